Context: an optimization exercise on an open-source flow, tuned for small area. The choices shown serve that exercise and are no tape-out recipe.
At most, simulation tests tie the RTL to the original design; equivalence was not proved.
The runs stand in the order in which they began. Some may have run side by side, so a run need not build on the results above it, and the first need not be the original design.
Some runs may be left out. An edit can pass the tests and still lose a function that they never use.
For runs 1, 12 and 13, only the layout was checked, not whether the RTL still works.
Power and IR drop assume default switching activity. The clock port is modelled as an ideal driver; clocking choices that lean on that would not hold on a real chip.

`design/flow/config.mk`:
```
export PLATFORM = sky130hd
export DESIGN_NAME = DLL_RD
export DESIGN_NICKNAME = DLL_RD
export VERILOG_FILES = /design/flow/design.v
export SDC_FILE = /design/flow/constraint.sdc
export NUM_CORES = 4
export LEC_CHECK = 0
export CAP_MARGIN = 20
export CORE_MARGIN = 2
export CORE_UTILIZATION = 40
export PLACE_DENSITY = 0.6
export SLEW_MARGIN = 20
```
`design/flow/constraint.sdc`:
```
create_clock -name core_clock -period 6.0 [get_ports {sclk}]
set_input_delay 1.2000 -clock core_clock [delete_from_list [all_inputs] [get_ports {sclk}]]
set_output_delay 1.2000 -clock core_clock [all_outputs]
set_load 0.01 [all_outputs]
```
`design/flow/design.v`:
```
package PCIE_PKG;
    typedef struct packed {                                 
        logic   [15:0]              zeros;
        logic   [15:0]              crc16;
        logic   [7:0]               acknak_seq_num_l;
        logic   [3:0]               reserved_l;
        logic   [3:0]               acknak_seq_num_h;
        logic   [7:0]               reserved_h;
        logic   [7:0]               dllp_type;
    } dllp_ACKNAK_packet_t;
    typedef struct packed {                                  
        logic   [15:0]              zeros;
        logic   [15:0]              crc16;
        logic   [23:0]              arbitrary_value;
        logic   [7:0]               dllp_type;
    } dllp_NOP_packet_t;
    typedef struct packed {                                  
        logic   [15:0]              zeros;
        logic   [15:0]              crc16;
        logic   [7:0]               dataFC_l;
        logic   [1:0]               hdrFC_l;
        logic   [1:0]               dataScale;
        logic   [3:0]               dataFC_h;
        logic   [1:0]               hdrScale;
        logic   [5:0]               hdrFC_h;
        logic   [7:0]               dllp_type;
    } dllp_FC_packet_t;
endpackage
module DLL_DLCMSM (
   input   wire    sclk,
   input   wire    srst_n,
   input   wire   init1_end_i,
   input   wire   init2_end_i,
   output  wire [1:0]    DLCM_state_o 
);
localparam              S_INACTIVE = 2'd0,
                        S_INIT1    = 2'd1,
                        S_INIT2    = 2'd2,
                        S_ACTIVE   = 2'd3;
reg    [1:0]         state, state_n;
always_ff @(posedge sclk) begin
    if (!srst_n) begin
        state               <= S_INACTIVE;
    end
    else begin
        state               <= state_n;
    end
end
always_comb begin
   state_n               = state;
   case (state)
      S_INACTIVE: begin
         if (srst_n) begin
            state_n = S_INIT1;
            end
         else begin
            state_n = S_INACTIVE;
         end
      end
      S_INIT1: begin
         if (init1_end_i) begin
            state_n = S_INIT2;
            end
         else begin
            state_n = S_INIT1;
         end
      end
      S_INIT2: begin
         if (init2_end_i) begin
            state_n = S_ACTIVE;
         end
         else begin
            state_n = S_INIT2;
         end
      end
      S_ACTIVE: begin
         state_n = S_ACTIVE;
      end
   endcase
end
assign DLCM_state_o = state;
endmodule
module DLL_DLLP_Generator
#(
    parameter   PIPE_DATA_WIDTH             = 256,
    parameter   SEQ_BITS                    = 12,
    parameter   CREDIT_LIMIT_P_HEADER       = 16,
    parameter   CREDIT_LIMIT_P_DATA         = 16,
    parameter   CREDIT_LIMIT_NP_HEADER      = 16,
    parameter   CREDIT_LIMIT_CPL_HEADER     = 16,
    parameter   CREDIT_LIMIT_CPL_DATA       = 16
)
(
    input   wire                                    sclk,
    input   wire                                    srst_n,
    input   wire     [1:0]                          DLCM_state_i,            
    output  wire                                    init1_send_o,            
    output  wire                                    init2_send_o,            
    input 	wire	[11:0]		                    cc_p_h_i,		         
    input 	wire	[11:0]		                    cc_p_d_i,		         
	input 	wire	[11:0]		                    cc_np_h_i,		         
	input 	wire	[11:0]		                    cc_cpl_h_i,	             
    input 	wire	[11:0]		                    cc_cpl_d_i,	             
    output  wire                                    updatefc_p_o,
    output  wire                                    updatefc_np_o,
    output  wire                                    updatefc_cpl_o,
    input   wire                                    NAK_scheduled_i,         
    input   wire    [SEQ_BITS-1:0]                  next_rcv_seq_i,          
    output  wire    [PIPE_DATA_WIDTH-1:0]           dllp_data_o,             
    output  wire                                    dllp_valid_o,             
    input   wire                                    arb_ready_i
);
reg [2:0]                   init1_state, init1_state_n;
reg [14:0]                  init1_cnt, init1_cnt_n;
reg                         init1_send, init1_send_n;
PCIE_PKG::dllp_FC_packet_t            init1_p_dllp;
PCIE_PKG::dllp_FC_packet_t            init1_np_dllp;
PCIE_PKG::dllp_FC_packet_t            init1_cpl_dllp;
PCIE_PKG::dllp_FC_packet_t            init1_p_dllp_n;
PCIE_PKG::dllp_FC_packet_t            init1_np_dllp_n;
PCIE_PKG::dllp_FC_packet_t            init1_cpl_dllp_n;
reg [47:0]                  init1_crc_input;
reg [15:0]                  init1_crc_temp;
reg [PIPE_DATA_WIDTH-1:0]   init1_dllp_data;
reg                         init1_dllp_valid;
localparam                  S_INIT1_IDLE     = 3'd0,
                            S_INIT1_CRC_P    = 3'd1,
                            S_INIT1_SEND_P   = 3'd2,
                            S_INIT1_CRC_NP   = 3'd3,
                            S_INIT1_SEND_NP  = 3'd4,
                            S_INIT1_CRC_CPL  = 3'd5,
                            S_INIT1_SEND_CPL = 3'd6,
                            S_INIT1_WAIT     = 3'd7;
always_ff @(posedge sclk) begin
    if (!srst_n || (DLCM_state_i != 2'd1)) begin
        init1_state     <= S_INIT1_IDLE;
        init1_cnt       <= 15'd0;
        init1_send      <= 1'b0;
    end
    else begin
        init1_state     <= init1_state_n;
        init1_cnt       <= init1_cnt_n;
        init1_send      <= init1_send_n;
    end
end
always_comb begin
    init1_state_n       = init1_state;
    init1_p_dllp_n = init1_p_dllp;
    init1_p_dllp_n.zeros = 16'd0;
    init1_np_dllp_n = init1_np_dllp;
    init1_np_dllp_n.zeros = 16'd0;
    init1_cpl_dllp_n = init1_cpl_dllp;
    init1_cpl_dllp_n.zeros = 16'd0;
    init1_cnt_n         = init1_cnt;
    init1_send_n        = init1_send;
    init1_crc_input     = 32'd0;
    init1_crc_temp      = 16'hFFFF;
    init1_dllp_data     = 'd0;
    init1_dllp_valid    = 1'b0;
    case (init1_state)
        S_INIT1_IDLE: begin
            if (DLCM_state_i == 2'd1) begin
                init1_p_dllp_n.crc16      = 16'd0;
                init1_p_dllp_n.dllp_type  = 8'b0100_0000;
                init1_p_dllp_n.hdrFC_h    = CREDIT_LIMIT_P_HEADER[7:2];
                init1_p_dllp_n.hdrFC_l    = CREDIT_LIMIT_P_HEADER[1:0];
                init1_p_dllp_n.dataFC_h   = CREDIT_LIMIT_P_DATA[11:8];
                init1_p_dllp_n.dataFC_l   = CREDIT_LIMIT_P_DATA[7:0];
                init1_p_dllp_n.hdrScale   = 2'b00;
                init1_p_dllp_n.dataScale  = 2'b00;
                init1_np_dllp_n.crc16      = 16'd0;
                init1_np_dllp_n.dllp_type  = 8'b0101_0000;
                init1_np_dllp_n.hdrFC_h    = CREDIT_LIMIT_NP_HEADER[7:2];
                init1_np_dllp_n.hdrFC_l    = CREDIT_LIMIT_NP_HEADER[1:0];
                init1_np_dllp_n.dataFC_h   = 4'd0;
                init1_np_dllp_n.dataFC_l   = 8'd0;
                init1_np_dllp_n.hdrScale   = 2'b00;
                init1_np_dllp_n.dataScale  = 2'b00;
                init1_cpl_dllp_n.crc16     = 16'd0;
                init1_cpl_dllp_n.dllp_type = 8'b0110_0000;
                init1_cpl_dllp_n.hdrFC_h   = CREDIT_LIMIT_CPL_HEADER[7:2];
                init1_cpl_dllp_n.hdrFC_l   = CREDIT_LIMIT_CPL_HEADER[1:0];
                init1_cpl_dllp_n.dataFC_h  = CREDIT_LIMIT_CPL_DATA[11:8];
                init1_cpl_dllp_n.dataFC_l  = CREDIT_LIMIT_CPL_DATA[7:0];
                init1_cpl_dllp_n.hdrScale  = 2'b00;
                init1_cpl_dllp_n.dataScale = 2'b00;
                init1_state_n            = S_INIT1_CRC_P;
            end
            else begin
                init1_state_n            = S_INIT1_IDLE;
            end
        end
        S_INIT1_CRC_P: begin
            init1_crc_input              = init1_p_dllp[31:0];
            for (int i = 0; i < 32; i++) begin
                if ((init1_crc_temp[15] ^ init1_crc_input[31 - i]) == 1'b1)
                    init1_crc_temp       = {init1_crc_temp[14:0], 1'b0} ^ 16'h100B;
                else
                    init1_crc_temp       = {init1_crc_temp[14:0], 1'b0};
            end
            init1_p_dllp_n.crc16           = ~init1_crc_temp;
            init1_state_n                = S_INIT1_SEND_P;
        end
        S_INIT1_SEND_P: begin
            init1_dllp_valid             = 1'b1;
            init1_dllp_data              = {192'd0, init1_p_dllp, 16'hACF0};
            if (arb_ready_i) begin
                init1_state_n                = S_INIT1_CRC_NP;
            end
        end
        S_INIT1_CRC_NP: begin
            if (!init1_send) begin
                init1_crc_input              = init1_np_dllp[31:0];
                for (int i = 0; i < 32; i++) begin
                    if ((init1_crc_temp[15] ^ init1_crc_input[31 - i]) == 1'b1)
                        init1_crc_temp       = {init1_crc_temp[14:0], 1'b0} ^ 16'h100B;
                    else
                        init1_crc_temp       = {init1_crc_temp[14:0], 1'b0};
                end
                init1_np_dllp_n.crc16          = ~init1_crc_temp;
            end
            init1_state_n                = S_INIT1_SEND_NP;
        end
        S_INIT1_SEND_NP: begin
            init1_dllp_valid             = 1'b1;
            init1_dllp_data              = {192'd0, init1_np_dllp, 16'hACF0};
            if (arb_ready_i) begin
                init1_state_n                = S_INIT1_CRC_CPL;
            end
        end
        S_INIT1_CRC_CPL: begin
            if (!init1_send) begin
                init1_crc_input              = init1_cpl_dllp[31:0];
                for (int i = 0; i < 32; i++) begin
                    if ((init1_crc_temp[15] ^ init1_crc_input[31 - i]) == 1'b1)
                        init1_crc_temp       = {init1_crc_temp[14:0], 1'b0} ^ 16'h100B;
                    else
                        init1_crc_temp       = {init1_crc_temp[14:0], 1'b0};
                end
                init1_cpl_dllp_n.crc16         = ~init1_crc_temp;
            end
            init1_state_n                = S_INIT1_SEND_CPL;
        end
        S_INIT1_SEND_CPL: begin
            init1_dllp_valid             = 1'b1;
            init1_dllp_data              = {128'd0, init1_cpl_dllp, 16'hACF0};
            if (arb_ready_i) begin
                init1_state_n                = S_INIT1_WAIT;
            end
        end
        S_INIT1_WAIT: begin
            init1_send_n                 = 1'b1;
            if (init1_cnt == 'd1023) begin
                init1_state_n            = S_INIT1_SEND_P;
                init1_cnt_n              = 15'd0;
            end
            else begin
                init1_state_n            = S_INIT1_WAIT;
                init1_cnt_n              = init1_cnt + 15'd1;
            end
        end
    endcase
end
reg [2:0]                   init2_state, init2_state_n;
reg [14:0]                  init2_cnt, init2_cnt_n;
reg                         init2_send, init2_send_n;
PCIE_PKG::dllp_FC_packet_t            init2_p_dllp;
PCIE_PKG::dllp_FC_packet_t            init2_np_dllp;
PCIE_PKG::dllp_FC_packet_t            init2_cpl_dllp;
PCIE_PKG::dllp_FC_packet_t            init2_p_dllp_n;
PCIE_PKG::dllp_FC_packet_t            init2_np_dllp_n;
PCIE_PKG::dllp_FC_packet_t            init2_cpl_dllp_n;
reg [47:0]                  init2_crc_input;
reg [15:0]                  init2_crc_temp;
reg [PIPE_DATA_WIDTH-1:0]   init2_dllp_data;
reg                         init2_dllp_valid;
localparam                  S_INIT2_IDLE     = 3'd0,
                            S_INIT2_CRC_P    = 3'd1,
                            S_INIT2_SEND_P   = 3'd2,
                            S_INIT2_CRC_NP   = 3'd3,
                            S_INIT2_SEND_NP  = 3'd4,
                            S_INIT2_CRC_CPL  = 3'd5,
                            S_INIT2_SEND_CPL = 3'd6,
                            S_INIT2_WAIT     = 3'd7;
always_ff @(posedge sclk) begin
    if (!srst_n || (DLCM_state_i != 2'd2)) begin
        init2_state     <= S_INIT2_IDLE;
        init2_cnt       <= 15'd0;
        init2_send      <= 1'b0;
    end
    else begin
        init2_state     <= init2_state_n;
        init2_cnt       <= init2_cnt_n;
        init2_send      <= init2_send_n;
    end
end
always_comb begin
    init2_state_n       = init2_state;
    init2_p_dllp_n = init2_p_dllp;
    init2_p_dllp_n.zeros = 16'd0;
    init2_np_dllp_n = init2_np_dllp;
    init2_np_dllp_n.zeros = 16'd0;
    init2_cpl_dllp_n = init2_cpl_dllp;
    init2_cpl_dllp_n.zeros = 16'd0;
    init2_cnt_n         = init2_cnt;
    init2_send_n        = init2_send;
    init2_crc_input     = 32'd0;
    init2_crc_temp      = 16'hFFFF;
    init2_dllp_data     = 'd0;
    init2_dllp_valid    = 1'b0;
    case (init2_state)
        S_INIT2_IDLE: begin
            if (DLCM_state_i == 2'd2) begin
                init2_p_dllp_n.crc16      = 16'd0;
                init2_p_dllp_n.dllp_type  = 8'b1100_0000;
                init2_p_dllp_n.hdrFC_h    = CREDIT_LIMIT_P_HEADER[7:2];
                init2_p_dllp_n.hdrFC_l    = CREDIT_LIMIT_P_HEADER[1:0];
                init2_p_dllp_n.dataFC_h   = CREDIT_LIMIT_P_DATA[11:8];
                init2_p_dllp_n.dataFC_l   = CREDIT_LIMIT_P_DATA[7:0];
                init2_p_dllp_n.hdrScale   = 2'b00;
                init2_p_dllp_n.dataScale  = 2'b00;
                init2_np_dllp_n.crc16      = 16'd0;
                init2_np_dllp_n.dllp_type  = 8'b1101_0000;
                init2_np_dllp_n.hdrFC_h    = CREDIT_LIMIT_NP_HEADER[7:2];
                init2_np_dllp_n.hdrFC_l    = CREDIT_LIMIT_NP_HEADER[1:0];
                init2_np_dllp_n.dataFC_h   = 4'd0;
                init2_np_dllp_n.dataFC_l   = 8'd0;
                init2_np_dllp_n.hdrScale   = 2'b00;
                init2_np_dllp_n.dataScale  = 2'b00;
                init2_cpl_dllp_n.crc16     = 16'd0;
                init2_cpl_dllp_n.dllp_type = 8'b1110_0000;
                init2_cpl_dllp_n.hdrFC_h   = CREDIT_LIMIT_CPL_HEADER[7:2];
                init2_cpl_dllp_n.hdrFC_l   = CREDIT_LIMIT_CPL_HEADER[1:0];
                init2_cpl_dllp_n.dataFC_h  = CREDIT_LIMIT_CPL_DATA[11:8];
                init2_cpl_dllp_n.dataFC_l  = CREDIT_LIMIT_CPL_DATA[7:0];
                init2_cpl_dllp_n.hdrScale  = 2'b00;
                init2_cpl_dllp_n.dataScale = 2'b00;
                init2_state_n            = S_INIT2_CRC_P;
            end
            else begin
                init2_state_n            = S_INIT2_IDLE;
            end
        end
        S_INIT2_CRC_P: begin
            init2_crc_input              = init2_p_dllp[31:0];
            for (int i = 0; i < 32; i++) begin
                if ((init2_crc_temp[15] ^ init2_crc_input[31 - i]) == 1'b1)
                    init2_crc_temp       = {init2_crc_temp[14:0], 1'b0} ^ 16'h100B;
                else
                    init2_crc_temp       = {init2_crc_temp[14:0], 1'b0};
            end
            init2_p_dllp_n.crc16           = ~init2_crc_temp;
            init2_state_n                = S_INIT2_SEND_P;
        end
        S_INIT2_SEND_P: begin
            init2_dllp_valid             = 1'b1;
            init2_dllp_data              = {192'd0, init2_p_dllp, 16'hACF0};
            if (arb_ready_i) begin
                init2_state_n                = S_INIT2_CRC_NP;
            end
        end
        S_INIT2_CRC_NP: begin
            if (!init2_send) begin
                init2_crc_input              = init2_np_dllp[31:0];
                for (int i = 0; i < 32; i++) begin
                    if ((init2_crc_temp[15] ^ init2_crc_input[31 - i]) == 1'b1)
                        init2_crc_temp       = {init2_crc_temp[14:0], 1'b0} ^ 16'h100B;
                    else
                        init2_crc_temp       = {init2_crc_temp[14:0], 1'b0};
                end
                init2_np_dllp_n.crc16          = ~init2_crc_temp;
            end
            init2_state_n                = S_INIT2_SEND_NP;
        end
        S_INIT2_SEND_NP: begin
            init2_dllp_valid             = 1'b1;
            init2_dllp_data              = {192'd0, init2_np_dllp, 16'hACF0};
            if (arb_ready_i) begin
                init2_state_n                = S_INIT2_CRC_CPL;
            end
        end
        S_INIT2_CRC_CPL: begin
            if (!init2_send) begin
                init2_crc_input              = init2_cpl_dllp[31:0];
                for (int i = 0; i < 32; i++) begin
                    if ((init2_crc_temp[15] ^ init2_crc_input[31 - i]) == 1'b1)
                        init2_crc_temp       = {init2_crc_temp[14:0], 1'b0} ^ 16'h100B;
                    else
                        init2_crc_temp       = {init2_crc_temp[14:0], 1'b0};
                end
                init2_cpl_dllp_n.crc16         = ~init2_crc_temp;
            end
            init2_state_n                = S_INIT2_SEND_CPL;
        end
        S_INIT2_SEND_CPL: begin
            init2_dllp_valid             = 1'b1;
            init2_dllp_data              = {128'd0, init2_cpl_dllp, 16'hACF0};
            if (arb_ready_i) begin
                init2_state_n                = S_INIT2_WAIT;
            end
        end
        S_INIT2_WAIT: begin
            init2_send_n                 = 1'b1;
            if (init2_cnt == 'd1023) begin
                init2_state_n            = S_INIT2_SEND_P;
                init2_cnt_n              = 15'd0;
            end
            else begin
                init2_state_n            = S_INIT2_WAIT;
                init2_cnt_n              = init2_cnt + 15'd1;
            end
        end
    endcase
end
reg [3:0]                   active_state, active_state_n;
reg [14:0]                  active_cnt, active_cnt_n;
PCIE_PKG::dllp_FC_packet_t            active_updatefc_p_dllp;
PCIE_PKG::dllp_FC_packet_t            active_updatefc_np_dllp;
PCIE_PKG::dllp_FC_packet_t            active_updatefc_cpl_dllp;
PCIE_PKG::dllp_ACKNAK_packet_t        active_acknak_dllp;
PCIE_PKG::dllp_FC_packet_t            active_updatefc_p_dllp_n;
PCIE_PKG::dllp_FC_packet_t            active_updatefc_np_dllp_n;
PCIE_PKG::dllp_FC_packet_t            active_updatefc_cpl_dllp_n;
PCIE_PKG::dllp_ACKNAK_packet_t        active_acknak_dllp_n;
reg [47:0]                  active_crc_input;
reg [15:0]                  active_crc_temp;
reg [PIPE_DATA_WIDTH-1:0]   active_dllp_data;
reg                         active_dllp_valid;
reg updatefc_p, updatefc_np, updatefc_cpl;
localparam                  S_ACTIVE_IDLE        = 4'd0,
                            S_ACTIVE_CRC_FC_P    = 4'd1,
                            S_ACTIVE_SEND_FC_P   = 4'd2,
                            S_ACTIVE_CRC_FC_NP   = 4'd3,
                            S_ACTIVE_SEND_FC_NP  = 4'd4,
                            S_ACTIVE_CRC_FC_CPL  = 4'd5,
                            S_ACTIVE_SEND_FC_CPL = 4'd6,
                            S_ACTIVE_CRC_AN      = 4'd7,
                            S_ACTIVE_SEND_AN     = 4'd8,
                            S_ACTIVE_WAIT        = 4'd9;
always_ff @(posedge sclk) begin
    if (!srst_n || (DLCM_state_i != 2'd3)) begin
        active_state    <= S_ACTIVE_IDLE;
        active_cnt      <= 15'd0;
    end
    else begin
        active_state    <= active_state_n;
        active_cnt      <= active_cnt_n;
    end
end
always_comb begin
    active_state_n      = active_state;
    active_updatefc_p_dllp_n = active_updatefc_p_dllp;
    active_updatefc_p_dllp_n.zeros = 16'd0;
    active_updatefc_np_dllp_n = active_updatefc_np_dllp;
    active_updatefc_np_dllp_n.zeros = 16'd0;
    active_updatefc_cpl_dllp_n = active_updatefc_cpl_dllp;
    active_updatefc_cpl_dllp_n.zeros = 16'd0;
    active_acknak_dllp_n = active_acknak_dllp;
    active_acknak_dllp_n.zeros = 16'd0;
    active_cnt_n        = active_cnt;
    active_crc_input    = 32'd0;
    active_crc_temp     = 16'hFFFF;
    active_dllp_data    = 'd0;
    active_dllp_valid   = 1'b0;
    updatefc_p   = 'd0;
    updatefc_np  = 'd0;
    updatefc_cpl = 'd0;
    case (active_state)
        S_ACTIVE_IDLE: begin
            if (DLCM_state_i == 2'd3) begin
                active_acknak_dllp_n.crc16            = 16'd0;
                active_acknak_dllp_n.dllp_type        = (NAK_scheduled_i)?'h00:'h10;
                active_acknak_dllp_n.acknak_seq_num_h = next_rcv_seq_i[11:8];
                active_acknak_dllp_n.acknak_seq_num_l = next_rcv_seq_i[7:0];
                active_acknak_dllp_n.reserved_h       = 'd0;
                active_acknak_dllp_n.reserved_l       = 'd0;
                active_updatefc_p_dllp_n.crc16      = 16'd0;
                active_updatefc_p_dllp_n.dllp_type  = 8'b1000_0000;
                active_updatefc_p_dllp_n.hdrFC_h    = cc_p_h_i[7:2];
                active_updatefc_p_dllp_n.hdrFC_l    = cc_p_h_i[1:0];
                active_updatefc_p_dllp_n.dataFC_h   = cc_p_d_i[11:8];
                active_updatefc_p_dllp_n.dataFC_l   = cc_p_d_i[7:0];
                active_updatefc_p_dllp_n.hdrScale   = 2'b00;
                active_updatefc_p_dllp_n.dataScale  = 2'b00;
                active_updatefc_np_dllp_n.crc16      = 16'd0;
                active_updatefc_np_dllp_n.dllp_type  = 8'b1001_0000;
                active_updatefc_np_dllp_n.hdrFC_h    = cc_np_h_i[7:2];
                active_updatefc_np_dllp_n.hdrFC_l    = cc_np_h_i[1:0];
                active_updatefc_np_dllp_n.dataFC_h   = 4'd0;
                active_updatefc_np_dllp_n.dataFC_l   = 8'd0;
                active_updatefc_np_dllp_n.hdrScale   = 2'b00;
                active_updatefc_np_dllp_n.dataScale  = 2'b00;
                active_updatefc_cpl_dllp_n.crc16      = 16'd0;
                active_updatefc_cpl_dllp_n.dllp_type  = 8'b1010_0000;
                active_updatefc_cpl_dllp_n.hdrFC_h    = cc_cpl_h_i[7:2];
                active_updatefc_cpl_dllp_n.hdrFC_l    = cc_cpl_h_i[1:0];
                active_updatefc_cpl_dllp_n.dataFC_h   = cc_cpl_d_i[11:8];
                active_updatefc_cpl_dllp_n.dataFC_l   = cc_cpl_d_i[7:0];
                active_updatefc_cpl_dllp_n.hdrScale   = 2'b00;
                active_updatefc_cpl_dllp_n.dataScale  = 2'b00;
                active_state_n            = S_ACTIVE_CRC_FC_P;
            end
            else begin
                active_state_n            = S_ACTIVE_IDLE;
            end
        end
        S_ACTIVE_CRC_FC_P: begin
            active_crc_input              = active_updatefc_p_dllp[31:0];
            for (int i = 0; i < 32; i++) begin
                if ((active_crc_temp[15] ^ active_crc_input[31 - i]) == 1'b1)
                    active_crc_temp       = {active_crc_temp[14:0], 1'b0} ^ 16'h100B;
                else
                    active_crc_temp       = {active_crc_temp[14:0], 1'b0};
            end
            active_updatefc_p_dllp_n.crc16  = ~active_crc_temp;
            active_state_n                = S_ACTIVE_SEND_FC_P;
        end
        S_ACTIVE_SEND_FC_P: begin
            active_dllp_valid             = 1'b1;
            active_dllp_data              = {192'd0, active_updatefc_p_dllp, 16'hACF0};
            if (arb_ready_i) begin
                updatefc_p                = 1'b1;
                active_state_n            = S_ACTIVE_CRC_FC_NP;
            end
        end
        S_ACTIVE_CRC_FC_NP: begin
            active_crc_input              = active_updatefc_np_dllp[31:0];
            for (int i = 0; i < 32; i++) begin
                if ((active_crc_temp[15] ^ active_crc_input[31 - i]) == 1'b1)
                    active_crc_temp       = {active_crc_temp[14:0], 1'b0} ^ 16'h100B;
                else
                    active_crc_temp       = {active_crc_temp[14:0], 1'b0};
            end
            active_updatefc_np_dllp_n.crc16  = ~active_crc_temp;
            active_state_n                 = S_ACTIVE_SEND_FC_NP;
        end
        S_ACTIVE_SEND_FC_NP: begin
            active_dllp_valid             = 1'b1;
            active_dllp_data              = {192'd0, active_updatefc_np_dllp, 16'hACF0};
            if (arb_ready_i) begin
                updatefc_np               = 1'b1;
                active_state_n                = S_ACTIVE_CRC_FC_CPL;
            end
        end
        S_ACTIVE_CRC_FC_CPL: begin
            active_crc_input              = active_updatefc_cpl_dllp[31:0];
            for (int i = 0; i < 32; i++) begin
                if ((active_crc_temp[15] ^ active_crc_input[31 - i]) == 1'b1)
                    active_crc_temp       = {active_crc_temp[14:0], 1'b0} ^ 16'h100B;
                else
                    active_crc_temp       = {active_crc_temp[14:0], 1'b0};
            end
            active_updatefc_cpl_dllp_n.crc16 = ~active_crc_temp;
            active_state_n                 = S_ACTIVE_SEND_FC_CPL;
        end
        S_ACTIVE_SEND_FC_CPL: begin
            active_dllp_valid             = 1'b1;
            active_dllp_data              = {192'd0, active_updatefc_cpl_dllp, 16'hACF0};
            if (arb_ready_i) begin
                updatefc_cpl               = 1'b1;
                active_state_n                = S_ACTIVE_CRC_AN;
            end
        end
        S_ACTIVE_CRC_AN: begin
            active_crc_input              = active_acknak_dllp[31:0];
            for (int i = 0; i < 32; i++) begin
                if ((active_crc_temp[15] ^ active_crc_input[31 - i]) == 1'b1)
                    active_crc_temp       = {active_crc_temp[14:0], 1'b0} ^ 16'h100B;
                else
                    active_crc_temp       = {active_crc_temp[14:0], 1'b0};
            end
            active_acknak_dllp_n.crc16      = ~active_crc_temp;
            active_state_n                = S_ACTIVE_SEND_AN;
        end
        S_ACTIVE_SEND_AN: begin
            active_dllp_valid             = 1'b1;
            active_dllp_data              = {192'd0, active_acknak_dllp, 16'hACF0};
            if (arb_ready_i) begin
                active_state_n                = S_ACTIVE_WAIT;
            end
        end
        S_ACTIVE_WAIT: begin
            if (active_cnt == 'd1023) begin
                active_state_n            = S_ACTIVE_IDLE;
                active_cnt_n              = 15'd0;
            end
            else begin
                active_state_n            = S_ACTIVE_WAIT;
                active_cnt_n              = active_cnt + 15'd1;
            end
        end
    endcase
end
always_ff @(posedge sclk) begin
    init1_p_dllp                <= init1_p_dllp_n;
    init1_np_dllp               <= init1_np_dllp_n;
    init1_cpl_dllp              <= init1_cpl_dllp_n;
    init2_p_dllp                <= init2_p_dllp_n;
    init2_np_dllp               <= init2_np_dllp_n;
    init2_cpl_dllp              <= init2_cpl_dllp_n;
    active_updatefc_p_dllp      <= active_updatefc_p_dllp_n;
    active_updatefc_np_dllp     <= active_updatefc_np_dllp_n;
    active_updatefc_cpl_dllp    <= active_updatefc_cpl_dllp_n;
    active_acknak_dllp          <= active_acknak_dllp_n;
end
assign dllp_data_o  =   (DLCM_state_i == 2'd1) ? init1_dllp_data : 
                        (DLCM_state_i == 2'd2) ? init2_dllp_data : 
                        (DLCM_state_i == 2'd3) ? active_dllp_data : 256'd0;
assign dllp_valid_o =   (DLCM_state_i == 2'd1) ? init1_dllp_valid : 
                        (DLCM_state_i == 2'd2) ? init2_dllp_valid : 
                        (DLCM_state_i == 2'd3) ? active_dllp_valid : 1'b0;
assign init1_send_o = init1_send;
assign init2_send_o = init2_send;
assign updatefc_p_o = updatefc_p;
assign updatefc_np_o = updatefc_np;
assign updatefc_cpl_o = updatefc_cpl;
endmodule
module DLL_Decoder
#( 
    parameter       PIPE_DATA_WIDTH     = 256,
    parameter       CREDIT_DEPTH        = 12
)
(   
    input   wire                                    sclk,
    input   wire                                    srst_n,
    output  wire                                    init1_received_o,
    output  wire                                    init2_received_o,
    input   wire                                    pipe2dll_valid_i,
    input   wire     [PIPE_DATA_WIDTH-1:0]          pipe2dll_data_i,
    output  wire                                    NAK_scheduled_o,  
    output  wire      [11:0]                        next_rcv_seq_o,   
    output  wire      [15:0]                        acknak_seq_num_o,  
    output  wire      [1:0]                         acknak_seq_en_o,   
    output   wire     [PIPE_DATA_WIDTH-1:0]          dll2tl_data_o,
    output   wire     [2:0]                          dll2tl_data_en_o,
    output   wire     [CREDIT_DEPTH-1:0]             ep_cc_p_h_o,
    output   wire     [CREDIT_DEPTH-1:0]             ep_cc_p_d_o,
    output   wire                                    ep_cc_p_en_o,
    output   wire     [CREDIT_DEPTH-1:0]             ep_cc_np_h_o,
    output   wire                                    ep_cc_np_en_o,
    output   wire     [CREDIT_DEPTH-1:0]             ep_cc_cpl_h_o,
    output   wire     [CREDIT_DEPTH-1:0]             ep_cc_cpl_d_o,
    output   wire                                    ep_cc_cpl_en_o,
    output   wire     [CREDIT_DEPTH-1:0]             ep_cl_p_h_o,
    output   wire     [CREDIT_DEPTH-1:0]             ep_cl_p_d_o,
    output   wire     [CREDIT_DEPTH-1:0]             ep_cl_np_h_o,
    output   wire     [CREDIT_DEPTH-1:0]             ep_cl_cpl_h_o,
    output   wire     [CREDIT_DEPTH-1:0]             ep_cl_cpl_d_o
);
reg [PIPE_DATA_WIDTH-1:0] dllp_32B, dllp_32B_n;
reg [CREDIT_DEPTH-1:0]  ep_cl_p_h, ep_cl_p_h_n,
                        ep_cl_p_d, ep_cl_p_d_n,
                        ep_cl_np_h, ep_cl_np_h_n,
                        ep_cl_cpl_h, ep_cl_cpl_h_n,
                        ep_cl_cpl_d, ep_cl_cpl_d_n;               
reg                     init2_p_received, init2_p_received_n,
                        init2_np_received, init2_np_received_n,
                        init2_cpl_received, init2_cpl_received_n;
reg [CREDIT_DEPTH-1:0]  ep_cc_p_h, ep_cc_p_h_n,
                        ep_cc_p_d, ep_cc_p_d_n,
                        ep_cc_np_h, ep_cc_np_h_n,
                        ep_cc_cpl_h, ep_cc_cpl_h_n,
                        ep_cc_cpl_d, ep_cc_cpl_d_n;
reg                     ep_cc_p_en, ep_cc_p_en_n,
                        ep_cc_np_en, ep_cc_np_en_n,
                        ep_cc_cpl_en, ep_cc_cpl_en_n;
reg [CREDIT_DEPTH-1:0]  acknak_seq_num, acknak_seq_num_n;
reg [1:0]               acknak_seq_en, acknak_seq_en_n;          
localparam          S_DLLP_IDLE         = 2'd0,
                    S_DLLP_CRC_CHECK    = 2'd1,
                    S_DLLP_GET_DATA     = 2'd2;
reg [1:0]  dllp_state, dllp_state_n;
reg [31:0] dllp_crc_input;
reg [15:0] dllp_crc_result;
always_ff @(posedge sclk) begin
    if (!srst_n) begin
        dllp_state          <= S_DLLP_IDLE;
        dllp_32B            <= 'd0;
        ep_cl_p_h           <= 'd0;
        ep_cl_p_d           <= 'd0;
        ep_cl_np_h          <= 'd0;
        ep_cl_cpl_h         <= 'd0;
        ep_cl_cpl_d         <= 'd0;
        init2_p_received    <= 'd0;
        init2_np_received   <= 'd0;
        init2_cpl_received  <= 'd0;
        ep_cc_p_h           <= 'd0;
        ep_cc_p_d           <= 'd0;
        ep_cc_np_h          <= 'd0;
        ep_cc_cpl_h         <= 'd0;
        ep_cc_cpl_d         <= 'd0;
        ep_cc_p_en          <= 'd0;
        ep_cc_np_en         <= 'd0;
        ep_cc_cpl_en        <= 'd0;
        acknak_seq_num      <= 'd0;
        acknak_seq_en       <= 'd0;
    end
    else begin
        dllp_state          <= dllp_state_n;
        dllp_32B            <= dllp_32B_n;
        ep_cl_p_h           <= ep_cl_p_h_n;
        ep_cl_p_d           <= ep_cl_p_d_n;
        ep_cl_np_h          <= ep_cl_np_h_n;
        ep_cl_cpl_h         <= ep_cl_cpl_h_n;
        ep_cl_cpl_d         <= ep_cl_cpl_d_n;
        init2_p_received    <= init2_p_received_n;
        init2_np_received   <= init2_np_received_n;
        init2_cpl_received  <= init2_cpl_received_n;
        ep_cc_p_h           <= ep_cc_p_h_n;
        ep_cc_p_d           <= ep_cc_p_d_n;
        ep_cc_np_h          <= ep_cc_np_h_n;
        ep_cc_cpl_h         <= ep_cc_cpl_h_n;
        ep_cc_cpl_d         <= ep_cc_cpl_d_n;
        ep_cc_p_en          <= ep_cc_p_en_n;
        ep_cc_np_en         <= ep_cc_np_en_n;
        ep_cc_cpl_en        <= ep_cc_cpl_en_n;
        acknak_seq_num      <= acknak_seq_num_n;
        acknak_seq_en       <= acknak_seq_en_n;
    end
end
always_comb begin
    dllp_crc_input              = 32'd0;
    dllp_crc_result             = 16'hFFFF;
    dllp_state_n          = dllp_state;
    dllp_32B_n            = dllp_32B;
    ep_cl_p_h_n           = ep_cl_p_h;
    ep_cl_p_d_n           = ep_cl_p_d;
    ep_cl_np_h_n          = ep_cl_np_h;
    ep_cl_cpl_h_n         = ep_cl_cpl_h;
    ep_cl_cpl_d_n         = ep_cl_cpl_d;
    init2_p_received_n    = init2_p_received;
    init2_np_received_n   = init2_np_received;
    init2_cpl_received_n  = init2_cpl_received;
    ep_cc_p_h_n           = ep_cc_p_h;
    ep_cc_p_d_n           = ep_cc_p_d;
    ep_cc_np_h_n          = ep_cc_np_h;
    ep_cc_cpl_h_n         = ep_cc_cpl_h;
    ep_cc_cpl_d_n         = ep_cc_cpl_d;
    ep_cc_p_en_n          = ep_cc_p_en;
    ep_cc_np_en_n         = ep_cc_np_en;
    ep_cc_cpl_en_n        = ep_cc_cpl_en;
    acknak_seq_num_n      = acknak_seq_num;
    acknak_seq_en_n       = acknak_seq_en;
    case(dllp_state)
        S_DLLP_IDLE: begin
            acknak_seq_en_n       = 'd0;
            ep_cc_p_en_n          = 'd0;
            ep_cc_np_en_n         = 'd0;
            ep_cc_cpl_en_n        = 'd0;
            if ((pipe2dll_valid_i == 1'b1) && (pipe2dll_data_i[15:0] == 16'hACF0)) begin
                dllp_32B_n      = pipe2dll_data_i;
                dllp_state_n    =   S_DLLP_CRC_CHECK;
            end
        end
        S_DLLP_CRC_CHECK: begin
            dllp_crc_input  = dllp_32B[47:16];
            for (int i = 0; i < 32; i++) begin
                if ((dllp_crc_result[15] ^ dllp_crc_input[31 - i]) == 1'b1)
                    dllp_crc_result       = {dllp_crc_result[14:0], 1'b0} ^ 16'h100B;
                else
                    dllp_crc_result       = {dllp_crc_result[14:0], 1'b0};
            end
            if (dllp_32B[63:48] == ~dllp_crc_result) begin   
                dllp_state_n              = S_DLLP_GET_DATA;
            end
            else begin                                       
                dllp_state_n              = S_DLLP_IDLE;
            end
        end
        S_DLLP_GET_DATA: begin
            case (dllp_32B[23:16])
                8'b0100_0000: begin  
                    ep_cl_p_h_n = {4'd0, dllp_32B[29:24], dllp_32B[39:38]};  
                    ep_cl_p_d_n = {dllp_32B[35:32], dllp_32B[47:40]};        
                end
                8'b0101_0000: begin  
                    ep_cl_np_h_n = {4'd0, dllp_32B[29:24], dllp_32B[39:38]};  
                end
                8'b0110_0000: begin  
                    ep_cl_cpl_h_n = {4'd0, dllp_32B[29:24], dllp_32B[39:38]};  
                    ep_cl_cpl_d_n = {dllp_32B[35:32], dllp_32B[47:40]};        
                end
                8'b1100_0000: begin  
                    init2_p_received_n = 1'b1;
                end
                8'b1101_0000: begin  
                    init2_np_received_n = 1'b1;
                end
                8'b1110_0000: begin  
                    init2_cpl_received_n = 1'b1;
                end
                8'b1000_0000: begin  
                    ep_cc_p_h_n = {4'd0, dllp_32B[29:24], dllp_32B[39:38]};  
                    ep_cc_p_d_n = {dllp_32B[35:32], dllp_32B[47:40]};        
                    ep_cc_p_en_n = 1'b1;
                end
                8'b1001_0000: begin  
                    ep_cc_np_h_n = {4'd0, dllp_32B[29:24], dllp_32B[39:38]};  
                    ep_cc_np_en_n = 1'b1;
                end
                8'b1010_0000: begin  
                    ep_cc_cpl_h_n = {4'd0, dllp_32B[29:24], dllp_32B[39:38]};  
                    ep_cc_cpl_d_n = {dllp_32B[35:32], dllp_32B[47:40]};        
                    ep_cc_cpl_en_n = 1'b1;
                end
                8'b0000_0000: begin  
                    acknak_seq_en_n    = 2'd1;
                    acknak_seq_num_n = {dllp_32B[35:32], dllp_32B[47:40]};  
                end
                8'b0001_0000: begin  
                    acknak_seq_en_n    = 2'd2;
                    acknak_seq_num_n = {dllp_32B[35:32], dllp_32B[47:40]};  
                end
                default: begin
                end
            endcase
            dllp_state_n          = S_DLLP_IDLE; 
        end
    endcase
end
localparam          S_TLP_IDLE              = 3'd0,
                    S_TLP_NP_SEQ_CHECK      = 3'd1,
                    S_TLP_NP_SEND_DATA      = 3'd2,
                    S_TLP_NP_DONE           = 3'd3,
                    S_TLP_P_CPL_GET_PAYLOAD = 3'd4,
                    S_TLP_P_CPL_SEQ_CHECK   = 3'd5,
                    S_TLP_P_CPL_SEND_DATA   = 3'd6,
                    S_TLP_P_CPL_DONE        = 3'd7;
reg [PIPE_DATA_WIDTH-1:0] tlp_first_32B, tlp_first_32B_n;
reg [PIPE_DATA_WIDTH-1:0] tlp_payload_32B[4], tlp_payload_32B_n[4];
reg [10:0] cnt, cnt_n;
reg [10:0] wcnt, wcnt_n;
reg [2:0]  tlp_state, tlp_state_n;
reg [11:0] next_rcv_seq, next_rcv_seq_n;
reg NAK_scheduled, NAK_scheduled_n;
reg     [PIPE_DATA_WIDTH-1:0]          dll2tl_data, dll2tl_data_n;
reg     [2:0]                          dll2tl_data_en, dll2tl_data_en_n;
always_ff @(posedge sclk) begin
    if (!srst_n) begin
        tlp_state          <= S_TLP_IDLE;
        tlp_first_32B      <= 'd0;
        cnt                <= 'd0;
        wcnt               <= 'd0;
        next_rcv_seq       <= 'd0;
        NAK_scheduled      <= 'd0;
        dll2tl_data        <= 'd0;
        dll2tl_data_en     <= 'd0;
        for (int i=0; i<4; i++) begin
            tlp_payload_32B[i] <= {PIPE_DATA_WIDTH{1'b0}};
        end
    end
    else begin
        tlp_state          <= tlp_state_n;
        tlp_first_32B      <= tlp_first_32B_n;
        cnt                <= cnt_n;
        wcnt               <= wcnt_n;
        next_rcv_seq       <= next_rcv_seq_n;
        NAK_scheduled      <= NAK_scheduled_n;
        dll2tl_data        <= dll2tl_data_n;
        dll2tl_data_en     <= dll2tl_data_en_n;
        for (int i=0; i<4; i++) begin
            tlp_payload_32B[i] <= tlp_payload_32B_n[i];
        end
    end
end
always_comb begin
    tlp_state_n          = tlp_state;
    tlp_first_32B_n      = tlp_first_32B;
    cnt_n                = cnt;
    wcnt_n               = wcnt;
    next_rcv_seq_n       = next_rcv_seq;
    NAK_scheduled_n      = NAK_scheduled;
    dll2tl_data_n        = dll2tl_data;
    dll2tl_data_en_n     = dll2tl_data_en;
    for (int i=0; i<4; i++) begin
        tlp_payload_32B_n[i] = tlp_payload_32B[i];
    end
    case (tlp_state)
        S_TLP_IDLE: begin
            dll2tl_data_en_n = 3'd0;
            if ((pipe2dll_valid_i == 1'b1) && (pipe2dll_data_i[15:0] != 16'hACF0)) begin
                tlp_first_32B_n = pipe2dll_data_i;
                if (pipe2dll_data_i[3:0] == 4'b1111) begin
                    tlp_state_n     =   S_TLP_NP_SEQ_CHECK;
                end
                else begin
                    wcnt_n          =   ((pipe2dll_data_i[14:4] - 'd6) / 8);
                    if (((pipe2dll_data_i[14:4] - 'd6) / 8) != 'd0) begin    
                        cnt_n           =   ((pipe2dll_data_i[14:4] - 'd6) / 8) - 1;
                        tlp_state_n     =   S_TLP_P_CPL_GET_PAYLOAD;
                    end
                    else begin
                        cnt_n           =   'd0;
                        tlp_state_n     =   S_TLP_P_CPL_SEQ_CHECK;
                    end
                end
            end
        end
        S_TLP_NP_SEQ_CHECK: begin
            if (next_rcv_seq == {tlp_first_32B[19:16], tlp_first_32B[31:24]}) begin  
                next_rcv_seq_n  = next_rcv_seq + 'd1;
                NAK_scheduled_n = 1'b0;
                tlp_state_n     = S_TLP_NP_SEND_DATA;
            end
            else begin  
                NAK_scheduled_n = 1'b1;
                tlp_state_n     = S_TLP_IDLE;
            end
        end
        S_TLP_NP_SEND_DATA: begin
            dll2tl_data_n    = {128'd0, tlp_first_32B[159:32]};
            dll2tl_data_en_n = 3'd3;  
            tlp_state_n      = S_TLP_NP_DONE;
        end
        S_TLP_NP_DONE: begin
            dll2tl_data_en_n = 3'd7;  
            tlp_state_n = S_TLP_IDLE;
        end
        S_TLP_P_CPL_GET_PAYLOAD: begin
            if (cnt == 'd0) begin
                tlp_payload_32B_n[cnt] = pipe2dll_data_i;
                cnt_n                  = (tlp_first_32B[14:4] - 'd6) / 8;
                tlp_state_n            = S_TLP_P_CPL_SEQ_CHECK;
            end
            else begin
                tlp_payload_32B_n[cnt] = pipe2dll_data_i;
                cnt_n                  = cnt - 'd1;
                tlp_state_n            = S_TLP_P_CPL_GET_PAYLOAD;
            end
        end
        S_TLP_P_CPL_SEQ_CHECK: begin
            if (next_rcv_seq == {tlp_first_32B[115:112], tlp_first_32B[127:120]}) begin  
                next_rcv_seq_n  = next_rcv_seq + 'd1;
                NAK_scheduled_n = 1'b0;
                tlp_state_n     = S_TLP_P_CPL_SEND_DATA;
            end
            else begin  
                NAK_scheduled_n = 1'b1;
                tlp_state_n     = S_TLP_IDLE;
            end
        end
        S_TLP_P_CPL_SEND_DATA: begin
            if (wcnt == cnt) begin
                dll2tl_data_n    = {128'd0, tlp_first_32B[255:128]};
                if (tlp_first_32B[135:128] == 8'b0110_0000) begin
                    dll2tl_data_en_n = 3'd1;  
                end
                else begin
                    dll2tl_data_en_n = 3'd5;  
                end
            end
            else begin
                dll2tl_data_n    = tlp_payload_32B[wcnt];
                if (tlp_first_32B[135:128] == 8'b0110_0000) begin
                    dll2tl_data_en_n = 3'd2;  
                end
                else begin
                    dll2tl_data_en_n = 3'd6;  
                end
            end
            tlp_state_n          = S_TLP_P_CPL_DONE;
        end
        S_TLP_P_CPL_DONE: begin
            if (wcnt != 'd0) begin
                wcnt_n           = wcnt - 'd1;
                dll2tl_data_en_n = 3'd7;  
                tlp_state_n      = S_TLP_P_CPL_SEND_DATA;
            end
            else begin
                dll2tl_data_en_n = 3'd7;  
                tlp_state_n      = S_TLP_IDLE;
            end
        end
    endcase
end
assign init1_received_o = ep_cl_p_h && ep_cl_p_d && ep_cl_np_h && ep_cl_cpl_h && ep_cl_cpl_d;
assign init2_received_o = init2_p_received && init2_np_received && init2_cpl_received;
assign ep_cl_p_h_o      = ep_cl_p_h;
assign ep_cl_p_d_o      = ep_cl_p_d;
assign ep_cl_np_h_o     = ep_cl_np_h;
assign ep_cl_cpl_h_o    = ep_cl_cpl_h;
assign ep_cl_cpl_d_o    = ep_cl_cpl_d;
assign ep_cc_p_h_o      = ep_cc_p_h;
assign ep_cc_p_d_o      = ep_cc_p_d;
assign ep_cc_np_h_o     = ep_cc_np_h;
assign ep_cc_cpl_h_o    = ep_cc_cpl_h;
assign ep_cc_cpl_d_o    = ep_cc_cpl_d;
assign ep_cc_p_en_o   = ep_cc_p_en;
assign ep_cc_np_en_o  = ep_cc_np_en;
assign ep_cc_cpl_en_o = ep_cc_cpl_en;
assign next_rcv_seq_o = next_rcv_seq;
assign NAK_scheduled_o = NAK_scheduled;
assign acknak_seq_en_o  = acknak_seq_en;
assign acknak_seq_num_o = acknak_seq_num;
assign dll2tl_data_o = dll2tl_data;
assign dll2tl_data_en_o = dll2tl_data_en;
endmodule
module DLL_RD(
	input wire sclk,
	input wire srst_n,
	input wire [11:0] cc_p_h_i,		         
    input wire [11:0] cc_p_d_i,		         
	input wire [11:0] cc_np_h_i,		     
	input wire [11:0] cc_cpl_h_i,	         
    input wire [11:0] cc_cpl_d_i,            
	output wire [255:0] dll2tl_data_o,
    output wire [2:0] dll2tl_data_en_o,
    output wire [11:0] ep_cc_p_h_o,
    output wire [11:0] ep_cc_p_d_o,
	output wire ep_cc_p_en_o,
    output wire [11:0] ep_cc_np_h_o,
    output wire ep_cc_np_en_o,
    output wire [11:0] ep_cc_cpl_h_o,
    output wire [11:0] ep_cc_cpl_d_o,
    output wire ep_cc_cpl_en_o,
    output wire [11:0] ep_cl_p_h_o,
    output wire [11:0] ep_cl_p_d_o,
    output wire [11:0] ep_cl_np_h_o,
    output wire [11:0] ep_cl_cpl_h_o,
    output wire [11:0] ep_cl_cpl_d_o,
	output wire ep_cl_en_o,
	output wire updatefc_p_o,
	output wire updatefc_np_o,
	output wire updatefc_cpl_o,
	input wire arb_ready_i,
	output wire dllp_valid_o,
	output wire [255:0] dllp_data_o,
	input pipe2dll_valid_i,
	input wire [255:0] pipe2dll_data_i,
	output wire [15:0] acknak_seq_num_o,
    output wire [1:0] acknak_seq_en_o,
	output wire [1:0] dlcm_state
);
assign ep_cl_en_o = (dlcm_state == 2'd3);
wire init1_send;
wire init2_send;
wire init1_received;
wire init2_received;
wire NAK_scheduled;
wire [11:0] next_rcv_seq;
DLL_DLCMSM dlcmsm 
(
	.sclk(sclk),
	.srst_n(srst_n),
	.init1_end_i(init1_send & init1_received),
	.init2_end_i(init2_send & init2_received),
	.DLCM_state_o(dlcm_state)
);
DLL_DLLP_Generator dllp_generator
(
	.sclk(sclk),
	.srst_n(srst_n),
	.DLCM_state_i(dlcm_state),
	.init1_send_o(init1_send),
	.init2_send_o(init2_send),
	.cc_p_h_i(cc_p_h_i),
	.cc_p_d_i(cc_p_d_i),
	.cc_np_h_i(cc_np_h_i),
	.cc_cpl_h_i(cc_cpl_h_i),
	.cc_cpl_d_i(cc_cpl_d_i),
	.updatefc_p_o(updatefc_p_o),
	.updatefc_np_o(updatefc_np_o),
	.updatefc_cpl_o(updatefc_cpl_o),
	.NAK_scheduled_i(NAK_scheduled),
	.next_rcv_seq_i(next_rcv_seq),
	.arb_ready_i(arb_ready_i),
	.dllp_data_o(dllp_data_o),
	.dllp_valid_o(dllp_valid_o)
);
DLL_Decoder decoder
(
	.sclk(sclk),
	.srst_n(srst_n),
	.init1_received_o(init1_received),
	.init2_received_o(init2_received),
	.pipe2dll_valid_i(pipe2dll_valid_i),
	.pipe2dll_data_i(pipe2dll_data_i),
	.NAK_scheduled_o(NAK_scheduled),
	.next_rcv_seq_o(next_rcv_seq),
	.acknak_seq_num_o(acknak_seq_num_o),
	.acknak_seq_en_o(acknak_seq_en_o),
	.dll2tl_data_o(dll2tl_data_o),
	.dll2tl_data_en_o(dll2tl_data_en_o),
	.ep_cc_p_h_o(ep_cc_p_h_o),
	.ep_cc_p_d_o(ep_cc_p_d_o),	
	.ep_cc_p_en_o(ep_cc_p_en_o),
	.ep_cc_np_h_o(ep_cc_np_h_o),
	.ep_cc_np_en_o(ep_cc_np_en_o),
	.ep_cc_cpl_h_o(ep_cc_cpl_h_o),
	.ep_cc_cpl_d_o(ep_cc_cpl_d_o),
	.ep_cc_cpl_en_o(ep_cc_cpl_en_o),
	.ep_cl_p_h_o(ep_cl_p_h_o),
	.ep_cl_p_d_o(ep_cl_p_d_o),
	.ep_cl_np_h_o(ep_cl_np_h_o),
	.ep_cl_cpl_h_o(ep_cl_cpl_h_o),
	.ep_cl_cpl_d_o(ep_cl_cpl_d_o)
);
endmodule
```
`design/flow/run.sh`:
```
#!/bin/bash
# synth_recipe.tcl (not shown) runs the flow's synth.tcl, then flattens the netlist and writes it again
# the make line also repeats each setting of config.mk as NAME=value (left out here)
make -C /OpenROAD-flow-scripts/flow DESIGN_CONFIG=/design/flow/config.mk WORK_HOME=/design/flow/orfs CLKGATE_MAP_FILE= SYNTH_SCRIPT=/design/flow/synth_recipe.tcl finish
```
==> run summary, run 1 <==
syn_area_per_cell=7.97 µm²; post-synth cell types=76; Power Density=about 320 mW/mm²; root buffer cell=clkbuf_16; Max Slew Vio Count=0; Ports=between 900 and 1k; asr flop ratio synth=0%; top post-synthesis cells by area=dfxtp_1 (43%), nand2_1 (14%), a21oi_1 (9.5%); Mapped Cells=10.4k; Sinks on Clock Net=1923; slowest stage delay, CP=610 ps; flop and latch count out of synthesis=1923; Core Util, Final=between 40% and 50%; Final nets=10.9k; routed vias=74.0k; PortBufs=734; initial drt markers=7889; post-synthesis sequential area ratio=48.2%; multi-input logic area=about 0.039 mm²; Reg power frac=~45%; drt drc=0; period utilization=81.9%; DR WL/cell=about 23 µm; cell taking the most area after synthesis=dfxtp_1; Die Y=459 µm; Min Clock Period, post-route=~4900 ps; number of flops mapped to enable cells by yosys=131; layout cells sized above 1=4.44%; post-route ant nets=0; Post-CTS Setup Inserts=0; Logic pwr share=13.8%; Switch Pwr=0.00903 W; YS warnings=5; Worst Skew=46.7 ps; worst reg2reg path depth=8; maxcap violations=0; Reg area=0.0398 mm²; Setup CP Type=reg -> out; relative slew slack=around a quarter; CTS tree=done; vias per cell=5.51; Buf/Inv on CP=3; final setup fails=0; slowest stage cell, crit path=nand2_1; worst path arrival time=between 3000 and 4000 ps; crit end category=output port; worst skew pair latency=880 ps; die area=0.210 mm²; Worst Path Max Fanout=22; Top delay family on crit path=buffers and inverters; Hold Path Class=reg -> reg; # resized after CTS=0; total negative slack=0 ps; CTS clk-pin slew, worst paths=60 ps; Num CTS Buffers=~200; total power=0.0312 W; Mapped Area=approximately 0.083 mm²; H-tree lvl count=4; crit path launch type=flop; worst slew pin tran=1150 ps; TritonRoute pass-1 iters=8; final wirelength=307000 µm; CORE AREA=0.205 mm²; Pint=0.0222 W; Hold Crit Depth=2; global-route wire length before repair=448000 µm; Initial Util=between 40% and 50%; remaining global-route overflow=0; Total GRT Usage=between 20 and 30%; clock share of power=41.5%; CTS Buffer Depth=3; antenna violations before repair=52; Top FF cell, synth=dfxtp_1; vias in the first global route=just under 70k; status=timing/DRC/antenna clean; dpl hpwl=201000 µm; number of core rows=166; unrepaired setup endpoints after global routing=false; cells along the critical path=nand2_1 -> inv_1 -> o31ai_2 -> buf_4 -> o21ai_0 -> clkdlybuf4s50_1; top cell type's share of synthesized area=43.4%; Lkg Pwr=33.7 nW; largest net degree at the start of global routing=between 150 and 200; Final Hold Viols=0; Worst VDD drop=0.315 mV; Critical Path RT=4800 ps; area grow syn2layout=17.9%; hold buffer count at CTS=0; FILL cells=between 15k and 20k; critical path depth=6; f_max=between 0.2 and 0.25 GHz; Die W=459 µm; Final Wtd Congestion=approximately 0.89; Net Sw Frac=28.9%
power groups by stage:
stage	combinational, W	sequential (W)	clock [W]
6_report	0.00432	0.0139	0.0130
5_1_grt	0.00469	0.0140	0.0137
4_1_cts	0.00429	0.0139	0.0131
3_5_place_dp	0.00427	0.0142	0
3_3_place_gp	0.00422	0.0142	0
2_1_floorplan	0.00267	0.0140	0
synth_stat cells (all sizes together), types with 131 or more instances:
| master | number |
|---|---|
| nand2 | 3177 |
| clkbuf | 789 |
| dfxtp | 1792 |
| xor2 | 132 |
| a21oi | 1562 |
| edfxtp | 131 |
| buf | 303 |
| xnor2 | 271 |
| a211oi | 131 |
| nor2 | 733 |
| a222oi | 256 |
| a22oi | 131 |
| o21ai | 440 |
per-stage QoR:
| step | area, µm² | cells | hold slack, ps | setup slack, ps |
|---|---|---|---|---|
| floorplan | 83600 | 10612 | 406 | 2470 |
| global placement | 90600 | 13040 | 438 | 1340 |
| detailed placement | 90600 | 13040 | 437 | 1310 |
| CTS | 97500 | 13413 | 451 | 985 |
| global route | 97500 | 13426 | 463 | 878 |
| finish | 97500 | 13435 | 450 | 1090 |
registers in the layout (all words and copies together), names as in the netlist, 15 cells and up:
| name | flops |
|---|---|
| dllp_generator.init2_cnt | 15 |
| dllp_generator.init1_cnt | 15 |
| dllp_generator.active_updatefc_cpl_dllp | 36 |
| dllp_generator.active_updatefc_p_dllp | 36 |
| decoder.dll2tl_data | 256 |
| decoder.tlp_payload_32B | 1024 |
| decoder.tlp_first_32B | 246 |
| decoder.dllp_32B | 48 |
| dllp_generator.active_acknak_dllp | 29 |
| dllp_generator.active_updatefc_np_dllp | 24 |
| dllp_generator.active_cnt | 15 |
final cells by class:
cell class,count,share of cell area [%]
antenna,22,0.0565
clock buffer,302,6.02
tap,2688,3.45
inverter,24,0.108
timing repair buffer,832,8.75
sequential,1923,40.8
clock inverter,71,1.02
multi-input combinational,7573,39.8
worst paths after layout:
path	startpoint	end	slack, ps
worst max-delay path	dlcmsm.state[0]	dllp_data_o[63]	1090
worst min-delay path	decoder.tlp_payload_32B[0][40]	decoder.tlp_payload_32B[0][40]	450
worst max register to register	decoder.wcnt[0]	decoder.dll2tl_data[13]	2090
worst min register to register	decoder.tlp_payload_32B[0][40]	decoder.tlp_payload_32B[0][40]	450
layer usage:
layer / GRT usage, % / wire length (µm) / vias to the layer above / part of all wire [%]
met5: 0 / 316 / - / 0.10
met4: 16.5 / 19800 / 50 / 6.4
met3: 4.93 / 23200 / 582 / 7.5
met2: 43.9 / 139000 / 2998 / 45
met1: 35.8 / 125000 / 35544 / 41
li1: - / - / 34867 / -
worst reg2reg max path, cell delays in order (launching register included):
cell,delay [ps]
dfxtp_1,560
xor2_1,140
nor4_1,620
nand3_4,550
buf_4,530
o21ai_0,880
a211oi_1,240
a21oi_1,170
nor2_1,50
placed cells by master, fill, tap and decap left out, types with 27 or more instances in the layout:
master           netlist  layout
a211oi_1             131     131
a21oi_1             1562    1562
a222oi_1             256     256
a22oi_1              131     131
buf_12                 0      36
buf_4                245      61
clkbuf_1             784      59
clkbuf_16              0     205
clkbuf_8               3      38
clkdlybuf4s50_1        0     734
clkinv_2               0      27
conb_1                 1     236
dfxtp_1             1792    1790
edfxtp_1             131     131
mux2i_1              120     120
nand2_1             3177    3172
nand3_1               42      40
nor2_1               733     733
nor3_1                31      30
o21ai_0              439     439
xnor2_1              254     254
xnor3_1               34      34
xor2_1               128     128
kinds of logic after synthesis:
logic type | count (synthesis) | share of synthesized area [%]
other | 1 | 0.00454
multiplexers | 121 | 1.47
buffers and inverters | 1116 | 6.24
adder cells (fa/ha/maj) | 18 | 0.272
XOR/XNOR | 455 | 6.00
AND/OR/NAND/NOR | 4140 | 19.4
flip-flops | 1923 | 48.2
AO/OA/AOI/OAI | 2603 | 18.4
==> run 2: changes to the inputs <==
==> design/flow/design.v (replaced) <==
package PCIE_PKG;
    typedef struct packed {                                 
        logic   [15:0]              zeros;
        logic   [15:0]              crc16;
        logic   [7:0]               acknak_seq_num_l;
        logic   [3:0]               reserved_l;
        logic   [3:0]               acknak_seq_num_h;
        logic   [7:0]               reserved_h;
        logic   [7:0]               dllp_type;
    } dllp_ACKNAK_packet_t;
    typedef struct packed {                                  
        logic   [15:0]              zeros;
        logic   [15:0]              crc16;
        logic   [23:0]              arbitrary_value;
        logic   [7:0]               dllp_type;
    } dllp_NOP_packet_t;
    typedef struct packed {                                  
        logic   [15:0]              zeros;
        logic   [15:0]              crc16;
        logic   [7:0]               dataFC_l;
        logic   [1:0]               hdrFC_l;
        logic   [1:0]               dataScale;
        logic   [3:0]               dataFC_h;
        logic   [1:0]               hdrScale;
        logic   [5:0]               hdrFC_h;
        logic   [7:0]               dllp_type;
    } dllp_FC_packet_t;
endpackage
module DLL_DLCMSM (
   input   wire    sclk,
   input   wire    srst_n,
   input   wire   init1_end_i,
   input   wire   init2_end_i,
   output  wire [1:0]    DLCM_state_o,
   output  wire          DLCM_change_o
);
localparam              S_INACTIVE = 2'd0,
                        S_INIT1    = 2'd1,
                        S_INIT2    = 2'd2,
                        S_ACTIVE   = 2'd3;
reg    [1:0]         state, state_n;
always_ff @(posedge sclk) begin
    if (!srst_n) state <= S_INACTIVE;
    else         state <= state_n;
end
always_comb begin
   state_n = state;
   case (state)
      S_INACTIVE: state_n = S_INIT1;
      S_INIT1:    if (init1_end_i) state_n = S_INIT2;
      S_INIT2:    if (init2_end_i) state_n = S_ACTIVE;
      default:    state_n = S_ACTIVE;
   endcase
end
assign DLCM_state_o  = state;
assign DLCM_change_o = !srst_n || (state_n != state);
endmodule
module DLL_DLLP_Generator
#(
    parameter   PIPE_DATA_WIDTH             = 256,
    parameter   SEQ_BITS                    = 12,
    parameter   CREDIT_LIMIT_P_HEADER       = 16,
    parameter   CREDIT_LIMIT_P_DATA         = 16,
    parameter   CREDIT_LIMIT_NP_HEADER      = 16,
    parameter   CREDIT_LIMIT_CPL_HEADER     = 16,
    parameter   CREDIT_LIMIT_CPL_DATA       = 16
)
(
    input   wire                                    sclk,
    input   wire                                    clear_i,                 
    input   wire     [1:0]                          DLCM_state_i,
    output  wire                                    init1_send_o,
    output  wire                                    init2_send_o,
    input 	wire	[11:0]		                    cc_p_h_i,
    input 	wire	[11:0]		                    cc_p_d_i,
	input 	wire	[11:0]		                    cc_np_h_i,
	input 	wire	[11:0]		                    cc_cpl_h_i,
    input 	wire	[11:0]		                    cc_cpl_d_i,
    output  wire                                    updatefc_p_o,
    output  wire                                    updatefc_np_o,
    output  wire                                    updatefc_cpl_o,
    input   wire                                    NAK_scheduled_i,
    input   wire    [SEQ_BITS-1:0]                  next_rcv_seq_i,
    output  wire    [PIPE_DATA_WIDTH-1:0]           dllp_data_o,
    output  wire                                    dllp_valid_o,
    input   wire                                    arb_ready_i
);
localparam  S_IDLE     = 4'd0,
            S_CRC_P    = 4'd1,
            S_SEND_P   = 4'd2,
            S_CRC_NP   = 4'd3,
            S_SEND_NP  = 4'd4,
            S_CRC_CPL  = 4'd5,
            S_SEND_CPL = 4'd6,
            S_CRC_AN   = 4'd7,
            S_SEND_AN  = 4'd8,
            S_WAIT     = 4'd9;
function automatic [15:0] dllp_crc(input [31:0] d);
    reg [15:0] c;
    begin
        c = 16'hFFFF;
        for (int i = 0; i < 32; i++) begin
            if (c[15] ^ d[31 - i]) c = {c[14:0], 1'b0} ^ 16'h100B;
            else                   c = {c[14:0], 1'b0};
        end
        dllp_crc = ~c;
    end
endfunction
wire active = (DLCM_state_i == 2'd3);
reg [3:0]   state, state_n;
reg [9:0]   cnt;
reg         sent;
always_comb begin
    state_n = state;
    case (state)
        S_IDLE:     state_n = S_CRC_P;
        S_CRC_P:    state_n = S_SEND_P;
        S_SEND_P:   if (arb_ready_i) state_n = S_CRC_NP;
        S_CRC_NP:   state_n = S_SEND_NP;
        S_SEND_NP:  if (arb_ready_i) state_n = S_CRC_CPL;
        S_CRC_CPL:  state_n = S_SEND_CPL;
        S_SEND_CPL: if (arb_ready_i) state_n = active ? S_CRC_AN : S_WAIT;
        S_CRC_AN:   state_n = S_SEND_AN;
        S_SEND_AN:  if (arb_ready_i) state_n = S_WAIT;
        S_WAIT:     if (&cnt) state_n = active ? S_IDLE : S_SEND_P;
        default:    state_n = S_IDLE;
    endcase
end
always_ff @(posedge sclk) begin
    if (clear_i) begin
        state   <= S_IDLE;
        cnt     <= 10'd0;
        sent    <= 1'b0;
    end
    else begin
        state   <= state_n;
        if (state == S_WAIT) begin
            cnt     <= cnt + 10'd1;
            sent    <= 1'b1;
        end
    end
end
reg [7:0]   p_h, np_h, cpl_h;
reg [11:0]  p_d, cpl_d, seq;
reg         nak;
always_ff @(posedge sclk) begin
    if (state == S_IDLE) begin
        p_h     <= cc_p_h_i[7:0];
        p_d     <= cc_p_d_i;
        np_h    <= cc_np_h_i[7:0];
        cpl_h   <= cc_cpl_h_i[7:0];
        cpl_d   <= cc_cpl_d_i;
        seq     <= next_rcv_seq_i;
        nak     <= NAK_scheduled_i;
    end
end
wire snd_p   = (state == S_SEND_P);
wire snd_np  = (state == S_SEND_NP);
wire snd_cpl = (state == S_SEND_CPL);
wire snd_an  = (state == S_SEND_AN);
reg [7:0]   typ;
reg [7:0]   hdr;
reg [11:0]  dat;
always_comb begin
    typ = 8'd0;
    hdr = 8'd0;
    dat = 12'd0;
    if (!active) begin
        typ[7] = DLCM_state_i[1];
        typ[6] = 1'b1;
        typ[5] = snd_cpl;
        typ[4] = snd_np;
        hdr    = snd_p  ? CREDIT_LIMIT_P_HEADER[7:0] :
                 snd_np ? CREDIT_LIMIT_NP_HEADER[7:0] : CREDIT_LIMIT_CPL_HEADER[7:0];
        dat    = snd_p  ? CREDIT_LIMIT_P_DATA[11:0] :
                 snd_np ? 12'd0 : CREDIT_LIMIT_CPL_DATA[11:0];
    end
    else begin
        typ[7] = !snd_an;
        typ[5] = snd_cpl;
        typ[4] = snd_np | (snd_an & !nak);
        hdr    = snd_p  ? p_h  :
                 snd_np ? np_h :
                 snd_cpl ? cpl_h : 8'd0;
        dat    = snd_p  ? p_d :
                 snd_np ? 12'd0 :
                 snd_cpl ? cpl_d : seq;
    end
end
wire [31:0] body = {dat[7:0], hdr[1:0], 2'b00, dat[11:8], 2'b00, hdr[7:2], typ};
assign dllp_data_o  = {176'd0, 16'd0, dllp_crc(body), body, 16'hACF0};
assign dllp_valid_o = snd_p | snd_np | snd_cpl | snd_an;
assign updatefc_p_o   = active & snd_p   & arb_ready_i;
assign updatefc_np_o  = active & snd_np  & arb_ready_i;
assign updatefc_cpl_o = active & snd_cpl & arb_ready_i;
assign init1_send_o = sent;
assign init2_send_o = sent;
endmodule
module DLL_Decoder
#( 
    parameter       PIPE_DATA_WIDTH     = 256,
    parameter       CREDIT_DEPTH        = 12
)
(   
    input   wire                                    sclk,
    input   wire                                    srst_n,
    output  wire                                    init1_received_o,
    output  wire                                    init2_received_o,
    input   wire                                    pipe2dll_valid_i,
    input   wire     [PIPE_DATA_WIDTH-1:0]          pipe2dll_data_i,
    output  wire                                    NAK_scheduled_o,
    output  wire      [11:0]                        next_rcv_seq_o,
    output  wire      [15:0]                        acknak_seq_num_o,
    output  wire      [1:0]                         acknak_seq_en_o,
    output   wire     [PIPE_DATA_WIDTH-1:0]          dll2tl_data_o,
    output   wire     [2:0]                          dll2tl_data_en_o,
    output   wire     [CREDIT_DEPTH-1:0]             ep_cc_p_h_o,
    output   wire     [CREDIT_DEPTH-1:0]             ep_cc_p_d_o,
    output   wire                                    ep_cc_p_en_o,
    output   wire     [CREDIT_DEPTH-1:0]             ep_cc_np_h_o,
    output   wire                                    ep_cc_np_en_o,
    output   wire     [CREDIT_DEPTH-1:0]             ep_cc_cpl_h_o,
    output   wire     [CREDIT_DEPTH-1:0]             ep_cc_cpl_d_o,
    output   wire                                    ep_cc_cpl_en_o,
    output   wire     [CREDIT_DEPTH-1:0]             ep_cl_p_h_o,
    output   wire     [CREDIT_DEPTH-1:0]             ep_cl_p_d_o,
    output   wire     [CREDIT_DEPTH-1:0]             ep_cl_np_h_o,
    output   wire     [CREDIT_DEPTH-1:0]             ep_cl_cpl_h_o,
    output   wire     [CREDIT_DEPTH-1:0]             ep_cl_cpl_d_o
);
function automatic [15:0] dllp_crc(input [31:0] d);
    reg [15:0] c;
    begin
        c = 16'hFFFF;
        for (int i = 0; i < 32; i++) begin
            if (c[15] ^ d[31 - i]) c = {c[14:0], 1'b0} ^ 16'h100B;
            else                   c = {c[14:0], 1'b0};
        end
        dllp_crc = ~c;
    end
endfunction
wire dllp_tok = (pipe2dll_data_i[15:0] == 16'hACF0);
localparam  D_IDLE  = 2'd0,
            D_OK    = 2'd1,      
            D_BAD   = 2'd2,      
            D_GET   = 2'd3;
reg [1:0]   dstate;
reg [7:0]   f_hdr;
reg [11:0]  f_dat;
reg [3:0]   f_act;               
wire crc_ok = (pipe2dll_data_i[63:48] == dllp_crc(pipe2dll_data_i[47:16]));
always_ff @(posedge sclk) begin
    if (!srst_n)
        dstate <= D_IDLE;
    else case (dstate)
        D_IDLE:  if (pipe2dll_valid_i && dllp_tok) dstate <= crc_ok ? D_OK : D_BAD;
        D_OK:    dstate <= D_GET;
        default: dstate <= D_IDLE;
    endcase
end
always_ff @(posedge sclk) begin
    if (dstate == D_IDLE) begin
        f_hdr <= {pipe2dll_data_i[29:24], pipe2dll_data_i[39:38]};
        f_dat <= {pipe2dll_data_i[35:32], pipe2dll_data_i[47:40]};
        f_act <= (pipe2dll_data_i[19:16] == 4'd0) ? pipe2dll_data_i[23:20] : 4'hF;
    end
end
wire get = (dstate == D_GET);
reg [7:0]   cl_p_h, cl_np_h, cl_cpl_h, cc_p_h, cc_np_h, cc_cpl_h;
reg [11:0]  cl_p_d, cl_cpl_d, cc_p_d, cc_cpl_d, an_num;
reg         i2_p, i2_np, i2_cpl;
reg         cc_p_en, cc_np_en, cc_cpl_en;
reg [1:0]   an_en;
always_ff @(posedge sclk) begin
    if (!srst_n) begin
        cl_p_h  <= 8'd0;  cl_p_d  <= 12'd0;
        cl_np_h <= 8'd0;
        cl_cpl_h <= 8'd0; cl_cpl_d <= 12'd0;
        cc_p_h  <= 8'd0;  cc_p_d  <= 12'd0;
        cc_np_h <= 8'd0;
        cc_cpl_h <= 8'd0; cc_cpl_d <= 12'd0;
        i2_p <= 1'b0; i2_np <= 1'b0; i2_cpl <= 1'b0;
        an_num  <= 12'd0;
    end
    else if (get) begin
        case (f_act)
            4'h4: begin cl_p_h   <= f_hdr; cl_p_d   <= f_dat; end
            4'h5: begin cl_np_h  <= f_hdr; end
            4'h6: begin cl_cpl_h <= f_hdr; cl_cpl_d <= f_dat; end
            4'hC: i2_p   <= 1'b1;
            4'hD: i2_np  <= 1'b1;
            4'hE: i2_cpl <= 1'b1;
            4'h8: begin cc_p_h   <= f_hdr; cc_p_d   <= f_dat; end
            4'h9: begin cc_np_h  <= f_hdr; end
            4'hA: begin cc_cpl_h <= f_hdr; cc_cpl_d <= f_dat; end
            4'h0, 4'h1: an_num <= f_dat;
            default: ;
        endcase
    end
end
always_ff @(posedge sclk) begin
    cc_p_en   <= srst_n & get & (f_act == 4'h8);
    cc_np_en  <= srst_n & get & (f_act == 4'h9);
    cc_cpl_en <= srst_n & get & (f_act == 4'hA);
    an_en     <= {srst_n & get & (f_act == 4'h1), srst_n & get & (f_act == 4'h0)};
end
assign init1_received_o = (|cl_p_h) && (|cl_p_d) && (|cl_np_h) && (|cl_cpl_h) && (|cl_cpl_d);
assign init2_received_o = i2_p && i2_np && i2_cpl;
assign ep_cl_p_h_o   = {4'd0, cl_p_h};
assign ep_cl_p_d_o   = cl_p_d;
assign ep_cl_np_h_o  = {4'd0, cl_np_h};
assign ep_cl_cpl_h_o = {4'd0, cl_cpl_h};
assign ep_cl_cpl_d_o = cl_cpl_d;
assign ep_cc_p_h_o   = {4'd0, cc_p_h};
assign ep_cc_p_d_o   = cc_p_d;
assign ep_cc_np_h_o  = {4'd0, cc_np_h};
assign ep_cc_cpl_h_o = {4'd0, cc_cpl_h};
assign ep_cc_cpl_d_o = cc_cpl_d;
assign ep_cc_p_en_o   = cc_p_en;
assign ep_cc_np_en_o  = cc_np_en;
assign ep_cc_cpl_en_o = cc_cpl_en;
assign acknak_seq_en_o  = an_en;
assign acknak_seq_num_o = {4'd0, an_num};
localparam  T_IDLE  = 3'd0,
            T_GETP  = 3'd1,
            T_SEQ   = 3'd2,
            T_SENDH = 3'd3,
            T_DONEH = 3'd4,
            T_SENDD = 3'd5,
            T_DONED = 3'd6;
reg [2:0]   tstate, tstate_n;
reg [127:0] hdr;
reg [255:0] pipe_q [4];
reg         np, match, last0;
reg [1:0]   m;                   
reg [2:0]   c;                   
reg [11:0]  next_rcv_seq;
reg         nak;
reg [2:0]   en;
wire        in_np  = (pipe2dll_data_i[3:0] == 4'hF);
wire [5:0]  len_m6 = pipe2dll_data_i[9:4] - 6'd6;       
wire [2:0]  in_n   = len_m6[5:3];
wire [11:0] in_seq = in_np ? {pipe2dll_data_i[19:16],  pipe2dll_data_i[31:24]}
                           : {pipe2dll_data_i[115:112], pipe2dll_data_i[127:120]};
wire posted = (hdr[7:0] == 8'h60);
reg shift;
always_comb begin
    shift    = 1'b0;
    tstate_n = tstate;
    case (tstate)
        T_IDLE:  if (pipe2dll_valid_i && !dllp_tok)
                     tstate_n = (in_np || in_n == 3'd0) ? T_SEQ : T_GETP;
        T_GETP:  begin
                     shift = 1'b1;
                     if (c[1:0] == m) tstate_n = T_SEQ;
                 end
        T_SEQ:   begin
                     shift    = !c[2];
                     tstate_n = match ? T_SENDH : T_IDLE;
                 end
        T_SENDH: begin
                     shift    = !c[2];
                     tstate_n = T_DONEH;
                 end
        T_DONEH: begin
                     shift    = !c[2];
                     tstate_n = last0 ? T_IDLE : T_SENDD;
                 end
        T_SENDD: tstate_n = T_DONED;
        T_DONED: begin
                     if (c[1:0] == m) tstate_n = T_IDLE;
                     else begin
                         shift    = 1'b1;
                         tstate_n = T_SENDD;
                     end
                 end
        default: tstate_n = T_IDLE;
    endcase
end
always_ff @(posedge sclk) begin
    if (!srst_n) tstate <= T_IDLE;
    else         tstate <= tstate_n;
end
always_ff @(posedge sclk) begin
    if (tstate == T_IDLE) begin
        hdr   <= in_np ? pipe2dll_data_i[159:32] : pipe2dll_data_i[255:128];
        np    <= in_np;
        last0 <= in_np || in_n == 3'd0;
        m     <= in_n[1:0] - 2'd1;
        match <= (in_seq == next_rcv_seq);
        c     <= 3'd0;
    end
    else if (shift)
        c     <= c + 3'd1;
end
always_ff @(posedge sclk) begin
    if (shift) begin
        pipe_q[0] <= pipe_q[1];
        pipe_q[1] <= pipe_q[2];
        pipe_q[2] <= pipe_q[3];
        pipe_q[3] <= pipe2dll_data_i;
    end
end
always_ff @(posedge sclk) begin
    if (!srst_n) begin
        next_rcv_seq <= 12'd0;
        nak          <= 1'b0;
    end
    else if (tstate == T_SEQ) begin
        if (match) next_rcv_seq <= next_rcv_seq + 12'd1;
        nak <= !match;
    end
end
always_ff @(posedge sclk) begin
    if (!srst_n) en <= 3'd0;
    else case (tstate)
        T_SENDH: en <= np ? 3'd3 : posted ? 3'd1 : 3'd5;
        T_SENDD: en <= posted ? 3'd2 : 3'd6;
        T_DONEH, T_DONED: en <= 3'd7;
        default: en <= 3'd0;
    endcase
end
assign dll2tl_data_o    = {pipe_q[0][255:128] & {128{tstate[1]}},
                           tstate[1] ? pipe_q[0][127:0] : hdr};
assign dll2tl_data_en_o = en;
assign next_rcv_seq_o  = next_rcv_seq;
assign NAK_scheduled_o = nak;
endmodule
module DLL_RD(
	input wire sclk,
	input wire srst_n,
	input wire [11:0] cc_p_h_i,		         
    input wire [11:0] cc_p_d_i,		         
	input wire [11:0] cc_np_h_i,		     
	input wire [11:0] cc_cpl_h_i,	         
    input wire [11:0] cc_cpl_d_i,            
	output wire [255:0] dll2tl_data_o,
    output wire [2:0] dll2tl_data_en_o,
    output wire [11:0] ep_cc_p_h_o,
    output wire [11:0] ep_cc_p_d_o,
	output wire ep_cc_p_en_o,
    output wire [11:0] ep_cc_np_h_o,
    output wire ep_cc_np_en_o,
    output wire [11:0] ep_cc_cpl_h_o,
    output wire [11:0] ep_cc_cpl_d_o,
    output wire ep_cc_cpl_en_o,
    output wire [11:0] ep_cl_p_h_o,
    output wire [11:0] ep_cl_p_d_o,
    output wire [11:0] ep_cl_np_h_o,
    output wire [11:0] ep_cl_cpl_h_o,
    output wire [11:0] ep_cl_cpl_d_o,
	output wire ep_cl_en_o,
	output wire updatefc_p_o,
	output wire updatefc_np_o,
	output wire updatefc_cpl_o,
	input wire arb_ready_i,
	output wire dllp_valid_o,
	output wire [255:0] dllp_data_o,
	input pipe2dll_valid_i,
	input wire [255:0] pipe2dll_data_i,
	output wire [15:0] acknak_seq_num_o,
    output wire [1:0] acknak_seq_en_o,
	output wire [1:0] dlcm_state
);
assign ep_cl_en_o = (dlcm_state == 2'd3);
wire init1_send;
wire init2_send;
wire init1_received;
wire init2_received;
wire dlcm_change;
wire NAK_scheduled;
wire [11:0] next_rcv_seq;
DLL_DLCMSM dlcmsm 
(
	.sclk(sclk),
	.srst_n(srst_n),
	.init1_end_i(init1_send & init1_received),
	.init2_end_i(init2_send & init2_received),
	.DLCM_state_o(dlcm_state),
	.DLCM_change_o(dlcm_change)
);
DLL_DLLP_Generator dllp_generator
(
	.sclk(sclk),
	.clear_i(dlcm_change),
	.DLCM_state_i(dlcm_state),
	.init1_send_o(init1_send),
	.init2_send_o(init2_send),
	.cc_p_h_i(cc_p_h_i),
	.cc_p_d_i(cc_p_d_i),
	.cc_np_h_i(cc_np_h_i),
	.cc_cpl_h_i(cc_cpl_h_i),
	.cc_cpl_d_i(cc_cpl_d_i),
	.updatefc_p_o(updatefc_p_o),
	.updatefc_np_o(updatefc_np_o),
	.updatefc_cpl_o(updatefc_cpl_o),
	.NAK_scheduled_i(NAK_scheduled),
	.next_rcv_seq_i(next_rcv_seq),
	.arb_ready_i(arb_ready_i),
	.dllp_data_o(dllp_data_o),
	.dllp_valid_o(dllp_valid_o)
);
DLL_Decoder decoder
(
	.sclk(sclk),
	.srst_n(srst_n),
	.init1_received_o(init1_received),
	.init2_received_o(init2_received),
	.pipe2dll_valid_i(pipe2dll_valid_i),
	.pipe2dll_data_i(pipe2dll_data_i),
	.NAK_scheduled_o(NAK_scheduled),
	.next_rcv_seq_o(next_rcv_seq),
	.acknak_seq_num_o(acknak_seq_num_o),
	.acknak_seq_en_o(acknak_seq_en_o),
	.dll2tl_data_o(dll2tl_data_o),
	.dll2tl_data_en_o(dll2tl_data_en_o),
	.ep_cc_p_h_o(ep_cc_p_h_o),
	.ep_cc_p_d_o(ep_cc_p_d_o),	
	.ep_cc_p_en_o(ep_cc_p_en_o),
	.ep_cc_np_h_o(ep_cc_np_h_o),
	.ep_cc_np_en_o(ep_cc_np_en_o),
	.ep_cc_cpl_h_o(ep_cc_cpl_h_o),
	.ep_cc_cpl_d_o(ep_cc_cpl_d_o),
	.ep_cc_cpl_en_o(ep_cc_cpl_en_o),
	.ep_cl_p_h_o(ep_cl_p_h_o),
	.ep_cl_p_d_o(ep_cl_p_d_o),
	.ep_cl_np_h_o(ep_cl_np_h_o),
	.ep_cl_cpl_h_o(ep_cl_cpl_h_o),
	.ep_cl_cpl_d_o(ep_cl_cpl_d_o)
);
endmodule
==> run 2 against run 1 <==
First-iteration DRC count is 73% lower; critical endpoint is now dllp_data_o[50]; maximum frequency is 16% lower; flip-flop and latch count is 524 lower; count of clock-buffer cells in the layout is 113 lower; final cell count is 55% lower; still clean on timing, DRC and antenna; clock power is about 30% lower; design area is 31% lower; setup slack worse by 930 ps; die area is 35% lower; largest power group unchanged; routed wire length is 56% lower.
==> run summary, run 2 <==
status=timing/DRC/antenna clean; die area=approximately 0.14 mm²; CTS tree=done; Initial Util=40.1%; total negative slack=0 ps; f_max=0.171 GHz; Hold Crit Endpoint=decoder.pipe_q[0][30]; highest-count cells in the layout ignoring fill and taps=edfxtp_1 (1242), clkdlybuf4s50_1 (721), nand2_1 (611); YS warnings=4; unrepaired setup endpoints after global routing=false; R2R Setup Slk=2990 ps; routed vias=~29k; CTS Buffer Depth=3; worst skew pair latency=770 ps; area grow syn2layout=26.3%; worst path arrival time=4640 ps; TritonRoute pass-1 iters=5; Die Y=369 µm; syn_area_per_cell=15.9 µm²; Mapped Cells=3361; crit path launch type=flop; Hold Startpoint=decoder.pipe_q[1][30]; top post-synthesis cells by area=edfxtp_1 (70%), dfxtp_1 (5.9%), nand2_1 (4.3%); number of flops mapped to enable cells by yosys=1242; Critical Path RT=4800 ps; flop and latch count out of synthesis=between 1k and 1.5k; Ports=~980; Mapped Area=0.0534 mm²; period utilization=97.4%; Lkg Pwr=between 20 and 25 nW; post-synthesis sequential area ratio=75.8%; layout cells sized above 1=11.4%; Final nets=4522; initial drt markers=~2.1k; hold buffer count at CTS=0; root buffer cell=clkbuf_16; Final Wtd Congestion=around 0.85; Largest regs=decoder.pipe_q (1024), decoder.hdr (128); final wirelength=136000 µm; Max Slew Vio Count=0; global-route wire length before repair=192000 µm; vias in the first global route=27.8k; relative slew slack=31.2%; R2R Path End=decoder.pipe_q[2][233]; post-synth cell types=80; PortBufs=~730; CTS clk-pin slew, worst paths=roughly 60 ps; antenna violations before repair=26; dpl cells=5793; drt drc=0; Hold Crit Depth=0; Die W=around 370 µm; Power Density=453 mW/mm²; worst slew pin tran=1020 ps; Hold Path Class=reg -> reg; Min Clock Period, post-route=between 5000 and 6000 ps; Top FF cell, synth=edfxtp_1; maxcap violations=0; dpl hpwl=94100 µm; number of core rows=134; post-route ant nets=0; H-tree lvl count=4; asr flop ratio synth=0%; most flop-heavy register=decoder.pipe_q; Worst Path Max Fanout=12; top cell type's share of synthesized area=between 60% and 70%; Worst VDD drop=0.366 mV; CORE AREA=around 0.13 mm²; max reg flops=1024; final setup fails=0; commonest non-fill, non-tap cell in the layout=edfxtp_1; DR WL/cell=22.3 µm; Num CTS Buffers=149; Worst Skew=between 30 and 40 ps; Finished Layout Cells=6104; Total GRT Usage=19.5%; reg2reg start=decoder.tstate[2]; Post-synth top cells=edfxtp_1 (1242), nand2_1 (613), buf_4 (245); largest net degree at the start of global routing=between 150 and 200; crit end category=output port; Setup CP Type=reg -> out; Sinks on Clock Net=1399; cell taking the most area after synthesis=edfxtp_1; leading cell type by number of instances after synthesis=edfxtp_1; vias per cell=around 4.7; worst reg2reg path depth=5; remaining global-route overflow=0; Final Hold Viols=0
## run 2: worst max-delay path by stage
stage	cells after the start	slack (ps)	to	start
floorplan	7	-12040	decoder.c[2]	decoder.tstate[1]
finish	14	160	dllp_data_o[50]	dllp_generator.state[2]
global route	14	1	dllp_data_o[50]	dllp_generator.state[2]
global placement	12	260	dllp_data_o[52]	dllp_generator.state[2]
detailed placement	12	160	dllp_data_o[52]	dllp_generator.state[2]
CTS	12	10	dllp_data_o[51]	dllp_generator.state[2]
## run 2: area by class of cell
type                       count  area [µm²]
clock inverter                88         832
inverter                      10        42.5
multi-input combinational   1829       11700
clock buffer                 189        4040
timing repair buffer         809        8120
tap                         1768        2210
fill                       11189       65500
antenna                       12        30.0
sequential                  1399       40400
## run 2: cells by family (layout without fill, tap and decap cells)
family	after synthesis	count (layout)	synth area share, %
and+or+nand+nor	978	978	8.26
DFF	1399	1399	75.8
buffers and inverters	375	1096	4.41
other	2	256	0.0141
AOI/OAI and AO/OA	203	203	2.74
muxes	183	183	3.75
adders and majority gates	4	4	0.0938
xor gates and xnor gates	217	217	4.98
## run 2: where the power goes
part / leakage, nW / internal, W / total (W) / switching (W)
sequential: 13.1 / 0.0150 / 0.0158 / 0.000764
combinational: 8.38 / 0.00219 / 0.00572 / 0.00352
clock: 2.35 / 0.00523 / 0.00904 / 0.00381
total: 23.9 / 0.0225 / 0.0306 / 0.00810
## run 2: per-layer routing
metal / global-route usage (%) / vias to the layer above / part of all wire [%]
met2: 31.6 / 1001 / 48
met3: 5.88 / 191 / 7.9
met5: 0 / - / 0.082
met1: 25.6 / 14315 / 42
li1: - / 13265 / -
met4: 5.06 / 18 / 2.1
## run 2: worst max-delay path: stages (launching register included)
cell and delay, ps:
dfxtp_4 420, buf_8 170, mux2_2 390, o21a_1 220
o21ai_2 180, nor2_4 80, buf_4 160, xor2_1 170
xnor3_2 480, xnor3_2 440, xor2_2 170, xnor2_2 200
buf_4 160, xnor2_1 110, clkdlybuf4s50_1 550
## run 2: repair_timing
action / CTS / global route
buffers inserted: 12 / 10
hold endpoints to repair: 0 / 0
endpoints found under the setup margin: 16 / 14
pin swaps: 15 / 10
gates resized for setup: 17 / 27
## run 2: through the flow
step           power, W  util, %  hold slack (ps)  setup WS [ps]  cell area [µm²]
2_1_floorplan    0.0186        -              400         -12040            54300
4_1_cts          0.0310     50.5              406           9.89            67200
3_3_place_gp     0.0217     46.8              400            257            62200
6_report         0.0306     50.7              405            159            67400
5_1_grt          0.0319     50.7              402           1.42            67400
3_5_place_dp     0.0218     46.8              405            160            62200
==> run 3: changes to the inputs <==
--- a/design/flow/config.mk
+++ b/design/flow/config.mk
@@ -8,5 +8,6 @@
 export CAP_MARGIN = 20
 export CORE_MARGIN = 2
 export CORE_UTILIZATION = 40
+export CTS_BUF_LIST = sky130_fd_sc_hd__clkbuf_4 sky130_fd_sc_hd__clkbuf_8
 export PLACE_DENSITY = 0.6
 export SLEW_MARGIN = 20
==> run 3 against run 2 <==
Still clean on timing, DRC and antenna; register-to-register slack gained 50 ps; power down 2.5%; global-route usage is 0.16 points higher; largest power group unchanged; final cell count increased by 2.2%.
==> run summary, run 3 <==
routed vias=29.1k; number of flops mapped to enable cells by yosys=about 1.2k; final wirelength=137000 µm; post-synth cell types=80; worst slew pin tran=approximately 1000 ps; post-synthesis sequential area ratio=75.8%; largest family of logic cells by synthesized area=simple AND/OR/NAND/NOR gates; highest-count cells in the layout ignoring fill and taps=edfxtp_1 (1242), clkdlybuf4s50_1 (711), nand2_1 (611); die area=~0.14 mm²; dpl hpwl=94100 µm; simple-gate share of the synthesized area=8.26%; Lkg Pwr=24.0 nW; most flop-heavy register=decoder.pipe_q; antenna violations before repair=28; max reg flops=1024; relative slew slack=30.8%; Core Util, Final=50.6%; worst path arrival time=4600 ps; number of core rows=134; Sinks on Clock Net=1399; Crit. Startpoint=dllp_generator.state[2]; Synth Area in Compound Gates=2.74%; YS warnings=4; period utilization=a little over nine tenths; initial drt markers=~2.2k; Top delay family on crit path=XOR/XNOR gates; most used cell, CP=xor3_1; global-route wire length before repair=194000 µm; post-route cell area=between 0.06 and 0.07 mm²; root buffer cell=clkbuf_8; maxcap violations=0; asr flop ratio synth=0%; Final Wtd Congestion=0.849; crit end category=output port; f_max=~0.17 GHz; Post-DP Area=roughly 0.062 mm²; remaining global-route overflow=0; Final nets=~4.6k; slowest stage delay, CP=420 ps; Worst Setup EP=dllp_data_o[51]; Mapped Cells=about 3.4k; cells along the critical path=buf_12 -> mux2_2 -> and3_1 -> a221oi_4 -> xnor3_1 -> xor3_1 -> xor2_1 -> o21ai_2 -> buf_4 -> xnor2_4 -> xnor3_2 -> xor3_1 -> dlygate4sd2_1; H-tree lvl count=4; largest net degree at the start of global routing=166; Power Density=about 440 mW/mm²; PortBufs=726; Min Clock Period, post-route=around 5800 ps; Post-synth top cells=edfxtp_1 (1242), nand2_1 (613), buf_4 (245); vias in the first global route=between 20k and 30k; Post-Synth Adder-Cell Area=less than 1%; CORE AREA=around 0.13 mm²; unrepaired setup endpoints after global routing=false; R2R Path End=decoder.pipe_q[2][101]; commonest non-fill, non-tap cell in the layout=edfxtp_1; Initial Util=40.1%; CTS Buffer Depth=3; slowest stage cell, crit path=dfxtp_4; reg2reg start=decoder.tstate[2]; Max Slew Vio Count=0; cell taking the most area after synthesis=edfxtp_1; Setup CP Type=reg -> out; vias per cell=4.66; Buf/Inv on CP=3; leading cell type by number of instances after synthesis=edfxtp_1; TritonRoute pass-1 iters=5; final setup fails=0; Worst Skew=61.3 ps; CTS clk-pin slew, worst paths=approximately 60 ps; worst skew pair latency=960 ps; Finished Layout Cells=~6.2k; post-route ant nets=0; Largest regs=decoder.pipe_q (1024), decoder.hdr (128); hold buffer count at CTS=0; Mapped Area=0.0534 mm²; Ports=983; Die W=approximately 370 µm; Worst Path Max Fanout=10; Top FF cell, synth=edfxtp_1; worst reg2reg path depth=5; Num CTS Buffers=224; top post-synthesis cells by area=edfxtp_1 (70%), dfxtp_1 (5.9%), nand2_1 (4.3%); dpl cells=slightly below 6k; Die Y=369 µm; Hold Path Class=reg -> reg; R2R Setup Slk=3040 ps; flop and latch count out of synthesis=1399; XOR/XNOR share of the synthesized area=4.98%; DR WL/cell=22.0 µm; Critical Path RT=4800 ps; area grow syn2layout=25.9%; status=timing/DRC/antenna clean; Final Hold Viols=0; drt drc=0; syn_area_per_cell=15.9 µm²; top cell type's share of synthesized area=69.9%; Total GRT Usage=19.7%; mux share of post-synthesis cell area=3.75%; CTS tree=done; crit path launch type=flop; Worst VDD drop=a little under 0.4 mV; critical path depth=13; layout cells sized above 1=roughly 15%
[run 3: changes by cell type in the layout (fill, tap and decap cells not counted), sizes merged]
cell,change
clkbuf,+133
clkdlybuf4s50,-10
buf,+7
dlymetal6s2s,+7
clkinvlp,-6
inv,+4
bufinv,-3
dlygate4sd2,+3
diode,+2
clkinv,-1
or3b,+1
[run 3: layer usage]
metal | track usage [%] | vias up | part of all wire (%)
met5 | 0 | - | 0.088
met4 | 6.15 | 20 | 2.2
met3 | 6.15 | 218 | 7.8
met2 | 31.6 | 1029 | 48
met1 | 25.4 | 14378 | 42
li1 | - | 13469 | -
[run 3: repair_timing]
item | CTS | global route
gates resized for setup | 35 | 30
setup buffers | 20 | 8
endpoints found under the setup margin | 16 | 15
pin swaps | 20 | 8
cloned | 0 | 1
[run 3: worst min-delay path by stage]
stage	start	to	slack, ps	cells past startpoint
finish	decoder.pipe_q[2][5]	decoder.pipe_q[1][5]	380	0
global route	decoder.pipe_q[1][6]	decoder.pipe_q[0][6]	390	0
CTS	decoder.pipe_q[1][6]	decoder.pipe_q[0][6]	380	0
detailed placement	decoder.pipe_q[1][0]	decoder.pipe_q[0][0]	400	0
global placement	decoder.pipe_q[3][97]	decoder.pipe_q[2][97]	400	0
floorplan	decoder.pipe_q[1][0]	decoder.pipe_q[0][0]	400	0
[run 3: cell type report]
cell class | instances | area, µm²
multi-input cells | 1830 | 11700
well taps | 1768 | 2210
inverters | 10 | 42.5
diodes | 14 | 35.0
repair buffers | 815 | 8150
clock inverters | 82 | 713
fillers | 11332 | 65700
clock buffers | 323 | 3860
flip-flops and latches | 1399 | 40500
[run 3: logic make-up after synthesis]
family          Yosys count
buf+inv                 375
xor+xnor                217
other cells               2
compound gates          203
simple gates            978
flops                  1399
mux                     183
fa+ha+maj                 4
[run 3: report_power, final]
| group | total (W) | internal, W | switching [W] |
|---|---|---|---|
| registers | 0.0158 | 0.0150 | 0.000771 |
| logic | 0.00573 | 0.00220 | 0.00353 |
| clock network | 0.00827 | 0.00448 | 0.00379 |
[run 3: metrics by stage]
step                TNS [ps]  hold slack [ps]  total power (W)  setup WS, ps
finish                     0              385           0.0298           196
detailed placement         0              405           0.0218           160
global route               0              387           0.0312        0.0555
floorplan                  -              400           0.0186        -12040
global placement           0              400           0.0217           257
CTS                    -17.3              382           0.0302         -17.3
==> run 4: changes to the inputs <==
==> design/flow/config.mk (replaced) <==
export PLATFORM = sky130hd
export DESIGN_NAME = DLL_RD
export DESIGN_NICKNAME = DLL_RD
export VERILOG_FILES = /design/flow/design.v
export SDC_FILE = /design/flow/constraint.sdc
export NUM_CORES = 4
export LEC_CHECK = 0
export ABC_AREA = 1
export CAP_MARGIN = 20
export CORE_MARGIN = 2
export CORE_UTILIZATION = 40
export PLACE_DENSITY = 0.6
export SLEW_MARGIN = 20
==> run 4 against run 3 <==
Critical path depth is 9 higher; design area is 1.5% higher; hold slack better by 15 ps; combinational power is about 20% higher; clock power is 12% higher; highest routed layer unchanged; utilization is 0.19 points lower; first-iteration DRC count is 27% higher; sequential power is about 10% higher.
==> run summary, run 4 <==
top post-synthesis cells by area=edfxtp_1 (68%), nand2_1 (9.4%), dfxtp_1 (5.8%); post-route ant nets=0; Max Slew Vio Count=0; Ports=983; syn_area_per_cell=12.2 µm²; Min Clock Period, post-route=roughly 5600 ps; drt drc=0; WHS=399 ps; H-tree lvl count=4; CTS tree=done; Finished Layout Cells=7192; highest-count cells in the layout ignoring fill and taps=nand2_1 (1368), edfxtp_1 (1242), clkdlybuf4s50_1 (725); number of core rows=135; final setup fails=0; post-synth cell types=55; Power Density=492 mW/mm²; Sinks on Clock Net=1399; Top delay family on crit path=simple AND/OR/NAND/NOR gates; most used cell, CP=nand2_1; maxcap violations=0; cells along the critical path=inv_2 -> nand2_1 -> nor2_4 -> nor2_4 -> nand3_1 -> o21ai_2 -> nand2_2 -> nand2_2 -> nand2_4 -> nand2_1 -> nand2_1 -> nand2_1 -> nand2_1 -> nand2_1 -> nand4_2 -> nand2_4 -> nand2_2 -> nand2_4 -> nand2_2 -> nand2_2 -> xor2_1 -> clkdlybuf4s50_1; die area=between 0.1 and 0.15 mm²; Reg power frac=51.8%; worst path arrival time=4430 ps; Top FF cell, synth=edfxtp_1; Largest regs=decoder.pipe_q (1024), decoder.hdr (128); final wirelength=150000 µm; worst skew pair latency=about 800 ps; period utilization=93.9%; Buf/Inv on CP=2; routed vias=33.7k; antenna violations before repair=33; largest net degree at the start of global routing=roughly 180; Pint=0.0238 W; Initial Util=about 40%; Total GRT Usage=a little over a fifth; Post-synth top cells=nand2_1 (1369), edfxtp_1 (1242), inv_1 (400); Final nets=5594; global-route wire length before repair=214000 µm; PortBufs=726; flop and latch count out of synthesis=1399; most flop-heavy register=decoder.pipe_q; TritonRoute pass-1 iters=8; Worst Path Max Fanout=8; clock share of power=between 20% and 30%; initial drt markers=between 2k and 3k; Setup CP Type=reg -> out; slowest stage cell, crit path=clkdlybuf4s50_1; leading cell type by number of instances after synthesis=nand2_1; Logic pwr share=20.6%; Hold Path Class=reg -> reg; max reg flops=around 1.0k; Net Sw Frac=29.2%; worst slew pin tran=1060 ps; f_max=roughly 0.18 GHz; Num CTS Buffers=150; area grow syn2layout=24.9%; Post-DP Area=0.0631 mm²; Die W=roughly 370 µm; Switch Pwr=just under 0.01 W; unrepaired setup endpoints after global routing=false; CORE AREA=about 0.14 mm²; Mapped Cells=4471; crit end category=output port; Final Wtd Congestion=between 0.8 and 0.9; Lkg Pwr=27.1 nW; top cell type's share of synthesized area=68.3%; commonest non-fill, non-tap cell in the layout=nand2_1; dpl cells=about 6.9k; number of flops mapped to enable cells by yosys=1242; layout cells sized above 1=7.76%; Mapped Area=0.0546 mm²; crit path launch type=flop; dpl hpwl=106000 µm; Final Hold Viols=0; root buffer cell=clkbuf_16; cell taking the most area after synthesis=edfxtp_1; YS warnings=4; Worst Skew=between 20 and 25 ps; FILL cells=11.9k; relative slew slack=29.3%; vias per cell=4.68; total negative slack=0 ps; Worst VDD drop=~0.39 mV; slowest stage delay, CP=roughly 560 ps; asr flop ratio synth=0%; Critical Path RT=4800 ps; CTS Buffer Depth=3; Core Util, Final=50.4%; post-synthesis sequential area ratio=74.0%; remaining global-route overflow=0; Die Y=374 µm; vias in the first global route=32.0k; status=timing/DRC/antenna clean; CTS clk-pin slew, worst paths=60 ps; DR WL/cell=~21 µm; post-route cell area=between 0.06 and 0.07 mm²
-- run 4: cell types whose count changed after synthesis, moves of 105 or more --
cell     change
mux2_2     -136
inv_1      +391
and2_1     -145
o21ai_0    +178
nand3_1    +157
nor2_1     +105
nand2_1    +756
-- run 4: path summary, 6_finish.rpt --
path / from / end / slack, ps / cells past startpoint
hold reg to reg: decoder.pipe_q[3][111] / decoder.pipe_q[2][111] / 400 / 0
setup reg to reg: decoder.tstate[1] / decoder.pipe_q[1][160] / 2690 / 6
hold / removal: decoder.pipe_q[3][111] / decoder.pipe_q[2][111] / 400 / 0
setup / recovery: dllp_generator.state[0] / dllp_data_o[61] / 370 / 22
-- run 4: kinds of logic (layout without fill, tap and decap cells) --
family	Yosys count	count (layout)	share of synthesized area (%)
buf+inv	791	1476	7.22
mux	1	1	0.0183
fa+ha+maj	4	4	0.0916
xor+xnor	59	59	0.973
simple gates	1880	1880	14.4
other cells	2	257	0.0137
compound gates	335	335	3.27
flops	1399	1399	74.0
-- run 4: timing repair --
action / in CTS / in global routing
setup buffers: 0 / 8
hold endpoints to repair: 0 / 0
setup endpoints to repair: 0 / 16
resized for setup: 0 / 7
hold buffers: 0 / 0
-- run 4: power by group through the flow --
stage	Sequential (W)	Clock [W]	Combinational, W
after global routing	0.0178	0.00991	0.00753
final	0.0174	0.00928	0.00690
after global placement	0.0175	0	0.00701
after floorplan	0.0149	0	0.00274
after detailed placement	0.0176	0	0.00705
after CTS	0.0174	0.00952	0.00706
-- run 4: metrics by stage --
step	power (W)	worst slack, ps
after detailed placement	0.0247	899
after CTS	0.0340	63.6
final	0.0336	367
after floorplan	0.0177	-5200
after global placement	0.0245	922
after global routing	0.0352	16.8
-- run 4: area by class of cell --
class / instances / area [µm²] / share of cell area [%]
Clock inverter: 94 / 1070 / 1.57
Sequential cell: 1399 / 40400 / 59.3
Antenna cell: 13 / 32.5 / 0.0477
Tap cell: 1781 / 2230 / 3.27
Multi-Input combinational cell: 2523 / 11200 / 16.4
Inverter: 425 / 1620 / 2.37
Clock buffer: 186 / 3930 / 5.76
Timing Repair Buffer: 771 / 7680 / 11.3
-- run 4: per-layer routing --
metal / track usage (%) / wire length (µm)
met3: 6.15 / 11000
met1: 28.0 / 65100
met4: 6.03 / 3340
met5: 0 / 207
met2: 33.4 / 70000
==> run 5: changes to the inputs <==
==> design/flow/flow/run.sh (new file) <==
#!/bin/bash
# The standard layout (standard.sh: ORFS synthesis, floorplan, place, CTS, route,
# finish), with the port buffers that global placement inserts made from
# sky130_fd_sc_hd__buf_1 instead of the cell buffer_ports picks by default.
set -euo pipefail
cd "$(dirname "$0")/.."
bash standard.sh "BUFFER_PORTS_ARGS=-buffer_cell sky130_fd_sc_hd__buf_1" finish > make_finish.log 2>&1
==> design/flow/standard.sh (new file) <==
#!/bin/bash
# synth_recipe.tcl (not shown) runs the flow's synth.tcl, then flattens the netlist and writes it again
# the make line also repeats each setting of config.mk as NAME=value (left out here)
make -C /OpenROAD-flow-scripts/flow DESIGN_CONFIG=/design/flow/config.mk WORK_HOME=/design/flow/orfs CLKGATE_MAP_FILE= SYNTH_SCRIPT=/design/flow/synth_recipe.tcl "${@:-finish}"
--- a/design/flow/config.mk
+++ b/design/flow/config.mk
@@ -5,9 +5,9 @@
 export SDC_FILE = /design/flow/constraint.sdc
 export NUM_CORES = 4
 export LEC_CHECK = 0
-export ABC_AREA = 1
 export CAP_MARGIN = 20
 export CORE_MARGIN = 2
 export CORE_UTILIZATION = 40
+export CTS_BUF_LIST = sky130_fd_sc_hd__clkbuf_4 sky130_fd_sc_hd__clkbuf_8
 export PLACE_DENSITY = 0.6
 export SLEW_MARGIN = 20
removed: design/flow/run.sh
==> run 5 against run 4 <==
Die area down 2.3%; design area down 8.4%; hold slack worse by 13 ps; final cell count down 13%; largest power group unchanged; still clean on timing, DRC and antenna; first-iteration DRC count down 22%; critical path type unchanged; flip-flop and latch count unchanged; sequential share of layout area up 5.4 points; combinational power down 29%.
==> run summary, run 5 <==
Setup CP Type=reg -> out; simple-gate share of the synthesized area=8.26%; crit end category=output port; CTS clk-pin slew, worst paths=60 ps; asr flop ratio synth=0%; multi-input logic area=0.0117 mm²; Hold Crit Depth=0; largest net degree at the start of global routing=200; Num CTS Buffers=about 220; Final Wtd Congestion=0.859; CORE AREA=about 0.13 mm²; PortBufs=726; mux share of post-synthesis cell area=between 3 and 4%; Final nets=4585; H-tree lvl count=4; YS warnings=4; area grow syn2layout=17.1%; total negative slack=0 ps; Worst VDD drop=0.377 mV; dpl hpwl=92300 µm; slowest stage cell, crit path=xnor3_2; drt drc=0; flop and latch count out of synthesis=1399; cells along the critical path=or2_1 -> nor2_2 -> o221ai_1 -> nand3_1 -> mux2_2 -> a21oi_4 -> xnor2_4 -> xnor3_2 -> xnor2_4 -> xor3_1 -> buf_1; number of core rows=134; post-synthesis sequential area ratio=75.8%; vias per cell=4.63; post-place setup slack=approximately 450 ps; Reg area=a little over 0.04 mm²; Min Clock Period, post-route=about 5700 ps; Worst Path Max Fanout=11; Mapped Area=0.0534 mm²; slowest stage delay, CP=approximately 450 ps; top post-synthesis cells by area=edfxtp_1 (70%), dfxtp_1 (5.9%), nand2_1 (4.3%); min setup slack post-route=roughly 260 ps; highest-count cells in the layout ignoring fill and taps=edfxtp_1 (1242), buf_1 (725), nand2_1 (610); TritonRoute pass-1 iters=5; Finished Layout Cells=6225; final wirelength=between 100000 and 150000 µm; post-route ant nets=0; Total GRT Usage=a little under a fifth; vias in the first global route=27.8k; largest family of logic cells by synthesized area=simple AND/OR/NAND/NOR gates; Core Util, Final=47.0%; Hold Path Class=reg -> reg; total power=0.0292 W; XOR/XNOR share of the synthesized area=4.98%; FILL cells=11.7k; Largest regs=decoder.pipe_q (1024), decoder.hdr (128); number of flops mapped to enable cells by yosys=1242; crit path launch type=flop; status=timing/DRC/antenna clean; Post-synth top cells=edfxtp_1 (1242), nand2_1 (613), buf_4 (245); Synth Area in Compound Gates=2.74%; relative slew slack=around 25%; cell taking the most area after synthesis=edfxtp_1; Sinks on Clock Net=1399; CTS tree=done; die area=0.136 mm²; Post-Synth Adder-Cell Area=0.0938%; global-route wire length before repair=188000 µm; f_max=0.174 GHz; worst path arrival time=4540 ps; antenna violations before repair=31; commonest non-fill, non-tap cell in the layout=edfxtp_1; Ports=983; CTS Buffer Depth=3; Power Density=~470 mW/mm²; Mapped Cells=3361; most used cell, CP=xnor2_4; worst skew pair latency=930 ps; Die Y=369 µm; post-synth cell types=80; maxcap violations=0; leading cell type by number of instances after synthesis=edfxtp_1; Critical Path RT=4800 ps; remaining global-route overflow=0; Worst Skew=39.0 ps; top cell type's share of synthesized area=69.9%; initial drt markers=2156; layout cells sized above 1=14.2%; max reg flops=1024; Die W=369 µm; routed vias=a little under 30k; Max Slew Vio Count=0; DR WL/cell=approximately 22 µm; final setup fails=0; most flop-heavy register=decoder.pipe_q; syn_area_per_cell=between 15 and 20 µm²; root buffer cell=clkbuf_8; Final Hold Viols=0; Top FF cell, synth=edfxtp_1; Initial Util=40.1%; worst slew pin tran=about 1100 ps; Lkg Pwr=22.0 nW; worst reg2reg path depth=7; period utilization=between 90 and 100%; dpl cells=between 5k and 6k
[run 5: routing by layer]
| metal | routed length, µm | share of wire [%] | up-vias | global-route usage [%] |
|---|---|---|---|---|
| li1 | - | - | 13412 | - |
| met1 | 56800 | 42 | 14134 | 25.3 |
| met5 | 91 | 0.068 | - | 0 |
| met3 | 10300 | 7.7 | 208 | 5.59 |
| met2 | 63200 | 47 | 1078 | 29.9 |
| met4 | 3480 | 2.6 | 14 | 6.81 |
[run 5: cell families after synthesis]
logic type | count (synthesis)
DFF | 1399
adders and majority gates | 4
AOI/OAI and AO/OA | 203
other | 2
buffers and inverters | 375
xor gates and xnor gates | 217
muxes | 183
and+or+nand+nor | 978
[run 5: cell type report]
type	instances	area share [%]
Antenna cell	9	0.0360
Clock buffer	306	6.11
Clock inverter	107	1.39
Inverter	10	0.0741
Multi-Input combinational cell	1829	18.7
Sequential cell	1399	64.7
Tap cell	1768	3.54
Timing Repair Buffer	797	5.46
[run 5: path summary, 6_finish.rpt]
check | slack (ps) | end | start
worst max register to register | 2790 | decoder.pipe_q[3][232] | decoder.tstate[1]
worst min-delay path | 390 | decoder.pipe_q[1][227] | decoder.pipe_q[2][227]
worst min register to register | 390 | decoder.pipe_q[1][227] | decoder.pipe_q[2][227]
worst max-delay path | 260 | dllp_data_o[51] | dllp_generator.state[3]
[run 5: per-stage QoR]
| stage | hold WS [ps] | area [µm²] |
|---|---|---|
| after floorplan | 400 | 54300 |
| after global placement | 400 | 57500 |
| after detailed placement | 405 | 57600 |
| after CTS | 289 | 62400 |
| after global routing | 339 | 62500 |
| final | 386 | 62500 |
[run 5: where the power goes]
group | switching (W) | total (W) | internal (W)
clock network | 0.00381 | 0.00843 | 0.00463
registers | 0.000777 | 0.0158 | 0.0151
logic | 0.00348 | 0.00491 | 0.00143
total | 0.00806 | 0.0292 | 0.0211
[run 5: critical path, delay by kind of cell, from the launching register on]
kind,cells,cell delay [ps]
simple gates,3,910
buf+inv,1,140
compound gates,2,480
xor+xnor,4,1300
flops,1,410
mux,1,380
[run 5: what timing repair did]
item                       CTS  global route
pin swaps                    9             7
hold buffers                 0             0
buffers inserted             6            10
hold endpoints to repair     0             0
gates resized for setup     15            14
setup endpoints to repair   16             9
==> run 6: changes to the inputs <==
--- a/design/flow/config.mk
+++ b/design/flow/config.mk
@@ -8,6 +8,8 @@
 export CAP_MARGIN = 20
 export CORE_MARGIN = 2
 export CORE_UTILIZATION = 40
-export CTS_BUF_LIST = sky130_fd_sc_hd__clkbuf_4 sky130_fd_sc_hd__clkbuf_8
+export CTS_BUF_LIST = sky130_fd_sc_hd__clkbuf_8
+export CTS_CLUSTER_DIAMETER = 60
+export CTS_CLUSTER_SIZE = 20
 export PLACE_DENSITY = 0.6
 export SLEW_MARGIN = 20
==> run 6 against run 5 <==
Combinational power hardly changed; clock power is 32% lower; clock skew is 2.7 ps higher; utilization is 1.7 points lower; non-clock buffer count is 4 lower; count of clock-buffer cells in the layout is 192 lower; synthesized cell count stayed put; die area stayed put; power is 9.5% lower; maximum frequency is 0.11% lower.
==> run summary, run 6 <==
Top FF cell, synth=edfxtp_1; total negative slack=0 ps; Pint=0.0186 W; area grow syn2layout=12.9%; Worst VDD drop=0.377 mV; Mapped Area=0.0534 mm²; Num CTS Buffers=111; Ports=983; syn_area_per_cell=15.9 µm²; max reg flops=1024; relative slew slack=19.5%; slowest stage cell, crit path=xor3_1; CTS Buffer Depth=3; Die W=about 370 µm; PortBufs=726; DR WL/cell=22.0 µm; initial drt markers=2270; commonest non-fill, non-tap cell in the layout=edfxtp_1; highest-count cells in the layout ignoring fill and taps=edfxtp_1 (1242), buf_1 (725), nand2_1 (612); number of core rows=134; Finished Layout Cells=6007; hold buffer count at CTS=0; crit path launch type=flop; post-synth cell types=80; routed vias=28.1k; Final nets=~4.5k; most used cell, CP=xor3_1; vias per cell=around 4.7; f_max=0.174 GHz; leading cell type by number of instances after synthesis=edfxtp_1; Reg power frac=about three fifths; Post-synth top cells=edfxtp_1 (1242), nand2_1 (613), buf_4 (245); Initial Util=between 40 and 50%; unrepaired setup endpoints after global routing=false; Mapped Cells=about 3.4k; slowest stage delay, CP=570 ps; Max Slew Vio Count=0; post-route ant nets=0; Final Hold Viols=0; reg2reg start=decoder.tstate[1]; cells along the critical path=or3b_4 -> buf_4 -> o21ai_0 -> xor3_1 -> xor2_1 -> o21ai_2 -> xnor2_2 -> xnor3_2 -> xor3_1 -> buf_1; final wirelength=roughly 130000 µm; Logic pwr share=a little under a fifth; worst path arrival time=4550 ps; Hold Startpoint=decoder.pipe_q[1][85]; Critical Path RT=4800 ps; final setup fails=0; remaining global-route overflow=0; top cell type's share of synthesized area=a little over two thirds; root buffer cell=clkbuf_8; dpl cells=5787; Power Density=438 mW/mm²; Hold Path Class=reg -> reg; dpl hpwl=92300 µm; YS warnings=4; number of flops mapped to enable cells by yosys=1242; Total GRT Usage=18.7%; flop and latch count out of synthesis=1399; TritonRoute pass-1 iters=5; largest net degree at the start of global routing=200; Min Clock Period, post-route=~5800 ps; Worst Skew=between 40 and 50 ps; top post-synthesis cells by area=edfxtp_1 (70%), dfxtp_1 (5.9%), nand2_1 (4.3%); maxcap violations=0; CORE AREA=0.133 mm²; drt drc=0; die area=0.136 mm²; Die Y=369 µm; period utilization=a little over nine tenths; crit end category=output port; most flop-heavy register=decoder.pipe_q; antenna violations before repair=29; worst skew pair latency=840 ps; Largest regs=decoder.pipe_q (1024), decoder.hdr (128); Setup CP Type=reg -> out; cell taking the most area after synthesis=edfxtp_1; Worst Path Max Fanout=11; asr flop ratio synth=0%; Final Wtd Congestion=0.859; worst slew pin tran=1210 ps; Net Sw Frac=~30%; Switch Pwr=0.00778 W; CTS tree=done; global-route wire length before repair=184000 µm; post-synthesis sequential area ratio=75.8%; status=timing/DRC/antenna clean; vias in the first global route=26.5k; H-tree lvl count=3; layout cells sized above 1=10.6%; Crit. Startpoint=dllp_generator.state[3]; clock share of power=21.6%; Lkg Pwr=20.7 nW; Sinks on Clock Net=about 1.4k; CTS clk-pin slew, worst paths=110 ps
-- run 6: area by class of cell --
type | count | area, µm²
Fill cell | 11868 | 72700
Antenna cell | 10 | 25.0
Multi-Input combinational cell | 1829 | 11700
Inverter | 10 | 42.5
Sequential cell | 1399 | 40400
Tap cell | 1768 | 2210
Timing Repair Buffer | 793 | 3370
Clock inverter | 84 | 912
Clock buffer | 114 | 1570
-- run 6: metal layers --
layer / GRT usage [%] / wire (µm) / vias to the layer above
met5: 0 / 78 / -
met4: 5.39 / 3000 / 12
met2: 29.9 / 62800 / 969
met3: 4.48 / 9480 / 170
li1: - / - / 13076
met1: 25.4 / 56600 / 13911
-- run 6: critical path: cells and delay by family, from the launching register on --
| family | cells | cell delay [ps] |
|---|---|---|
| compound gates | 2 | 770 |
| flops | 1 | 430 |
| buf+inv | 2 | 310 |
| simple gates | 1 | 510 |
| xor+xnor | 5 | 1710 |
-- run 6: stage by stage --
| step | utilization, % | power (W) | hold WS (ps) | setup slack [ps] | cell area, µm² |
|---|---|---|---|---|---|
| 2_1_floorplan | - | 0.0186 | 400 | -12040 | 54300 |
| 3_3_place_gp | 43.3 | 0.0209 | 400 | 456 | 57500 |
| 5_1_grt | 45.3 | 0.0277 | 393 | 13.9 | 60200 |
| 3_5_place_dp | 43.3 | 0.0211 | 405 | 453 | 57600 |
| 6_report | 45.3 | 0.0264 | 391 | 249 | 60200 |
| 4_1_cts | 45.2 | 0.0268 | 381 | 3.37 | 60100 |
-- run 6: worst paths after layout --
path / slack, ps / to / cells after the start
worst max-delay path: 250 / dllp_data_o[51] / 10
worst min-delay path: 390 / decoder.pipe_q[0][85] / 0
worst max register to register: 2800 / decoder.pipe_q[0][116] / 7
worst min register to register: 390 / decoder.pipe_q[0][85] / 0
-- run 6: cell families (layout without fill, tap and decap cells) --
group,Yosys count,after routing,share of synthesized area [%]
compound gates,203,203,2.74
xor+xnor,217,217,4.98
fa+ha+maj,4,4,0.0938
buf+inv,375,1001,4.41
flops,1399,1399,75.8
mux,183,183,3.75
other cells,2,254,0.0141
simple gates,978,978,8.26
-- run 6: power groups by stage --
stage	Combinational [W]	Sequential (W)	Clock [W]
floorplan	0.00305	0.0156	0
global placement	0.00498	0.0159	0
detailed placement	0.00502	0.0160	0
CTS	0.00504	0.0158	0.00593
global route	0.00537	0.0161	0.00626
finish	0.00491	0.0158	0.00570
-- run 6: timing repair --
item,in CTS,in global routing
setup buffers,5,7
cloned,0,0
resized for setup,9,16
pin swaps,7,8
endpoints found under the setup margin,16,7
==> run 7: changes to the inputs <==
--- a/design/flow/config.mk
+++ b/design/flow/config.mk
@@ -8,8 +8,9 @@
 export CAP_MARGIN = 20
 export CORE_MARGIN = 2
 export CORE_UTILIZATION = 40
-export CTS_BUF_LIST = sky130_fd_sc_hd__clkbuf_8
-export CTS_CLUSTER_DIAMETER = 60
-export CTS_CLUSTER_SIZE = 20
+export CTS_BUF_LIST = sky130_fd_sc_hd__clkbuf_16
+export CTS_CLUSTER_DIAMETER = 80
+export CTS_CLUSTER_SIZE = 30
+export GPL_TIMING_DRIVEN = 0
 export PLACE_DENSITY = 0.6
 export SLEW_MARGIN = 20
==> run 7 against run 6 <==
Still clean; die area unchanged; synthesized cell count stayed put; critical path depth is 4 higher; non-clock buffer count grew 376; first-iteration DRC count up 13%; maximum frequency decreased by 0.48%; global-route usage rose by 2.1 points; combinational power is 33% higher.
==> run summary, run 7 <==
initial drt markers=2574; post-synthesis sequential area ratio=between 70% and 80%; min setup slack post-route=222 ps; Setup CP Type=reg -> out; Die Y=between 300 and 400 µm; Largest regs=decoder.pipe_q (1024), decoder.hdr (128); Hold Crit Endpoint=decoder.pipe_q[1][151]; vias per cell=4.66; total power=0.0284 W; max reg flops=1024; highest-count cells in the layout ignoring fill and taps=edfxtp_1 (1242), buf_1 (729), nand2_1 (612); Worst VDD drop=0.306 mV; vias in the first global route=28.1k; met2 Usage GRT=34.4%; relative slew slack=25.7%; crit path launch type=flop; top post-synthesis cells by area=edfxtp_1 (70%), dfxtp_1 (5.9%), nand2_1 (4.3%); Ports=983; Final Hold Viols=0; f_max=0.173 GHz; total negative slack=0 ps; Critical Path RT=4800 ps; Hold Crit Depth=0; cell taking the most area after synthesis=edfxtp_1; worst reg2reg path depth=12; crit end category=output port; R2R Setup Slk=2750 ps; largest net degree at the start of global routing=33; Max Slew Vio Count=0; asr flop ratio synth=0%; Mapped Area=0.0534 mm²; Top FF cell, synth=edfxtp_1; area grow syn2layout=19.7%; CTS tree=done; antenna violations before repair=28; commonest non-fill, non-tap cell in the layout=edfxtp_1; worst slew pin tran=around 1100 ps; Core Util, Final=between 40 and 50%; Hold Startpoint=decoder.pipe_q[2][151]; CORE AREA=0.133 mm²; post-place setup slack=-5.71 ps; Most Used Layer, Global Route=met2; remaining global-route overflow=0; status=timing/DRC/antenna clean; PortBufs=726; GRT met3 Usage=4.62%; Total GRT Usage=20.8%; Mapped Cells=around 3.4k; Min Clock Period, post-route=5780 ps; die area=~0.14 mm²; layout cells sized above 1=14.4%; Worst Skew=30.1 ps; Worst Path Max Fanout=10; period utilization=between 90% and 100%; leading cell type by number of instances after synthesis=edfxtp_1; root buffer cell=clkbuf_16; global-route wire length before repair=roughly 200000 µm; maxcap violations=0; Final nets=4807; TritonRoute pass-1 iters=5; FILL cells=11.6k; Post-synth top cells=edfxtp_1 (1242), nand2_1 (613), buf_4 (245); Die W=~370 µm; R2R Path End=decoder.pipe_q[0][224]; final wirelength=about 150000 µm; YS warnings=4; DR WL/cell=about 23 µm; worst skew pair latency=approximately 710 ps; H-tree lvl count=3; Power Density=roughly 440 mW/mm²; Sinks on Clock Net=1399; number of flops mapped to enable cells by yosys=roughly 1.2k; drt drc=0; CTS clk-pin slew, worst paths=100 ps; Num CTS Buffers=74; dpl hpwl=111000 µm; post-route ant nets=0; final setup fails=0; Hold Path Class=reg -> reg; flop and latch count out of synthesis=1399; Lkg Pwr=22.7 nW; routed vias=approximately 30k; Final Wtd Congestion=slightly below 0.9; number of core rows=134; Initial Util=40.1%; worst path arrival time=approximately 4600 ps; top cell type's share of synthesized area=between 60% and 70%; syn_area_per_cell=15.9 µm²; reg2reg start=decoder.tstate[2]; CTS Buffer Depth=3; post-synth cell types=80; most flop-heavy register=decoder.pipe_q; met1 Track Usage GR=27.2%
run 7: layer usage:
layer,up-vias,share of wire (%)
met4,12,2.9
met5,-,0.047
li1,13753,-
met3,194,7.5
met1,14463,41
met2,1022,49
run 7: critical path, cell delays in order (launching register included):
cell and delay (ps):
dfxtp_1 310, buf_2 170, or2_0 210, clkbuf_2 180
nand2_1 160, buf_2 270, nand2_1 80, o21ai_1 290
xor3_1 550, xor2_1 180, o21ai_2 290, xnor2_4 200
xnor3_1 470, xor3_1 390, buf_1 140
run 7: through the flow:
stage               area (µm²)  hold WS, ps  instances
floorplan                54300          400       3603
global placement         59300          400       6097
global route             63900          397       6305
detailed placement       61000          405       6166
finish                   63900          398       6312
CTS                      63800          394       6294
run 7: final cells by class:
| type | instances | area [µm²] | area share (%) |
|---|---|---|---|
| buffer | 365 | 2350 | 3.68 |
| timing repair buffer | 804 | 4500 | 7.05 |
| sequential | 1399 | 40400 | 63.3 |
| tap | 1768 | 2210 | 3.46 |
| clock buffer | 76 | 1900 | 2.98 |
| inverter | 10 | 37.5 | 0.0587 |
| clock inverter | 51 | 798 | 1.25 |
| antenna | 10 | 25.0 | 0.0392 |
| multi-input combinational | 1829 | 11600 | 18.2 |
run 7: worst max path at each step:
stage | slack [ps] | depth (start not counted) | from | to
floorplan | -12040 | 7 | decoder.tstate[1] | decoder.c[2]
global placement | -18860 | 6 | decoder.tstate[0] | decoder.c[2]
detailed placement | -6 | 10 | pipe2dll_data_i[44] | decoder.dstate[1]
CTS | 9 | 13 | dllp_generator.state[2] | dllp_data_o[51]
global route | -7 | 15 | dllp_generator.state[2] | dllp_data_o[52]
finish | 220 | 14 | dllp_generator.state[2] | dllp_data_o[51]
run 7: cell families (layout without fill, tap and decap cells):
family / count (synthesis) / in the layout / share of synthesized area, %
compound gates: 203 / 203 / 2.74
buf+inv: 375 / 1306 / 4.41
flops: 1399 / 1399 / 75.8
xor+xnor: 217 / 217 / 4.98
mux: 183 / 183 / 3.75
other cells: 2 / 254 / 0.0141
simple gates: 978 / 978 / 8.26
fa+ha+maj: 4 / 4 / 0.0938
run 7: what timing repair did:
item                                    CTS  global route
endpoints found under the setup margin    7             4
gates resized for setup                  11            13
pin swaps                                 1             6
hold buffers                              0             0
buffers inserted                          1             8
run 7: power by group:
part	leakage, nW	total (W)	internal, W	switching, W
logic	8.29	0.00653	0.00263	0.00390
registers	13.1	0.0157	0.0149	0.000726
clock network	1.30	0.00621	0.00267	0.00354
total	22.7	0.0284	0.0202	0.00818
==> run 8: changes to the inputs <==
==> design/flow/config.mk (replaced) <==
export PLATFORM = sky130hd
export DESIGN_NAME = DLL_RD
export DESIGN_NICKNAME = DLL_RD
export VERILOG_FILES = /design/flow/design.v
export SDC_FILE = /design/flow/constraint.sdc
export NUM_CORES = 4
export LEC_CHECK = 0
export CAP_MARGIN = 5
export CORE_MARGIN = 2
export CORE_UTILIZATION = 40
export CTS_BUF_LIST = sky130_fd_sc_hd__clkbuf_16
export CTS_CLUSTER_DIAMETER = 80
export CTS_CLUSTER_SIZE = 30
export PLACE_DENSITY = 0.6
export SLEW_MARGIN = 5
==> run 8 against run 7 <==
Flip-flop and latch count stayed put; power is 6.3% lower; count of clock-buffer cells in the layout is 3 lower; still clean on timing, DRC and antenna; setup slack better by 20 ps; largest power group unchanged; routed wire length is 9.7% lower.
==> run summary, run 8 <==
Sinks on Clock Net=roughly 1.4k; Mapped Cells=between 3k and 4k; reg2reg start=decoder.tstate[1]; TritonRoute pass-1 iters=5; global-route wire length before repair=approximately 180000 µm; Num CTS Buffers=72; max reg flops=just over 1k; Setup CP Type=reg -> out; final setup fails=0; root buffer cell=clkbuf_16; f_max=0.174 GHz; dpl hpwl=92600 µm; CORE AREA=0.133 mm²; Post-DP Area=0.0575 mm²; maxcap violations=0; CTS tree=done; Reg area=between 0.04 and 0.05 mm²; multi-input logic area=0.0116 mm²; Worst VDD drop=0.380 mV; top cell type's share of synthesized area=69.9%; vias per cell=around 4.7; Total GRT Usage=18.6%; Power Density=442 mW/mm²; layout cells sized above 1=under 10%; most flop-heavy register=decoder.pipe_q; total power=roughly 0.027 W; Top FF cell, synth=edfxtp_1; Core Util, Final=roughly 45%; Final Wtd Congestion=0.859; Mapped Area=between 0.05 and 0.06 mm²; Worst Path Max Fanout=12; worst skew pair latency=700 ps; Hold Path Class=reg -> reg; post-route ant nets=0; status=timing/DRC/antenna clean; final wirelength=roughly 130000 µm; Max Slew Vio Count=0; highest-count cells in the layout ignoring fill and taps=edfxtp_1 (1242), buf_1 (725), nand2_1 (612); Largest regs=decoder.pipe_q (1024), decoder.hdr (128); remaining global-route overflow=0; Hold Crit Depth=0; area grow syn2layout=12.8%; die area=approximately 0.14 mm²; Finished Layout Cells=5928; number of flops mapped to enable cells by yosys=1242; cell taking the most area after synthesis=edfxtp_1; initial drt markers=between 2k and 2.5k; flop and latch count out of synthesis=approximately 1.4k; Final nets=~4.4k; period utilization=96.0%; drt drc=0; YS warnings=4; FILL cells=between 10k and 15k; crit path launch type=flop; PortBufs=726; commonest non-fill, non-tap cell in the layout=edfxtp_1; Crit. Startpoint=dllp_generator.state[3]; CTS clk-pin slew, worst paths=110 ps; worst slew pin tran=~1200 ps; Die Y=between 300 and 400 µm; top post-synthesis cells by area=edfxtp_1 (70%), dfxtp_1 (5.9%), nand2_1 (4.3%); Die W=around 370 µm; Hold Startpoint=decoder.pipe_q[2][114]; crit end category=output port; worst reg2reg path depth=7; asr flop ratio synth=0%; largest net degree at the start of global routing=200; post-synth cell types=80; Final Hold Viols=0; syn_area_per_cell=~16 µm²; vias in the first global route=26.4k; DR WL/cell=around 22 µm; Min Clock Period, post-route=5760 ps; Initial Util=between 40% and 50%; antenna violations before repair=27; R2R Path End=decoder.pipe_q[2][217]; unrepaired setup endpoints after global routing=false; post-route cell area=0.0602 mm²; Lkg Pwr=20.7 nW; Hold Crit Endpoint=decoder.pipe_q[1][114]; R2R Setup Slk=between 2000 and 3000 ps; leading cell type by number of instances after synthesis=edfxtp_1; relative slew slack=17.3%; dpl cells=5786; total negative slack=0 ps; CTS Buffer Depth=3; Ports=983; number of core rows=134; post-synthesis sequential area ratio=75.8%; Post-synth top cells=edfxtp_1 (1242), nand2_1 (613), buf_4 (245); Critical Path RT=around 4800 ps; worst path arrival time=4560 ps; Worst Skew=43.8 ps; H-tree lvl count=3; routed vias=28.0k
run 8: critical path, cell delays in order (launching register included):
cell,delay (ps)
dfxtp_1,420
or3b_4,530
nor2_2,260
a211oi_1,70
a211o_1,400
xor2_4,260
xnor3_2,480
xnor3_2,480
xor2_2,190
xnor2_2,210
xnor3_1,430
buf_1,140
run 8: power breakdown:
group	leakage [nW]	total, W	internal, W	switching [W]
registers	13.1	0.0158	0.0150	0.000771
clock network	1.23	0.00592	0.00246	0.00345
logic	6.28	0.00491	0.00143	0.00348
total	20.7	0.0266	0.0189	0.00770
run 8: per-stage QoR:
stage                     setup WS, ps  hold WS [ps]
after floorplan                 -12040           400
after global placement             456           400
after detailed placement           446           405
after CTS                         48.4           385
after global routing              13.6           386
final                              241           378
run 8: repair_timing:
| action | 4_1_cts | 5_1_grt |
|---|---|---|
| setup endpoints to repair | 10 | 5 |
| hold buffers | 0 | 0 |
| pin swaps | 2 | 5 |
| setup buffers | 0 | 9 |
| resized for setup | 8 | 3 |
run 8: cell families (layout without fill, tap and decap cells):
family,count (synthesis),count (layout),synth area share (%)
adder cells (fa/ha/maj),4,4,0.0938
other,2,254,0.0141
XOR/XNOR,217,217,4.98
flip-flops,1399,1399,75.8
buffers and inverters,375,922,4.41
multiplexers,183,183,3.75
AO/OA/AOI/OAI,203,203,2.74
AND/OR/NAND/NOR,978,978,8.26
run 8: worst max-delay path by stage:
stage	slack, ps	to	cells after the start
2_1_floorplan	-12040	decoder.c[2]	7
3_3_place_gp	460	dllp_data_o[52]	12
5_1_grt	10	dllp_data_o[54]	13
3_5_place_dp	450	dllp_data_o[52]	12
6_report	240	dllp_data_o[52]	11
4_1_cts	50	dllp_data_o[52]	12
run 8: cell type report:
class,count,area share (%)
well taps,1768,3.67
repair buffers,790,5.57
inverters,10,0.0707
clock inverters,49,1.16
clock buffers,73,3.03
flip-flops and latches,1399,67.2
multi-input cells,1829,19.3
diodes,10,0.0416
run 8: metal layers:
| metal | GRT usage [%] | wire (µm) | part of all wire [%] | vias to the layer above |
|---|---|---|---|---|
| li1 | - | - | - | 12966 |
| met1 | 25.2 | 56600 | 43 | 14008 |
| met2 | 30.1 | 63000 | 48 | 903 |
| met3 | 4.39 | 9050 | 6.9 | 154 |
| met4 | 4.97 | 2540 | 1.9 | 12 |
| met5 | 0 | 75 | 0.057 | - |
==> run 9: changes to the inputs <==
==> design/flow/config.mk (replaced) <==
export PLATFORM = sky130hd
export DESIGN_NAME = DLL_RD
export DESIGN_NICKNAME = DLL_RD
export VERILOG_FILES = /design/flow/design.v
export SDC_FILE = /design/flow/constraint.sdc
export NUM_CORES = 4
export LEC_CHECK = 0
export CAP_MARGIN = 20
export CORE_MARGIN = 2
export CORE_UTILIZATION = 40
export CTS_BUF_LIST = sky130_fd_sc_hd__clkbuf_16
export CTS_CLUSTER_DIAMETER = 80
export CTS_CLUSTER_SIZE = 30
export PLACE_DENSITY = 0.6
export SLEW_MARGIN = 20
==> run 9 against run 8 <==
Still clean; power is 0.67% lower; die area unchanged; non-clock buffer count unchanged; highest routed layer unchanged.
==> run summary, run 9 <==
asr flop ratio synth=0%; largest family of logic cells by synthesized area=simple AND/OR/NAND/NOR gates; hold buffer count at CTS=0; slowest stage delay, CP=490 ps; vias per cell=~4.7; Worst VDD drop=0.377 mV; DRT met1 WL=approximately 56000 µm; total negative slack=0 ps; global-route wire length before repair=183000 µm; Post-synth top cells=edfxtp_1 (1242), nand2_1 (613), buf_4 (245); Met2 Wirelength=between 60000 and 70000 µm; mux share of post-synthesis cell area=roughly 3.8%; CTS clk-pin slew, worst paths=roughly 100 ps; Mapped Area=0.0534 mm²; Critical Path RT=4800 ps; root buffer cell=clkbuf_16; routed vias=27.9k; slowest stage cell, crit path=xnor3_1; remaining global-route overflow=0; Worst Path Max Fanout=12; vias in the first global route=26.2k; number of core rows=134; Die Y=369 µm; top post-synthesis cells by area=edfxtp_1 (70%), dfxtp_1 (5.9%), nand2_1 (4.3%); post-route ant nets=0; Initial Util=between 40% and 50%; die area=0.136 mm²; min setup slack post-route=about 230 ps; final wirelength=131000 µm; drt drc=0; Die W=369 µm; XOR/XNOR share of the synthesized area=4.98%; Top FF cell, synth=edfxtp_1; worst skew pair latency=approximately 700 ps; CTS Buffer Depth=3; highest-count cells in the layout ignoring fill and taps=edfxtp_1 (1242), buf_1 (725), nand2_1 (612); Final Hold Viols=0; DR WL/cell=roughly 22 µm; Worst Skew=~37 ps; top cell type's share of synthesized area=69.9%; WL met3=9430 µm; total power=about 0.026 W; Synth Area in Compound Gates=under 10%; PortBufs=726; Max Slew Vio Count=0; initial drt markers=2295; commonest non-fill, non-tap cell in the layout=edfxtp_1; Power Density=440 mW/mm²; YS warnings=4; post-route cell area=around 0.06 mm²; dpl cells=5787; syn_area_per_cell=15.9 µm²; period utilization=96.1%; Post-Synth Adder-Cell Area=0.0938%; Highest Signal Layer=met5; post-synth cell types=80; dpl hpwl=92300 µm; max reg flops=1024; post-place setup slack=approximately 450 ps; Ports=slightly below 1k; area grow syn2layout=12.6%; Num CTS Buffers=70; Post-DP Area=0.0576 mm²; leading cell type by number of instances after synthesis=edfxtp_1; Min Clock Period, post-route=5770 ps; Final nets=4424; antenna violations before repair=30; worst slew pin tran=between 1000 and 1500 ps; Lkg Pwr=a little over 20 nW; Setup CP Type=reg -> out; TritonRoute pass-1 iters=5; flop and latch count out of synthesis=~1.4k; largest net degree at the start of global routing=200; final setup fails=0; crit path launch type=flop; relative slew slack=26.3%; crit end category=output port; worst path arrival time=4570 ps; most flop-heavy register=decoder.pipe_q; cell taking the most area after synthesis=edfxtp_1; Sinks on Clock Net=1399; simple-gate share of the synthesized area=8.26%; cells along the critical path=buf_4 -> nor3b_1 -> buf_4 -> o21ai_0 -> a221oi_4 -> xnor3_1 -> xor3_1 -> xor2_1 -> o21ai_2 -> xnor2_2 -> xnor3_1 -> xor3_1 -> buf_1; post-synthesis sequential area ratio=approximately three quarters; Finished Layout Cells=5921; f_max=0.173 GHz; number of flops mapped to enable cells by yosys=1242; Final Wtd Congestion=0.859; Largest regs=decoder.pipe_q (1024), decoder.hdr (128); maxcap violations=0; Hold Path Class=reg -> reg; CTS tree=done; Mapped Cells=3361; Total GRT Usage=18.5%; status=timing/DRC/antenna clean; CORE AREA=about 0.13 mm²; H-tree lvl count=3; layout cells sized above 1=8.61%
[run 9: cell counts after synthesis]
Identical to the previous run, type by type.
[run 9: cell type report]
class	instances	area [µm²]
timing repair buffer	790	3350
sequential	1399	40400
inverter	10	42.5
multi-input combinational	1829	11600
antenna	9	22.5
clock inverter	44	609
clock buffer	72	1800
tap	1768	2210
fill	11819	72900
[run 9: final timing paths]
check	start	end	slack [ps]	depth (start not counted)
setup / recovery	dllp_generator.state[1]	dllp_data_o[51]	230	13
hold / removal	decoder.pipe_q[2][114]	decoder.pipe_q[1][114]	390	0
setup reg to reg	decoder.tstate[1]	decoder.pipe_q[2][231]	2810	7
hold reg to reg	decoder.pipe_q[2][114]	decoder.pipe_q[1][114]	390	0
[run 9: kinds of logic (layout without fill, tap and decap cells)]
group                    after synthesis  after routing
other                                  2            253
multiplexers                         183            183
XOR/XNOR                             217            217
buffers and inverters                375            916
AO/OA/AOI/OAI                        203            203
AND/OR/NAND/NOR                      978            978
flip-flops                          1399           1399
adder cells (fa/ha/maj)                4              4
[run 9: timing repair]
action	CTS	global route
resized for setup	4	7
setup endpoints to repair	7	4
setup buffers	0	9
pin swaps	1	5
[run 9: layer usage]
| layer | up-vias | track usage [%] |
|---|---|---|
| li1 | 12948 | - |
| met1 | 13865 | 25.3 |
| met2 | 957 | 29.6 |
| met3 | 158 | 4.28 |
| met4 | 12 | 5.09 |
| met5 | - | 0 |
[run 9: critical path: cells and delay by family (launching register included)]
| family | cells | cell delay (ps) |
|---|---|---|
| AOI/OAI and AO/OA | 3 | 640 |
| buffers and inverters | 3 | 530 |
| and+or+nand+nor | 1 | 210 |
| DFF | 1 | 350 |
| xor gates and xnor gates | 6 | 2170 |
[run 9: stage by stage]
step	utilization (%)	hold slack, ps
after floorplan	-	400
after detailed placement	43.3	405
after global routing	45.2	394
after global placement	43.3	400
final	45.2	391
after CTS	45.1	398
[run 9: power breakdown]
| group | leakage, nW | total [W] | switching, W | internal, W |
|---|---|---|---|---|
| registers | 13.1 | 0.0158 | 0.000770 | 0.0150 |
| clock network | 1.18 | 0.00575 | 0.00332 | 0.00243 |
| logic | 6.30 | 0.00490 | 0.00347 | 0.00143 |
==> run 10: changes to the inputs <==
--- a/design/flow/config.mk
+++ b/design/flow/config.mk
@@ -7,9 +7,9 @@
 export LEC_CHECK = 0
 export CAP_MARGIN = 20
 export CORE_MARGIN = 2
-export CORE_UTILIZATION = 40
+export CORE_UTILIZATION = 60
 export CTS_BUF_LIST = sky130_fd_sc_hd__clkbuf_16
 export CTS_CLUSTER_DIAMETER = 80
 export CTS_CLUSTER_SIZE = 30
-export PLACE_DENSITY = 0.6
+export PLACE_DENSITY = 0.75
 export SLEW_MARGIN = 20
==> run 10 against run 9 <==
Die area decreased by 33%; synthesized cell count unchanged; routed wire length is 5.5% lower; flip-flop and latch count did not move; highest routed layer unchanged; critical path depth is 2 lower; non-clock buffer count fell by 14; first-iteration DRC count rose by 17%; hold slack better by 15 ps.
==> run summary, run 10 <==
status=timing/DRC/antenna clean; FILL cells=6111; dpl hpwl=88100 µm; Min Clock Period, post-route=5740 ps; Mapped Area=0.0534 mm²; max reg flops=1024; Setup CP Type=reg -> out; DR WL/cell=about 23 µm; Die W=302 µm; CTS Buffer Depth=3; cell taking the most area after synthesis=edfxtp_1; CTS clk-pin slew, worst paths=110 ps; Final nets=roughly 4.4k; flop and latch count out of synthesis=roughly 1.4k; unrepaired setup endpoints after global routing=false; CTS tree=done; worst path arrival time=4540 ps; most flop-heavy register=decoder.pipe_q; global-route wire length before repair=172000 µm; crit path launch type=flop; period utilization=95.6%; Lkg Pwr=a little over 20 nW; Total GRT Usage=26.0%; post-synthesis sequential area ratio=75.8%; Max Slew Vio Count=0; final setup fails=0; TritonRoute pass-1 iters=5; PortBufs=~730; post-synth cell types=80; Worst Skew=33.7 ps; area grow syn2layout=9.58%; syn_area_per_cell=15.9 µm²; multi-input logic area=0.0116 mm²; Die Y=302 µm; root buffer cell=clkbuf_16; f_max=0.174 GHz; final wirelength=approximately 120000 µm; Worst Path Max Fanout=13; crit end category=output port; top cell type's share of synthesized area=between 60% and 70%; relative slew slack=28.8%; Worst VDD drop=0.415 mV; Post-synth top cells=edfxtp_1 (1242), nand2_1 (613), buf_4 (245); post-route ant nets=0; Largest regs=decoder.pipe_q (1024), decoder.hdr (128); leading cell type by number of instances after synthesis=edfxtp_1; number of core rows=109; Num CTS Buffers=56; Reg area=0.0404 mm²; vias in the first global route=26.2k; die area=0.0914 mm²; Top FF cell, synth=edfxtp_1; routed vias=28.2k; drt drc=0; Ports=983; number of flops mapped to enable cells by yosys=around 1.2k; Critical Path RT=around 4800 ps; Mapped Cells=3361; total negative slack=0 ps; remaining global-route overflow=0; Final Hold Viols=0; CORE AREA=0.0882 mm²; hold buffer count at CTS=0; worst slew pin tran=around 1100 ps; Hold Path Class=reg -> reg; asr flop ratio synth=0%; vias per cell=5.34; highest-count cells in the layout ignoring fill and taps=edfxtp_1 (1242), buf_1 (725), nand2_1 (611); top post-synthesis cells by area=edfxtp_1 (70%), dfxtp_1 (5.9%), nand2_1 (4.3%); total power=between 0.02 and 0.03 W; Initial Util=60.5%; largest net degree at the start of global routing=about 170; H-tree lvl count=2; maxcap violations=0; Finished Layout Cells=between 5k and 6k; commonest non-fill, non-tap cell in the layout=edfxtp_1; worst skew pair latency=680 ps; antenna violations before repair=20; layout cells sized above 1=7.49%; Power Density=around 430 mW/mm²; dpl cells=approximately 5.2k; YS warnings=4; initial drt markers=around 2.7k; Final Wtd Congestion=between 0.8 and 0.9; Sinks on Clock Net=1399
-- run 10: cell counts after synthesis --
Identical to the previous run, type by type.
-- run 10: cells by family after synthesis --
group	Yosys count	synth area share, %
other cells	2	0.0141
flops	1399	75.8
mux	183	3.75
xor+xnor	217	4.98
compound gates	203	2.74
buf+inv	375	4.41
simple gates	978	8.26
fa+ha+maj	4	0.0938
-- run 10: cell type report --
cell class	count	share of cell area (%)
flip-flops and latches	1399	69.2
multi-input cells	1829	19.9
repair buffers	776	5.50
well taps	1165	2.49
clock buffers	58	2.48
clock inverters	28	0.389
inverters	10	0.0727
diodes	13	0.0556
-- run 10: worst paths after layout --
path              slack, ps                     from  cells after the start                      to
setup / recovery        260  dllp_generator.state[0]                     11         dllp_data_o[51]
hold / removal          410    decoder.pipe_q[1][20]                      0   decoder.pipe_q[0][20]
setup reg to reg       2500        decoder.tstate[1]                      7  decoder.pipe_q[0][189]
hold reg to reg         410    decoder.pipe_q[1][20]                      0   decoder.pipe_q[0][20]
-- run 10: layer usage --
| layer | vias to the layer above | track usage [%] | wire length [µm] |
|---|---|---|---|
| met5 | - | 0 | 127 |
| met4 | 18 | 7.26 | 3430 |
| met3 | 172 | 6.21 | 10900 |
| met2 | 1199 | 43.0 | 60600 |
| met1 | 13909 | 34.9 | 48200 |
| li1 | 12881 | - | - |
-- run 10: worst max-delay path, cell delays in order, from the launching register on --
cell and delay (ps):
dfxtp_1 630, or2_1 310, o22ai_1 170, a221oi_4 360
xnor3_1 470, xor3_1 250, xor2_1 180, o21ai_2 110
xnor2_2 340, xnor3_1 500, xor3_1 380, buf_1 140
-- run 10: through the flow --
stage          setup WS, ps  instance area [µm²]  util (%)  hold WS (ps)
2_1_floorplan        -12040                54300         -           400
3_3_place_gp            460                56700      64.2           400
3_5_place_dp            408                56700      64.2           405
4_1_cts                5.23                58400      66.2           410
5_1_grt                16.9                58500      66.3           417
6_report                264                58500      66.3           406
-- run 10: timing repair --
action / 4_1_cts / 5_1_grt
cloned: 0 / 0
endpoints found under the setup margin: 7 / 6
endpoints found under the hold margin: 0 / 0
setup buffers: 0 / 5
resized for setup: 4 / 9
pin swaps: 1 / 4
-- run 10: report_power, final --
part | internal [W] | switching (W) | total, W | leakage, nW
clock network | 0.00181 | 0.00286 | 0.00467 | 0.866
registers | 0.0150 | 0.000821 | 0.0158 | 13.1
logic | 0.00144 | 0.00342 | 0.00486 | 6.21
==> run 11: changes to the inputs <==
==> design/flow/config.mk (replaced) <==
export PLATFORM = sky130hd
export DESIGN_NAME = DLL_RD
export DESIGN_NICKNAME = DLL_RD
export VERILOG_FILES = /design/flow/design.v
export SDC_FILE = /design/flow/constraint.sdc
export NUM_CORES = 4
export LEC_CHECK = 0
export CAP_MARGIN = 20
export CORE_MARGIN = 2
export CORE_UTILIZATION = 40
export CTS_BUF_LIST = sky130_fd_sc_hd__clkbuf_16
export CTS_CLUSTER_DIAMETER = 60
export CTS_CLUSTER_SIZE = 36
export PLACE_DENSITY = 0.6
export SLEW_MARGIN = 20
==> run 11 against run 10 <==
Power up 13%; utilization down 20 points; global-route usage shrank 7.3 points; non-clock buffer count grew 16; synthesized area unchanged; flip-flop and latch count did not move; die area up 49%; routed wire length increased by 6.8%; largest cell class unchanged; largest power group unchanged.
==> run summary, run 11 <==
layout cells sized above 1=around a tenth; Switch Pwr=roughly 0.0082 W; H-tree lvl count=3; Mapped Area=0.0534 mm²; Buf/Inv on CP=1; largest net degree at the start of global routing=200; Hold Path Class=reg -> reg; Pint=between 0.02 and 0.025 W; slowest stage cell, crit path=or3b_4; YS warnings=4; flop and latch count out of synthesis=1399; TritonRoute pass-1 iters=8; post-synthesis sequential area ratio=75.8%; remaining global-route overflow=0; post-synth cell types=80; Logic pwr share=17.1%; Critical Path RT=4800 ps; Final Hold Viols=0; vias in the first global route=~27k; Die W=369 µm; post-route ant nets=0; worst skew pair latency=750 ps; relative slew slack=a little over a quarter; worst path arrival time=4570 ps; most flop-heavy register=decoder.pipe_q; Top FF cell, synth=edfxtp_1; post-place setup slack=453 ps; total negative slack=0 ps; Die Y=369 µm; Setup CP Type=reg -> out; DR WL/cell=approximately 22 µm; dpl hpwl=92300 µm; hold buffer count at CTS=0; PortBufs=between 700 and 800; initial drt markers=about 2.3k; Worst Skew=45.9 ps; Worst Path Max Fanout=12; Largest regs=decoder.pipe_q (1024), decoder.hdr (128); leading cell type by number of instances after synthesis=edfxtp_1; number of flops mapped to enable cells by yosys=1242; worst slew pin tran=1100 ps; number of core rows=134; Reg power frac=55.1%; Lkg Pwr=21.4 nW; Top delay family on crit path=XOR/XNOR gates; final wirelength=roughly 130000 µm; most used cell, CP=xnor3_2; root buffer cell=clkbuf_16; die area=0.136 mm²; Min Clock Period, post-route=5770 ps; top post-synthesis cells by area=edfxtp_1 (70%), dfxtp_1 (5.9%), nand2_1 (4.3%); routed vias=28.3k; crit path launch type=flop; commonest non-fill, non-tap cell in the layout=edfxtp_1; cells along the critical path=or3b_4 -> nor2_2 -> a211oi_1 -> a211o_1 -> xor2_4 -> xnor3_2 -> xnor3_2 -> xor2_2 -> xnor2_2 -> xnor3_1 -> buf_1; Initial Util=40.1%; asr flop ratio synth=0%; slowest stage delay, CP=530 ps; Ports=983; period utilization=96.2%; antenna violations before repair=27; Final nets=4465; Total GRT Usage=18.7%; CTS Buffer Depth=3; clock share of power=approximately 28%; maxcap violations=0; highest-count cells in the layout ignoring fill and taps=edfxtp_1 (1242), buf_1 (725), nand2_1 (612); unrepaired setup endpoints after global routing=false; global-route wire length before repair=185000 µm; top cell type's share of synthesized area=69.9%; Power Density=465 mW/mm²; syn_area_per_cell=15.9 µm²; Worst VDD drop=0.378 mV; Max Slew Vio Count=0; min setup slack post-route=between 200 and 250 ps; area grow syn2layout=15.6%; final setup fails=0; Sinks on Clock Net=1399; CTS clk-pin slew, worst paths=100 ps; drt drc=0; Net Sw Frac=28.8%; CTS tree=done; crit end category=output port; max reg flops=1024; Final Wtd Congestion=approximately 0.86; CORE AREA=0.133 mm²; vias per cell=~4.7; cell taking the most area after synthesis=edfxtp_1; Post-synth top cells=edfxtp_1 (1242), nand2_1 (613), buf_4 (245); Mapped Cells=3361; Num CTS Buffers=109; status=timing/DRC/antenna clean; f_max=roughly 0.17 GHz
run 11: timing repair:
| item | in CTS | in global routing |
|---|---|---|
| pin swaps | 2 | 5 |
| cloned | 0 | 0 |
| endpoints found under the setup margin | 10 | 5 |
| gates resized for setup | 7 | 5 |
| endpoints found under the hold margin | 0 | 0 |
| setup buffers | 0 | 11 |
run 11: path summary, 6_finish.rpt:
path,endpoint,slack [ps],cells past startpoint,startpoint
worst min-delay path,decoder.pipe_q[2][163],380,0,decoder.pipe_q[3][163]
worst max-delay path,dllp_data_o[52],230,11,dllp_generator.state[3]
worst min register to register,decoder.pipe_q[2][163],380,0,decoder.pipe_q[3][163]
worst max register to register,decoder.pipe_q[0][141],2790,7,decoder.tstate[1]
run 11: stage by stage:
stage / std cells / cell area [µm²] / hold slack, ps / power (W) / utilization [%]
after floorplan: 3603 / 54300 / 400 / 0.0186 / -
after global placement: 5786 / 57500 / 400 / 0.0209 / 43.3
after detailed placement: 5787 / 57600 / 405 / 0.0211 / 43.3
after CTS: 5993 / 61600 / 372 / 0.0291 / 46.3
after global routing: 6008 / 61700 / 383 / 0.0300 / 46.4
final: 6009 / 61700 / 381 / 0.0287 / 46.4
run 11: cell families (layout without fill, tap and decap cells):
logic type / after synthesis / count (layout) / synth area share, %
compound gates: 203 / 203 / 2.74
xor+xnor: 217 / 217 / 4.98
fa+ha+maj: 4 / 4 / 0.0938
buf+inv: 375 / 1008 / 4.41
flops: 1399 / 1399 / 75.8
mux: 183 / 183 / 3.75
other cells: 2 / 249 / 0.0141
simple gates: 978 / 978 / 8.26
run 11: per-layer routing:
layer  vias to the layer above  track usage [%]  part of all wire [%]
li1                      13119                -                     -
met1                     13990             25.4                    43
met2                       961             30.0                    48
met3                       196             4.50                   7.2
met4                        14             5.40                   2.4
met5                         -                0                 0.064
run 11: worst register-to-register path, stage by stage, from the launching register on:
cell,delay [ps]
dfxtp_4,380
buf_12,430
o21ai_0,260
o21ai_0,130
nand2_1,110
o21ai_4,230
buf_12,340
buf_4,860
run 11: power groups by stage:
stage / Combinational, W / Sequential [W] / Clock [W]
finish: 0.00491 / 0.0158 / 0.00795
global route: 0.00537 / 0.0161 / 0.00854
CTS: 0.00504 / 0.0158 / 0.00819
detailed placement: 0.00502 / 0.0160 / 0
global placement: 0.00498 / 0.0159 / 0
floorplan: 0.00305 / 0.0156 / 0
run 11: cell type report:
cell class,count,area [µm²]
Antenna cell,5,12.5
Clock buffer,110,2750
Clock inverter,96,1270
Fill cell,11713,71200
Inverter,10,42.5
Multi-Input combinational cell,1829,11600
Sequential cell,1399,40400
Tap cell,1768,2210
Timing Repair Buffer,792,3370
==> run 12: changes to the inputs <==
--- a/design/flow/design.v
+++ b/design/flow/design.v
@@ -342,63 +342,81 @@
 wire [2:0]  in_n   = len_m6[5:3];
 wire [11:0] in_seq = in_np ? {pipe2dll_data_i[19:16],  pipe2dll_data_i[31:24]}
                            : {pipe2dll_data_i[115:112], pipe2dll_data_i[127:120]};
-wire posted = (hdr[7:0] == 8'h60);
-reg shift;
+reg         posted;              
+reg shift_c;         
+reg adv_hi;          
 always_comb begin
-    shift    = 1'b0;
+    shift_c  = 1'b0;
+    adv_hi   = 1'b0;
     tstate_n = tstate;
     case (tstate)
         T_IDLE:  if (pipe2dll_valid_i && !dllp_tok)
                      tstate_n = (in_np || in_n == 3'd0) ? T_SEQ : T_GETP;
         T_GETP:  begin
-                     shift = 1'b1;
+                     shift_c = 1'b1;
                      if (c[1:0] == m) tstate_n = T_SEQ;
                  end
         T_SEQ:   begin
-                     shift    = !c[2];
+                     shift_c  = !c[2];
                      tstate_n = match ? T_SENDH : T_IDLE;
                  end
         T_SENDH: begin
-                     shift    = !c[2];
+                     shift_c  = !c[2];
                      tstate_n = T_DONEH;
                  end
         T_DONEH: begin
-                     shift    = !c[2];
+                     shift_c  = !c[2];
                      tstate_n = last0 ? T_IDLE : T_SENDD;
                  end
         T_SENDD: tstate_n = T_DONED;
         T_DONED: begin
                      if (c[1:0] == m) tstate_n = T_IDLE;
                      else begin
-                         shift    = 1'b1;
+                         adv_hi   = 1'b1;
                          tstate_n = T_SENDD;
                      end
                  end
         default: tstate_n = T_IDLE;
     endcase
 end
+wire t_idle   = (tstate == T_IDLE);
+wire t_sendd  = (tstate == T_SENDD);
+wire shift_hi = shift_c | adv_hi;
+wire shift_lo = shift_c | t_sendd;
 always_ff @(posedge sclk) begin
     if (!srst_n) tstate <= T_IDLE;
     else         tstate <= tstate_n;
 end
 always_ff @(posedge sclk) begin
-    if (tstate == T_IDLE) begin
-        hdr   <= in_np ? pipe2dll_data_i[159:32] : pipe2dll_data_i[255:128];
-        np    <= in_np;
-        last0 <= in_np || in_n == 3'd0;
-        m     <= in_n[1:0] - 2'd1;
-        match <= (in_seq == next_rcv_seq);
-        c     <= 3'd0;
+    hdr <= (hdr                      & {128{!t_idle && !t_sendd}})
+         | (pipe2dll_data_i[159:32]  & {128{t_idle &&  in_np}})
+         | (pipe2dll_data_i[255:128] & {128{t_idle && !in_np}})
+         | (pipe_q[0][127:0]         & {128{t_sendd}});
+end
+always_ff @(posedge sclk) begin
+    if (t_idle) begin
+        np          <= in_np;
+        posted      <= (pipe2dll_data_i[135:128] == 8'h60);
+        last0       <= in_np || in_n == 3'd0;
+        m           <= in_n[1:0] - 2'd1;
+        match       <= (in_seq == next_rcv_seq);
+        c           <= 3'd0;
     end
-    else if (shift)
-        c     <= c + 3'd1;
+    else if (shift_hi)
+        c           <= c + 3'd1;
 end
 always_ff @(posedge sclk) begin
-    if (shift) begin
-        pipe_q[0] <= pipe_q[1];
-        pipe_q[1] <= pipe_q[2];
-        pipe_q[2] <= pipe_q[3];
-        pipe_q[3] <= pipe2dll_data_i;
+    if (shift_hi) begin
+        pipe_q[0][255:128] <= pipe_q[1][255:128];
+        pipe_q[1][255:128] <= pipe_q[2][255:128];
+        pipe_q[2][255:128] <= pipe_q[3][255:128];
+        pipe_q[3][255:128] <= pipe2dll_data_i[255:128];
+    end
+    if (shift_lo) begin
+        pipe_q[0][127:0]   <= pipe_q[1][127:0];
+        pipe_q[1][127:0]   <= pipe_q[2][127:0];
+        pipe_q[2][127:0]   <= pipe_q[3][127:0];
+        pipe_q[3][127:0]   <= pipe2dll_data_i[127:0];
     end
 end
 always_ff @(posedge sclk) begin
@@ -420,8 +438,7 @@
         default: en <= 3'd0;
     endcase
 end
-assign dll2tl_data_o    = {pipe_q[0][255:128] & {128{tstate[1]}},
-                           tstate[1] ? pipe_q[0][127:0] : hdr};
+assign dll2tl_data_o    = {pipe_q[0][255:128] & {128{tstate[1]}}, hdr};
 assign dll2tl_data_en_o = en;
 assign next_rcv_seq_o  = next_rcv_seq;
 assign NAK_scheduled_o = nak;
==> design/flow/config.mk (replaced) <==
export PLATFORM = sky130hd
export DESIGN_NAME = DLL_RD
export DESIGN_NICKNAME = DLL_RD
export VERILOG_FILES = /design/flow/design.v
export SDC_FILE = /design/flow/constraint.sdc
export NUM_CORES = 4
export LEC_CHECK = 0
export CAP_MARGIN = 20
export CORE_MARGIN = 2
export CORE_UTILIZATION = 60
export CTS_BUF_LIST = sky130_fd_sc_hd__clkbuf_16
export CTS_CLUSTER_DIAMETER = 80
export CTS_CLUSTER_SIZE = 30
export PLACE_DENSITY = 0.75
export SLEW_MARGIN = 20
==> run 12 against run 11 <==
Still clean on timing, DRC and antenna; first-iteration DRC count up 48%; maximum frequency grew 1.0%; final cell count down 15%; hold slack worse by 12 ps; routed wire length increased by 3.5%; clock power is 39% lower; via count grew 1.9%; sequential share of layout area rose by 3.2 points; largest power group unchanged; highest routed layer unchanged.
==> run summary, run 12 <==
antenna violations before repair=52; CTS clk-pin slew, worst paths=about 120 ps; crit end category=output port; dpl hpwl=99800 µm; Final nets=4225; crit path launch type=flop; die area=0.0888 mm²; Die W=just under 300 µm; worst slew pin tran=1110 ps; final setup fails=0; Sinks on Clock Net=1400; worst skew pair latency=710 ps; area grow syn2layout=10.0%; Hold Path Class=reg -> reg; cells along the critical path=nor4bb_2 -> buf_4 -> nand2_1 -> and2_1 -> a21oi_1 -> nor3_4 -> buf_4 -> xnor2_4 -> xnor2_2 -> xnor3_1 -> xor2_2 -> xnor3_1 -> buf_1; TritonRoute pass-1 iters=7; post-synth cell types=78; CTS Buffer Depth=3; Core Util, Final=66.8%; slowest stage cell, crit path=dfxtp_2; highest-count cells in the layout ignoring fill and taps=edfxtp_1 (1115), buf_1 (725), dfxtp_1 (280); maxcap violations=0; layout cells sized above 1=4.86%; syn_area_per_cell=16.2 µm²; top cell type's share of synthesized area=between 60% and 70%; asr flop ratio synth=0%; Critical Path RT=4800 ps; Max Slew Vio Count=0; Setup CP Type=reg -> out; H-tree lvl count=2; worst path arrival time=4510 ps; most flop-heavy register=decoder.pipe_q; Largest regs=decoder.pipe_q (1024), decoder.hdr (128); commonest non-fill, non-tap cell in the layout=edfxtp_1; top post-synthesis cells by area=edfxtp_1 (65%), dfxtp_1 (11%), buf_4 (3.6%); Min Clock Period, post-route=5710 ps; status=timing/DRC/antenna clean; Die Y=298 µm; post-route ant nets=0; flop and latch count out of synthesis=1400; drt drc=0; Lkg Pwr=19.7 nW; Post-synth top cells=edfxtp_1 (1115), dfxtp_1 (285), buf_4 (246); initial drt markers=3349; Final Hold Viols=0; Worst VDD drop=roughly 0.9 mV; Final Wtd Congestion=0.893; max reg flops=1024; Crit. Startpoint=dllp_generator.state[2]; Ports=983; YS warnings=4; post-synthesis sequential area ratio=~76%; global-route wire length before repair=190000 µm; CTS tree=done; dpl cells=~5k; period utilization=95.2%; Total GRT Usage=30.0%; cell taking the most area after synthesis=edfxtp_1; final wirelength=136000 µm; Mapped Area=roughly 0.052 mm²; CORE AREA=0.0854 mm²; Initial Util=60.7%; hold buffer count at CTS=0; Worst Skew=77.2 ps; remaining global-route overflow=0; f_max=0.175 GHz; Worst Path Max Fanout=16; Num CTS Buffers=57; vias per cell=around 5.6; DR WL/cell=26.7 µm; root buffer cell=clkbuf_16; number of flops mapped to enable cells by yosys=1115; WHS=approximately 370 ps; largest net degree at the start of global routing=around 170; number of core rows=between 100 and 150; vias in the first global route=26.7k; relative slew slack=25.7%; Hold Startpoint=decoder.pipe_q[3][126]; Mapped Cells=3200; total power=~0.028 W; PortBufs=726; Power Density=493 mW/mm²; reg2reg start=decoder.tstate[1]; slowest stage delay, CP=between 400 and 500 ps; leading cell type by number of instances after synthesis=edfxtp_1; routed vias=approximately 29k; Finished Layout Cells=5108; Top FF cell, synth=edfxtp_1
run 12: changes by cell type after synthesis, moves of 9 or more:
cell	delta
xor3_1	-10
a22oi_1	+65
o21ai_0	+55
a22o_1	+66
xnor2_1	+12
edfxtp_1	-127
xor2_1	+9
dfxtp_1	+128
mux2_2	-134
a221o_1	+67
nand2_1	-377
buf_1	+12
mux2i_1	+54
run 12: repair_timing:
| action | CTS | global route |
|---|---|---|
| gates resized for setup | 1 | 8 |
| pin swaps | 0 | 2 |
| setup buffers | 0 | 5 |
| endpoints found under the setup margin | 1 | 10 |
run 12: logic make-up (layout without fill, tap and decap cells):
| family | count (synthesis) | in the layout | synth area share, % |
|---|---|---|---|
| adder cells (fa/ha/maj) | 4 | 4 | 0.0965 |
| XOR/XNOR | 231 | 231 | 5.09 |
| other | 2 | 261 | 0.0145 |
| AO/OA/AOI/OAI | 465 | 465 | 6.69 |
| flip-flops | 1400 | 1400 | 75.6 |
| multiplexers | 103 | 103 | 1.99 |
| buffers and inverters | 395 | 900 | 4.69 |
| AND/OR/NAND/NOR | 600 | 600 | 5.87 |
run 12: worst paths after layout:
path	end	slack, ps	depth (start not counted)
max	dllp_data_o[51]	290	13
min	decoder.pipe_q[2][126]	370	0
max reg2reg	decoder.hdr[118]	2520	7
min reg2reg	decoder.pipe_q[2][126]	370	0
run 12: stage by stage:
step	TNS, ps	area, µm²	worst slack, ps
3_3_place_gp	0	55100	863
5_1_grt	-2.10	57000	-2.10
6_report	0	57000	288
4_1_cts	0	56900	17.5
3_5_place_dp	0	55100	748
2_1_floorplan	-1781020	52800	-3480
run 12: metal layers:
metal,track usage [%],routed length (µm),up-vias
met5,0,245,-
met4,10.5,5420,40
met3,8.90,16000,262
met2,47.8,64700,1529
met1,39.8,50100,14297
li1,-,-,12699
run 12: layout make-up:
type                    count  area (µm²)
diodes                     17        42.5
well taps                1144        1430
clock inverters            47         378
flip-flops and latches   1400       39200
inverters                  16        60.1
clock buffers              58        1450
fillers                  6013       28400
multi-input cells        1647       11300
repair buffers            779        3200
run 12: report_power, final:
part / switching (W) / internal, W
Clock: 0.00294 / 0.00188
Combinational: 0.00454 / 0.00164
Sequential: 0.00122 / 0.0159
run 12: worst max-delay path: cells and delay by family (launching register included):
kind,cells,cell delay [ps]
xor gates and xnor gates,5,1610
DFF,1,490
buffers and inverters,3,590
AOI/OAI and AO/OA,1,280
and+or+nand+nor,4,830
==> run 13: changes to the inputs <==
--- a/design/flow/design.v
+++ b/design/flow/design.v
@@ -405,19 +405,17 @@
     else if (shift_hi)
         c           <= c + 3'd1;
 end
+wire hold_c  = t_idle | (tstate == T_SENDD) |
+               ((tstate == T_SEQ || tstate == T_SENDH || tstate == T_DONEH) & c[2]);
+wire hold_hi = hold_c | ((tstate == T_DONED) & (c[1:0] == m));
+wire hold_lo = hold_c | (tstate == T_DONED);
+wire [255:0] sh_m = {{128{shift_hi}}, {128{shift_lo}}};
+wire [255:0] hd_m = {{128{hold_hi}},  {128{hold_lo}}};
 always_ff @(posedge sclk) begin
-    if (shift_hi) begin
-        pipe_q[0][255:128] <= pipe_q[1][255:128];
-        pipe_q[1][255:128] <= pipe_q[2][255:128];
-        pipe_q[2][255:128] <= pipe_q[3][255:128];
-        pipe_q[3][255:128] <= pipe2dll_data_i[255:128];
-    end
-    if (shift_lo) begin
-        pipe_q[0][127:0]   <= pipe_q[1][127:0];
-        pipe_q[1][127:0]   <= pipe_q[2][127:0];
-        pipe_q[2][127:0]   <= pipe_q[3][127:0];
-        pipe_q[3][127:0]   <= pipe2dll_data_i[127:0];
-    end
+    pipe_q[0] <= (pipe_q[0] & hd_m) | (pipe_q[1]       & sh_m);
+    pipe_q[1] <= (pipe_q[1] & hd_m) | (pipe_q[2]       & sh_m);
+    pipe_q[2] <= (pipe_q[2] & hd_m) | (pipe_q[3]       & sh_m);
+    pipe_q[3] <= (pipe_q[3] & hd_m) | (pipe2dll_data_i & sh_m);
 end
 always_ff @(posedge sclk) begin
     if (!srst_n) begin
==> run 13 against run 12 <==
Still clean on timing, DRC and antenna; utilization shrank 1.0 points; via count grew 31%; sequential share of layout area shrank 17 points; final cell count grew 22%; clock skew shrank 33 ps; global-route usage grew 3.6 points; combinational power grew 72%; design area shrank 1.9%; routed wire length grew 15%; count of clock-buffer cells in the layout shrank 1; hold slack gained 93 ps; power grew 7.8%.
==> run summary, run 13 <==
slowest stage cell, crit path=xor3_2; syn_area_per_cell=about 11 µm²; post-route ant nets=0; H-tree lvl count=2; post-synth cell types=75; Final Hold Viols=0; Total GRT Usage=33.6%; worst skew pair latency=a little over 700 ps; Setup CP Type=reg -> out; crit end category=output port; Max Slew Vio Count=0; cells along the critical path=and4bb_1 -> buf_4 -> and2_1 -> o21ai_0 -> o211a_2 -> mux2_2 -> xnor2_2 -> xor2_1 -> xor3_2 -> xor2_2 -> xnor2_1 -> xnor2_2 -> buf_1; commonest non-fill, non-tap cell in the layout=dfxtp_1; most flop-heavy register=decoder.pipe_q; Finished Layout Cells=6251; area grow syn2layout=8.62%; YS warnings=4; vias per cell=6.03; hold buffer count at CTS=0; Most Used Layer, Global Route=met2; Worst VDD drop=0.516 mV; maxcap violations=0; min setup slack post-route=157 ps; die area=a little under 0.09 mm²; Mapped Cells=4587; layout cells sized above 1=4.03%; cell taking the most area after synthesis=dfxtp_1; relative slew slack=24.1%; number of flops mapped to enable cells by yosys=91; Num CTS Buffers=57; final wirelength=156000 µm; total power=0.0303 W; Worst Skew=around 44 ps; global-route wire length before repair=226000 µm; met2 Usage GRT=51.1%; top cell type's share of synthesized area=50.8%; post-place setup slack=577 ps; period utilization=97.4%; Post-DP Area=about 0.054 mm²; Sinks on Clock Net=1400; slowest stage delay, CP=560 ps; final setup fails=0; Top FF cell, synth=dfxtp_1; root buffer cell=clkbuf_16; Die Y=297 µm; status=timing/DRC/antenna clean; top post-synthesis cells by area=dfxtp_1 (51%), a22o_1 (17%), edfxtp_1 (5.3%); Ports=983; TritonRoute pass-1 iters=5; met1 Track Usage GR=44.9%; worst path arrival time=about 4600 ps; Initial Util=60.5%; Lkg Pwr=22.4 nW; Mapped Area=between 0.05 and 0.06 mm²; DR WL/cell=25.0 µm; Power Density=~540 mW/mm²; f_max=approximately 0.17 GHz; Largest regs=decoder.pipe_q (1024), decoder.hdr (128); dpl hpwl=112000 µm; initial drt markers=approximately 4k; most used cell, CP=xnor2_2; number of core rows=107; Critical Path RT=4800 ps; CTS tree=done; remaining global-route overflow=0; antenna violations before repair=30; PortBufs=roughly 730; Hold Path Class=reg -> reg; leading cell type by number of instances after synthesis=dfxtp_1; worst slew pin tran=1140 ps; GRT met3 Usage=under 10%; flop and latch count out of synthesis=1400; total negative slack=0 ps; Worst Path Max Fanout=14; asr flop ratio synth=0%; highest-count cells in the layout ignoring fill and taps=dfxtp_1 (1304), a22o_1 (1025), buf_1 (726); drt drc=0; CORE AREA=0.0851 mm²; Post-synth top cells=dfxtp_1 (1309), a22o_1 (1025), clkbuf_1 (325); routed vias=37.7k; max reg flops=1024; largest net degree at the start of global routing=227; Die W=roughly 300 µm; Final Wtd Congestion=about 0.97; post-route cell area=about 0.056 mm²; Final nets=about 5.4k; post-synthesis sequential area ratio=56.1%; vias in the first global route=33.6k; CTS clk-pin slew, worst paths=120 ps; dpl cells=approximately 6.1k; CTS Buffer Depth=3; Min Clock Period, post-route=5840 ps; crit path launch type=flop
## run 13: final cells by class
cell class                 instances  area, µm²
clock buffer                      57       1430
clock inverter                    23        288
tap                             1144       1430
timing repair buffer             788       3350
inverter                          18       70.1
sequential                      1400      29000
multi-input combinational       2800      20400
fill                            6839      29200
antenna                           21       52.6
## run 13: path summary, 6_finish.rpt
check	start	to	slack, ps	cells after the start
max	dllp_generator.state[3]	dllp_data_o[52]	160	13
min	decoder.an_num[11]	decoder.an_num[11]	460	2
max reg2reg	decoder.tstate[1]	decoder.hdr[120]	2730	6
min reg2reg	decoder.an_num[11]	decoder.an_num[11]	460	2
## run 13: power breakdown
part / internal, W / switching, W
logic: 0.00461 / 0.00595
registers: 0.0129 / 0.00203
clock network: 0.00185 / 0.00298
## run 13: per-stage QoR
step	utilization (%)	hold WS [ps]
2_1_floorplan	-	402
3_3_place_gp	63.5	438
3_5_place_dp	63.5	444
4_1_cts	65.5	460
5_1_grt	65.7	469
6_report	65.7	462
## run 13: kinds of logic after synthesis
family	count (synthesis)	share of synthesized area, %
flip-flops	1400	56.1
AO/OA/AOI/OAI	1512	23.2
XOR/XNOR	240	4.79
adder cells (fa/ha/maj)	4	0.0971
multiplexers	172	3.35
buffers and inverters	629	6.44
AND/OR/NAND/NOR	628	6.02
other	2	0.0146
## run 13: timing repair
action / CTS / global route
pin swaps: 1 / 6
gates resized for setup: 11 / 21
buffers inserted: 0 / 4
endpoints found under the setup margin: 4 / 4
## run 13: worst max-delay path, delay by kind of cell (launching register included)
kind | cells | cell delay, ps
AOI/OAI and AO/OA | 2 | 430
xor gates and xnor gates | 6 | 1760
buffers and inverters | 2 | 380
DFF | 1 | 450
muxes | 1 | 440
and+or+nand+nor | 2 | 510
## run 13: per-layer routing
layer,wire [µm],up-vias
li1,-,17254
met1,63700,18409
met2,69400,1710
met3,15900,323
met4,7210,24
met5,152,-
==> run 14: changes to the inputs <==
--- a/design/flow/design.v
+++ b/design/flow/design.v
@@ -405,9 +405,9 @@
     else if (shift_hi)
         c           <= c + 3'd1;
 end
-wire hold_c  = t_idle | (tstate == T_SENDD) |
+wire hold_c  = t_idle |
                ((tstate == T_SEQ || tstate == T_SENDH || tstate == T_DONEH) & c[2]);
-wire hold_hi = hold_c | ((tstate == T_DONED) & (c[1:0] == m));
+wire hold_hi = hold_c | t_sendd | ((tstate == T_DONED) & (c[1:0] == m));
 wire hold_lo = hold_c | (tstate == T_DONED);
 wire [255:0] sh_m = {{128{shift_hi}}, {128{shift_lo}}};
 wire [255:0] hd_m = {{128{hold_hi}},  {128{hold_lo}}};
==> run 14 against run 13 <==
Critical path depth fell by 1; maximum frequency is 0.34% lower; setup slack worse by 20 ps; via count down 1.4%; die area rose by 0.44%; non-clock buffer count decreased by 4; utilization shrank 0.056 points; count of clock-buffer cells in the layout decreased by 1; clock power is 2% lower; power grew 3.5%; design area barely moved; register-to-register slack worse by 190 ps; critical path type unchanged.
==> run summary, run 14 <==
final setup fails=0; Final nets=5342; Largest regs=decoder.pipe_q (1024), decoder.hdr (128); Worst Path Max Fanout=29; Hold Crit Depth=2; f_max=approximately 0.17 GHz; period utilization=97.7%; Highest Signal Layer=met5; syn_area_per_cell=11.4 µm²; post-place setup slack=493 ps; drt drc=0; R2R Setup Slk=2540 ps; Max Slew Vio Count=0; number of flops mapped to enable cells by yosys=slightly above 90; Net Sw Frac=a little over a third; Lkg Pwr=22.7 nW; Switch Pwr=0.0115 W; Min Clock Period, post-route=5860 ps; routed vias=around 37k; WL met3=14200 µm; Mapped Cells=4549; top cell type's share of synthesized area=around 50%; area grow syn2layout=8.21%; Pint=0.0199 W; CTS clk-pin slew, worst paths=100 ps; max reg flops=1024; clock share of power=15.0%; post-route cell area=0.0560 mm²; Post-synth top cells=dfxtp_1 (1309), a22o_1 (1027), clkbuf_1 (336); Top FF cell, synth=dfxtp_1; Sinks on Clock Net=1400; die area=0.0886 mm²; YS warnings=4; cells along the critical path=buf_6 -> mux2_1 -> a22o_1 -> nand2_1 -> xor2_2 -> xor3_2 -> mux2i_2 -> xnor3_2 -> xor2_4 -> xnor2_4 -> xnor3_1 -> buf_1; number of core rows=107; Setup CP Type=reg -> out; root buffer cell=clkbuf_16; Ports=983; Hold Path Class=reg -> reg; Initial Util=60.7%; Post-DP Area=between 0.05 and 0.06 mm²; top post-synthesis cells by area=dfxtp_1 (51%), a22o_1 (17%), edfxtp_1 (5.3%); DR WL/cell=approximately 24 µm; dpl hpwl=~110000 µm; Critical Path RT=about 4800 ps; CTS tree=done; crit path launch type=flop; slowest stage delay, CP=approximately 500 ps; min setup slack post-route=137 ps; unrepaired setup endpoints after global routing=false; final wirelength=151000 µm; total power=0.0314 W; relative slew slack=21.8%; Total GRT Usage=between 30% and 40%; crit end category=output port; Worst VDD drop=0.690 mV; cell taking the most area after synthesis=dfxtp_1; remaining global-route overflow=0; worst skew pair latency=690 ps; Reg power frac=48.0%; post-synthesis sequential area ratio=55.9%; flop and latch count out of synthesis=1400; total negative slack=0 ps; Worst Skew=around 24 ps; Die Y=slightly below 300 µm; vias per cell=6.00; TritonRoute pass-1 iters=6; global-route wire length before repair=219000 µm; Met2 Wirelength=approximately 66000 µm; Mapped Area=0.0518 mm²; initial drt markers=3654; Die W=298 µm; R2R Path End=decoder.pipe_q[0][221]; worst reg2reg path depth=7; commonest non-fill, non-tap cell in the layout=dfxtp_1; largest net degree at the start of global routing=251; most flop-heavy register=decoder.pipe_q; DRT met1 WL=64900 µm; post-synth cell types=between 70 and 80; Logic pwr share=36.9%; Buf/Inv on CP=2; layout cells sized above 1=3.81%; Top delay family on crit path=XOR/XNOR gates; CTS Buffer Depth=3; worst path arrival time=4660 ps; Crit. Startpoint=dllp_generator.state[2]; maxcap violations=0; Final Hold Viols=0; H-tree lvl count=2; asr flop ratio synth=0%; PortBufs=726; Hold Crit Endpoint=decoder.an_num[5]; Power Density=approximately 560 mW/mm²; highest-count cells in the layout ignoring fill and taps=dfxtp_1 (1305), a22o_1 (1027), buf_1 (725); Final Wtd Congestion=0.917; CORE AREA=about 0.085 mm²; Num CTS Buffers=55; reg2reg start=decoder.tstate[2]; status=timing/DRC/antenna clean; post-route ant nets=0; worst slew pin tran=1170 ps; antenna violations before repair=31; Hold Startpoint=decoder.an_num[5]; slowest stage cell, crit path=dfxtp_2; vias in the first global route=32.9k; leading cell type by number of instances after synthesis=dfxtp_1
[run 14: cell types whose count changed in the layout (fill, tap and decap cells not counted), sizes merged, moves of 6 or more]
| cell | before | now |
|---|---|---|
| a21boi | 3 | 99 |
| a21oi | 130 | 29 |
| a22oi | 132 | 140 |
| and3 | 10 | 20 |
| mux2 | 4 | 16 |
| nor2 | 116 | 68 |
| nor2b | 5 | 28 |
| nor3 | 21 | 10 |
| nor4bb | 6 | 0 |
| o21a | 16 | 5 |
| xnor2 | 155 | 146 |
| xnor3 | 16 | 22 |
[run 14: worst min-delay path: cells and delay by family (launching register included)]
kind | cells | cell delay (ps)
AND/OR/NAND/NOR | 1 | 40
AO/OA/AOI/OAI | 1 | 60
flip-flops | 1 | 320
[run 14: layer usage]
| layer | global-route usage, % | up-vias |
|---|---|---|
| met3 | 8.73 | 265 |
| li1 | - | 17130 |
| met4 | 11.9 | 28 |
| met2 | 48.1 | 1503 |
| met1 | 45.2 | 18266 |
| met5 | 0 | - |
[run 14: area by class of cell]
type / count / area [µm²]
Timing Repair Buffer: 784 / 3350
Clock buffer: 56 / 1400
Tap cell: 1144 / 1430
Multi-Input combinational cell: 2762 / 20600
Sequential cell: 1400 / 28900
Antenna cell: 17 / 42.5
Inverter: 15 / 56.3
Fill cell: 6797 / 29300
Clock inverter: 22 / 238
[run 14: timing repair]
action,4_1_cts,5_1_grt
resized for setup,6,7
pin swaps,1,2
hold buffers,0,0
setup endpoints to repair,8,8
buffers inserted,2,1
[run 14: cell families (layout without fill, tap and decap cells)]
family                   after synthesis  after routing  share of synthesized area [%]
buffers and inverters                629            877                           6.42
adder cells (fa/ha/maj)                4              4                         0.0967
AND/OR/NAND/NOR                      592            592                           5.69
other                                  2            261                         0.0145
XOR/XNOR                             235            235                           4.78
multiplexers                         182            182                           3.59
flip-flops                          1400           1400                           55.9
AO/OA/AOI/OAI                       1505           1505                           23.5
[run 14: how the worst max path moves through the flow]
| stage | end | slack (ps) | cells past startpoint |
|---|---|---|---|
| 6_report | dllp_data_o[51] | 140 | 12 |
| 5_1_grt | dllp_data_o[51] | 20 | 12 |
| 4_1_cts | dllp_data_o[51] | 3 | 12 |
| 3_5_place_dp | dllp_data_o[51] | 490 | 11 |
| 3_3_place_gp | dllp_data_o[51] | 510 | 11 |
| 2_1_floorplan | dllp_data_o[51] | 1270 | 11 |
[run 14: through the flow]
stage | util, % | hold WS (ps) | instances
floorplan | - | 406 | 4791
global placement | 63.6 | 448 | 6102
detailed placement | 63.6 | 447 | 6102
CTS | 65.6 | 471 | 6182
global route | 65.7 | 489 | 6191
finish | 65.7 | 470 | 6200
[run 14: power groups by stage]
stage / Sequential [W] / Clock [W] / Combinational, W
after floorplan: 0.0147 / 0 / 0.00883
after global placement: 0.0151 / 0 / 0.0112
after detailed placement: 0.0152 / 0 / 0.0115
after CTS: 0.0150 / 0.00478 / 0.0115
after global routing: 0.0154 / 0.00509 / 0.0126
final: 0.0151 / 0.00471 / 0.0116
==> run 15: changes to the inputs <==
--- a/design/flow/config.mk
+++ b/design/flow/config.mk
@@ -7,9 +7,9 @@
 export LEC_CHECK = 0
 export CAP_MARGIN = 20
 export CORE_MARGIN = 2
-export CORE_UTILIZATION = 60
+export CORE_UTILIZATION = 75
 export CTS_BUF_LIST = sky130_fd_sc_hd__clkbuf_16
 export CTS_CLUSTER_DIAMETER = 80
 export CTS_CLUSTER_SIZE = 30
-export PLACE_DENSITY = 0.75
+export PLACE_DENSITY = 0.85
 export SLEW_MARGIN = 20
==> run 15 against run 14 <==
The run now fails in I/O pin placement; synthesized cell count is the same; synthesized area is the same.
==> run summary, run 15 <==
top cell type's share of synthesized area=50.6%; top post-synthesis cells by area=dfxtp_1 (51%), a22o_1 (17%), edfxtp_1 (5.3%); post-synthesis sequential area ratio=55.9%; run-stopping error=[ERROR PPL-0024] Number of IO pins (983) exceeds maximum number of available positions (960). Increase the die perimeter from 1066.92um to 1336.88um.; Initial Util=75.6%; syn_area_per_cell=11.4 µm²; status=did not finish; number of core rows=96; flop and latch count out of synthesis=1400; Top FF cell, synth=dfxtp_1; Mapped Cells=between 4k and 5k; leading cell type by number of instances after synthesis=dfxtp_1; post-synth cell types=79; asr flop ratio synth=0%; Mapped Area=0.0518 mm²; number of flops mapped to enable cells by yosys=91; Post-synth top cells=dfxtp_1 (1309), a22o_1 (1027), clkbuf_1 (336); Stop stage=I/O pin placement; YS warnings=4; cell taking the most area after synthesis=dfxtp_1; Die W=around 270 µm; Die Y=between 200 and 300 µm
-- run 15: cells by family after synthesis --
family,count (synthesis),synth area share (%)
adder cells (fa/ha/maj),4,0.0967
AND/OR/NAND/NOR,592,5.69
multiplexers,182,3.59
AO/OA/AOI/OAI,1505,23.5
flip-flops,1400,55.9
buffers and inverters,629,6.42
other,2,0.0145
XOR/XNOR,235,4.78
==> run 16: changes to the inputs <==
==> design/flow/flow/run.sh (replaced) <==
#!/bin/bash
# The standard layout (standard.sh: ORFS synthesis, floorplan, place, CTS, route,
# finish) with two changes: the port buffers that global placement inserts are
# sky130_fd_sc_hd__buf_1, and clock tree synthesis inserts no dummy loads.
set -euo pipefail
cd "$(dirname "$0")/.."
CTS="-sink_clustering_enable -repair_clock_nets -buf_list sky130_fd_sc_hd__clkbuf_16"
CTS="$CTS -sink_clustering_size 30 -sink_clustering_max_diameter 80 -dont_use_dummy_load"
bash standard.sh "BUFFER_PORTS_ARGS=-buffer_cell sky130_fd_sc_hd__buf_1" "CTS_ARGS=$CTS" finish > make_finish.log 2>&1
--- a/design/flow/config.mk
+++ b/design/flow/config.mk
@@ -7,9 +7,9 @@
 export LEC_CHECK = 0
 export CAP_MARGIN = 20
 export CORE_MARGIN = 2
-export CORE_UTILIZATION = 75
+export CORE_UTILIZATION = 60
 export CTS_BUF_LIST = sky130_fd_sc_hd__clkbuf_16
 export CTS_CLUSTER_DIAMETER = 80
 export CTS_CLUSTER_SIZE = 30
-export PLACE_DENSITY = 0.85
+export PLACE_DENSITY = 0.75
 export SLEW_MARGIN = 20
==> run 16 against run 15 <==
Now clean on timing, DRC and antenna; synthesized area did not move; synthesized cell count did not move.
==> run summary, run 16 <==
Largest regs=decoder.pipe_q (1024), decoder.hdr (128); status=timing/DRC/antenna clean; Setup CP Type=reg -> out; leading cell type by number of instances after synthesis=dfxtp_1; CTS Buffer Depth=3; most flop-heavy register=decoder.pipe_q; drt drc=0; global-route wire length before repair=around 220000 µm; initial drt markers=approximately 3.6k; DR WL/cell=24.5 µm; asr flop ratio synth=0%; Hold Path Class=reg -> reg; post-route ant nets=0; CTS clk-pin slew, worst paths=80 ps; top post-synthesis cells by area=dfxtp_1 (51%), a22o_1 (17%), edfxtp_1 (5.3%); Num CTS Buffers=55; vias per cell=around 6; number of core rows=107; syn_area_per_cell=about 11 µm²; root buffer cell=clkbuf_16; f_max=0.171 GHz; crit path launch type=flop; top cell type's share of synthesized area=50.6%; worst slew pin tran=1270 ps; Max Slew Vio Count=0; largest net degree at the start of global routing=between 200 and 300; Switch Pwr=0.0113 W; Mapped Area=~0.052 mm²; post-synthesis sequential area ratio=55.9%; worst skew pair latency=700 ps; H-tree lvl count=2; commonest non-fill, non-tap cell in the layout=dfxtp_1; Min Clock Period, post-route=5850 ps; period utilization=97.4%; Final nets=~5.3k; Power Density=roughly 560 mW/mm²; routed vias=roughly 37k; Net Sw Frac=36.5%; die area=0.0886 mm²; met1 Track Usage GR=a little under half; dpl hpwl=around 110000 µm; CTS tree=done; relative slew slack=15.3%; PortBufs=726; total negative slack=0 ps; clock share of power=around 14%; remaining global-route overflow=0; Post-synth top cells=dfxtp_1 (1309), a22o_1 (1027), clkbuf_1 (336); Ports=983; Worst Skew=70.1 ps; antenna violations before repair=32; Critical Path RT=approximately 4800 ps; crit end category=output port; GRT met3 Usage=just under 9%; Worst VDD drop=0.694 mV; number of flops mapped to enable cells by yosys=91; dpl cells=6102; maxcap violations=0; Most Used Layer, Global Route=met2; Post-DP Area=around 0.054 mm²; Total GRT Usage=about a third; Mapped Cells=4549; Final Wtd Congestion=a little over 0.9; Die W=298 µm; Worst Path Max Fanout=29; layout cells sized above 1=under 10%; Final Hold Viols=0; Lkg Pwr=22.6 nW; cell taking the most area after synthesis=dfxtp_1; Finished Layout Cells=6179; met2 Usage GRT=48.1%; Die Y=298 µm; unrepaired setup endpoints after global routing=false; Sinks on Clock Net=1400; Reg power frac=48.6%; area grow syn2layout=7.68%; CORE AREA=0.0853 mm²; vias in the first global route=32.8k; flop and latch count out of synthesis=around 1.4k; post-synth cell types=79; highest-count cells in the layout ignoring fill and taps=dfxtp_1 (1305), a22o_1 (1027), buf_1 (725); max reg flops=1024; Pint=0.0197 W; YS warnings=4; final setup fails=0; final wirelength=151000 µm; TritonRoute pass-1 iters=6; worst path arrival time=4650 ps; Logic pwr share=37.3%; post-route cell area=around 0.056 mm²; Initial Util=between 60% and 70%; Top FF cell, synth=dfxtp_1
[run 16: cell counts after synthesis]
No cell type changed its count.
[run 16: layout make-up]
| cell class | count | area [µm²] |
|---|---|---|
| fillers | 6825 | 29500 |
| flip-flops and latches | 1400 | 28900 |
| multi-input cells | 2763 | 20600 |
| repair buffers | 783 | 3330 |
| well taps | 1144 | 1430 |
| clock buffers | 55 | 1380 |
| inverters | 15 | 56.3 |
| diodes | 19 | 47.5 |
[run 16: routing by layer]
metal / vias to the layer above / part of all wire, %
met3: 262 / 9.3
met2: 1502 / 44
met1: 18234 / 43
met5: - / 0.12
li1: 17105 / -
met4: 28 / 4.1
[run 16: cells by family after synthesis]
kind of cell | Yosys count | synth area share, %
other cells | 2 | 0.0145
fa+ha+maj | 4 | 0.0967
xor+xnor | 235 | 4.78
buf+inv | 629 | 6.42
flops | 1400 | 55.9
compound gates | 1505 | 23.5
simple gates | 592 | 5.69
mux | 182 | 3.59
[run 16: final timing paths]
check                           slack [ps]                     end               startpoint  depth (start not counted)
worst max-delay path                   150         dllp_data_o[51]  dllp_generator.state[2]                         12
worst max register to register        2550  decoder.pipe_q[0][221]        decoder.tstate[2]                          7
worst min register to register         470       decoder.an_num[5]        decoder.an_num[5]                          2
worst min-delay path                   470       decoder.an_num[5]        decoder.an_num[5]                          2
[run 16: worst max-delay path, stage by stage, from the launching register on]
cell and delay, ps:
dfxtp_2 480, buf_6 300, mux2_2 440, a31oi_1 220
a21boi_2 340, xnor3_1 310, xnor2_1 300, o22ai_1 130
a22oi_1 440, xor2_4 320, xnor2_4 170, xnor3_1 430
buf_1 140
[run 16: per-stage QoR]
stage / worst slack (ps) / hold WS [ps] / utilization [%] / power, W
detailed placement: 493 / 447 / 63.6 / 0.0266
global placement: 510 / 448 / 63.6 / 0.0263
global route: 34.0 / 486 / 65.3 / 0.0328
CTS: 8.08 / 463 / 65.3 / 0.0309
floorplan: 1270 / 406 / - / 0.0236
finish: 154 / 466 / 65.4 / 0.0310
[run 16: repair_timing]
item | 4_1_cts | 5_1_grt
cloned | 0 | 1
endpoints found under the setup margin | 8 | 10
hold buffers | 0 | 0
buffers inserted | 2 | 0
endpoints found under the hold margin | 0 | 0
pin swaps | 1 | 2
gates resized for setup | 3 | 9
[run 16: power by group through the flow]
stage               combinational, W  sequential, W  clock, W
detailed placement            0.0115         0.0152         0
CTS                           0.0115         0.0150   0.00444
finish                        0.0116         0.0151   0.00437
global placement              0.0112         0.0151         0
global route                  0.0126         0.0154   0.00475
floorplan                    0.00883         0.0147         0
==> run 17: changes to the inputs <==
--- a/design/flow/config.mk
+++ b/design/flow/config.mk
@@ -7,9 +7,9 @@
 export LEC_CHECK = 0
 export CAP_MARGIN = 20
 export CORE_MARGIN = 2
-export CORE_UTILIZATION = 60
+export CORE_UTILIZATION = 66
 export CTS_BUF_LIST = sky130_fd_sc_hd__clkbuf_16
 export CTS_CLUSTER_DIAMETER = 80
 export CTS_CLUSTER_SIZE = 30
-export PLACE_DENSITY = 0.75
+export PLACE_DENSITY = 0.8
 export SLEW_MARGIN = 20
==> run 17 against run 16 <==
Sequential share of layout area up 0.14 points; power is essentially flat; via count is 1.6% higher; clock power is essentially flat; register-to-register slack worse by 260 ps; non-clock buffer count unchanged; critical path depth stayed put; setup slack better by 57 ps; sequential power hardly changed; clock skew fell by 7.2 ps; critical endpoint unchanged.
==> run summary, run 17 <==
status=timing/DRC/antenna clean; vias in the first global route=33.4k; Net Sw Frac=roughly 37%; TritonRoute pass-1 iters=6; routed vias=37.7k; YS warnings=4; top cell type's share of synthesized area=around half; dpl cells=6000; crit end category=output port; Reg power frac=48.7%; Top FF cell, synth=dfxtp_1; antenna violations before repair=36; Largest regs=decoder.pipe_q (1024), decoder.hdr (128); area grow syn2layout=7.38%; Critical Path RT=4800 ps; Worst Path Max Fanout=15; Power Density=approximately 560 mW/mm²; vias per cell=just over 6; crit path launch type=flop; die area=0.0807 mm²; worst path arrival time=4590 ps; Logic pwr share=37.3%; Min Clock Period, post-route=5790 ps; drt drc=0; leading cell type by number of instances after synthesis=dfxtp_1; commonest non-fill, non-tap cell in the layout=dfxtp_1; hold buffer count at CTS=0; Die W=284 µm; Final Hold Viols=0; FILL cells=5785; post-route ant nets=0; Finished Layout Cells=6079; clock share of power=between 10 and 15%; Num CTS Buffers=between 50 and 60; Mapped Cells=4549; Worst Skew=roughly 63 ps; highest-count cells in the layout ignoring fill and taps=dfxtp_1 (1306), a22o_1 (1027), buf_1 (725); Die Y=284 µm; Sinks on Clock Net=1400; CTS Buffer Depth=3; post-synth cell types=79; Final nets=5340; CTS tree=done; largest net degree at the start of global routing=around 250; worst slew pin tran=1130 ps; most flop-heavy register=decoder.pipe_q; worst reg2reg path depth=7; Hold Path Class=reg -> reg; Setup CP Type=reg -> out; period utilization=96.5%; cell taking the most area after synthesis=dfxtp_1; Initial Util=66.7%; Mapped Area=0.0518 mm²; maxcap violations=0; WHS=419 ps; CORE AREA=0.0776 mm²; Pint=0.0197 W; global-route wire length before repair=221000 µm; PortBufs=a little over 700; dpl hpwl=108000 µm; Worst VDD drop=0.788 mV; flop and latch count out of synthesis=1400; Total GRT Usage=35.8%; CTS clk-pin slew, worst paths=110 ps; Ports=roughly 1000; worst skew pair latency=630 ps; Max Slew Vio Count=0; number of core rows=102; post-synthesis sequential area ratio=55.9%; remaining global-route overflow=0; f_max=roughly 0.17 GHz; final setup fails=0; max reg flops=between 1k and 1.5k; DR WL/cell=around 25 µm; Post-DP Area=approximately 0.054 mm²; Post-CTS Setup Inserts=0; layout cells sized above 1=3.45%; top post-synthesis cells by area=dfxtp_1 (51%), a22o_1 (17%), edfxtp_1 (5.3%); H-tree lvl count=2; initial drt markers=approximately 4.3k; asr flop ratio synth=0%; Core Util, Final=71.6%; Final Wtd Congestion=between 0.9 and 1; relative slew slack=24.6%; root buffer cell=clkbuf_16; syn_area_per_cell=roughly 11 µm²; Hold Crit Depth=1; Lkg Pwr=approximately 23 nW; post-route cell area=0.0556 mm²; final wirelength=about 150000 µm; Switch Pwr=0.0114 W; number of flops mapped to enable cells by yosys=91; Post-synth top cells=dfxtp_1 (1309), a22o_1 (1027), clkbuf_1 (336)
[run 17: changes by cell type in the layout (fill, tap and decap cells not counted), sizes merged]
cell,previous run,this run
diode,19,25
clkbuf,55,54
nor3b,5,4
[run 17: repair_timing]
item / in CTS / in global routing
endpoints found under the setup margin: 5 / 4
resized for setup: 4 / 8
pin swaps: 1 / 1
[run 17: area by class of cell]
cell class                      instances  area (µm²)  area share (%)
Sequential cell                      1400       28900            52.1
Multi-Input combinational cell       2762       20500            37.0
Timing Repair Buffer                  783        3330            5.99
Clock buffer                           54        1350            2.43
Tap cell                             1040        1300            2.34
Antenna cell                           25        62.6           0.113
Inverter                               15        56.3           0.101
[run 17: power by group through the flow]
stage          Clock, W  Sequential [W]  Combinational, W
3_5_place_dp          0          0.0152            0.0114
6_report        0.00435          0.0151            0.0116
5_1_grt         0.00469          0.0155            0.0125
3_3_place_gp          0          0.0151            0.0111
4_1_cts         0.00437          0.0150            0.0115
2_1_floorplan         0          0.0147           0.00883
[run 17: kinds of logic after synthesis]
family / count (synthesis) / share of synthesized area (%)
other: 2 / 0.0145
multiplexers: 182 / 3.59
AND/OR/NAND/NOR: 592 / 5.69
XOR/XNOR: 235 / 4.78
adder cells (fa/ha/maj): 4 / 0.0967
flip-flops: 1400 / 55.9
AO/OA/AOI/OAI: 1505 / 23.5
buffers and inverters: 629 / 6.42
[run 17: per-stage QoR]
stage               setup slack, ps  power (W)  TNS (ps)
CTS                            64.6     0.0309         0
global route                  -15.9     0.0327     -15.9
detailed placement              389     0.0266         0
finish                          210     0.0310         0
global placement                444     0.0262         0
floorplan                      1270     0.0236         0
[run 17: metal layers]
| metal | up-vias | routed length, µm | GRT usage (%) |
|---|---|---|---|
| met5 | - | 225 | 0 |
| li1 | 17096 | - | - |
| met4 | 36 | 5730 | 13.0 |
| met1 | 18535 | 63400 | 50.9 |
| met3 | 285 | 16500 | 9.96 |
| met2 | 1764 | 66000 | 52.2 |
[run 17: critical path, stage by stage (launching register included)]
cell     delay [ps]
dfxtp_4         490
buf_4           250
mux2_1          350
a22o_1          270
nand2_1         120
xor2_2          170
xor3_2          460
mux2i_2         310
xnor3_2         420
xor2_4          310
xnor2_4         170
xnor3_1         470
buf_1           150
[run 17: path summary, 6_finish.rpt]
path,start,end,slack (ps)
setup reg to reg,decoder.tstate[1],decoder.hdr[41],2290
hold / removal,decoder.pipe_q[2][129],decoder.pipe_q[1][129],420
hold reg to reg,decoder.pipe_q[2][129],decoder.pipe_q[1][129],420
setup / recovery,dllp_generator.state[2],dllp_data_o[51],210
==> run 18: changes to the inputs <==
--- a/design/flow/design.v
+++ b/design/flow/design.v
@@ -143,16 +143,16 @@
 reg [7:0]   p_h, np_h, cpl_h;
 reg [11:0]  p_d, cpl_d, seq;
 reg         nak;
+wire s_load = (state == S_IDLE);
+wire s_hold = (state != S_IDLE) && (state <= S_WAIT);     
 always_ff @(posedge sclk) begin
-    if (state == S_IDLE) begin
-        p_h     <= cc_p_h_i[7:0];
-        p_d     <= cc_p_d_i;
-        np_h    <= cc_np_h_i[7:0];
-        cpl_h   <= cc_cpl_h_i[7:0];
-        cpl_d   <= cc_cpl_d_i;
-        seq     <= next_rcv_seq_i;
-        nak     <= NAK_scheduled_i;
-    end
+    p_h     <= (p_h   & {8{s_hold}})  | (cc_p_h_i[7:0]   & {8{s_load}});
+    p_d     <= (p_d   & {12{s_hold}}) | (cc_p_d_i        & {12{s_load}});
+    np_h    <= (np_h  & {8{s_hold}})  | (cc_np_h_i[7:0]  & {8{s_load}});
+    cpl_h   <= (cpl_h & {8{s_hold}})  | (cc_cpl_h_i[7:0] & {8{s_load}});
+    cpl_d   <= (cpl_d & {12{s_hold}}) | (cc_cpl_d_i      & {12{s_load}});
+    seq     <= (seq   & {12{s_hold}}) | (next_rcv_seq_i  & {12{s_load}});
+    nak     <= (nak   & s_hold)       | (NAK_scheduled_i & s_load);
 end
 wire snd_p   = (state == S_SEND_P);
 wire snd_np  = (state == S_SEND_NP);
@@ -258,12 +258,12 @@
         default: dstate <= D_IDLE;
     endcase
 end
+wire d_load = !dstate[0] && !dstate[1];      
+wire d_hold = dstate[0] || dstate[1];
 always_ff @(posedge sclk) begin
-    if (dstate == D_IDLE) begin
-        f_hdr <= {pipe2dll_data_i[29:24], pipe2dll_data_i[39:38]};
-        f_dat <= {pipe2dll_data_i[35:32], pipe2dll_data_i[47:40]};
-        f_act <= (pipe2dll_data_i[19:16] == 4'd0) ? pipe2dll_data_i[23:20] : 4'hF;
-    end
+    f_hdr <= (f_hdr & {8{d_hold}})  | ({pipe2dll_data_i[29:24], pipe2dll_data_i[39:38]} & {8{d_load}});
+    f_dat <= (f_dat & {12{d_hold}}) | ({pipe2dll_data_i[35:32], pipe2dll_data_i[47:40]} & {12{d_load}});
+    f_act <= (f_act & {4{d_hold}})  | (((pipe2dll_data_i[19:16] == 4'd0) ? pipe2dll_data_i[23:20] : 4'hF) & {4{d_load}});
 end
 wire get = (dstate == D_GET);
 reg [7:0]   cl_p_h, cl_np_h, cl_cpl_h, cc_p_h, cc_np_h, cc_cpl_h;
@@ -271,32 +271,28 @@
 reg         i2_p, i2_np, i2_cpl;
 reg         cc_p_en, cc_np_en, cc_cpl_en;
 reg [1:0]   an_en;
+wire w_cl_p   = get & (f_act == 4'h4);
+wire w_cl_np  = get & (f_act == 4'h5);
+wire w_cl_cpl = get & (f_act == 4'h6);
+wire w_cc_p   = get & (f_act == 4'h8);
+wire w_cc_np  = get & (f_act == 4'h9);
+wire w_cc_cpl = get & (f_act == 4'hA);
+wire w_an     = get & (f_act[3:1] == 3'd0);
 always_ff @(posedge sclk) begin
-    if (!srst_n) begin
-        cl_p_h  <= 8'd0;  cl_p_d  <= 12'd0;
-        cl_np_h <= 8'd0;
-        cl_cpl_h <= 8'd0; cl_cpl_d <= 12'd0;
-        cc_p_h  <= 8'd0;  cc_p_d  <= 12'd0;
-        cc_np_h <= 8'd0;
-        cc_cpl_h <= 8'd0; cc_cpl_d <= 12'd0;
-        i2_p <= 1'b0; i2_np <= 1'b0; i2_cpl <= 1'b0;
-        an_num  <= 12'd0;
-    end
-    else if (get) begin
-        case (f_act)
-            4'h4: begin cl_p_h   <= f_hdr; cl_p_d   <= f_dat; end
-            4'h5: begin cl_np_h  <= f_hdr; end
-            4'h6: begin cl_cpl_h <= f_hdr; cl_cpl_d <= f_dat; end
-            4'hC: i2_p   <= 1'b1;
-            4'hD: i2_np  <= 1'b1;
-            4'hE: i2_cpl <= 1'b1;
-            4'h8: begin cc_p_h   <= f_hdr; cc_p_d   <= f_dat; end
-            4'h9: begin cc_np_h  <= f_hdr; end
-            4'hA: begin cc_cpl_h <= f_hdr; cc_cpl_d <= f_dat; end
-            4'h0, 4'h1: an_num <= f_dat;
-            default: ;
-        endcase
-    end
+    cl_p_h   <= (cl_p_h   & {8{srst_n & !w_cl_p}})    | (f_hdr & {8{srst_n & w_cl_p}});
+    cl_p_d   <= (cl_p_d   & {12{srst_n & !w_cl_p}})   | (f_dat & {12{srst_n & w_cl_p}});
+    cl_np_h  <= (cl_np_h  & {8{srst_n & !w_cl_np}})   | (f_hdr & {8{srst_n & w_cl_np}});
+    cl_cpl_h <= (cl_cpl_h & {8{srst_n & !w_cl_cpl}})  | (f_hdr & {8{srst_n & w_cl_cpl}});
+    cl_cpl_d <= (cl_cpl_d & {12{srst_n & !w_cl_cpl}}) | (f_dat & {12{srst_n & w_cl_cpl}});
+    cc_p_h   <= (cc_p_h   & {8{srst_n & !w_cc_p}})    | (f_hdr & {8{srst_n & w_cc_p}});
+    cc_p_d   <= (cc_p_d   & {12{srst_n & !w_cc_p}})   | (f_dat & {12{srst_n & w_cc_p}});
+    cc_np_h  <= (cc_np_h  & {8{srst_n & !w_cc_np}})   | (f_hdr & {8{srst_n & w_cc_np}});
+    cc_cpl_h <= (cc_cpl_h & {8{srst_n & !w_cc_cpl}})  | (f_hdr & {8{srst_n & w_cc_cpl}});
+    cc_cpl_d <= (cc_cpl_d & {12{srst_n & !w_cc_cpl}}) | (f_dat & {12{srst_n & w_cc_cpl}});
+    an_num   <= (an_num   & {12{srst_n & !w_an}})     | (f_dat & {12{srst_n & w_an}});
+    i2_p     <= srst_n & (i2_p   | (get & (f_act == 4'hC)));
+    i2_np    <= srst_n & (i2_np  | (get & (f_act == 4'hD)));
+    i2_cpl   <= srst_n & (i2_cpl | (get & (f_act == 4'hE)));
 end
 always_ff @(posedge sclk) begin
     cc_p_en   <= srst_n & get & (f_act == 4'h8);
==> run 18 against run 17 <==
Flip-flop and latch count stayed put; still clean on timing, DRC and antenna; routed wire length hardly changed; sequential share of layout area down 0.36 points; largest cell class unchanged; largest power group unchanged; global-route usage grew 0.50 points; maximum frequency increased by 0.28%; synthesized cell count decreased by 4.2%; synthesized area is 1.8% lower; highest routed layer unchanged.
==> run summary, run 18 <==
status=timing/DRC/antenna clean; Finished Layout Cells=5898; Worst Path Max Fanout=14; Top FF cell, synth=dfxtp_1; maxcap violations=0; layout cells sized above 1=around 3.8%; asr flop ratio synth=0%; syn_area_per_cell=11.7 µm²; Sinks on Clock Net=between 1k and 1.5k; relative slew slack=around a quarter; Post-synth top cells=dfxtp_1 (1370), a22o_1 (1249), clkbuf_1 (335); f_max=0.173 GHz; PortBufs=726; vias per cell=6.33; Pint=0.0195 W; dpl hpwl=roughly 110000 µm; Final nets=5167; root buffer cell=clkbuf_16; Net Sw Frac=a little over a third; Logic pwr share=between 30% and 40%; DR WL/cell=~26 µm; Num CTS Buffers=55; largest net degree at the start of global routing=260; remaining global-route overflow=0; routed vias=between 30k and 40k; Ports=983; TritonRoute pass-1 iters=6; Switch Pwr=0.0110 W; FILL cells=5708; initial drt markers=4124; Setup CP Type=reg -> out; drt drc=0; crit path launch type=flop; Largest regs=decoder.pipe_q (1024), decoder.hdr (128); post-synthesis sequential area ratio=55.7%; CTS clk-pin slew, worst paths=90 ps; vias in the first global route=between 30k and 40k; post-route ant nets=0; global-route wire length before repair=approximately 220000 µm; Die W=282 µm; Hold Path Class=reg -> reg; Initial Util=66.8%; period utilization=~96%; Worst VDD drop=0.655 mV; CTS tree=done; max reg flops=between 1k and 1.5k; final wirelength=152000 µm; post-synth cell types=80; clock share of power=14.3%; number of flops mapped to enable cells by yosys=30; crit end category=output port; Min Clock Period, post-route=just under 6000 ps; Critical Path RT=4800 ps; Mapped Area=0.0508 mm²; Final Wtd Congestion=0.922; Reg area=0.0283 mm²; Final Hold Viols=0; worst path arrival time=4570 ps; Die Y=282 µm; H-tree lvl count=2; Max Slew Vio Count=0; commonest non-fill, non-tap cell in the layout=dfxtp_1; leading cell type by number of instances after synthesis=dfxtp_1; die area=0.0792 mm²; antenna violations before repair=35; Reg power frac=between 40 and 50%; top cell type's share of synthesized area=between 50% and 60%; hold buffer count at CTS=0; dpl cells=5811; number of core rows=just over 100; YS warnings=4; worst slew pin tran=roughly 1100 ps; multi-input logic area=0.0203 mm²; CORE AREA=0.0761 mm²; cell taking the most area after synthesis=dfxtp_1; area grow syn2layout=7.81%; flop and latch count out of synthesis=1400; top post-synthesis cells by area=dfxtp_1 (54%), a22o_1 (22%), buf_4 (3.7%); Total GRT Usage=36.3%; Worst Skew=68.7 ps; final setup fails=0; R2R Setup Slk=2780 ps; most flop-heavy register=decoder.pipe_q; total power=0.0305 W; Lkg Pwr=22.8 nW; highest-count cells in the layout ignoring fill and taps=dfxtp_1 (1366), a22o_1 (1249), buf_1 (725); WHS=between 400 and 500 ps; worst skew pair latency=670 ps; Mapped Cells=between 4k and 5k; Power Density=557 mW/mm²; CTS Buffer Depth=3
==> run 18: through the flow <==
| step | setup slack [ps] | setup TNS [ps] | area (µm²) | utilization (%) |
|---|---|---|---|---|
| finish | 227 | 0 | 54800 | 72.0 |
| global route | -5.66 | -5.66 | 54700 | 72.0 |
| CTS | 31.8 | 0 | 54600 | 71.8 |
| detailed placement | 505 | 0 | 53300 | 70.0 |
| global placement | 550 | 0 | 53200 | 70.0 |
| floorplan | 1250 | 0 | 51700 | - |
==> run 18: area by class of cell <==
type	count	share of cell area [%]
multi-input combinational	2573	37.0
tap	1030	2.35
clock buffer	55	2.51
timing repair buffer	793	6.18
antenna	27	0.123
sequential	1400	51.7
inverter	20	0.142
==> run 18: kinds of logic (layout without fill, tap and decap cells) <==
family | Yosys count | count (layout) | share of synthesized area, %
adder cells (fa/ha/maj) | 4 | 4 | 0.0985
flip-flops | 1400 | 1400 | 55.7
XOR/XNOR | 219 | 219 | 4.89
other | 2 | 271 | 0.0148
AO/OA/AOI/OAI | 1584 | 1584 | 26.2
AND/OR/NAND/NOR | 426 | 426 | 4.62
buffers and inverters | 626 | 868 | 6.49
multiplexers | 96 | 96 | 1.91
==> run 18: metal layers <==
metal | share of wire [%] | wire length (µm) | up-vias | GRT usage, %
li1 | - | - | 16794 | -
met1 | 40 | 61200 | 18335 | 49.5
met2 | 44 | 66700 | 1875 | 53.9
met3 | 11 | 16100 | 337 | 9.63
met4 | 5.1 | 7770 | 20 | 17.0
met5 | 0.086 | 131 | - | 0
==> run 18: worst max-delay path, stage by stage (launching register included) <==
cell and delay (ps):
dfxtp_2 530, buf_4 280, mux2_2 380, nand2_1 120, a211oi_1 90, o31a_1 430, xnor2_1 350, xnor3_1 550
xnor2_4 290, xnor3_1 540, xor3_1 260, buf_1 160
==> run 18: timing repair <==
item | in CTS | in global routing
gates cloned | 0 | 0
hold endpoints to repair | 0 | 0
endpoints found under the setup margin | 4 | 6
buffers inserted | 0 | 4
pin swaps | 0 | 2
gates resized for setup | 4 | 6
==> run 18: final timing paths <==
path / startpoint / to / cells past startpoint
worst max-delay path: dllp_generator.state[2] / dllp_data_o[51] / 11
worst min-delay path: decoder.pipe_q[0][134] / decoder.pipe_q[0][134] / 1
worst max register to register: decoder.tstate[1] / decoder.hdr[56] / 7
worst min register to register: decoder.pipe_q[0][134] / decoder.pipe_q[0][134] / 1
==> run 18: power by group through the flow <==
stage          Combinational [W]  Clock, W  Sequential [W]
2_1_floorplan            0.00838         0          0.0146
3_3_place_gp              0.0106         0          0.0151
3_5_place_dp              0.0109         0          0.0151
4_1_cts                   0.0109   0.00441          0.0150
5_1_grt                   0.0120   0.00471          0.0154
6_report                  0.0111   0.00437          0.0151
==> run 19: changes to the inputs <==
--- a/design/flow/config.mk
+++ b/design/flow/config.mk
@@ -7,9 +7,9 @@
 export LEC_CHECK = 0
 export CAP_MARGIN = 20
 export CORE_MARGIN = 2
-export CORE_UTILIZATION = 66
+export CORE_UTILIZATION = 60
 export CTS_BUF_LIST = sky130_fd_sc_hd__clkbuf_16
 export CTS_CLUSTER_DIAMETER = 80
 export CTS_CLUSTER_SIZE = 30
-export PLACE_DENSITY = 0.8
+export PLACE_DENSITY = 0.75
 export SLEW_MARGIN = 20
==> run 19 against run 18 <==
Setup slack worse by 12 ps; routed wire length grew 2.9%; design area up 0.25%; largest cell class unchanged; clock skew is 9.2 ps higher; clock power increased by 2%; first-iteration DRC count fell by 14%; combinational power about the same; non-clock buffer count fell by 4; count of clock-buffer cells in the layout rose by 2; flip-flop and latch count is the same; largest power group unchanged; power barely moved.
==> run summary, run 19 <==
Hold Startpoint=decoder.pipe_q[3][149]; remaining global-route overflow=0; final wirelength=156000 µm; worst slew pin tran=roughly 1100 ps; crit path launch type=flop; worst path arrival time=4590 ps; R2R Setup Slk=2120 ps; Core Util, Final=roughly two thirds; Hold Path Class=reg -> reg; Worst VDD drop=0.560 mV; die area=0.0871 mm²; YS warnings=4; largest net degree at the start of global routing=234; top post-synthesis cells by area=dfxtp_1 (54%), a22o_1 (22%), buf_4 (3.7%); Power Density=556 mW/mm²; Worst Setup EP=dllp_data_o[51]; Final nets=just over 5k; Post-synth top cells=dfxtp_1 (1370), a22o_1 (1249), clkbuf_1 (335); final setup fails=0; Top FF cell, synth=dfxtp_1; drt drc=0; Largest regs=decoder.pipe_q (1024), decoder.hdr (128); Setup CP Type=reg -> out; top cell type's share of synthesized area=54.0%; H-tree lvl count=2; Final Wtd Congestion=0.975; total negative slack=0 ps; post-route ant nets=0; unrepaired setup endpoints after global routing=false; status=timing/DRC/antenna clean; number of core rows=~110; crit end category=output port; Die Y=295 µm; cells along the critical path=nand2_1 -> clkinv_1 -> buf_4 -> nand2_1 -> a211oi_1 -> xnor3_1 -> xnor3_1 -> xnor3_1 -> xnor2_2 -> xor3_1 -> buf_1; post-synth cell types=80; worst skew pair latency=690 ps; CTS Buffer Depth=3; Lkg Pwr=22.8 nW; Critical Path RT=4800 ps; most flop-heavy register=decoder.pipe_q; post-synthesis sequential area ratio=between 50% and 60%; slowest stage delay, CP=800 ps; area grow syn2layout=8.08%; Initial Util=60.6%; global-route wire length before repair=about 220000 µm; leading cell type by number of instances after synthesis=dfxtp_1; vias in the first global route=between 30k and 40k; flop and latch count out of synthesis=1400; routed vias=37.0k; Worst Path Max Fanout=15; asr flop ratio synth=0%; syn_area_per_cell=11.7 µm²; Final Hold Viols=0; Crit. Startpoint=dlcmsm.state[1]; period utilization=96.4%; layout cells sized above 1=3.84%; max reg flops=slightly above 1k; PortBufs=726; Ports=between 900 and 1k; CORE AREA=0.0838 mm²; relative slew slack=between 20% and 30%; dpl hpwl=112000 µm; TritonRoute pass-1 iters=6; antenna violations before repair=24; Total GRT Usage=33.9%; Max Slew Vio Count=0; reg2reg start=decoder.tstate[1]; vias per cell=around 6; DR WL/cell=around 26 µm; slowest stage cell, crit path=a211oi_1; CTS tree=done; most used cell, CP=xnor3_1; highest-count cells in the layout ignoring fill and taps=dfxtp_1 (1365), a22o_1 (1249), buf_1 (725); commonest non-fill, non-tap cell in the layout=dfxtp_1; Die W=295 µm; Mapped Area=0.0508 mm²; f_max=0.173 GHz; initial drt markers=3533; cell taking the most area after synthesis=dfxtp_1; worst reg2reg path depth=6; Worst Skew=77.9 ps; root buffer cell=clkbuf_16; Mapped Cells=4357; number of flops mapped to enable cells by yosys=30; CTS clk-pin slew, worst paths=roughly 100 ps; Min Clock Period, post-route=5790 ps; maxcap violations=0; Sinks on Clock Net=1400; Num CTS Buffers=57; R2R Path End=decoder.hdr[46]
[run 19: cell count changes in the layout (fill, tap and decap cells not counted), sizes merged]
cell	before	now
diode	27	15
buf	792	788
clkbuf	56	58
clkinv	2	3
inv	18	17
[run 19: timing repair]
item,CTS,global route
endpoints found under the hold margin,0,0
pin swaps,1,1
resized for setup,2,12
hold buffers,0,0
buffers inserted,2,1
endpoints found under the setup margin,5,8
[run 19: logic make-up after synthesis]
kind of cell / after synthesis / share of synthesized area (%)
DFF: 1400 / 55.7
adders and majority gates: 4 / 0.0985
xor gates and xnor gates: 219 / 4.89
muxes: 96 / 1.91
AOI/OAI and AO/OA: 1584 / 26.2
and+or+nand+nor: 426 / 4.62
other: 2 / 0.0148
buffers and inverters: 626 / 6.49
[run 19: layout make-up]
class                           instances  area, µm²
Antenna cell                           15       37.5
Timing Repair Buffer                  789       3340
Tap cell                             1134       1420
Inverter                               20       76.3
Multi-Input combinational cell       2573      20300
Sequential cell                      1400      28300
Clock buffer                           57       1430
Fill cell                            6699      28900
[run 19: stage by stage]
stage          area (µm²)  hold slack (ps)  setup WS (ps)  cells  total power, W
5_1_grt             54900              466           4.59   5979          0.0321
6_report            54900              463            215   5988          0.0305
3_5_place_dp        53400              449            570   5913          0.0260
4_1_cts             54800              463           12.9   5972          0.0304
3_3_place_gp        53400              448            594   5913          0.0257
2_1_floorplan       51700              434           1250   4599          0.0230
[run 19: how the worst min path moves through the flow]
stage / cells past startpoint / end
detailed placement: 1 / decoder.pipe_q[0][167]
finish: 1 / decoder.pipe_q[2][149]
global placement: 1 / decoder.i2_cpl
floorplan: 1 / dllp_generator.cpl_h[1]
global route: 1 / decoder.pipe_q[2][153]
CTS: 1 / decoder.pipe_q[2][149]
[run 19: power breakdown]
group / switching, W / internal (W)
Clock: 0.00276 / 0.00170
Combinational: 0.00616 / 0.00488
Sequential: 0.00210 / 0.0129
[run 19: layer usage]
layer  vias up  wire (µm)  track usage, %  part of all wire [%]
li1      16786          -               -                     -
met1     18204      65300            47.0                    42
met2      1652      68800            51.3                    44
met3       293      14800            7.90                   9.5
met4        20       7280            13.8                   4.7
met5         -        118               0                 0.076
[run 19: worst max-delay path: cells and delay by family (launching register included)]
kind            cells  cell delay [ps]
simple gates        2              290
compound gates      1              800
xor+xnor            5             2020
buf+inv             3              390
flops               1              450

[separate check: timing with driven ports]
The results above use ideal ports. As a check the final layouts listed here were re-extracted and re-timed, cells and wires unchanged. Step 1: set_driving_cell puts a clkbuf_16 on sclk and a buf_2 on each other input, an assumption about the parent block. Step 2 also shifts input and output timing later by t, the mid clock arrival at the registers, as if the neighbouring blocks saw the same clock. a / b / c = ideal / step 1 / step 2; a / b = the first two.
| run | t, ns | setup slack, ns | cell pins on the clock port's net |
|---|---|---|---|
| run 1 | 0.944 | 1.089 / 0.997 / 1.216 | 1 |
| run 2 | 0.833 | 0.159 / 0.083 / 0.335 | 1 |
| run 3 | 1.000 | 0.196 / 0.121 / 0.323 | 1 |
| run 4 | 0.859 | 0.367 / 0.287 / 0.962 | 1 |
| run 5 | 0.989 | 0.256 / 0.179 / 0.787 | 1 |
| run 6 | 0.901 | 0.249 / 0.168 / 0.805 | 1 |
| run 7 | 0.776 | 0.222 / 0.139 / 0.068 | 1 |
| run 8 | 0.759 | 0.241 / 0.167 / 0.858 | 1 |
| run 9 | 0.748 | 0.233 / 0.158 / 0.837 | 1 |
| run 10 | 0.738 | 0.264 / 0.192 / 0.696 | 1 |
| run 11 | 0.802 | 0.231 / 0.155 / 0.820 | 1 |
| run 12 | 0.742 | 0.288 / 0.215 / 0.894 | 1 |
| run 13 | 0.764 | 0.157 / 0.077 / 0.842 | 1 |
| run 14 | 0.750 | 0.137 / 0.063 / 0.813 | 1 |
| run 16 | 0.725 | 0.154 / 0.079 / 0.804 | 1 |
| run 17 | 0.700 | 0.210 / 0.135 / 0.835 | 1 |
| run 18 | 0.715 | 0.227 / 0.148 / 0.825 | 1 |
| run 19 | 0.717 | 0.215 / 0.139 / 0.618 | 1 |
After both steps every run listed still meets setup and hold. For run 7, which loses most, drivers alone change the setup slack by -0.083 ns; drivers and shift together by -0.154 ns.
